This design comes from an exercise in tuning for small area, a short achievable clock period and few clock cycles on the open sky130 flow, not from production work. Where RTL was checked, it was by simulation tests only, not by an equivalence proof against the original. The runs stand in the order in which they began. Some may have run side by side, so a run need not build on the results above it, and the first need not be the original design. Some runs may be left out. An edit can pass the tests and still lose a function that they never use. For runs 5 to 7, 11, 14 and 16, only the layout was checked, not whether the RTL still works.

==> flow/design.v <==
module EX#(parameter DATA_WIDTH = 16,
           parameter ADDR_WIDTH = 8,
           parameter IMM8_WIDTH = 8,
           parameter REG_WIDTH  = 4,
           parameter CV_WIDTH   = 11,
           parameter OP_WIDTH   = 4)
       (input clk,
        input rst,
        input[ADDR_WIDTH-1:0] PCE_i,
        input[DATA_WIDTH-1:0] r1_data_r_i,
        input[DATA_WIDTH-1:0] r2_data_r_i,
        input[IMM8_WIDTH-1:0] imm8E_i,
        input[REG_WIDTH-1:0] rsE_i,
        input[REG_WIDTH-1:0] rdE_i,
        input flush_EX_MEM_i,
        input stall_EX_MEM_i,
        input RegWriteE_i ,
        input[1:0] ALUopE_i ,
        input BranchE_i ,
        input MemReadE_i ,
        input RegDstE_i ,
        input MemWriteE_i ,
        input MemToRegE_i ,
        input MovE_i ,
        input FloatingE_i ,
        input jumpE_i,
        output[DATA_WIDTH-1:0] floating_din_1_o,
        output[DATA_WIDTH-1:0] floating_din_2_o,
        output reg[ADDR_WIDTH-1:0] PCM_o,
        output reg[DATA_WIDTH-1:0] WriteDataM_o,
        output reg[IMM8_WIDTH-1:0] imm8M_o,
        output reg[REG_WIDTH-1:0]  rsM_o,
        output reg[REG_WIDTH-1:0]  WriteRegM_o,
        output reg[DATA_WIDTH-1:0] alu_outM_o,
        output reg RegWriteM_o ,
        output reg BranchM_o ,
        output reg MemReadM_o ,
        output reg MemWriteM_o ,
        output reg MemToRegM_o ,
        output reg MovM_o,
        output reg jumpM_o,
        output reg FloatingE_o,
        input[DATA_WIDTH-1:0] WBResultM_i,
        input[DATA_WIDTH-1:0] ResultW_i,
        input[1:0] alu_src1_i,
        input[1:0] alu_src2_i);
reg[DATA_WIDTH-1:0] alu_in1;
reg[DATA_WIDTH-1:0] alu_in2;
wire[DATA_WIDTH-1:0] WriteDataE_w;
wire[DATA_WIDTH-1:0] WriteRegE_w;
reg[DATA_WIDTH-1:0] alu_w;
always @(*)
begin
    case(alu_src1_i)
        'd0:
        begin
            alu_in1 = r1_data_r_i;
        end
        'd1:
        begin
            alu_in1 = WBResultM_i;
        end
        'd2:
        begin
            alu_in1 = ResultW_i;
        end
        default:
        begin
            alu_in1 = r1_data_r_i;
        end
    endcase
end
always @(*)
begin
    case(alu_src2_i)
        'd0:
        begin
            alu_in2 = r2_data_r_i;
        end
        'd1:
        begin
            alu_in2 = WBResultM_i;
        end
        'd2:
        begin
            alu_in2 = ResultW_i;
        end
        default:
        begin
            alu_in2 = r2_data_r_i;
        end
    endcase
end
always @(*)
begin
    case(ALUopE_i)
        2'b00:
            alu_w = alu_in1 + alu_in2;
        2'b01:
            alu_w = alu_in1 - alu_in2;
        2'b10:
            alu_w = alu_in1 < alu_in2;
        default:
            alu_w = 2'd0;
    endcase
end
always @(posedge clk)
begin
    if(rst)
    begin
        PCM_o <= 'd0;
        WriteDataM_o<='d0;
        imm8M_o<='d0;
        rsM_o<='d0;
        WriteRegM_o<='d0;
        alu_outM_o<='d0;
        RegWriteM_o<='d0;
        BranchM_o<='d0;
        MemReadM_o<='d0;
        MemWriteM_o<='d0;
        MemToRegM_o<='d0;
        MovM_o<='d0;
        jumpM_o <= 'd0;
        FloatingE_o <= 'd0;
    end
    else if(flush_EX_MEM_i)
    begin
        PCM_o <= 'd0;
        WriteDataM_o<='d0;
        imm8M_o<= 'd15;
        rsM_o<= 'd15;
        WriteRegM_o<= 'd15;
        alu_outM_o<= 'd15;
        RegWriteM_o<='d0;
        BranchM_o<='d0;
        MemReadM_o<='d0;
        MemWriteM_o<='d0;
        MemToRegM_o<='d0;
        MovM_o<='d0;
        jumpM_o <= 'd0;
        FloatingE_o <= 'd0;
    end
    else if(stall_EX_MEM_i)
    begin
        PCM_o <= PCM_o;
        WriteDataM_o        <=  WriteDataM_o;
        imm8M_o             <=  imm8M_o;
        rsM_o               <=  rsM_o;
        WriteRegM_o         <=  WriteRegM_o;
        alu_outM_o          <=  alu_outM_o;
        RegWriteM_o         <=  RegWriteM_o;
        BranchM_o           <=  BranchM_o;
        MemReadM_o          <=  MemReadM_o;
        MemWriteM_o         <=  MemWriteM_o;
        MemToRegM_o         <=  MemToRegM_o;
        MovM_o              <=  MovM_o;
        jumpM_o <= jumpM_o;
        FloatingE_o <= FloatingE_o;
    end
    else
    begin
        PCM_o <= PCE_i;
        WriteDataM_o        <=  WriteDataE_w;
        imm8M_o             <=  imm8E_i;
        rsM_o               <=  rsE_i;
        WriteRegM_o         <=  WriteRegE_w;
        alu_outM_o          <=  alu_w;
        RegWriteM_o         <=  RegWriteE_i;
        BranchM_o           <=  BranchE_i;
        MemReadM_o          <=  MemReadE_i;
        MemWriteM_o         <=  MemWriteE_i;
        MemToRegM_o         <=  MemToRegE_i;
        MovM_o              <=  MovE_i;
        jumpM_o <= jumpE_i;
        FloatingE_o <= FloatingE_i;
    end
end
assign WriteDataE_w = alu_in1;
assign WriteRegE_w  = RegDstE_i ? rsE_i : rdE_i;
endmodule
module hazardUnit#(parameter REG_WIDTH = 4)
       (
           input  clk,
           input  rst,
           input[REG_WIDTH-1:0] rsE        ,
           input[REG_WIDTH-1:0] rtE        ,
           input RegWriteD  ,
           input RegWriteM  ,
           input RegWriteW  ,
           input R_type     ,
           input[REG_WIDTH-1:0] WriteRegM  ,
           input[REG_WIDTH-1:0] WriteRegW  ,
           input[REG_WIDTH-1:0] rsM        ,
           input[REG_WIDTH-1:0] rsD        ,
           input[REG_WIDTH-1:0] rtD        ,
           input MemReadE   ,
           input MemWriteM  ,
           input MemReadW   ,
           input PCSrc      ,
           input jump       ,
           output reg[1:0] alu_src1,
           output reg[1:0] alu_src2,
           output reg      mem_src,
           output reg      flushEX_MEM,
           output reg      flushIF_ID,
           output reg      pcstall,
           output reg      flushID_EX,
           output reg      IF_IDstall,
           output reg      ID_EXstall,
           output reg      EX_MEMstall,
           output reg      MEM_WBstall);
reg branch_hazard_flag_w;
reg branch_hazard_flag_r;
wire branch_flush_flag = branch_hazard_flag_w ;
reg[2:0] flush_cnt;
wire flush_done_flag  = (flush_cnt == 'd3);
always @(*)
begin
    if((rsE == WriteRegM) && (RegWriteM == 1) && (MemReadE != 1))
    begin
        alu_src1 = 2'b01;
    end
    else if ((rsE == WriteRegW) && (RegWriteW == 1) && (MemReadE != 1))
    begin
        alu_src1 = 2'b10;
    end
    else
    begin
        alu_src1 = 2'b00;
    end
end
always @(*)
begin
    if((rtE == WriteRegM) && (RegWriteM == 1) && (MemReadE != 1))
    begin
        alu_src2 = 2'b01;
    end
    else if ((rtE == WriteRegW) && (RegWriteW == 1) && (MemReadE != 1))
    begin
        alu_src2 = 2'b10;
    end
    else
    begin
        alu_src2 = 2'b00;
    end
end
always @(*)
begin
    if((rsM == WriteRegW) && (MemReadW == 1) && (MemWriteM == 1))
    begin
        mem_src = 1'b1;
    end
    else
    begin
        mem_src = 1'b0;
    end
end
always @(*)
begin
    if(((((rsD == rsE) || (rtD == rsE)) && (MemReadE == 1)) && (R_type == 1)) || (branch_flush_flag))
    begin
        IF_IDstall  = 1'b0;
        ID_EXstall  = 1'b0;
        EX_MEMstall = 1'b0;
        MEM_WBstall = 1'b0;
        pcstall     = 1'b1;
        flushID_EX   = 1'b1;
    end
    else
    begin
        IF_IDstall  = 1'b0;
        ID_EXstall  = 1'b0;
        EX_MEMstall = 1'b0;
        MEM_WBstall = 1'b0;
        pcstall     = 1'b0;
        flushID_EX   = 1'b0;
    end
end
always @(*)
begin
    if(jump==1)
    begin
        flushIF_ID  = 1'b1;
        flushEX_MEM = 1'b0;
    end
    else if(branch_flush_flag)
    begin
        flushIF_ID  = 1'b1;
        flushEX_MEM = 1'b1;
    end
    else
    begin
        flushIF_ID  = 1'b0;
        flushEX_MEM = 1'b0;
    end
end
always @(posedge clk)
begin
    if(rst)
    begin
        flush_cnt <= 3'd0;
    end
    else if(branch_hazard_flag_r || branch_hazard_flag_w)
    begin
        flush_cnt <= flush_cnt + 3'd1;
    end
    else if(flush_done_flag)
    begin
        flush_cnt <= 3'd0;
    end
    else
    begin
        flush_cnt <= flush_cnt;
    end
end
always @(posedge clk)
begin
    branch_hazard_flag_r <= rst ? 1'd0 : branch_hazard_flag_w;
end
always @(*)
begin
    if(rst)
    begin
        branch_hazard_flag_w = 1'b0;
    end
    else if(PCSrc)
    begin
        branch_hazard_flag_w = 1'd1;
    end
    else if(flush_done_flag)
    begin
        branch_hazard_flag_w = 1'b0;
    end
    else
    begin
        branch_hazard_flag_w = branch_hazard_flag_r;
    end
end
endmodule
module ID#(parameter DATA_WIDTH = 16,
           parameter ADDR_WIDTH = 8,
           parameter IMM8_WIDTH = 8,
           parameter REG_WIDTH  = 4,
           parameter CV_WIDTH   = 11,
           parameter OP_WIDTH   = 4)
       (input rst,
        input clk,
        input[ADDR_WIDTH-1:0] PCD_i,
        input[DATA_WIDTH-1:0] instruction_mem_rD_i,
        input flush_ID_EX_i,
        input stall_ID_EX_i,
        output[REG_WIDTH-1:0] reg_file_r1,
        output[REG_WIDTH-1:0] reg_file_r2,
        output[REG_WIDTH-1:0]  rsD ,
        output[REG_WIDTH-1:0]  rtD ,
        output[REG_WIDTH-1:0]  rdD ,
        output RegWrite_o,
        output R_type    ,
        output reg[REG_WIDTH-1:0]  rtE,
        output reg[REG_WIDTH-1:0]  rsE,
        output reg[REG_WIDTH-1:0]  rdE,
        output reg[ADDR_WIDTH-1:0] PCE,
        output reg[IMM8_WIDTH-1:0] imm8D,
        output Stop,
        output reg RegWriteE,
        output reg[1:0] ALUopE,
        output reg BranchE,
        output reg MemReadE,
        output reg RegDstE,
        output reg MemWriteE,
        output reg MemToRegE,
        output reg MovE,
        output reg FloatingE,
        output reg jumpE
       );
assign  rsD     = instruction_mem_rD_i[11:8];
assign  rtD     = instruction_mem_rD_i[7:4];
assign  rdD     = instruction_mem_rD_i[3:0];
wire[IMM8_WIDTH-1:0] imm8D_w = instruction_mem_rD_i[7:0];
wire[OP_WIDTH-1:0]   opcode = instruction_mem_rD_i[15:12];
wire[1:0] ALUop;
wire RegWrite;
wire Branch;
wire MemRead;
wire RegDst;
wire MemWrite;
wire MemToReg;
wire Mov;
wire Floating;
wire Jump;
assign reg_file_r1 = rsD;
assign reg_file_r2 = rtD;
CTR ctr(.opcode_i(opcode),
        .RegWrite(RegWrite),
        .ALUop(ALUop),
        .Branch(Branch),
        .MemRead(MemRead),
        .RegDst(RegDst),
        .MemWrite(MemWrite),
        .Jump(Jump),
        .MemToReg(MemToReg),
        .Mov(Mov),
        .Floating(Floating),
        .Stop(Stop),
        .R_type(R_type));
assign RegWrite_o = RegWrite;
always @(posedge clk)
begin: ID_EX
    if(rst)
    begin
        PCE   <= PCD_i;
        RegWriteE <= 'd0;
        ALUopE <= 'd0;
        BranchE <= 'd0;
        MemReadE <= 'd0;
        RegDstE <= 'd0;
        MemWriteE <= 'd0;
        MemToRegE <= 'd0;
        MovE <= 'd0;
        FloatingE <= 'd0;
        rtE <= 'd15;
        rsE <= 'd15;
        rdE <= 'd15;
        imm8D<= 'd250;
        jumpE <= 'd0;
    end
    else if(stall_ID_EX_i)
    begin
        PCE   <= PCE;
        RegWriteE <= RegWriteE;
        ALUopE <= ALUopE;
        BranchE <= BranchE;
        MemReadE <= MemReadE;
        RegDstE <= RegDstE;
        MemWriteE <= MemWriteE;
        MemToRegE <= MemToRegE;
        MovE <= MovE;
        FloatingE <= FloatingE;
        rtE <= rtE;
        rsE <= rsE;
        rdE <= rdE;
        imm8D<= imm8D;
        jumpE <= jumpE;
    end
    else if(flush_ID_EX_i)
    begin
        PCE   <= 'd0;
        RegWriteE <= 'd0;
        ALUopE <= 'd0;
        BranchE <= 'd0;
        MemReadE <= 'd0;
        RegDstE <= 'd0;
        MemWriteE <= 'd0;
        MemToRegE <= 'd0;
        MovE <= 'd0;
        FloatingE <= 'd0;
        rtE <= 'd0;
        rsE <= 'd0;
        rdE <= 'd0;
        imm8D<='d0;
        jumpE <= 'd0;
    end
    else
    begin
        PCE   <= PCD_i;
        RegWriteE <= RegWrite;
        ALUopE <= ALUop;
        BranchE <= Branch;
        MemReadE <= MemRead;
        RegDstE <= RegDst;
        MemWriteE <= MemWrite;
        MemToRegE <= MemToReg;
        MovE <= Mov;
        FloatingE <= Floating;
        rtE <= rtD;
        rsE <= rsD;
        rdE <= rdD;
        imm8D<=imm8D_w;
        jumpE <= Jump;
    end
end
endmodule
module CTR#(parameter OP_WIDTH = 4,
            parameter CV_WIDTH = 12)
       (input [OP_WIDTH-1:0] opcode_i,
        output RegWrite ,
        output[1:0] ALUop ,
        output Branch ,
        output MemRead ,
        output RegDst ,
        output MemWrite ,
        output Jump ,
        output MemToReg ,
        output Mov ,
        output Floating ,
        output Stop,
        output R_type);
localparam ADD =    4'b0010 ;
localparam SW =     4'b0001 ;
localparam LW =     4'b0000 ;
localparam SUB =    4'b0100 ;
localparam MOV =    4'b0011 ;
localparam JMPZ =   4'b0101 ;
localparam STOP =   4'b0111 ;
localparam ADDF =   4'b1000 ;
localparam MULTF =  4'b1001 ;
localparam NOP =    4'b1111 ;
localparam SLT =    4'b1010 ;
localparam JUMP =   4'b0110 ;
wire _ADD_       = opcode_i == ADD;
wire _SW_        = opcode_i == SW;
wire _LW_        = opcode_i == LW;
wire _SUB_       = opcode_i == SUB;
wire _MOV_       = opcode_i == MOV;
wire _JMPZ_      = opcode_i == JMPZ;
wire _STOP_      = opcode_i == STOP;
wire _ADDF_      = opcode_i == ADDF;
wire _MULTF_     = opcode_i == MULTF;
wire _NOP_       = opcode_i == NOP;
wire _SLT_       = opcode_i == SLT;
wire _JUMP_      = opcode_i == JUMP;
assign R_type    = _ADD_ || _SUB_ || _MULTF_ || _NOP_ || _STOP_ || _JMPZ_ || _SLT_;  
localparam ADD_CV   =       12'b100000000000;
localparam SW_CV    =       12'b000000100000;
localparam LW_CV    =       12'b100011001000;
localparam SUB_CV   =       12'b101000000000;
localparam MOV_CV   =       12'b100001000100;
localparam JMPZ_CV  =       12'b000100000000;
localparam STOP_CV  =       12'b000000000001;
localparam ADDF_CV  =       12'b100000000010;
localparam MULTF_CV =       12'b100000000010;
localparam NOP_CV   =       12'b000000000000;
localparam SLT_CV   =       12'b110000000000;
localparam JUMP_CV  =       12'b000000010000;
reg[CV_WIDTH-1:0] control_vector;
always @(*)
begin
    case(opcode_i)
        ADD:
        begin
            control_vector = ADD_CV;
        end
        SW:
        begin
            control_vector = SW_CV;
        end
        LW:
        begin
            control_vector = LW_CV;
        end
        SUB:
        begin
            control_vector = SUB_CV;
        end
        MOV:
        begin
            control_vector = MOV_CV;
        end
        JMPZ:
        begin
            control_vector = JMPZ_CV;
        end
        STOP:
        begin
            control_vector = STOP_CV;
        end
        ADDF:
        begin
            control_vector = ADDF_CV;
        end
        MULTF:
        begin
            control_vector = MULTF_CV;
        end
        NOP:
        begin
            control_vector = NOP_CV;
        end
        JUMP:
        begin
            control_vector = JUMP_CV;
        end
        SLT:
        begin
            control_vector = SLT_CV;
        end
        default:
        begin
            control_vector = NOP;
        end
    endcase
end
assign {RegWrite,ALUop[1:0],Branch,MemRead,RegDst,MemWrite,Jump,MemToReg,Mov,Floating,Stop} = control_vector;
endmodule
module IF#(parameter DATA_WIDTH = 16,
           parameter ADDR_WIDTH = 8)
       (input rst,
        input clk,
        input jump_i,
        input PC_src_i,
        input start,
        input[ADDR_WIDTH-1:0] branchAddr_i,
        input[ADDR_WIDTH-1:0] jumpAddr_i,
        input flushIF_ID_i,
        input stallIF_ID_i,
        input stallPC_i,
        output[ADDR_WIDTH-1:0]  im_addr_o,
        output                  im_rd_o,
        output reg[ADDR_WIDTH-1:0] PCD_IF_ID_rd_o,
        output reg processor_status_r_o,
        output[ADDR_WIDTH-1:0] PC);
reg[ADDR_WIDTH-1:0] pc_rd;
reg[ADDR_WIDTH-1:0] pc_wr;
wire[ADDR_WIDTH-1:0] PCF;
always @(posedge clk)
begin
    processor_status_r_o <= (rst) ? 1'b0 : (start ? 1'b1 :processor_status_r_o);
end
always @(posedge clk)
begin
    pc_rd <= rst ? 'd0 : pc_wr;
end
always @(*)
begin
    if(stallPC_i)
    begin
        pc_wr = pc_rd;
    end
    else if(PC_src_i)
    begin
        pc_wr = branchAddr_i;
    end
    else if(jump_i)
    begin
        pc_wr = jumpAddr_i;
    end
    else if(processor_status_r_o)
    begin
        pc_wr = PCF;
    end
    else
    begin
        pc_wr = pc_rd;
    end
end
assign PCF = pc_rd + 8'b1;
assign PC  = pc_rd;
assign im_addr_o = pc_rd;
assign im_rd_o   = 1'b1;
always @(posedge clk)
begin
    if(rst)
    begin
        PCD_IF_ID_rd_o <= 8'd0;
    end
    else if(stallIF_ID_i)
    begin
        PCD_IF_ID_rd_o <= PCD_IF_ID_rd_o;
    end
    else if(flushIF_ID_i)
    begin
        PCD_IF_ID_rd_o <= 8'd0;
    end
    else
    begin
        PCD_IF_ID_rd_o <= PCF;
    end
end
endmodule
module MEM #(parameter DATA_WIDTH = 16,
             parameter ADDR_WIDTH = 8,
             parameter IMM8_WIDTH = 8,
             parameter REG_WIDTH  = 4,
             parameter CV_WIDTH   = 11,
             parameter OP_WIDTH   = 4)
       (input clk,
        input rst,
        input[ADDR_WIDTH-1:0] PCM_i,
        input[DATA_WIDTH-1:0] alu_outM_i,
        input[DATA_WIDTH-1:0] WriteDataM_i,
        input[IMM8_WIDTH-1:0] imm8M_i,
        input[REG_WIDTH-1:0] rsM_i,
        input[REG_WIDTH-1:0] WriteRegM_i,
        input stall_MEM_WB_i,
        input MemSrc_i,
        input RegWriteM_i,
        input BranchM_i,
        input MemReadM_i,
        input MemWriteM_i,
        input MemToRegM_i,
        input MovM_i,
        input jumpM_i,
        input FloatingM_i,
        input[DATA_WIDTH-1:0] floating_Result_i,
        input[DATA_WIDTH-1:0] ResultW_i,
        output[ADDR_WIDTH-1:0] branchAddr_o,
        output[ADDR_WIDTH-1:0] jumpAddr_o,
        output jumpM_o,
        output[DATA_WIDTH-1:0] WBResultM_w,
        output reg[DATA_WIDTH-1:0] WBResultM_o,
        output reg[REG_WIDTH-1:0] WriteRegM_o,
        output reg RegWriteM_o ,
        output reg MemToRegM_o ,
        output reg MemReadM_o,
        output dm_rd,
        output dm_wr,
        output[ADDR_WIDTH-1:0] MemAddr_o,
        output[DATA_WIDTH-1:0] WriteDataM_o,
        output PC_src_o
       );
assign PC_src_o = ((WriteDataM_o == 'd0) && (BranchM_i) );
assign jumpM_o = jumpM_i;
assign branchAddr_o = imm8M_i;
assign jumpAddr_o   = imm8M_i;
assign  dm_wr = MemWriteM_i;
assign  dm_rd = MemReadM_i;
assign  MemAddr_o = imm8M_i;
assign WriteDataM_o = MemSrc_i ?  ResultW_i : WriteDataM_i ;
wire[DATA_WIDTH-1:0] sign_extended_val = {{8{imm8M_i[7]}},imm8M_i[7:0]};
assign WBResultM_w = MovM_i ? sign_extended_val : (FloatingM_i ? floating_Result_i:alu_outM_i);
always @(posedge clk)
begin
    if(rst)
    begin
        RegWriteM_o <= 'd0;
        MemToRegM_o <= 'd0;
        WBResultM_o <= 'd0;
        WriteRegM_o <= 'd0;
        MemReadM_o  <= 'd0;
    end
    else if(stall_MEM_WB_i)
    begin
        RegWriteM_o <= RegWriteM_o;
        MemToRegM_o <= MemToRegM_o;
        WBResultM_o <= WBResultM_o;
        WriteRegM_o <= WriteRegM_o;
        MemReadM_o  <= MemReadM_o;
    end
    else
    begin
        RegWriteM_o <= RegWriteM_i;
        MemToRegM_o <= MemToRegM_i;
        WBResultM_o <= WBResultM_w;
        WriteRegM_o <= WriteRegM_i;
        MemReadM_o  <= MemReadM_i;
    end
end
endmodule
module reg_file #(
parameter  DEPTH = 4,
parameter  ADDR = 2,
parameter  WIDTH = 8)
(
input     rst,
input     clk,
input     w_en,                    
input     [ADDR-1:0]    w_addr,    
input     r1_en,                   
input     r2_en,                   
input     [ADDR-1:0]    r1_addr,   
input     [ADDR-1:0]    r2_addr,   
input     [WIDTH-1:0]   w_data,    
output reg   [WIDTH-1:0]   r1_data,   
output reg   [WIDTH-1:0]   r2_data    
);
reg [WIDTH-1:0]    rf[0:DEPTH-1];
always @(posedge clk)
begin
  r1_data <= (r1_en) ? rf[r1_addr] : {(WIDTH){1'b0}};
  r2_data <= (r2_en) ? rf[r2_addr] : {(WIDTH){1'b0}};
end
always@(negedge clk)  
begin: rf_block
  integer i;
  if(rst)
     for(i=0; i<DEPTH; i=i+1)
           rf[i] <= {(WIDTH){1'b0}};
  else if(w_en)
           rf[w_addr] <= w_data;
end
endmodule
module WB #(parameter DATA_WIDTH = 16,
            parameter ADDR_WIDTH = 8,
            parameter IMM8_WIDTH = 8,
            parameter REG_WIDTH  = 4,
            parameter CV_WIDTH   = 11,
            parameter OP_WIDTH   = 4
           )(input clk,
             input rst,
             input[DATA_WIDTH-1:0] WBResultW_i,
             input[REG_WIDTH-1:0] WriteRegW_i,
             input  RegWriteW_i,
             input  MemToRegW_i,
             output RegWriteW_o,
             input[DATA_WIDTH-1:0] memData_r_i,
             output[DATA_WIDTH-1:0] ResultW_o,
             output[REG_WIDTH-1:0] WriteRegW_o
             );
assign ResultW_o = MemToRegW_i ? memData_r_i : WBResultW_i;
assign WriteRegW_o = WriteRegW_i;
assign RegWriteW_o = RegWriteW_i;
endmodule
module pipelinedPS#(parameter OP_WIDTH  = 4,
                    parameter CV_WIDTH  = 10,
                    parameter HZ_CV_WIDTH  = 10,
                    parameter STATES_WIDTH  = 15,
                    parameter ADDR_WIDTH  = 8,
                    parameter DATA_WIDTH  = 16,
                    parameter REG_WIDTH   = 4,
                    parameter IMM8_WIDTH  = 8,
                    parameter REG_NUM     = 16)
       (
           input  clk,
           input  rst,
           input  start,                   
           output reg stop_o,              
           input   [DATA_WIDTH-1:0]  im_r_data,       
           output  [ADDR_WIDTH-1:0]  im_addr,         
           output  [ADDR_WIDTH-1:0] dm_addr,          
           output  dm_wr,                  
           input  [DATA_WIDTH-1:0] dm_r_data,        
           output [DATA_WIDTH-1:0] dm_w_data         
       );
wire[OP_WIDTH-1:0] opcode;
wire RegWriteD; 
wire RegWriteE,BranchE,MemReadE,RegDstE,MemWriteE,MemToRegE ,MovE,FloatingE,jumpE; 
wire[1:0] ALUopE;
wire RegWriteM,BranchM,MemReadM,MemWriteM,MemToRegM ,MovM,jumpM; 
wire RegWriteW,MemToRegW; 
wire[1:0] alu_src1,alu_src2;
wire mem_src,flushEX_MEM,flushIF_ID,pcstall,flushID_EX ,IF_IDstall ,ID_EXstall ,EX_MEMstall,MEM_WBstall ;
wire[REG_WIDTH-1:0] rsI,rtI;
wire R_type;
wire[ADDR_WIDTH-1:0] PCD;
wire[ADDR_WIDTH-1:0] PC;
wire[REG_WIDTH-1:0] rsD,rtD,rdD;
wire[REG_WIDTH-1:0] rf_r1_addr,rf_r2_addr;
wire[DATA_WIDTH-1:0] rf_r1_data,rf_r2_data;
wire[ADDR_WIDTH-1:0]PCE;
wire[REG_WIDTH-1:0] rtE,rsE,rdE;
wire[IMM8_WIDTH-1:0] imm8E;
wire[ADDR_WIDTH-1:0] PCM;
wire[DATA_WIDTH-1:0] WriteDataM;
wire[IMM8_WIDTH-1:0] imm8M;
wire[REG_WIDTH-1:0] rsM;
wire[REG_WIDTH-1:0] WriteRegM;
wire[DATA_WIDTH-1:0] alu_outM;
wire[DATA_WIDTH-1:0] WBResultM;
wire[DATA_WIDTH-1:0] WBResultM_w;
wire MemReadW;
wire PC_src;
wire[ADDR_WIDTH-1:0] branchAddr;
wire[ADDR_WIDTH-1:0] jumpAddr;
wire jumpM_f;
wire[DATA_WIDTH-1:0] ResultW;
wire[REG_WIDTH-1:0]  WriteRegW;
wire[REG_WIDTH-1:0] WriteRegW_rf;
wire RegWriteW_rf;  
wire stop_wr;
always @(posedge clk )
begin
    stop_o <= rst ? 0 : stop_wr;
end
reg[DATA_WIDTH-1:0] instruction_pipe;
reg[DATA_WIDTH-1:0] dm_data_pipe;
hazardUnit#(
              .REG_WIDTH   ( REG_WIDTH )
          )u_hazardUnit(
              .clk         ( clk         ),
              .rst         ( rst         ),
              .rsE         ( rsE         ),
              .rtE         ( rtE         ),
              .RegWriteM   ( RegWriteM   ),
              .RegWriteW   ( RegWriteW   ),
              .WriteRegM   ( WriteRegM   ),
              .WriteRegW   ( WriteRegW   ),
              .rsM         ( rsM         ),
              .rsD         ( rsD         ),
              .rtD         ( rtD         ),
              .MemReadE    ( MemReadE    ),
              .RegWriteD   ( RegWriteD   ),
              .R_type      ( R_type      ),
              .PCSrc       ( PC_src       ),
              .jump        ( jumpM_f      ),
              .alu_src1    ( alu_src1    ),
              .alu_src2    ( alu_src2    ),
              .mem_src     ( mem_src     ),
              .flushEX_MEM ( flushEX_MEM ),
              .flushIF_ID  ( flushIF_ID  ),
              .pcstall     ( pcstall     ),
              .MemReadW    ( MemReadW    ),
              .MemWriteM   ( MemWriteM   ),
              .flushID_EX  ( flushID_EX  ),
              .IF_IDstall  ( IF_IDstall  ),
              .ID_EXstall  ( ID_EXstall  ),
              .EX_MEMstall ( EX_MEMstall ),
              .MEM_WBstall ( MEM_WBstall )
          );
IF#(
      .DATA_WIDTH   ( DATA_WIDTH ),
      .ADDR_WIDTH   ( ADDR_WIDTH )
  )u_IF(
      .rst          ( rst          ),
      .clk          ( clk          ),
      .start(start),
      .jump_i       ( jumpM_f    ),
      .PC_src_i     ( PC_src     ),
      .branchAddr_i ( branchAddr ),
      .jumpAddr_i   ( jumpAddr   ),
      .im_addr_o    ( im_addr    ),
      .im_rd_o      (            ),
      .PCD_IF_ID_rd_o ( PCD ),
      .flushIF_ID_i ( flushIF_ID ),
      .stallIF_ID_i ( IF_IDstall ),
      .PC(PC),
      .stallPC_i    ( pcstall    )
  );
always @(negedge clk)
begin
    instruction_pipe <= (rst || flushIF_ID) ? 16'b1111_0000_0000_0000 : im_r_data;
end
ID#(
      .DATA_WIDTH           ( DATA_WIDTH ),
      .ADDR_WIDTH           ( ADDR_WIDTH ),
      .IMM8_WIDTH           ( IMM8_WIDTH ),
      .REG_WIDTH            ( REG_WIDTH ),
      .CV_WIDTH             ( CV_WIDTH ),
      .OP_WIDTH             ( OP_WIDTH )
  )u_ID(
      .rst                  ( rst                  ),
      .clk                  ( clk                  ),
      .PCD_i                ( PCD             ),
      .instruction_mem_rD_i ( instruction_pipe     ),
      .flush_ID_EX_i        ( flushID_EX           ),
      .stall_ID_EX_i        ( ID_EXstall           ),
      .reg_file_r1          ( rf_r1_addr          ),
      .reg_file_r2          ( rf_r2_addr          ),
      .rsD                  ( rsD                  ),
      .rtD                  ( rtD                  ),
      .Stop                 ( stop_wr              ),
      .rtE                  ( rtE                  ),
      .rsE                  ( rsE                  ),
      .rdE                  ( rdE                  ),
      .PCE                  ( PCE                  ),
      .imm8D                ( imm8E                ),
      .RegWriteE            ( RegWriteE            ),
      .ALUopE               ( ALUopE               ),
      .BranchE              ( BranchE              ),
      .MemReadE             ( MemReadE             ),
      .RegDstE              ( RegDstE              ),
      .MemWriteE            ( MemWriteE            ),
      .MemToRegE            ( MemToRegE            ),
      .MovE                 ( MovE                 ),
      .FloatingE            ( FloatingE            ),
      .jumpE                ( jumpE                ),
      .RegWrite_o(RegWriteD),
      .R_type(R_type)
  );
reg_file#(
            .DEPTH   ( REG_NUM ),
            .ADDR    ( REG_WIDTH ),
            .WIDTH   ( DATA_WIDTH )
        )u_reg_file(
            .rst     ( rst     ),
            .clk     ( clk     ),
            .r1_en   ( 1'b1   ),
            .r2_en   ( 1'b1   ),
            .r1_addr ( rf_r1_addr ),
            .r2_addr ( rf_r2_addr ),
            .w_data  ( ResultW    ),
            .w_addr  ( WriteRegW_rf  ),
            .w_en    ( RegWriteW_rf  ),
            .r1_data ( rf_r1_data ),
            .r2_data ( rf_r2_data )
        );
EX#(
      .DATA_WIDTH     ( DATA_WIDTH ),
      .ADDR_WIDTH     ( ADDR_WIDTH ),
      .IMM8_WIDTH     ( IMM8_WIDTH ),
      .REG_WIDTH      ( REG_WIDTH ),
      .CV_WIDTH       ( CV_WIDTH ),
      .OP_WIDTH       ( OP_WIDTH )
  )u_EX(
      .clk            ( clk            ),
      .rst            ( rst            ),
      .PCE_i          ( PCE          ),
      .r1_data_r_i    ( rf_r1_data    ),
      .r2_data_r_i    ( rf_r2_data    ),
      .imm8E_i        ( imm8E        ),
      .rsE_i          ( rsE          ),
      .rdE_i          ( rdE          ),
      .floating_din_1_o(),
      .floating_din_2_o(),
      .flush_EX_MEM_i ( flushEX_MEM ),
      .stall_EX_MEM_i ( EX_MEMstall ),
      .RegWriteE_i    ( RegWriteE    ),
      .ALUopE_i       ( ALUopE       ),
      .BranchE_i      ( BranchE      ),
      .MemReadE_i     ( MemReadE     ),
      .RegDstE_i      ( RegDstE      ),
      .MemWriteE_i    ( MemWriteE    ),
      .MemToRegE_i    ( MemToRegE    ),
      .MovE_i         ( MovE         ),
      .FloatingE_i    ( FloatingE    ),
      .jumpE_i        ( jumpE        ),
      .PCM_o          ( PCM          ),
      .WriteDataM_o   ( WriteDataM   ),
      .imm8M_o        ( imm8M        ),
      .rsM_o          ( rsM          ),
      .WriteRegM_o    ( WriteRegM    ),
      .RegWriteM_o    ( RegWriteM    ),
      .alu_outM_o     ( alu_outM     ),
      .BranchM_o      ( BranchM      ),
      .MemReadM_o     ( MemReadM     ),
      .MemWriteM_o    ( MemWriteM    ),
      .MemToRegM_o    ( MemToRegM    ),
      .MovM_o         ( MovM         ),
      .jumpM_o        ( jumpM        ),
      .WBResultM_i    ( WBResultM_w  ),
      .ResultW_i      ( ResultW      ),
      .alu_src1_i     ( alu_src1     ),
      .alu_src2_i     ( alu_src2     )
  );
MEM#(
       .DATA_WIDTH     ( DATA_WIDTH ),
       .ADDR_WIDTH     ( ADDR_WIDTH ),
       .IMM8_WIDTH     ( IMM8_WIDTH ),
       .REG_WIDTH      ( REG_WIDTH ),
       .CV_WIDTH       ( CV_WIDTH ),
       .OP_WIDTH       ( OP_WIDTH )
   )u_MEM(
       .clk            ( clk            ),
       .rst            ( rst            ),
       .PCM_i          ( PCM          ),
       .alu_outM_i     ( alu_outM     ),
       .WriteDataM_i   ( WriteDataM   ),
       .imm8M_i        ( imm8M        ),
       .rsM_i          ( rsM          ),
       .stall_MEM_WB_i ( MEM_WBstall   ),
       .MemSrc_i       ( mem_src       ),
       .WriteRegM_i    ( WriteRegM    ),
       .RegWriteM_i    ( RegWriteM    ),
       .MemReadM_o     ( MemReadW     ),
       .ResultW_i      ( ResultW      ),
       .BranchM_i      ( BranchM      ),
       .MemToRegM_i    ( MemToRegM    ),
       .MovM_i         ( MovM         ),
       .jumpM_i        ( jumpM        ),
       .FloatingM_i    ( 1'b0         ),
       .floating_Result_i ( {DATA_WIDTH{1'b0}} ),
       .branchAddr_o   ( branchAddr   ),
       .PC_src_o       ( PC_src       ),
       .jumpAddr_o     ( jumpAddr     ),
       .WBResultM_w    ( WBResultM_w  ),
       .WBResultM_o    ( WBResultM    ),
       .WriteRegM_o    ( WriteRegW    ),
       .RegWriteM_o    ( RegWriteW    ),
       .MemToRegM_o    ( MemToRegW    ),
       .jumpM_o        ( jumpM_f      ),
       .MemWriteM_i    ( MemWriteM    ),
       .MemReadM_i     ( MemReadM     ),
       .dm_rd          (              ),
       .dm_wr          ( dm_wr        ),
       .MemAddr_o      ( dm_addr      ),
       .WriteDataM_o   ( dm_w_data    )
   );
always @(posedge clk)
begin
    dm_data_pipe <= rst ? 'd0 : dm_r_data;  
end
WB#(
      .DATA_WIDTH   ( DATA_WIDTH ),
      .ADDR_WIDTH   ( ADDR_WIDTH ),
      .IMM8_WIDTH   ( IMM8_WIDTH ),
      .REG_WIDTH    ( REG_WIDTH  ),
      .CV_WIDTH     ( CV_WIDTH   ),
      .OP_WIDTH     ( OP_WIDTH   )
  )u_WB(
      .clk          ( clk          ),
      .rst          ( rst          ),
      .WBResultW_i  ( WBResultM  ),
      .WriteRegW_i  ( WriteRegW  ),
      .RegWriteW_i  ( RegWriteW  ),
      .MemToRegW_i  ( MemToRegW  ),
      .RegWriteW_o  ( RegWriteW_rf  ),
      .memData_r_i  ( dm_data_pipe  ),
      .ResultW_o    ( ResultW       ),
      .WriteRegW_o  ( WriteRegW_rf  )
  );
endmodule
==> flow/run.sh <==
#!/bin/bash
# synth_recipe.tcl (not shown) runs the flow's synth.tcl, then flattens the netlist and writes it again
# the make line also repeats each setting of config.mk as NAME=value (left out here)
make -C /OpenROAD-flow-scripts/flow DESIGN_CONFIG=/design/flow/config.mk WORK_HOME=/design/flow/orfs CLKGATE_MAP_FILE= SYNTH_SCRIPT=/design/flow/synth_recipe.tcl finish
==> flow/config.mk <==
export PLATFORM = sky130hd
export DESIGN_NAME = pipelinedPS
export DESIGN_NICKNAME = pipelinedPS
export VERILOG_FILES = /design/flow/design.v
export SDC_FILE = /design/flow/constraint.sdc
export NUM_CORES = 4
export LEC_CHECK = 0
export CAP_MARGIN = 20
export CORE_MARGIN = 2
export CORE_UTILIZATION = 40
export SLEW_MARGIN = 20
==> flow/constraint.sdc <==
create_clock -name core_clock -period 6.0 [get_ports {clk}]
set_input_delay 1.2000 -clock core_clock [delete_from_list [all_inputs] [get_ports {clk}]]
set_output_delay 1.2000 -clock core_clock [all_outputs]
set_load 0.01 [all_outputs]
==> results.toml, run 1 <==
[status]
status = "complete, no violations"

[die]
initial_core_util_pct = 40.6
rows = 84
die_w_um = 236
die_area_um2 = 55500
die_h_um = 236
io_pins = 69
core_um2 = 52900

[drt]
wirelength_um = 59600
viasPerCell = 5.46
routedWlPerCell_um = 21.0
first_pass_iters = 5
vias = 15500
drc = 0
first_iter_violations = 1444
ant_nets = 0

[worst_setup_path]
worstSetupEndpointType = "flop"
worstPathArrival_ns = 3.12
critPathRequiredTime_ns = 3.54
crit_fanout = 20
crit_path_start_kind = "flop"
worstSetupPathType = "flop to flop"

[timing]
finClkSkew_ns = 0.0652
maxSlewHeadroom_pct = 27.8
setup_slack_ns = 0.422
drv_slew = 0
rsz0062_at_grt = "false"
finalHoldViolations = 0
worst_pin_slew_ns = 1.08
setup_violations = 0

[cts]
clk_path_buf_depth = 3
cts_tree = "yes"
cts_hold_buf = 0
cts.sinks = 447
clk_pin_slew_ns = 0.06
cts_buffers = 50
cts-htree-levels = 2
cts_resized = 0
clk_latency_ns = 0.65
clockRootBuffer = "clkbuf_16"
post-cts-setup-buffers = 0

[placed_design]
gp_congestion = 0.904
preCtsSetupSlack_ns = 0.0504
port_buffers = 68
place.detailed.hpwl_um = 41100

[synthesis]
synth_cell_types = 72
synthFlopType = "edfxtp_1"
syn-mean-instance-area_um2 = 12.1
syn-num-nets = 1848
netlist_top_cells_count = "330 x nor2_1, 256 x edfxtp_1, 191 x dfxtp_1"
yosysMostFrequentCell = "nor2_1"
yosys_warnings = 8
ys_async_sr_fraction_pct = 0
synth-seq-cells = 447
synth_top_area_share_pct = 35.8
yosysTopAreaCell = "edfxtp_1"
synthTopCellsByArea = "edfxtp_1 36%, dfxtp_1 18%, mux4_2 17%"
synth-edff-count = 256
synth_cells = 1774
synth_area_um2 = 21500
ys_seq_area_share_pct = 53.6

[layout]
antennaDiodeCount = 0
area_growth_pct = 21.6
drive_gt1_share_pct = 16.7
fin_nets = 2193

[global_routing]
grt_pass1_vias = 15900
antenna_found_initial = 1
grt_overflow = 0
grt_pass1_wl_um = 91200
grt_max_degree = 69
grt_usage_pct = 21.5

[job]
maxCapViolCount = 0

[worst_hold_path]
hp-class = "flop to flop"
[routing by layer]
| layer | global-route usage (%) | vias to the layer above | part of all wire (%) |
|---|---|---|---|
| li1 | - | 7137 | - |
| met1 | 28.2 | 7741 | 42 |
| met2 | 34.5 | 598 | 48 |
| met3 | 5.48 | 67 | 8.1 |
| met4 | 7.62 | 2 | 1.7 |
| met5 | 0 | - | 0.022 |
[path summary, 6_finish.rpt]
check,cells after the start,from,endpoint,slack [ns]
worst min register to register,1,u_ID.BranchE,u_EX.BranchM_o,0.42
worst max register to register,12,u_MEM.MemToRegM_o,u_ID.ctr.control_vector[11],0.42
worst min-delay path,1,u_ID.BranchE,u_EX.BranchM_o,0.42
worst max-delay path,12,u_MEM.MemToRegM_o,u_ID.ctr.control_vector[11],0.42
[cell usage in the layout (no fill, tap or decap), drive strengths merged, types with 4 or more instances in the layout]
cell type      Yosys  routed
inv               50     343
nor2             332     332
edfxtp           256     256
dfxtp            191     191
mux4             160     160
nand2            128     128
buf               41      77
clkdlybuf4s50      0      67
o21ai             61      61
clkbuf            92      60
mux2i             51      51
a21oi             49      49
and2              40      40
ha                37      37
nor2b             36      36
nand3             27      27
nor3              23      23
xnor2             22      22
o211ai            22      22
and3              19      19
xor2              18      18
nor4              13      13
nand2b            12      12
clkinv             2      12
o31ai              9       9
a211oi             8       8
bufinv             0       7
nor3b              5       5
mux2               4       4
a31o               4       4
[area by class of cell]
cell class,instances,area [um^2]
fill,4725,26700
clock buffer,60,1360
tap,688,861
inverter,51,191
timing repair buffer,144,1460
clock inverter,314,1420
multi-input combinational,1142,9300
sequential,447,11500
[critical path, stage by stage, from the launching register on]
cell and delay, ns:
dfxtp_1 0.35, buf_12 0.20, nor3_1 0.08, a21oi_1 0.30
a211oi_4 0.10, a221oi_4 0.33, nand3_2 0.22, nor2_1 0.23
inv_1 0.10, ha_1 0.21, a21oi_1 0.13, o21ai_0 0.10
a21oi_1 0.15
[registers in the layout, summed over array words and instances (netlist names), 3 cells and up]
| register | cells |
|---|---|
| dm_data_pipe | 16 |
| instruction_pipe | 16 |
| u_EX.WriteDataM_o | 16 |
| u_EX.WriteRegM_o | 4 |
| u_EX.alu_outM_o | 16 |
| u_EX.imm8M_o | 8 |
| u_EX.rsM_o | 4 |
| u_ID.ctr.control_vector | 11 |
| u_ID.imm8D | 8 |
| u_ID.rsE | 4 |
| u_IF.pc_rd | 8 |
| u_MEM.WBResultM_o | 16 |
| u_MEM.WriteRegM_o | 4 |
| u_hazardUnit.flush_cnt | 3 |
| u_reg_file.r1_data | 16 |
| u_reg_file.r2_data | 16 |
| u_reg_file.rf | 256 |
[kinds of logic (layout without fill, tap and decap cells)]
family / count (synthesis) / count (layout) / share of synthesized area (%)
compound gates: 194 / 194 / 5.92
xor+xnor: 40 / 40 / 1.63
fa+ha+maj: 39 / 39 / 2.34
buf+inv: 185 / 569 / 3.50
flops: 447 / 447 / 53.6
mux: 215 / 215 / 19.4
simple gates: 654 / 654 / 13.6
[through the flow]
stage,hold slack (ns),utilization [%],area [um^2],std cells,setup TNS [ns]
after detailed placement,0.415,44.1,23300,2473,0
after global placement,0.408,44.1,23300,2473,0
final,0.425,49.4,26100,2846,0
after floorplan,0.406,-,21500,1774,-1.09
after global routing,0.438,49.4,26100,2846,0
after CTS,0.429,49.4,26100,2846,0
Testbench counts, summed over its fixed seeds: cycles 83,267.
Power of run 1 is not shown: the default activity estimate is doubtful for this run.
==> run 2, diff against run 1 <==
==> flow/design.v (replaced) <==
module pipelinedPS#(parameter OP_WIDTH  = 4,
                    parameter CV_WIDTH  = 10,
                    parameter HZ_CV_WIDTH  = 10,
                    parameter STATES_WIDTH  = 15,
                    parameter ADDR_WIDTH  = 8,
                    parameter DATA_WIDTH  = 16,
                    parameter REG_WIDTH   = 4,
                    parameter IMM8_WIDTH  = 8,
                    parameter REG_NUM     = 16)
       (
           input  clk,
           input  rst,
           input  start,
           output reg stop_o,
           input   [DATA_WIDTH-1:0]  im_r_data,
           output  [ADDR_WIDTH-1:0]  im_addr,
           output  [ADDR_WIDTH-1:0] dm_addr,
           output  dm_wr,
           input  [DATA_WIDTH-1:0] dm_r_data,
           output [DATA_WIDTH-1:0] dm_w_data
       );
reg  [7:0]  pc;         
reg         run;
reg         vE;
reg         weE, lwE, swE, jmpzE, jumpE;
reg  [1:0]  aluE;       
reg  [3:0]  rdE;
reg  [7:0]  immE;
reg  [15:0] aE, bE;
reg         gapE;       
reg         dsE;        
reg         weW;
reg  [3:0]  rdW;
reg  [15:0] valW;
reg  [15:0] rf [0:15];
wire [15:0] ins = im_r_data;
wire [3:0]  op  = ins[15:12];
wire [3:0]  rs  = ins[11:8];
wire [3:0]  rt  = ins[7:4];
wire [3:0]  rd  = ins[3:0];
wire vF = run | start;
wire f_lw    = (op == 4'b0000);
wire f_sw    = (op == 4'b0001);
wire f_add   = (op == 4'b0010);
wire f_mov   = (op == 4'b0011);
wire f_sub   = (op == 4'b0100);
wire f_jmpz  = (op == 4'b0101);
wire f_jump  = (op == 4'b0110);
wire f_stop  = (op == 4'b0111);
wire f_addf  = (op == 4'b1000);
wire f_multf = (op == 4'b1001);
wire f_slt   = (op == 4'b1010);
wire f_nop   = (op == 4'b1111);
wire f_we    = f_lw | f_add | f_mov | f_sub | f_addf | f_multf | f_slt;
wire f_rtype = f_add | f_sub | f_multf | f_nop | f_stop | f_jmpz | f_slt;
wire [3:0] f_rd = (f_lw | f_mov) ? rs : rd;
wire [1:0] f_alu = f_sub ? 2'd1 : f_slt ? 2'd2 : f_mov ? 2'd3 : 2'd0;
wire [15:0] sum  = aE + bE;
wire [15:0] diff = aE - bE;
reg  [15:0] aluout;
always @(*) begin
    case (aluE)
        2'd0: aluout = sum;
        2'd1: aluout = diff;
        2'd2: aluout = {15'd0, (aE < bE)};
        default: aluout = {{8{immE[7]}}, immE};
    endcase
end
wire e_skip = vE & jmpzE & (aE == 16'd0);    
wire e_jump = vE & jumpE & ~(f_lw & (rs == 4'd0));
wire gapF = (vE & lwE & f_rtype & ((rs == rdE) | (rt == rdE))) | (vE & dsE) | e_skip;
wire e_fwd_g = lwE & ~(f_addf & ~gapF);
wire [15:0] resE = e_fwd_g ? dm_r_data : aluout;
wire useW_lw = gapE | gapF;
wire hitE_a = vE & weE & (rdE == rs);
wire hitE_b = vE & weE & (rdE == rt);
wire hitW_a = weW & (rdW == rs);
wire hitW_b = weW & (rdW == rt);
reg [15:0] a_n, b_n;
always @(*) begin
    if (f_lw) begin
        a_n = (hitW_a & useW_lw) ? valW : rf[rs];
        b_n = (hitW_b & useW_lw) ? valW : rf[rt];
    end else begin
        a_n = hitE_a ? resE : hitW_a ? valW : rf[rs];
        b_n = hitE_b ? resE : hitW_b ? valW : rf[rt];
    end
end
wire [7:0] fa = e_skip ? pc + 8'd1 : pc;
assign im_addr = fa;
always @(posedge clk) begin
    if (rst) begin
        pc <= 8'd1;
        run <= 1'b0;
        stop_o <= 1'b0;
        vE <= 1'b0;
        weW <= 1'b0;
    end else begin
        if (vF)
            pc <= e_jump ? immE : fa + 8'd1;
        run <= vF & ~f_stop;
        stop_o <= vF & f_stop;
        vE <= vF;
        weW <= vE & weE;
    end
end
always @(posedge clk) begin
    weE   <= f_we;
    lwE   <= f_lw;
    swE   <= f_sw;
    jmpzE <= f_jmpz;
    jumpE <= f_jump;
    aluE  <= f_alu;
    rdE   <= f_rd;
    immE  <= ins[7:0];
    aE    <= a_n;
    bE    <= b_n;
    gapE  <= gapF;
    dsE   <= vE & jumpE;
    rdW   <= rdE;
    valW  <= lwE ? dm_r_data : aluout;
end
always @(posedge clk) begin: rf_write
    integer i;
    for (i = 0; i < 16; i = i + 1)
        if (rst)
            rf[i] <= 16'd0;
        else if (weW && rdW == i)
            rf[i] <= valW;
end
assign dm_addr   = immE;
assign dm_wr     = vE & swE;
assign dm_w_data = aE;
endmodule
==> results.toml, run 2 <==
[status]
status = "complete, no violations"

[drt]
vias = 20900
routedWlPerCell_um = 30.8
first_pass_iters = 7
first_iter_violations = 2994
ant_nets = 0
wirelength_um = 101000
viasPerCell = 6.39
drc = 0

[timing]
maxSlewHeadroom_pct = 14.8
finalSetupTns_ns = 0
worst_pin_slew_ns = 1.28
finalHoldViolations = 0
rsz0062_at_grt = "false"
fmax_ghz = 0.210
finClkSkew_ns = 0.0185
drv_slew = 0
fin_crit_ns = 4.75
fin_crit_sh_pct = 79.2
setup_violations = 0

[global_routing]
grt_pass1_vias = 19600
antenna_found_initial = 2
grt_overflow = 0
grt_usage_pct = 38.9
grt_max_degree = 141
grt_pass1_wl_um = 142000

[layout]
largest_register_ffs = 256
mostFrequentLayoutCells = "631 x nand2_1, 351 x a21oi_1, 341 x dfxtp_1"
multi_input_area_um2 = 11700
nFillCells = 4931
drive_gt1_share_pct = 9.42
post-route-util_pct = 45.6
area_growth_pct = 13.1
fin_nets = 2645
regArea_um2 = 6830
top_register = "rf"
final_common_cell = "nand2_1"

[synthesis]
yosysMostFrequentCell = "nand2_1"
syn-num-nets = 2680
yosys_warnings = 2
synthTopCellsByArea = "dfxtp_1 35%, nand2_1 12%, a21oi_1 8.9%"
synth-seq-cells = 341
ys_seq_area_share_pct = 34.8
synth_cell_types = 102
yosysTopAreaCell = "dfxtp_1"
synth_cells = 2610
synth_area_um2 = 19600
syn-mean-instance-area_um2 = 7.52
synth-edff-count = 0
netlist_top_cells_count = "633 x nand2_1, 351 x a21oi_1, 341 x dfxtp_1"
synth_top_area_share_pct = 34.8
synthFlopType = "dfxtp_1"
ys_async_sr_fraction_pct = 0

[die]
die_area_um2 = 50900
io_pins = 69
die_w_um = 226
initial_core_util_pct = 40.3
core_um2 = 48700
rows = 81
die_h_um = 226

[worst_setup_path]
worstSetupPathType = "flop to primary output"
crit_fanout = 10
cpPeakStageDelay_ns = 0.60
worstPathArrival_ns = 3.55
worstPathCellList = "nor4_2 > nand3b_2 > or2_1 > nor4_4 > xor2_1 > clkdlybuf4s50_1"
critPathRequiredTime_ns = 4.80
reg2reg_depth = 9
cp_slowest_cell = "clkdlybuf4s50_1"
crit_path_start_kind = "flop"
worstSetupEndpointType = "primary output"

[job]
maxCapViolCount = 0

[placed_design]
port_buffers = 68
gp_congestion = 1.01
place.detailed.hpwl_um = 70000

[cts]
clk_latency_ns = 0.57
cts.sinks = 341
clk_pin_slew_ns = 0.06
clockRootBuffer = "clkbuf_16"
post-cts-setup-buffers = 0
cts_buffers = 40
cts_tree = "yes"
cts-htree-levels = 2
cts_hold_buf = 0
cts_resized = 0
clk_path_buf_depth = 3

[worst_hold_path]
hold_path_depth = 0
hp-class = "flop to flop"
-- run 2: final timing paths --
check,startpoint,end,slack (ns)
max,aE[8],im_addr[7],1.25
min,rdE[3],rdW[3],0.41
max reg2reg,aE[6],bE[15],2.44
min reg2reg,rdE[3],rdW[3],0.41
-- run 2: critical path, delay by kind of cell, from the launching register on --
| kind | cells | cell delay, ns |
|---|---|---|
| XOR/XNOR | 1 | 0.30 |
| flip-flops | 1 | 0.41 |
| buffers and inverters | 1 | 0.60 |
| AND/OR/NAND/NOR | 4 | 1.65 |
-- run 2: final cells by class --
type                       count  area share [%]
clock inverter                11           0.873
clock buffer                  57            5.30
tap                          664            3.74
timing repair buffer         147            5.63
multi-input combinational   1994            52.9
antenna                        1          0.0113
inverter                      51           0.862
sequential                   341            30.7
-- run 2: metrics by stage --
step,setup slack [ns],cells,instance area (um^2),hold WS (ns)
5_1_grt,1.20,3265,22200,0.406
6_report,1.25,3266,22200,0.409
4_1_cts,1.24,3265,22200,0.396
3_5_place_dp,1.56,3197,20800,0.395
3_3_place_gp,1.57,3197,20800,0.394
2_1_floorplan,2.86,2610,19600,0.375
-- run 2: logic make-up (layout without fill, tap and decap cells) --
| group | after synthesis | count (layout) | share of synthesized area (%) |
|---|---|---|---|
| and+or+nand+nor | 1035 | 1035 | 23.9 |
| AOI/OAI and AO/OA | 792 | 792 | 26.4 |
| DFF | 341 | 341 | 34.8 |
| buffers and inverters | 275 | 266 | 5.89 |
| muxes | 96 | 96 | 5.14 |
| xor gates and xnor gates | 36 | 36 | 1.61 |
| adders and majority gates | 35 | 35 | 2.31 |
| other | 0 | 1 | 0 |
-- run 2: per-layer routing --
layer  part of all wire (%)  routed length, um  GRT usage (%)
met1                     39              39400           49.0
met2                     44              44400           61.4
met3                    9.9               9960           8.18
met4                    6.8               6810           22.8
met5                  0.026                 26              0
Testbench counts for the RTL of run 2, summed over its fixed seeds: cycles 65,245.
Power of run 2 is not shown: the default activity estimate is doubtful for this run.
==> run 3, diff against run 2 <==
--- a/flow/config.mk
+++ b/flow/config.mk
@@ -8,4 +8,5 @@
 export CAP_MARGIN = 20
 export CORE_MARGIN = 2
 export CORE_UTILIZATION = 40
+export SETUP_SLACK_MARGIN = 3.0
 export SLEW_MARGIN = 20
==> results.toml, run 3 <==
[placed_design]
dpl.cell_count = 3194
gp_congestion = 1.03
port_buffers = 68
place.detailed.hpwl_um = 72000
placed_area_um2 = 20900

[drt]
viasPerCell = 6.46
ant_nets = 0
routedWlPerCell_um = 31.3
first_iter_violations = 3128
first_pass_iters = 9
vias = 21500
wirelength_um = 105000
drc = 0

[timing]
setup_violations = 0
maxSlewHeadroom_pct = 15.5
fin_crit_ns = 3.59
rsz0062_at_grt = "true"
finalHoldViolations = 0
worst_pin_slew_ns = 1.26
finalSetupTns_ns = 0
fmax_ghz = 0.279
fin_crit_sh_pct = 59.8
finClkSkew_ns = 0.0221
drv_slew = 0

[worst_setup_path]
cp.depth = 6
crit_fanout = 5
path_buf_inv = 2
worstSetupEndpointType = "primary output"
worstSetupPathType = "flop to primary output"
cp_top_family = "simple AND/OR/NAND/NOR gates"
crit_top_cell = "nor4_4"
critPathRequiredTime_ns = 4.80
cp_slowest_cell = "nor4_4"
reg2reg_depth = 23
reg2reg_slack_ns = 2.52
crit_path_start_kind = "flop"
reg2reg_to = "pc[4]"
cp-endpoint = "im_addr[6]"
worstPathCellList = "nor4_4 > nand3b_4 > buf_8 > nor4_4 > xnor2_1 > buf_2"
r2r-start = "aE[8]"
cpPeakStageDelay_ns = 0.44
worstPathArrival_ns = 2.39
cp-startpoint = "aE[8]"

[die]
core_um2 = 48700
rows = 81
io_pins = 69
die_h_um = 226
die_area_um2 = 50900
initial_core_util_pct = 40.3
die_w_um = 226

[cts]
clockRootBuffer = "clkbuf_16"
cts_hold_buf = 0
clk_path_buf_depth = 3
cts_buffers = 39
cts-htree-levels = 2
clk_latency_ns = 0.59
clk_pin_slew_ns = 0.06
cts_tree = "yes"
cts.sinks = 341

[synthesis]
netlist_top_cells_count = "633 x nand2_1, 351 x a21oi_1, 341 x dfxtp_1"
synth_xor_area_share_pct = 1.61
synth_fa_ha_area_share_pct = 2.31
synth-seq-cells = 341
muxShareOfSynthArea_pct = 5.14
yosys_warnings = 2
synthSimpleGateAreaFrac_pct = 23.9
syn-mean-instance-area_um2 = 7.52
yosysTopAreaCell = "dfxtp_1"
synth_area_um2 = 19600
synth_compound_area_share_pct = 26.4
yosysMostFrequentCell = "nand2_1"
synth_cells = 2610
synthTopCellsByArea = "dfxtp_1 35%, nand2_1 12%, a21oi_1 8.9%"
ys_seq_area_share_pct = 34.8
ys_async_sr_fraction_pct = 0
synthFlopType = "dfxtp_1"
synth_cell_types = 102
synth-edff-count = 0
synth_top_family_by_area = "compound AO/OA/AOI/OAI gates"
synth_top_area_share_pct = 34.8
syn-num-nets = 2680

[layout]
drive_gt1_share_pct = 16.5
final_common_cell = "nand2_1"
top_register = "rf"
area_growth_pct = 20.8
mostFrequentLayoutCells = "628 x nand2_1, 348 x a21oi_1, 328 x dfxtp_1"
largest_register_ffs = 256
fin_nets = 2711
final_cells = 3336
nFillCells = 4818
design_area_um2 = 23700

[global_routing]
grt_usage_pct = 40.2
grt_overflow = 0
antenna_found_initial = 1
grt_max_degree = 187
grt_pass1_wl_um = 147000
grt_pass1_vias = 20400

[worst_hold_path]
hold_path_depth = 0
hp-class = "flop to flop"

[job]
maxCapViolCount = 0

[status]
status = "complete, no violations"
## run 3: per-stage QoR
step | hold WS, ns | utilization [%] | setup slack (ns)
2_1_floorplan | 0.375 | - | 2.98
3_3_place_gp | 0.389 | 42.8 | 1.48
3_5_place_dp | 0.386 | 42.9 | 1.55
4_1_cts | 0.394 | 47.8 | 2.41
5_1_grt | 0.397 | 48.7 | 2.40
6_report | 0.398 | 48.7 | 2.41
## run 3: area by class of cell
type | count | area [um^2] | share of cell area (%)
Multi-Input combinational cell | 1995 | 12500 | 52.6
Sequential cell | 341 | 6850 | 28.9
Timing Repair Buffer | 213 | 2030 | 8.57
Clock buffer | 53 | 1110 | 4.68
Tap cell | 664 | 831 | 3.50
Clock inverter | 18 | 223 | 0.939
Inverter | 51 | 208 | 0.875
Antenna cell | 1 | 2.50 | 0.0105
## run 3: logic make-up after synthesis
logic type,Yosys count
buffers and inverters,275
AND/OR/NAND/NOR,1035
XOR/XNOR,36
adder cells (fa/ha/maj),35
multiplexers,96
flip-flops,341
AO/OA/AOI/OAI,792
## run 3: timing repair
action / 4_1_cts / 5_1_grt
setup endpoints to repair: 56 / 52
setup buffers: 52 / 12
endpoints found under the hold margin: 0 / 0
pin swaps: 35 / 23
cloned: 3 / 3
gates resized for setup: 193 / 66
## run 3: routing by layer
layer / share of wire (%) / track usage, % / wire [um] / up-vias
li1: - / - / - / 9365
met1: 39 / 49.8 / 40500 / 10400
met2: 44 / 63.7 / 46400 / 1426
met3: 9.8 / 8.34 / 10300 / 388
met4: 7.1 / 25.6 / 7430 / 0
met5: 0 / 0 / 0 / -
## run 3: worst min path at each step
stage	start	to	slack, ns
after floorplan	rdE[0]	rdW[0]	0.38
after global placement	rdE[1]	rdW[1]	0.39
after detailed placement	rdE[1]	rdW[1]	0.39
after CTS	rdE[3]	rdW[3]	0.39
after global routing	rdE[3]	rdW[3]	0.40
final	rdE[3]	rdW[3]	0.40
Power of run 3 is not shown: the default activity estimate is doubtful for this run.
==> run 4, diff against run 3 <==
--- a/flow/config.mk
+++ b/flow/config.mk
@@ -5,6 +5,7 @@
 export SDC_FILE = /design/flow/constraint.sdc
 export NUM_CORES = 4
 export LEC_CHECK = 0
+export ABC_CLOCK_PERIOD_IN_PS = 2500
 export CAP_MARGIN = 20
 export CORE_MARGIN = 2
 export CORE_UTILIZATION = 40
==> results.toml, run 4 <==
[status]
status = "complete, no violations"

[timing]
maxSlewHeadroom_pct = 15.5
drv_slew = 0
finalSetupTns_ns = 0
fin_crit_sh_pct = 59.8
finalHoldViolations = 0
rsz0062_at_grt = "true"
setup_violations = 0
fin_crit_ns = 3.59
finClkSkew_ns = 0.0221
worst_pin_slew_ns = 1.26
fmax_ghz = 0.279

[global_routing]
grt_overflow = 0
grt_max_degree = 187
grt_pass1_wl_um = 147000
grt_pass1_vias = 20400
grt_usage_pct = 40.2
antenna_found_initial = 1

[layout]
mostFrequentLayoutCells = "628 x nand2_1, 348 x a21oi_1, 328 x dfxtp_1"
largest_register_ffs = 256
fin_nets = 2711
multi_input_area_um2 = 12500
nFillCells = 4818
drive_gt1_share_pct = 16.5
area_growth_pct = 20.8
regArea_um2 = 6850
final_common_cell = "nand2_1"
final_cells = 3336
top_register = "rf"

[placed_design]
place.detailed.hpwl_um = 72000
port_buffers = 68
dpl.cell_count = 3194
gp_congestion = 1.03

[synthesis]
synth_top_area_share_pct = 34.8
synth_area_um2 = 19600
yosysTopAreaCell = "dfxtp_1"
synth_cells = 2610
netlist_top_cells_count = "633 x nand2_1, 351 x a21oi_1, 341 x dfxtp_1"
synthFlopType = "dfxtp_1"
synthTopCellsByArea = "dfxtp_1 35%, nand2_1 12%, a21oi_1 8.9%"
synth-seq-cells = 341
syn-mean-instance-area_um2 = 7.52
yosys_warnings = 2
yosysMostFrequentCell = "nand2_1"
synth_cell_types = 102
synth-edff-count = 0
ys_async_sr_fraction_pct = 0
ys_seq_area_share_pct = 34.8
syn-num-nets = 2680

[cts]
cts_hold_buf = 0
cts_buffers = 39
cts-htree-levels = 2
cts_tree = "yes"
cts.sinks = 341
clk_latency_ns = 0.59
clk_pin_slew_ns = 0.06
clockRootBuffer = "clkbuf_16"
clk_path_buf_depth = 3

[die]
rows = 81
io_pins = 69
initial_core_util_pct = 40.3
die_area_um2 = 50900
die_w_um = 226
die_h_um = 226
core_um2 = 48700

[worst_setup_path]
worstPathArrival_ns = 2.39
r2r-start = "aE[8]"
reg2reg_slack_ns = 2.52
reg2reg_depth = 23
critPathRequiredTime_ns = 4.80
crit_path_start_kind = "flop"
crit_fanout = 5
reg2reg_to = "pc[4]"
worstSetupPathType = "flop to primary output"
worstSetupEndpointType = "primary output"

[drt]
vias = 21500
ant_nets = 0
drc = 0
met2_length_um = 46400
met1_length_um = 40500
routedWlPerCell_um = 31.3
first_iter_violations = 3128
viasPerCell = 6.46
first_pass_iters = 9
dr_wl_met3_um = 10300
dr.max_layer_used = "met4"
wirelength_um = 105000

[worst_hold_path]
hold_path_depth = 0
hp-class = "flop to flop"
min_to = "rdW[3]"
hold_start = "rdE[3]"

[job]
maxCapViolCount = 0
[run 4: critical path, cell delays in order (launching register included)]
cell,delay [ns]
dfxtp_4,0.36
nor4_4,0.44
nand3b_4,0.16
buf_8,0.16
nor4_4,0.27
xnor2_1,0.23
buf_2,0.20
[run 4: how the worst max path moves through the flow]
stage	cells after the start	end	startpoint	slack, ns
floorplan	10	aE[3]	im_r_data[12]	2.98
global route	6	im_addr[6]	aE[8]	2.40
global placement	9	bE[15]	im_r_data[7]	1.48
CTS	6	im_addr[7]	aE[8]	2.41
finish	6	im_addr[6]	aE[8]	2.41
detailed placement	9	bE[14]	im_r_data[5]	1.55
[run 4: repair_timing]
| action | 4_1_cts | 5_1_grt |
|---|---|---|
| pin swaps | 35 | 23 |
| setup endpoints to repair | 56 | 52 |
| cloned | 3 | 3 |
| gates resized for setup | 193 | 66 |
| setup buffers | 52 | 12 |
[run 4: cells by family (layout without fill, tap and decap cells)]
family / after synthesis / after routing / share of synthesized area, %
muxes: 96 / 96 / 5.14
buffers and inverters: 275 / 335 / 5.89
and+or+nand+nor: 1035 / 1035 / 23.9
AOI/OAI and AO/OA: 792 / 793 / 26.4
DFF: 341 / 341 / 34.8
xor gates and xnor gates: 36 / 36 / 1.61
other: 0 / 1 / 0
adders and majority gates: 35 / 35 / 2.31
[run 4: layout make-up]
cell class	count	share of cell area, %
repair buffers	213	8.57
multi-input cells	1995	52.6
well taps	664	3.50
clock inverters	18	0.939
clock buffers	53	4.68
flip-flops and latches	341	28.9
diodes	1	0.0105
inverters	51	0.875
[run 4: metal layers]
layer / vias up / track usage (%)
met4: 0 / 25.6
met2: 1426 / 63.7
li1: 9365 / -
met3: 388 / 8.34
met1: 10400 / 49.8
met5: - / 0
[run 4: metrics by stage]
step | util [%] | hold slack, ns | instance area, um^2 | setup WS [ns]
final | 48.7 | 0.398 | 23700 | 2.41
after global routing | 48.7 | 0.397 | 23700 | 2.40
after CTS | 47.8 | 0.394 | 23300 | 2.41
after detailed placement | 42.9 | 0.386 | 20900 | 1.55
after global placement | 42.8 | 0.389 | 20900 | 1.48
after floorplan | - | 0.375 | 19800 | 2.98
Power of run 4 is not shown: the default activity estimate is doubtful for this run.
==> run 5, diff against run 4 <==
--- a/flow/design.v
+++ b/flow/design.v
@@ -55,20 +55,14 @@
 wire f_rtype = f_add | f_sub | f_multf | f_nop | f_stop | f_jmpz | f_slt;
 wire [3:0] f_rd = (f_lw | f_mov) ? rs : rd;
 wire [1:0] f_alu = f_sub ? 2'd1 : f_slt ? 2'd2 : f_mov ? 2'd3 : 2'd0;
-wire [15:0] sum  = aE + bE;
-wire [15:0] diff = aE - bE;
-reg  [15:0] aluout;
-always @(*) begin
-    case (aluE)
-        2'd0: aluout = sum;
-        2'd1: aluout = diff;
-        2'd2: aluout = {15'd0, (aE < bE)};
-        default: aluout = {{8{immE[7]}}, immE};
-    endcase
-end
+wire        inv  = aluE[0] | aluE[1];
+wire [16:0] sum  = {1'b0, aE} + {1'b0, bE ^ {16{inv}}} + {16'd0, inv};
+wire        ltu  = ~sum[16];
+wire [15:0] aluout = (aluE == 2'd3) ? {{8{immE[7]}}, immE} :
+                     (aluE == 2'd2) ? {15'd0, ltu} : sum[15:0];
 wire e_skip = vE & jmpzE & (aE == 16'd0);    
 wire e_jump = vE & jumpE & ~(f_lw & (rs == 4'd0));
-wire gapF = (vE & lwE & f_rtype & ((rs == rdE) | (rt == rdE))) | (vE & dsE) | e_skip;
+wire gapF = (vE & lwE & f_rtype & ((rs == rdE) | (rt == rdE))) | (vE & dsE);
 wire e_fwd_g = lwE & ~(f_addf & ~gapF);
 wire [15:0] resE = e_fwd_g ? dm_r_data : aluout;
 wire useW_lw = gapE | gapF;
@@ -76,18 +70,29 @@
 wire hitE_b = vE & weE & (rdE == rt);
 wire hitW_a = weW & (rdW == rs);
 wire hitW_b = weW & (rdW == rt);
+wire [15:0] sel_a = 16'd1 << rs;
+wire [15:0] sel_b = 16'd1 << rt;
+reg  [15:0] rf_a, rf_b;
+integer j;
+always @(*) begin
+    rf_a = 16'd0;
+    rf_b = 16'd0;
+    for (j = 0; j < 16; j = j + 1) begin
+        rf_a = rf_a | (rf[j] & {16{sel_a[j]}});
+        rf_b = rf_b | (rf[j] & {16{sel_b[j]}});
+    end
+end
 reg [15:0] a_n, b_n;
 always @(*) begin
     if (f_lw) begin
-        a_n = (hitW_a & useW_lw) ? valW : rf[rs];
-        b_n = (hitW_b & useW_lw) ? valW : rf[rt];
+        a_n = (hitW_a & useW_lw) ? valW : rf_a;
+        b_n = (hitW_b & useW_lw) ? valW : rf_b;
     end else begin
-        a_n = hitE_a ? resE : hitW_a ? valW : rf[rs];
-        b_n = hitE_b ? resE : hitW_b ? valW : rf[rt];
+        a_n = hitE_a ? resE : hitW_a ? valW : rf_a;
+        b_n = hitE_b ? resE : hitW_b ? valW : rf_b;
     end
 end
-wire [7:0] fa = e_skip ? pc + 8'd1 : pc;
-assign im_addr = fa;
+assign im_addr = pc;
 always @(posedge clk) begin
     if (rst) begin
         pc <= 8'd1;
@@ -97,10 +102,10 @@
         weW <= 1'b0;
     end else begin
         if (vF)
-            pc <= e_jump ? immE : fa + 8'd1;
-        run <= vF & ~f_stop;
-        stop_o <= vF & f_stop;
-        vE <= vF;
+            pc <= e_jump ? immE : pc + 8'd1;
+        run <= vF & ~(f_stop & ~e_skip);
+        stop_o <= vF & f_stop & ~e_skip;
+        vE <= vF & ~e_skip;
         weW <= vE & weE;
     end
 end
--- a/flow/config.mk
+++ b/flow/config.mk
@@ -5,9 +5,8 @@
 export SDC_FILE = /design/flow/constraint.sdc
 export NUM_CORES = 4
 export LEC_CHECK = 0
-export ABC_CLOCK_PERIOD_IN_PS = 2500
 export CAP_MARGIN = 20
 export CORE_MARGIN = 2
 export CORE_UTILIZATION = 40
-export SETUP_SLACK_MARGIN = 3.0
+export SETUP_SLACK_MARGIN = 3.5
 export SLEW_MARGIN = 20
==> results.toml, run 5 <==
[layout]
final_common_cell = "nand2_1"
area_growth_pct = 27.9
drive_gt1_share_pct = 19.7
mostFrequentLayoutCells = "592 x nand2_1, 317 x dfxtp_1, 303 x a21oi_1"
largest_register_ffs = 256
final_cells = 2941
top_register = "rf"
nFillCells = 4060
fin_nets = 2387
antennaDiodeCount = 0

[worst_setup_path]
critPathRequiredTime_ns = 6.46
reg2reg_depth = 12
worstSetupPathType = "flop to flop"
reg2reg_to = "aE[12]"
cp-endpoint = "aE[12]"
r2r-start = "aluE[1]"
worstSetupEndpointType = "flop"
reg2reg_slack_ns = 3.03
worstPathArrival_ns = 3.43
cp-startpoint = "aluE[1]"
crit_fanout = 5
crit_path_start_kind = "flop"

[global_routing]
met2_usage_pct = 58.0
grt_use_met3_pct = 10.2
grt_use_met1_pct = 46.4
grt_busiest_layer = "met2"
antenna_found_initial = 1
grt_pass1_vias = 17700
grt_max_degree = 138
grt_pass1_wl_um = 122000
grt_usage_pct = 37.4
grt_overflow = 0

[drt]
drc = 0
first_pass_iters = 6
wirelength_um = 85800
viasPerCell = 6.38
ant_nets = 0
routedWlPerCell_um = 29.2
first_iter_violations = 2510
vias = 18800

[synthesis]
synth-edff-count = 0
yosysMostFrequentCell = "nand2_1"
synth_cell_types = 84
syn-mean-instance-area_um2 = 7.75
synth-seq-cells = 341
netlist_top_cells_count = "599 x nand2_1, 341 x dfxtp_1, 311 x a21oi_1"
ys_async_sr_fraction_pct = 0
synthFlopType = "dfxtp_1"
synth_top_area_share_pct = 39.2
yosysTopAreaCell = "dfxtp_1"
synth_area_um2 = 17400
ys_seq_area_share_pct = 39.2
syn-num-nets = 2298
yosys_warnings = 2
synthTopCellsByArea = "dfxtp_1 39%, nand2_1 13%, a21oi_1 8.9%"
synth_cells = 2246

[timing]
maxSlewHeadroom_pct = 17.9
finClkSkew_ns = 0.0217
fmax_ghz = 0.337
rsz0062_at_grt = "true"
finalHoldViolations = 0
drv_slew = 0
finalSetupTns_ns = 0
fin_crit_sh_pct = 49.4
fin_crit_ns = 2.97
worst_pin_slew_ns = 1.23
setup_violations = 0

[cts]
clockRootBuffer = "clkbuf_16"
cts_buffers = 40
clk_path_buf_depth = 3
clk_latency_ns = 0.58
cts_hold_buf = 0
cts.sinks = 341
cts-htree-levels = 2
cts_tree = "yes"
clk_pin_slew_ns = 0.06

[die]
initial_core_util_pct = 40.5
die_area_um2 = 45200
rows = 76
die_h_um = 213
io_pins = 69
die_w_um = 213
core_um2 = 43000

[job]
maxCapViolCount = 0

[status]
status = "complete, no violations"

[placed_design]
dpl.cell_count = 2765
place.detailed.hpwl_um = 54500
gp_congestion = 1.00
port_buffers = 68

[worst_hold_path]
hp-class = "flop to flop"
-- run 5: changes by cell type in the layout (fill, tap and decap cells not counted), sizes merged, moves of 25 or more --
cell           change
mux2i             -34
nand2             -34
a21oi             -40
inv               -26
dlygate4sd2       +33
nor2b             -25
a22oi             +26
clkdlybuf4s50     -26
nor2              -56
o21ai             -38
-- run 5: layout make-up --
class	count	area [um^2]	share of cell area, %
flip-flops and latches	341	6860	30.8
multi-input cells	1686	10800	48.4
inverters	24	92.6	0.416
repair buffers	242	2580	11.6
clock inverters	10	52.6	0.236
well taps	585	732	3.29
clock buffers	53	1160	5.22
-- run 5: critical path, cell delays in order (launching register included) --
cell and delay (ns):
dfxtp_4 0.38, nor2_4 0.04, buf_6 0.12, buf_16 0.13, xnor2_2 0.13, ha_1 0.31, a21o_4 0.24, and2_4 0.16
o21a_4 0.23, o221a_4 0.26, o21a_1 0.19, o311a_1 0.39, o311ai_2 0.27
-- run 5: worst min path at each step --
stage | start | to | slack (ns) | cells past startpoint
2_1_floorplan | rdE[0] | rdW[0] | 0.38 | 0
3_3_place_gp | rdE[0] | rdW[0] | 0.40 | 0
3_5_place_dp | rdE[0] | rdW[0] | 0.40 | 0
4_1_cts | rdE[0] | rdW[0] | 0.43 | 0
5_1_grt | rdE[0] | rdW[0] | 0.44 | 0
6_report | rdE[0] | rdW[0] | 0.43 | 0
-- run 5: what timing repair did --
action | 4_1_cts | 5_1_grt
hold endpoints to repair | 0 | 0
buffers inserted | 80 | 22
gates cloned | 9 | 2
gates resized for setup | 270 | 81
pin swaps | 75 | 66
endpoints found under the setup margin | 96 | 88
-- run 5: logic make-up (layout without fill, tap and decap cells) --
group / count (synthesis) / after routing / synth area share, %
muxes: 44 / 44 / 2.68
DFF: 341 / 341 / 39.2
buffers and inverters: 220 / 329 / 5.12
and+or+nand+nor: 893 / 893 / 23.1
xor gates and xnor gates: 39 / 39 / 2.01
AOI/OAI and AO/OA: 692 / 693 / 26.6
adders and majority gates: 17 / 17 / 1.27
-- run 5: through the flow --
step	cell area (um^2)	hold WS, ns	utilization [%]	setup WS (ns)
floorplan	17800	0.375	-	2.98
global placement	18700	0.398	43.6	1.25
detailed placement	18800	0.402	43.8	1.28
CTS	21700	0.431	50.5	2.96
global route	22300	0.444	51.8	2.98
finish	22300	0.432	51.8	3.03
-- run 5: metal layers --
layer / wire, um / up-vias
li1: - / 8248
met1: 32800 / 8894
met2: 37900 / 1263
met3: 9640 / 351
met4: 5440 / 2
met5: 18 / -
Power of run 5 is not shown: the default activity estimate is doubtful for this run.
==> run 6, diff against run 5 <==
--- a/flow/config.mk
+++ b/flow/config.mk
@@ -8,5 +8,5 @@
 export CAP_MARGIN = 20
 export CORE_MARGIN = 2
 export CORE_UTILIZATION = 40
-export SETUP_SLACK_MARGIN = 3.5
+export SETUP_SLACK_MARGIN = 3.0
 export SLEW_MARGIN = 20
==> results.toml, run 6 <==
[die]
rows = 76
io_pins = 69
die_w_um = 213
die_area_um2 = 45200
die_h_um = 213
core_um2 = 43000
initial_core_util_pct = 40.5

[placed_design]
placed_area_um2 = 18700
gp_congestion = 1.03
preCtsSetupSlack_ns = 1.34
port_buffers = 68
place.detailed.hpwl_um = 54500
dpl.cell_count = 2771

[layout]
largest_register_ffs = 256
design_area_um2 = 21000
antennaDiodeCount = 0
area_growth_pct = 20.5
top_register = "rf"
final_cells = 2887
drive_gt1_share_pct = 14.3
final_common_cell = "nand2_1"
fin_nets = 2325
nFillCells = 4212
mostFrequentLayoutCells = "596 x nand2_1, 338 x dfxtp_1, 306 x a21oi_1"

[drt]
viasPerCell = 6.40
drc = 0
ant_nets = 0
first_pass_iters = 8
first_iter_violations = 2841
vias = 18500
routedWlPerCell_um = 28.8
wirelength_um = 83100

[synthesis]
netlist_top_cells_count = "599 x nand2_1, 341 x dfxtp_1, 311 x a21oi_1"
yosysMostFrequentCell = "nand2_1"
syn-num-nets = 2298
synth-edff-count = 0
synthFlopType = "dfxtp_1"
synth_compound_area_share_pct = 26.6
synthTopCellsByArea = "dfxtp_1 39%, nand2_1 13%, a21oi_1 8.9%"
synth_top_area_share_pct = 39.2
synth_cells = 2246
synth_fa_ha_area_share_pct = 1.27
syn-mean-instance-area_um2 = 7.75
synth_area_um2 = 17400
synth-seq-cells = 341
synth_top_family_by_area = "compound AO/OA/AOI/OAI gates"
synth_xor_area_share_pct = 2.01
synthSimpleGateAreaFrac_pct = 23.1
ys_seq_area_share_pct = 39.2
ys_async_sr_fraction_pct = 0
yosysTopAreaCell = "dfxtp_1"
synth_cell_types = 84
muxShareOfSynthArea_pct = 2.68
yosys_warnings = 2

[global_routing]
antenna_found_initial = 3
grt_overflow = 0
grt_usage_pct = 36.3
grt_pass1_wl_um = 119000
grt_max_degree = 152
grt_pass1_vias = 17300

[worst_setup_path]
cp-endpoint = "bE[7]"
r2r-start = "aluE[1]"
crit_path_start_kind = "input port"
cp-startpoint = "im_r_data[5]"
worstSetupEndpointType = "flop"
crit_fanout = 33
reg2reg_slack_ns = 2.97
worstPathArrival_ns = 3.53
reg2reg_depth = 14
worstSetupPathType = "input port to flop"
critPathRequiredTime_ns = 6.46
reg2reg_to = "bE[7]"

[cts]
cts_hold_buf = 0
cts_buffers = 39
cts-htree-levels = 2
cts.sinks = 341
cts_tree = "yes"
clk_latency_ns = 0.58
clockRootBuffer = "clkbuf_16"
clk_path_buf_depth = 3
clk_pin_slew_ns = 0.06

[timing]
setup_violations = 0
drv_slew = 0
maxSlewHeadroom_pct = 17.8
setup_slack_ns = 2.93
finalSetupTns_ns = 0
fin_crit_ns = 3.07
finClkSkew_ns = 0.0166
worst_pin_slew_ns = 1.23
rsz0062_at_grt = "true"
fin_crit_sh_pct = 51.1
fmax_ghz = 0.326
finalHoldViolations = 0

[worst_hold_path]
hp-class = "flop to flop"

[status]
status = "complete, no violations"

[job]
maxCapViolCount = 0
==> run 6: cell counts after synthesis <==
Identical to the previous run, type by type.
==> run 6: layer usage <==
layer	track usage [%]	vias to the layer above	part of all wire [%]
met3	10.1	350	12
met4	23.1	6	6.8
li1	-	8120	-
met2	55.7	1299	44
met5	0	-	0.057
met1	44.7	8712	38
==> run 6: what timing repair did <==
item	in CTS	in global routing
gates cloned	2	0
endpoints found under the setup margin	52	37
pin swaps	38	24
gates resized for setup	95	43
buffers inserted	36	8
==> run 6: how the worst min path moves through the flow <==
stage / endpoint / depth (start not counted) / startpoint
after global routing: rdW[0] / 0 / rdE[0]
final: rdW[0] / 0 / rdE[0]
after global placement: rdW[0] / 0 / rdE[0]
after CTS: rdW[0] / 0 / rdE[0]
after floorplan: rdW[0] / 0 / rdE[0]
after detailed placement: rdW[0] / 0 / rdE[0]
==> run 6: layout make-up <==
cell class              count  area (um^2)  area share (%)
flip-flops and latches    341         6830            32.6
clock inverters            16          219            1.04
inverters                  24         90.1           0.430
clock buffers              54         1130            5.41
well taps                 585          732            3.49
multi-input cells        1685        10300            49.2
repair buffers            182         1650            7.86
==> run 6: kinds of logic (layout without fill, tap and decap cells) <==
kind of cell,after synthesis,in the layout
AND/OR/NAND/NOR,893,893
multiplexers,44,44
flip-flops,341,341
adder cells (fa/ha/maj),17,17
AO/OA/AOI/OAI,692,692
buffers and inverters,220,276
XOR/XNOR,39,39
==> run 6: worst max-delay path, stage by stage <==
cell and delay, ns:
buf_6 0.33, and4bb_2 0.51, a22oi_1 0.27, nand2_1 0.07, a221oi_1 0.67, a21oi_1 0.16, a221o_1 0.29
==> run 6: stage by stage <==
step | utilization (%) | hold WS [ns]
2_1_floorplan | - | 0.375
6_report | 48.8 | 0.407
3_3_place_gp | 43.5 | 0.387
5_1_grt | 48.8 | 0.420
3_5_place_dp | 43.6 | 0.394
4_1_cts | 48.3 | 0.403
Power of run 6 is not shown: the default activity estimate is doubtful for this run.
==> run 7, diff against run 6 <==
--- a/flow/config.mk
+++ b/flow/config.mk
@@ -7,6 +7,6 @@
 export LEC_CHECK = 0
 export CAP_MARGIN = 20
 export CORE_MARGIN = 2
-export CORE_UTILIZATION = 40
-export SETUP_SLACK_MARGIN = 3.0
+export CORE_UTILIZATION = 70
+export SETUP_SLACK_MARGIN = 3.2
 export SLEW_MARGIN = 20
==> results.toml, run 7 <==
[die]
rows = 57
io_pins = 69
die_w_um = 162
die_h_um = 162
initial_core_util_pct = 71.3

[synthesis]
synth_cells = 2246
synthTopCellsByArea = "dfxtp_1 39%, nand2_1 13%, a21oi_1 8.9%"
synthFlopType = "dfxtp_1"
syn-num-nets = 2298
yosys_warnings = 2
synth_top_area_share_pct = 39.2
yosysTopAreaCell = "dfxtp_1"
synth-edff-count = 0
syn-mean-instance-area_um2 = 7.75
ys_seq_area_share_pct = 39.2
synth-seq-cells = 341
yosysMostFrequentCell = "nand2_1"
synth_cell_types = 84
netlist_top_cells_count = "599 x nand2_1, 341 x dfxtp_1, 311 x a21oi_1"
ys_async_sr_fraction_pct = 0
synth_area_um2 = 17400

[status]
stop_stage = "global routing (5_1_grt)"
error = "[ERROR GRT-0232] Routing congestion too high. Check the congestion heatmap in the GUI."
status = "aborted with a tool error"

[cts]
cts_hold_buf = 0
cts-htree-levels = 2
cts_buffers = 35
cts.sinks = 341
clockRootBuffer = "clkbuf_16"
clk_path_buf_depth = 3

[timing]
endpoint_type = "register data pin"
worst_endpoint = "bE[14]$_DFF_P_/D"

[global_routing]
grt_usage_pct = 83.4
grt_overflow = 115
grt_max_degree = 269
antenna_found_initial = 14

[placed_design]
gp_congestion = 1.13
place.detailed.hpwl_um = 47500
port_buffers = 68
-- run 7: stage by stage --
step / cells / instance area (um^2) / hold slack (ns) / worst slack, ns / utilization [%]
2_1_floorplan: 2246 / 17700 / 0.375 / 2.98 / -
3_3_place_gp: 2492 / 18300 / 0.385 / 1.35 / 75.2
3_5_place_dp: 2493 / 18300 / 0.391 / 1.33 / 75.2
4_1_cts: 2614 / 20500 / 0.393 / 2.96 / 84.2
-- run 7: cell families after synthesis --
group	Yosys count	synth area share, %
AND/OR/NAND/NOR	893	23.1
AO/OA/AOI/OAI	692	26.6
flip-flops	341	39.2
buffers and inverters	220	5.12
multiplexers	44	2.68
XOR/XNOR	39	2.01
adder cells (fa/ha/maj)	17	1.27
-- run 7: layer usage --
layer  overflow  GRT usage, %
met1          6          84.5
met2         42          94.7
met3          8          73.4
met4         58          81.0
met5          1          46.8
-- run 7: what timing repair did --
| action | CTS |
|---|---|
| buffers inserted | 56 |
| cloned | 5 |
| resized for setup | 145 |
| pin swaps | 46 |
| setup endpoints to repair | 55 |
-- run 7: worst min-delay path by stage --
stage / startpoint / endpoint / slack (ns) / cells past startpoint
after floorplan: rdE[0] / rdW[0] / 0.38 / 0
after global placement: rdE[0] / rdW[0] / 0.39 / 0
after detailed placement: rdE[0] / rdW[0] / 0.39 / 0
after CTS: rdE[0] / rdW[0] / 0.39 / 0
==> run 8, diff against run 7 <==
--- a/flow/design.v
+++ b/flow/design.v
@@ -23,7 +23,8 @@
 reg         run;
 reg         vE;
 reg         weE, lwE, swE, jmpzE, jumpE;
-reg  [1:0]  aluE;       
+reg         invE;       
+reg         sltE, movE;
 reg  [3:0]  rdE;
 reg  [7:0]  immE;
 reg  [15:0] aE, bE;
@@ -54,12 +55,10 @@
 wire f_we    = f_lw | f_add | f_mov | f_sub | f_addf | f_multf | f_slt;
 wire f_rtype = f_add | f_sub | f_multf | f_nop | f_stop | f_jmpz | f_slt;
 wire [3:0] f_rd = (f_lw | f_mov) ? rs : rd;
-wire [1:0] f_alu = f_sub ? 2'd1 : f_slt ? 2'd2 : f_mov ? 2'd3 : 2'd0;
-wire        inv  = aluE[0] | aluE[1];
-wire [16:0] sum  = {1'b0, aE} + {1'b0, bE ^ {16{inv}}} + {16'd0, inv};
+wire [16:0] sum  = {1'b0, aE} + {1'b0, bE ^ {16{invE}}} + {16'd0, invE};
 wire        ltu  = ~sum[16];
-wire [15:0] aluout = (aluE == 2'd3) ? {{8{immE[7]}}, immE} :
-                     (aluE == 2'd2) ? {15'd0, ltu} : sum[15:0];
+wire [15:0] aluout = movE ? {{8{immE[7]}}, immE} :
+                     sltE ? {15'd0, ltu} : sum[15:0];
 wire e_skip = vE & jmpzE & (aE == 16'd0);    
 wire e_jump = vE & jumpE & ~(f_lw & (rs == 4'd0));
 wire gapF = (vE & lwE & f_rtype & ((rs == rdE) | (rt == rdE))) | (vE & dsE);
@@ -82,16 +81,14 @@
         rf_b = rf_b | (rf[j] & {16{sel_b[j]}});
     end
 end
-reg [15:0] a_n, b_n;
-always @(*) begin
-    if (f_lw) begin
-        a_n = (hitW_a & useW_lw) ? valW : rf_a;
-        b_n = (hitW_b & useW_lw) ? valW : rf_b;
-    end else begin
-        a_n = hitE_a ? resE : hitW_a ? valW : rf_a;
-        b_n = hitE_b ? resE : hitW_b ? valW : rf_b;
-    end
-end
+wire ua_E = hitE_a & ~f_lw;
+wire ub_E = hitE_b & ~f_lw;
+wire ua_W = hitW_a & ~ua_E & (~f_lw | useW_lw);
+wire ub_W = hitW_b & ~ub_E & (~f_lw | useW_lw);
+wire ua_R = ~ua_E & ~ua_W;
+wire ub_R = ~ub_E & ~ub_W;
+wire [15:0] a_n = (resE & {16{ua_E}}) | (valW & {16{ua_W}}) | (rf_a & {16{ua_R}});
+wire [15:0] b_n = (resE & {16{ub_E}}) | (valW & {16{ub_W}}) | (rf_b & {16{ub_R}});
 assign im_addr = pc;
 always @(posedge clk) begin
     if (rst) begin
@@ -115,7 +112,9 @@
     swE   <= f_sw;
     jmpzE <= f_jmpz;
     jumpE <= f_jump;
-    aluE  <= f_alu;
+    invE  <= f_sub | f_slt;
+    sltE  <= f_slt;
+    movE  <= f_mov;
     rdE   <= f_rd;
     immE  <= ins[7:0];
     aE    <= a_n;
--- a/flow/config.mk
+++ b/flow/config.mk
@@ -7,6 +7,6 @@
 export LEC_CHECK = 0
 export CAP_MARGIN = 20
 export CORE_MARGIN = 2
-export CORE_UTILIZATION = 70
-export SETUP_SLACK_MARGIN = 3.2
+export CORE_UTILIZATION = 50
+export SETUP_SLACK_MARGIN = 3.0
 export SLEW_MARGIN = 20
==> results.toml, run 8 <==
[status]
status = "complete, no violations"

[global_routing]
grt_usage_pct = 42.8
grt_pass1_wl_um = 107000
grt_overflow = 0
antenna_found_initial = 1
grt_pass1_vias = 16000
grt_max_degree = 111

[cts]
cts.sinks = 342
cts_hold_buf = 0
cts_buffers = 39
cts_tree = "yes"
clk_path_buf_depth = 3
cts-htree-levels = 2
clk_latency_ns = 0.55
clockRootBuffer = "clkbuf_16"
clk_pin_slew_ns = 0.06

[drt]
wirelength_um = 75300
drc = 0
routedWlPerCell_um = 29.1
viasPerCell = 6.79
first_iter_violations = 2509
ant_nets = 0
first_pass_iters = 8
vias = 17600

[worst_setup_path]
reg2reg_slack_ns = 3.07
crit_path_start_kind = "input port"
reg2reg_to = "aE[13]"
worstPathArrival_ns = 3.48
cpPeakStageDelay_ns = 0.61
reg2reg_depth = 9
cp_top_family = "simple AND/OR/NAND/NOR gates"
cp-endpoint = "bE[14]"
r2r-start = "invE"
worstSetupPathType = "input port to flop"
critPathRequiredTime_ns = 6.48
path_buf_inv = 2
crit_fanout = 10
cp-startpoint = "im_r_data[5]"
worstSetupEndpointType = "flop"
worstPathCellList = "clkdlybuf4s15_2 > nand2b_1 > nor2_2 > buf_4 > a221oi_1 > a31oi_1 > a221o_1"
cp.depth = 7
cp_slowest_cell = "nor2_2"

[layout]
area_growth_pct = 16.5
multi_input_area_um2 = 9220
final_cells = 2584
mostFrequentLayoutCells = "553 x nand2_1, 341 x dfxtp_1, 298 x a21oi_1"
largest_register_ffs = 256
regArea_um2 = 6850
nFillCells = 3001
drive_gt1_share_pct = 10.9
final_common_cell = "nand2_1"
top_register = "rf"
fin_nets = 2162

[synthesis]
synthTopCellsByArea = "dfxtp_1 41%, nand2_1 13%, a21oi_1 9.1%"
syn-num-nets = 2152
ys_async_sr_fraction_pct = 0
synth-edff-count = 0
ys_seq_area_share_pct = 41.5
synth_top_area_share_pct = 41.5
synth_cell_types = 63
netlist_top_cells_count = "555 x nand2_1, 342 x dfxtp_1, 300 x a21oi_1"
synth-seq-cells = 342
yosysTopAreaCell = "dfxtp_1"
synth_area_um2 = 16500
synthFlopType = "dfxtp_1"
syn-mean-instance-area_um2 = 7.86
synth_cells = 2100
yosys_warnings = 2
yosysMostFrequentCell = "nand2_1"

[worst_hold_path]
hp-class = "flop to flop"

[die]
die_w_um = 186
io_pins = 69
rows = 66
die_h_um = 186
die_area_um2 = 34500
initial_core_util_pct = 50.7
core_um2 = 32500

[timing]
fmax_ghz = 0.333
fin_crit_ns = 3.00
fin_crit_sh_pct = 50.0
finalHoldViolations = 0
maxSlewHeadroom_pct = 12.5
rsz0062_at_grt = "true"
worst_pin_slew_ns = 1.31
finalSetupTns_ns = 0
finClkSkew_ns = 0.0198
drv_slew = 0
setup_violations = 0

[placed_design]
place.detailed.hpwl_um = 45300
gp_congestion = 0.953
port_buffers = 68
dpl.cell_count = 2499

[job]
maxCapViolCount = 0
[run 8: cell types whose count changed after synthesis, moves of 17 or more]
cell	change
a221o_1	+18
a22o_1	+34
a221oi_1	+36
and3_1	+20
nand2_1	-44
buf_2	-22
nand3_1	-18
xor2_1	+17
a222oi_1	-20
mux2i_1	-23
[run 8: timing repair]
item                                    CTS  global route
resized for setup                        55            19
pin swaps                                 3             1
setup buffers                            12             0
endpoints found under the setup margin   44            30
[run 8: routing by layer]
| metal | global-route usage [%] | vias up | part of all wire [%] | wire (um) |
|---|---|---|---|---|
| met4 | 25.9 | 0 | 7.2 | 5420 |
| li1 | - | 7592 | - | - |
| met3 | 13.5 | 388 | 14 | 10400 |
| met1 | 53.2 | 8178 | 36 | 27300 |
| met5 | 0 | - | 0 | 0 |
| met2 | 64.8 | 1393 | 43 | 32200 |
[run 8: worst min path at each step]
stage / start / endpoint / slack, ns / cells after the start
floorplan: rdE[0] / rdW[0] / 0.37 / 0
global placement: rdE[2] / rdW[2] / 0.39 / 0
detailed placement: rdE[2] / rdW[2] / 0.38 / 0
CTS: rdE[2] / rdW[2] / 0.39 / 0
global route: rdE[2] / rdW[2] / 0.40 / 0
finish: rdE[2] / rdW[2] / 0.39 / 0
[run 8: metrics by stage]
stage | area [um^2] | hold slack (ns) | utilization [%] | worst slack (ns)
6_report | 19200 | 0.387 | 59.1 | 3.00
5_1_grt | 19200 | 0.396 | 59.1 | 2.98
4_1_cts | 19200 | 0.388 | 59.0 | 3.00
3_5_place_dp | 17600 | 0.384 | 54.2 | 1.64
3_3_place_gp | 17600 | 0.388 | 54.0 | 1.68
2_1_floorplan | 16500 | 0.373 | - | 3.08
[run 8: worst register-to-register path: stages, from the launching register on]
cell	delay [ns]
dfxtp_4	0.39
xor2_1	0.17
ha_1	0.39
a21oi_1	0.27
o21ai_0	0.26
and3_1	0.29
a21o_1	0.22
a211oi_2	0.25
a21oi_1	0.21
a221o_1	0.35
[run 8: kinds of logic (layout without fill, tap and decap cells)]
| kind of cell | Yosys count | in the layout | synth area share, % |
|---|---|---|---|
| compound gates | 691 | 691 | 28.1 |
| xor+xnor | 41 | 41 | 2.18 |
| fa+ha+maj | 17 | 17 | 1.33 |
| buf+inv | 180 | 221 | 4.40 |
| flops | 342 | 342 | 41.5 |
| mux | 17 | 17 | 1.15 |
| other cells | 0 | 1 | 0 |
| simple gates | 812 | 812 | 21.3 |
[run 8: cell type report]
cell class,count,share of cell area (%)
Clock buffer,51,5.78
Multi-Input combinational cell,1578,48.0
Clock inverter,21,1.07
Sequential cell,342,35.6
Timing Repair Buffer,141,6.54
Antenna cell,1,0.0130
Inverter,8,0.156
Tap cell,442,2.88
Testbench counts for the RTL of run 8, summed over its fixed seeds: cycles 67,337.
Power of run 8 is not shown: the default activity estimate is doubtful for this run.
==> run 9, diff against run 8 <==
==> flow/design.v (replaced) <==
module pipelinedPS#(parameter OP_WIDTH  = 4,
                    parameter CV_WIDTH  = 10,
                    parameter HZ_CV_WIDTH  = 10,
                    parameter STATES_WIDTH  = 15,
                    parameter ADDR_WIDTH  = 8,
                    parameter DATA_WIDTH  = 16,
                    parameter REG_WIDTH   = 4,
                    parameter IMM8_WIDTH  = 8,
                    parameter REG_NUM     = 16)
       (
           input  clk,
           input  rst,
           input  start,
           output reg stop_o,
           input   [DATA_WIDTH-1:0]  im_r_data,
           output  [ADDR_WIDTH-1:0]  im_addr,
           output  [ADDR_WIDTH-1:0] dm_addr,
           output  dm_wr,
           input  [DATA_WIDTH-1:0] dm_r_data,
           output [DATA_WIDTH-1:0] dm_w_data
       );
reg  [7:0]  pc;         
reg         run;
reg         vR;
reg  [15:0] ir;
reg         dsR;        
reg         vE;
reg         weE, lwE, swE, jmpzE;
reg         invE;       
reg         sltE, movE;
reg  [3:0]  rdE;
reg  [7:0]  immE;
reg  [15:0] aE, bE;
reg         gapE;       
reg         dsE;
reg         weW;
reg  [3:0]  rdW;
reg  [15:0] valW;
reg  [15:0] rf [0:15];
wire vF = run | start;
wire f_stop  = (im_r_data[15:12] == 4'b0111);
wire f_lwr0  = (im_r_data[15:8] == 8'h00);      
wire [3:0]  op  = ir[15:12];
wire [3:0]  rs  = ir[11:8];
wire [3:0]  rt  = ir[7:4];
wire [3:0]  rd  = ir[3:0];
wire r_lw    = (op == 4'b0000);
wire r_sw    = (op == 4'b0001);
wire r_add   = (op == 4'b0010);
wire r_mov   = (op == 4'b0011);
wire r_sub   = (op == 4'b0100);
wire r_jmpz  = (op == 4'b0101);
wire r_jump  = (op == 4'b0110);
wire r_stop  = (op == 4'b0111);
wire r_addf  = (op == 4'b1000);
wire r_multf = (op == 4'b1001);
wire r_slt   = (op == 4'b1010);
wire r_nop   = (op == 4'b1111);
wire r_we    = r_lw | r_add | r_mov | r_sub | r_addf | r_multf | r_slt;
wire r_rtype = r_add | r_sub | r_multf | r_nop | r_stop | r_jmpz | r_slt;
wire [3:0] r_rd = (r_lw | r_mov) ? rs : rd;
wire r_jumpgo = vR & r_jump & ~f_lwr0;
wire [16:0] sum  = {1'b0, aE} + {1'b0, bE ^ {16{invE}}} + {16'd0, invE};
wire        ltu  = ~sum[16];
wire [15:0] aluout = movE ? {{8{immE[7]}}, immE} :
                     sltE ? {15'd0, ltu} : sum[15:0];
wire e_skip = vE & jmpzE & (aE == 16'd0);    
wire gapR = (vE & lwE & r_rtype & ((rs == rdE) | (rt == rdE))) | (vE & dsE);
wire e_fwd_g = lwE & ~(r_addf & ~gapR);
wire [15:0] resE = e_fwd_g ? dm_r_data : aluout;
wire useW_lw = gapE | gapR;
wire hitE_a = vE & weE & (rdE == rs);
wire hitE_b = vE & weE & (rdE == rt);
wire hitW_a = weW & (rdW == rs);
wire hitW_b = weW & (rdW == rt);
wire [15:0] sel_a = 16'd1 << rs;
wire [15:0] sel_b = 16'd1 << rt;
reg  [15:0] rf_a, rf_b;
integer j;
always @(*) begin
    rf_a = 16'd0;
    rf_b = 16'd0;
    for (j = 0; j < 16; j = j + 1) begin
        rf_a = rf_a | (rf[j] & {16{sel_a[j]}});
        rf_b = rf_b | (rf[j] & {16{sel_b[j]}});
    end
end
wire ua_E = hitE_a & ~r_lw;
wire ub_E = hitE_b & ~r_lw;
wire ua_W = hitW_a & ~ua_E & (~r_lw | useW_lw);
wire ub_W = hitW_b & ~ub_E & (~r_lw | useW_lw);
wire ua_R = ~ua_E & ~ua_W;
wire ub_R = ~ub_E & ~ub_W;
wire [15:0] a_n = (resE & {16{ua_E}}) | (valW & {16{ua_W}}) | (rf_a & {16{ua_R}});
wire [15:0] b_n = (resE & {16{ub_E}}) | (valW & {16{ub_W}}) | (rf_b & {16{ub_R}});
assign im_addr = pc;
always @(posedge clk) begin
    if (rst) begin
        pc <= 8'd1;
        run <= 1'b0;
        stop_o <= 1'b0;
        vR <= 1'b0;
        vE <= 1'b0;
        weW <= 1'b0;
    end else begin
        if (vF)
            pc <= r_jumpgo ? ir[7:0] : pc + 8'd1;
        run <= vF & ~f_stop;
        stop_o <= vF & f_stop;
        vR <= vF;
        vE <= vR & ~e_skip;
        weW <= vE & weE;
    end
end
always @(posedge clk) begin
    ir    <= im_r_data;
    dsR   <= vR & r_jump;
    weE   <= r_we;
    lwE   <= r_lw;
    swE   <= r_sw;
    jmpzE <= r_jmpz;
    invE  <= r_sub | r_slt;
    sltE  <= r_slt;
    movE  <= r_mov;
    rdE   <= r_rd;
    immE  <= ir[7:0];
    aE    <= a_n;
    bE    <= b_n;
    gapE  <= gapR;
    dsE   <= dsR;
    rdW   <= rdE;
    valW  <= lwE ? dm_r_data : aluout;
end
always @(posedge clk) begin: rf_write
    integer i;
    for (i = 0; i < 16; i = i + 1)
        if (rst)
            rf[i] <= 16'd0;
        else if (weW && rdW == i)
            rf[i] <= valW;
end
assign dm_addr   = immE;
assign dm_wr     = vE & swE;
assign dm_w_data = aE;
endmodule
--- a/flow/config.mk
+++ b/flow/config.mk
@@ -8,5 +8,5 @@
 export CAP_MARGIN = 20
 export CORE_MARGIN = 2
 export CORE_UTILIZATION = 50
-export SETUP_SLACK_MARGIN = 3.0
+export SETUP_SLACK_MARGIN = 3.7
 export SLEW_MARGIN = 20
==> results.toml, run 9 <==
[layout]
regArea_um2 = 7290
mostFrequentLayoutCells = "554 x nand2_1, 313 x dfxtp_1, 281 x a21oi_1"
drive_gt1_share_pct = 19.4
largest_register_ffs = 256
top_register = "rf"
final_common_cell = "nand2_1"
multi_input_area_um2 = 9760
final_cells = 2687
nFillCells = 2971
antennaDiodeCount = 0
fin_nets = 2261
area_growth_pct = 22.0

[global_routing]
grt_busiest_layer = "met2"
grt_usage_pct = 41.3
antenna_found_initial = 2
grt_pass1_wl_um = 109000
grt_max_degree = 137
grt_pass1_vias = 16800
grt_use_met3_pct = 11.4
grt_use_met1_pct = 52.4
met2_usage_pct = 62.8
grt_overflow = 0

[synthesis]
yosys_warnings = 2
synth_area_um2 = 17000
syn-num-nets = 2180
ys_async_sr_fraction_pct = 0
synth-edff-count = 0
yosysMostFrequentCell = "nand2_1"
synth_cell_types = 69
synthFlopType = "dfxtp_1"
synthTopCellsByArea = "dfxtp_1 42%, nand2_1 12%, a21oi_1 8.6%"
syn-mean-instance-area_um2 = 8.00
yosysTopAreaCell = "dfxtp_1"
synth_cells = 2128
synth_top_area_share_pct = 42.2
netlist_top_cells_count = "561 x nand2_1, 359 x dfxtp_1, 292 x a21oi_1"
ys_seq_area_share_pct = 42.2
synth-seq-cells = 359

[die]
core_um2 = 33500
die_h_um = 188
rows = 67
die_w_um = 188
initial_core_util_pct = 50.7
die_area_um2 = 35500
io_pins = 69

[worst_hold_path]
hold_path_depth = 0
hold_start = "dsR"
min_to = "dsE"
hp-class = "flop to flop"

[cts]
cts_buffers = 39
cts.sinks = 359
cts_tree = "yes"
cts_hold_buf = 0
clk_path_buf_depth = 3
clk_latency_ns = 0.57
clk_pin_slew_ns = 0.06
cts-htree-levels = 2
clockRootBuffer = "clkbuf_16"

[timing]
finalSetupTns_ns = 0
finClkSkew_ns = 0.0357
fmax_ghz = 0.372
fin_crit_ns = 2.69
setup_violations = 0
drv_slew = 0
finalHoldViolations = 0
worst_pin_slew_ns = 1.24
maxSlewHeadroom_pct = 16.9
rsz0062_at_grt = "true"
fin_crit_sh_pct = 44.8

[drt]
routedWlPerCell_um = 28.1
viasPerCell = 6.65
ant_nets = 0
vias = 17900
drc = 0
first_pass_iters = 6
wirelength_um = 75600
first_iter_violations = 2843

[worst_setup_path]
reg2reg_depth = 10
worstSetupPathType = "flop to flop"
worstSetupEndpointType = "flop"
worstPathArrival_ns = 3.12
r2r-start = "invE"
reg2reg_slack_ns = 3.31
cpPeakStageDelay_ns = 0.41
reg2reg_to = "aE[0]"
cp_slowest_cell = "a311o_1"
critPathRequiredTime_ns = 6.43
crit_path_start_kind = "flop"
crit_top_cell = "buf_4"
worstPathCellList = "buf_12 > buf_4 > buf_4 > xor2_1 > ha_1 > o21ai_0 > a311o_1 > a22oi_1 > a21bo_1 > a221o_1"
crit_fanout = 8

[job]
maxCapViolCount = 0

[placed_design]
place.detailed.hpwl_um = 43400
dpl.cell_count = 2538
gp_congestion = 0.923
port_buffers = 68

[status]
status = "complete, no violations"
==> run 9: cell types whose count changed after synthesis, moves of 8 or more <==
cell,delta
a21oi_1,-8
a221oi_1,-10
a22o_1,-10
a22oi_1,+26
clkbuf_1,-13
dfxtp_1,+17
o21ai_0,-8
==> run 9: worst max-delay path, delay by kind of cell, from the launching register on <==
kind,cells,cell delay [ns]
buf+inv,3,0.39
fa+ha+maj,1,0.36
compound gates,5,1.31
xor+xnor,1,0.15
flops,1,0.37
==> run 9: area by class of cell <==
type                            count  area share, %
Sequential cell                   359           35.1
Tap cell                          448           2.70
Clock buffer                       54           5.50
Multi-Input combinational cell   1587           47.0
Timing Repair Buffer              209           8.20
Clock inverter                     17           1.23
Inverter                           13          0.235
==> run 9: worst max path at each step <==
stage,startpoint,to,slack (ns),cells after the start
6_report,invE,aE[0],3.31,10
5_1_grt,invE,aE[11],3.24,11
4_1_cts,invE,aE[10],3.38,10
3_5_place_dp,im_r_data[12],pc[4],2.49,8
3_3_place_gp,im_r_data[13],pc[4],2.56,8
2_1_floorplan,invE,aE[14],3.42,12
==> run 9: cell families (layout without fill, tap and decap cells) <==
kind of cell               Yosys count  count (layout)  synth area share [%]
AOI/OAI and AO/OA                  693             694                  27.9
buffers and inverters              183             293                  4.46
DFF                                359             359                  42.2
xor gates and xnor gates            43              43                  2.21
muxes                               15              15                 0.985
and+or+nand+nor                    818             818                  20.9
adders and majority gates           17              17                  1.29
==> run 9: repair_timing <==
| action | 4_1_cts | 5_1_grt |
|---|---|---|
| resized for setup | 250 | 80 |
| cloned | 2 | 0 |
| pin swaps | 42 | 30 |
| setup endpoints to repair | 161 | 207 |
| buffers inserted | 54 | 22 |
==> run 9: per-layer routing <==
metal / vias up / wire, um
met3: 365 / 9810
met2: 1313 / 32500
met5: - / 13
li1: 7823 / -
met4: 2 / 5120
met1: 8373 / 28200
==> run 9: metrics by stage <==
step                      hold slack (ns)  cell area [um^2]  setup slack [ns]  util, %
final                               0.328             20800              3.31     61.9
after global routing                0.335             20800              3.24     61.9
after CTS                           0.327             20400              3.38     60.7
after detailed placement            0.312             18300              2.49     54.5
after global placement              0.315             18200              2.56     54.4
after floorplan                     0.310             17200              3.42        -
Testbench counts for the RTL of run 9, summed over its fixed seeds: cycles 67,337.
Power of run 9 is not shown: the default activity estimate is doubtful for this run.
==> run 10, diff against run 9 <==
--- a/flow/config.mk
+++ b/flow/config.mk
@@ -8,5 +8,5 @@
 export CAP_MARGIN = 20
 export CORE_MARGIN = 2
 export CORE_UTILIZATION = 50
-export SETUP_SLACK_MARGIN = 3.7
+export SETUP_SLACK_MARGIN = 3.4
 export SLEW_MARGIN = 20
==> results.toml, run 10 <==
[status]
status = "complete, no violations"

[synthesis]
synthSimpleGateAreaFrac_pct = 20.9
yosys_warnings = 2
ys_async_sr_fraction_pct = 0
synthFlopType = "dfxtp_1"
synthTopCellsByArea = "dfxtp_1 42%, nand2_1 12%, a21oi_1 8.6%"
synth_xor_area_share_pct = 2.21
synth_area_um2 = 17000
syn-mean-instance-area_um2 = 8.00
synth-seq-cells = 359
yosysTopAreaCell = "dfxtp_1"
muxShareOfSynthArea_pct = 0.985
netlist_top_cells_count = "561 x nand2_1, 359 x dfxtp_1, 292 x a21oi_1"
synth_cells = 2128
synth-edff-count = 0
synth_top_family_by_area = "compound AO/OA/AOI/OAI gates"
yosysMostFrequentCell = "nand2_1"
synth_fa_ha_area_share_pct = 1.29
ys_seq_area_share_pct = 42.2
synth_cell_types = 69
syn-num-nets = 2180
synth_compound_area_share_pct = 27.9
synth_top_area_share_pct = 42.2

[drt]
ant_nets = 0
first_iter_violations = 3074
first_pass_iters = 7
drc = 0
routedWlPerCell_um = 28.6
viasPerCell = 6.76
wirelength_um = 75200
vias = 17800

[layout]
nFillCells = 3056
final_common_cell = "nand2_1"
antennaDiodeCount = 0
drive_gt1_share_pct = 12.5
mostFrequentLayoutCells = "559 x nand2_1, 337 x dfxtp_1, 287 x a21oi_1"
top_register = "rf"
fin_nets = 2206
largest_register_ffs = 256
area_growth_pct = 17.7

[timing]
fin_crit_sh_pct = 44.2
finClkSkew_ns = 0.0127
setup_violations = 0
finalHoldViolations = 0
rsz0062_at_grt = "true"
finalSetupTns_ns = 0
maxSlewHeadroom_pct = 17.6
drv_slew = 0
worst_pin_slew_ns = 1.23
fmax_ghz = 0.377
fin_crit_ns = 2.65
setup_slack_ns = 3.35

[worst_setup_path]
path_buf_inv = 2
reg2reg_slack_ns = 3.35
reg2reg_to = "aE[9]"
cpPeakStageDelay_ns = 0.39
cp_slowest_cell = "dfxtp_4"
worstSetupPathType = "flop to flop"
worstPathArrival_ns = 3.11
cp_top_family = "compound AO/OA/AOI/OAI gates"
crit_fanout = 6
r2r-start = "invE"
crit_path_start_kind = "flop"
worstPathCellList = "buf_6 > xor2_2 > ha_1 > a41oi_4 > nand4_1 > o211ai_1 > buf_4 > mux2i_1 > nand3_1 > a221o_1"
critPathRequiredTime_ns = 6.45
reg2reg_depth = 10
worstSetupEndpointType = "flop"

[worst_hold_path]
hold_path_depth = 0
hold_start = "dsR"
hp-class = "flop to flop"
min_to = "dsE"

[global_routing]
grt_pass1_wl_um = 108000
antenna_found_initial = 1
grt_max_degree = 157
grt_pass1_vias = 16700
grt_overflow = 0
grt_usage_pct = 41.3

[die]
rows = 67
core_um2 = 33500
die_h_um = 188
die_w_um = 188
io_pins = 69
initial_core_util_pct = 50.7
die_area_um2 = 35500

[cts]
clk_path_buf_depth = 3
clk_latency_ns = 0.57
clk_pin_slew_ns = 0.07
cts-htree-levels = 2
cts_tree = "yes"
clockRootBuffer = "clkbuf_16"
cts_hold_buf = 0
cts_buffers = 39
cts.sinks = 359

[placed_design]
place.detailed.hpwl_um = 44100
preCtsSetupSlack_ns = 2.56
port_buffers = 68
gp_congestion = 0.960

[job]
maxCapViolCount = 0
[run 10: cell count changes in the layout (fill, tap and decap cells not counted), sizes merged]
cell           previous run  this run
dlygate4sd2               0        34
a2111oi                   3         2
clkbuf                   65        53
clkinvlp                  2         4
buf                     171        86
clkdlybuf4s50            25        33
bufinv                    5         6
bufbuf                    1         0
inv                      16        13
[run 10: kinds of logic (layout without fill, tap and decap cells)]
family,count (synthesis),in the layout
mux,15,15
flops,359,359
xor+xnor,43,43
buf+inv,183,237
simple gates,818,818
compound gates,693,693
fa+ha+maj,17,17
[run 10: cell type report]
cell class / instances / area (um^2) / area share, %
clock inverters: 17 / 245 / 1.22
inverters: 13 / 48.8 / 0.244
multi-input cells: 1586 / 9480 / 47.3
flip-flops and latches: 359 / 7220 / 36.0
well taps: 448 / 561 / 2.80
repair buffers: 155 / 1340 / 6.67
clock buffers: 52 / 1140 / 5.68
[run 10: layer usage]
| layer | wire length, um | global-route usage (%) |
|---|---|---|
| met2 | 32000 | 61.7 |
| met1 | 27600 | 51.9 |
| met3 | 10400 | 12.7 |
| met5 | 12 | 0 |
| met4 | 5260 | 25.8 |
[run 10: worst register-to-register path, stage by stage, from the launching register on]
cell,delay (ns)
dfxtp_4,0.39
buf_6,0.14
xor2_2,0.17
ha_1,0.34
a41oi_4,0.31
nand4_1,0.14
o211ai_1,0.17
buf_4,0.19
mux2i_1,0.17
nand3_1,0.15
a221o_1,0.37
[run 10: per-stage QoR]
stage | std cells | instance area [um^2] | hold slack, ns | util, %
final | 2630 | 20000 | 0.336 | 59.7
after CTS | 2623 | 19800 | 0.335 | 58.9
after floorplan | 2128 | 17000 | 0.310 | -
after global placement | 2537 | 18100 | 0.318 | 54.1
after detailed placement | 2537 | 18100 | 0.318 | 54.1
after global routing | 2630 | 20000 | 0.348 | 59.7
[run 10: worst max-delay path by stage]
stage / from / end / slack [ns] / cells past startpoint
floorplan: invE / aE[14] / 3.41 / 12
global placement: invE / aE[12] / 2.63 / 10
detailed placement: invE / aE[12] / 2.56 / 10
CTS: invE / aE[14] / 3.36 / 10
global route: invE / aE[9] / 3.23 / 10
finish: invE / aE[9] / 3.35 / 10
[run 10: what timing repair did]
item | 4_1_cts | 5_1_grt
pin swaps | 16 | 24
setup endpoints to repair | 84 | 62
gates resized for setup | 90 | 40
setup buffers | 17 | 5
cloned | 0 | 2
Power of run 10 is not shown: the default activity estimate is doubtful for this run.
==> run 11, diff against run 10 <==
--- a/flow/design.v
+++ b/flow/design.v
@@ -73,26 +73,28 @@
 wire hitE_b = vE & weE & (rdE == rt);
 wire hitW_a = weW & (rdW == rs);
 wire hitW_b = weW & (rdW == rt);
-wire [15:0] sel_a = 16'd1 << rs;
-wire [15:0] sel_b = 16'd1 << rt;
-reg  [15:0] rf_a, rf_b;
-integer j;
-always @(*) begin
-    rf_a = 16'd0;
-    rf_b = 16'd0;
-    for (j = 0; j < 16; j = j + 1) begin
-        rf_a = rf_a | (rf[j] & {16{sel_a[j]}});
-        rf_b = rf_b | (rf[j] & {16{sel_b[j]}});
-    end
-end
 wire ua_E = hitE_a & ~r_lw;
 wire ub_E = hitE_b & ~r_lw;
 wire ua_W = hitW_a & ~ua_E & (~r_lw | useW_lw);
 wire ub_W = hitW_b & ~ub_E & (~r_lw | useW_lw);
 wire ua_R = ~ua_E & ~ua_W;
 wire ub_R = ~ub_E & ~ub_W;
-wire [15:0] a_n = (resE & {16{ua_E}}) | (valW & {16{ua_W}}) | (rf_a & {16{ua_R}});
-wire [15:0] b_n = (resE & {16{ub_E}}) | (valW & {16{ub_W}}) | (rf_b & {16{ub_R}});
+wire [17:0] sel_a = {ua_E, ua_W, (16'd1 << rs) & {16{ua_R}}};
+wire [17:0] sel_b = {ub_E, ub_W, (16'd1 << rt) & {16{ub_R}}};
+wire [15:0] a_n, b_n;
+genvar g, k;
+generate
+    for (g = 0; g < 16; g = g + 1) begin: rdp
+        wire [17:0] col;
+        for (k = 0; k < 16; k = k + 1) begin: c
+            assign col[k] = rf[k][g];
+        end
+        assign col[16] = valW[g];
+        assign col[17] = resE[g];
+        rf_rdmux ua (.d(col), .sel(sel_a), .y(a_n[g]));
+        rf_rdmux ub (.d(col), .sel(sel_b), .y(b_n[g]));
+    end
+endgenerate
 assign im_addr = pc;
 always @(posedge clk) begin
     if (rst) begin
@@ -131,15 +133,38 @@
     rdW   <= rdE;
     valW  <= lwE ? dm_r_data : aluout;
 end
+wire [15:0] rf_wen = {16{rst}} | ({16{weW}} & (16'd1 << rdW));
+wire [15:0] rf_wd  = rst ? 16'd0 : valW;
 always @(posedge clk) begin: rf_write
     integer i;
     for (i = 0; i < 16; i = i + 1)
-        if (rst)
-            rf[i] <= 16'd0;
-        else if (weW && rdW == i)
-            rf[i] <= valW;
+        if (rf_wen[i])
+            rf[i] <= rf_wd;
 end
 assign dm_addr   = immE;
 assign dm_wr     = vE & swE;
 assign dm_w_data = aE;
 endmodule
+module rf_rdmux(input [17:0] d, input [17:0] sel, output y);
+wire [5:0] p;
+wire [1:0] q;
+genvar k;
+generate
+    for (k = 0; k < 6; k = k + 1) begin: g
+        rf_aoi222 u (.a(d[3*k]), .b(sel[3*k]), .c(d[3*k+1]), .d(sel[3*k+1]),
+                     .e(d[3*k+2]), .f(sel[3*k+2]), .y(p[k]));
+    end
+endgenerate
+rf_nand3 n0 (.a(p[0]), .b(p[1]), .c(p[2]), .y(q[0]));
+rf_nand3 n1 (.a(p[3]), .b(p[4]), .c(p[5]), .y(q[1]));
+rf_or2   o  (.a(q[0]), .b(q[1]), .y(y));
+endmodule
+module rf_aoi222(input a, input b, input c, input d, input e, input f, output y);
+assign y = ~((a & b) | (c & d) | (e & f));
+endmodule
+module rf_nand3(input a, input b, input c, output y);
+assign y = ~(a & b & c);
+endmodule
+module rf_or2(input a, input b, output y);
+assign y = a | b;
+endmodule
--- a/flow/config.mk
+++ b/flow/config.mk
@@ -10,3 +10,5 @@
 export CORE_UTILIZATION = 50
 export SETUP_SLACK_MARGIN = 3.4
 export SLEW_MARGIN = 20
+export SYNTH_HIERARCHICAL = 1
+export SYNTH_MINIMUM_KEEP_SIZE = 0
==> results.toml, run 11 <==
[status]
status = "complete, no violations"

[synthesis]
synth_compound_area_share_pct = 18.1
synth_cell_types = 58
synthSimpleGateAreaFrac_pct = 11.0
synth_top_family_by_area = "compound AO/OA/AOI/OAI gates"
synth_fa_ha_area_share_pct = 1.45
ys_seq_area_share_pct = 64.3
syn-mean-instance-area_um2 = 13.6
yosys_warnings = 8
synth_xor_area_share_pct = 2.43
synth_area_um2 = 15200
synthFlopType = "edfxtp_1"
ys_async_sr_fraction_pct = 0
muxShareOfSynthArea_pct = 1.54
netlist_top_cells_count = "256 x edfxtp_1, 192 x a222oi_1, 103 x dfxtp_1"
synth_cells = 1111
synthTopCellsByArea = "edfxtp_1 51%, dfxtp_1 14%, a222oi_1 13%"
yosysTopAreaCell = "edfxtp_1"
synth_top_area_share_pct = 50.7
synth-seq-cells = 359
synth-edff-count = 256
yosysMostFrequentCell = "edfxtp_1"
syn-num-nets = 1163

[timing]
worst_pin_slew_ns = 0.968
finClkSkew_ns = 0.0141
rsz0062_at_grt = "true"
drv_slew = 0
maxSlewHeadroom_pct = 35.4
fin_crit_ns = 3.14
setup_violations = 0
setup_slack_ns = 2.86
finalSetupTns_ns = 0
fin_crit_sh_pct = 52.4
finalHoldViolations = 0
fmax_ghz = 0.318

[layout]
post-route-util_pct = 67.0
regArea_um2 = 9820
nFillCells = 2067
fin_nets = 1372
multi_input_area_um2 = 6140
final_common_cell = "edfxtp_1"
area_growth_pct = 31.4
top_register = "rf"
largest_register_ffs = 256
mostFrequentLayoutCells = "256 x edfxtp_1, 192 x a222oi_1, 87 x buf_4"
drive_gt1_share_pct = 28.4

[cts]
clk_pin_slew_ns = 0.06
clockRootBuffer = "clkbuf_16"
cts_buffers = 38
cts-htree-levels = 2
clk_path_buf_depth = 3
clk_latency_ns = 0.53
cts.sinks = 359
cts_tree = "yes"

[global_routing]
grt_usage_pct = 33.1
grt_max_degree = 45
antenna_found_initial = 1
grt_pass1_wl_um = 76600
grt_pass1_vias = 11900
grt_overflow = 0

[die]
core_um2 = 29700
initial_core_util_pct = 51.0
die_h_um = 178
rows = 63
io_pins = 69
die_w_um = 178
die_area_um2 = 31700

[drt]
routedWlPerCell_um = 30.8
ant_nets = 0
first_iter_violations = 2767
vias = 12400
first_pass_iters = 17
wirelength_um = 53600
viasPerCell = 7.16
drc = 0

[worst_setup_path]
worstPathArrival_ns = 3.55
crit_path_start_kind = "flop"
worstSetupEndpointType = "flop"
critPathRequiredTime_ns = 6.41
crit_fanout = 7
worstSetupPathType = "flop to flop"

[job]
maxCapViolCount = 0

[placed_design]
port_buffers = 68
gp_congestion = 0.877
preCtsSetupSlack_ns = 2.20
place.detailed.hpwl_um = 31100

[worst_hold_path]
hp-class = "flop to flop"
==> run 11: final timing paths <==
kind / startpoint / to / slack [ns] / cells past startpoint
hold / removal: dsR / dsE / 0.33 / 0
hold reg to reg: dsR / dsE / 0.33 / 0
setup reg to reg: invE / bE[11] / 2.86 / 13
setup / recovery: invE / bE[11] / 2.86 / 13
==> run 11: per-module statistics from Yosys (local to each module, per instance), a selection <==
module / cells / flops+latches / copies in the design
pipelinedPS: 823 / 359 / 1
rf_aoi222: 1 / 0 / 192
rf_nand3: 1 / 0 / 64
rf_or2: 1 / 0 / 32
==> run 11: final cells by class <==
cell class | instances | share of cell area, %
antenna | 1 | 0.0126
clock buffer | 54 | 5.87
clock inverter | 13 | 0.327
inverter | 8 | 0.151
multi-input combinational | 709 | 30.8
sequential | 359 | 49.3
tap | 390 | 2.45
timing repair buffer | 204 | 11.1
==> run 11: cell families (layout without fill, tap and decap cells) <==
kind of cell	Yosys count	count (layout)
other cells	0	1
compound gates	313	313
fa+ha+maj	17	17
xor+xnor	42	42
simple gates	316	316
flops	359	359
mux	21	21
buf+inv	43	279
==> run 11: layer usage <==
| layer | vias to the layer above | routed length [um] | GRT usage, % |
|---|---|---|---|
| met2 | 970 | 24100 | 51.6 |
| li1 | 5196 | - | - |
| met5 | - | 0 | 0 |
| met4 | 0 | 1480 | 9.63 |
| met1 | 6143 | 21100 | 47.3 |
| met3 | 129 | 6930 | 6.71 |
==> run 11: critical path, stage by stage, from the launching register on <==
cell      delay [ns]
dfxtp_4         0.36
buf_12          0.14
buf_12          0.14
xor2_2          0.18
ha_4            0.26
a21o_1          0.20
a21o_1          0.18
a21o_1          0.18
a21o_1          0.19
xor2_2          0.15
a221o_1         0.33
a222oi_1        0.35
nand3_1         0.12
or2_1           0.25
==> run 11: per-stage QoR <==
step | std cells | hold WS, ns | cell area [um^2]
final | 1738 | 0.327 | 19900
after global routing | 1737 | 0.342 | 19900
after floorplan | 1111 | 0.310 | 15300
after detailed placement | 1543 | 0.318 | 16500
after CTS | 1709 | 0.333 | 19400
after global placement | 1543 | 0.314 | 16500
==> run 11: repair_timing <==
item,4_1_cts,5_1_grt
pin swaps,84,68
gates resized for setup,172,60
setup buffers,98,28
cloned,1,0
hold buffers,0,0
endpoints found under the setup margin,421,264
Power of run 11 is not shown: the default activity estimate is doubtful for this run.
==> run 12, diff against run 11 <==
--- a/flow/design.v
+++ b/flow/design.v
@@ -73,28 +73,28 @@
 wire hitE_b = vE & weE & (rdE == rt);
 wire hitW_a = weW & (rdW == rs);
 wire hitW_b = weW & (rdW == rt);
+wire [15:0] sel_a = 16'd1 << rs;
+wire [15:0] sel_b = 16'd1 << rt;
+wire [15:0] rf_a, rf_b;
+genvar g, k;
+generate
+    for (g = 0; g < 16; g = g + 1) begin: rdp
+        wire [15:0] col;
+        for (k = 0; k < 16; k = k + 1) begin: c
+            assign col[k] = rf[k][g];
+        end
+        rf_rdmux ua (.d(col), .sel(sel_a), .y(rf_a[g]));
+        rf_rdmux ub (.d(col), .sel(sel_b), .y(rf_b[g]));
+    end
+endgenerate
 wire ua_E = hitE_a & ~r_lw;
 wire ub_E = hitE_b & ~r_lw;
 wire ua_W = hitW_a & ~ua_E & (~r_lw | useW_lw);
 wire ub_W = hitW_b & ~ub_E & (~r_lw | useW_lw);
 wire ua_R = ~ua_E & ~ua_W;
 wire ub_R = ~ub_E & ~ub_W;
-wire [17:0] sel_a = {ua_E, ua_W, (16'd1 << rs) & {16{ua_R}}};
-wire [17:0] sel_b = {ub_E, ub_W, (16'd1 << rt) & {16{ub_R}}};
-wire [15:0] a_n, b_n;
-genvar g, k;
-generate
-    for (g = 0; g < 16; g = g + 1) begin: rdp
-        wire [17:0] col;
-        for (k = 0; k < 16; k = k + 1) begin: c
-            assign col[k] = rf[k][g];
-        end
-        assign col[16] = valW[g];
-        assign col[17] = resE[g];
-        rf_rdmux ua (.d(col), .sel(sel_a), .y(a_n[g]));
-        rf_rdmux ub (.d(col), .sel(sel_b), .y(b_n[g]));
-    end
-endgenerate
+wire [15:0] a_n = (resE & {16{ua_E}}) | (valW & {16{ua_W}}) | (rf_a & {16{ua_R}});
+wire [15:0] b_n = (resE & {16{ub_E}}) | (valW & {16{ub_W}}) | (rf_b & {16{ub_R}});
 assign im_addr = pc;
 always @(posedge clk) begin
     if (rst) begin
@@ -145,16 +145,17 @@
 assign dm_wr     = vE & swE;
 assign dm_w_data = aE;
 endmodule
-module rf_rdmux(input [17:0] d, input [17:0] sel, output y);
+module rf_rdmux(input [15:0] d, input [15:0] sel, output y);
 wire [5:0] p;
 wire [1:0] q;
 genvar k;
 generate
-    for (k = 0; k < 6; k = k + 1) begin: g
+    for (k = 0; k < 5; k = k + 1) begin: g
         rf_aoi222 u (.a(d[3*k]), .b(sel[3*k]), .c(d[3*k+1]), .d(sel[3*k+1]),
                      .e(d[3*k+2]), .f(sel[3*k+2]), .y(p[k]));
     end
 endgenerate
+rf_nand2 u5 (.a(d[15]), .b(sel[15]), .y(p[5]));
 rf_nand3 n0 (.a(p[0]), .b(p[1]), .c(p[2]), .y(q[0]));
 rf_nand3 n1 (.a(p[3]), .b(p[4]), .c(p[5]), .y(q[1]));
 rf_or2   o  (.a(q[0]), .b(q[1]), .y(y));
@@ -162,6 +163,9 @@
 module rf_aoi222(input a, input b, input c, input d, input e, input f, output y);
 assign y = ~((a & b) | (c & d) | (e & f));
 endmodule
+module rf_nand2(input a, input b, output y);
+assign y = ~(a & b);
+endmodule
 module rf_nand3(input a, input b, input c, output y);
 assign y = ~(a & b & c);
 endmodule
==> results.toml, run 12 <==
[cts]
clk_pin_slew_ns = 0.06
cts_tree = "yes"
clk_latency_ns = 0.54
cts_hold_buf = 0
clk_path_buf_depth = 3
clockRootBuffer = "clkbuf_16"
cts_buffers = 38
cts-htree-levels = 2
cts.sinks = 359

[worst_hold_path]
hp-class = "flop to flop"

[worst_setup_path]
path_buf_inv = 1
cp_top_family = "simple AND/OR/NAND/NOR gates"
crit_fanout = 16
crit_path_start_kind = "flop"
reg2reg_to = "aE[13]"
critPathRequiredTime_ns = 6.40
cpPeakStageDelay_ns = 0.46
worstSetupEndpointType = "flop"
worstPathCellList = "nand2b_4 > nor2_1 > buf_4 > a222oi_1 > nand3_1 > or2_4 > and2b_1 > a211oi_2 > a21oi_1"
reg2reg_depth = 9
worstPathArrival_ns = 2.99
cp-endpoint = "aE[13]"
r2r-start = "ir[8]"
reg2reg_slack_ns = 3.41
cp.depth = 9
cp-startpoint = "ir[8]"
worstSetupPathType = "flop to flop"
cp_slowest_cell = "a222oi_1"

[timing]
maxSlewHeadroom_pct = 30.1
drv_slew = 0
worst_pin_slew_ns = 1.05
finClkSkew_ns = 0.0255
finalSetupTns_ns = 0
rsz0062_at_grt = "true"
fin_crit_sh_pct = 43.1
fmax_ghz = 0.386
setup_violations = 0
finalHoldViolations = 0
fin_crit_ns = 2.59

[synthesis]
yosys_warnings = 8
synth_top_area_share_pct = 48.8
ys_async_sr_fraction_pct = 0
synth_cell_types = 66
syn-num-nets = 1290
synth_area_um2 = 15700
synthFlopType = "edfxtp_1"
yosysTopAreaCell = "edfxtp_1"
synth-seq-cells = 359
synth_cells = 1238
ys_seq_area_share_pct = 61.9
yosysMostFrequentCell = "edfxtp_1"
netlist_top_cells_count = "256 x edfxtp_1, 160 x a222oi_1, 103 x dfxtp_1"
synthTopCellsByArea = "edfxtp_1 49%, dfxtp_1 13%, a222oi_1 10%"
synth-edff-count = 256
syn-mean-instance-area_um2 = 12.7

[die]
initial_core_util_pct = 51.1
rows = 64
io_pins = 69
die_area_um2 = 32900
core_um2 = 30800
die_h_um = 181
die_w_um = 181

[global_routing]
grt_overflow = 0
met2_usage_pct = 47.8
grt_use_met3_pct = 4.63
grt_pass1_wl_um = 74100
grt_max_degree = 45
grt_pass1_vias = 11600
grt_use_met1_pct = 42.0
antenna_found_initial = 0
grt_busiest_layer = "met2"
grt_usage_pct = 30.3

[drt]
first_iter_violations = 1845
first_pass_iters = 10
wirelength_um = 50900
viasPerCell = 6.80
vias = 12200
ant_nets = 0
routedWlPerCell_um = 28.4
drc = 0

[layout]
top_register = "rf"
final_common_cell = "edfxtp_1"
drive_gt1_share_pct = 18.7
fin_nets = 1420
mostFrequentLayoutCells = "256 x edfxtp_1, 160 x a222oi_1, 84 x dfxtp_1"
largest_register_ffs = 256
antennaDiodeCount = 0
nFillCells = 2470
area_growth_pct = 19.5

[job]
maxCapViolCount = 0

[status]
status = "complete, no violations"

[placed_design]
place.detailed.hpwl_um = 32500
gp_congestion = 0.916
port_buffers = 68
-- run 12: changes by cell type in the layout (fill, tap and decap cells not counted), sizes merged, moves of 13 or more --
cell,before,now
buf,136,67
nand2,36,85
o21ai,17,36
nor2,61,74
a222oi,192,160
a211oi,4,17
-- run 12: per-module statistics from Yosys, one instance, submodules excluded, excerpt --
| module | flops+latches | cells inside |
|---|---|---|
| rf_or2 | 0 | 1 |
| rf_nand3 | 0 | 1 |
| rf_nand2 | 0 | 1 |
| pipelinedPS | 359 | 950 |
| rf_aoi222 | 0 | 1 |
-- run 12: worst reg2reg max path: cells and delay by family, from the launching register on --
| family | cells | cell delay (ns) |
|---|---|---|
| DFF | 1 | 0.42 |
| AOI/OAI and AO/OA | 3 | 0.79 |
| buffers and inverters | 1 | 0.21 |
| and+or+nand+nor | 5 | 1.05 |
-- run 12: worst min-delay path by stage --
stage / from / endpoint / slack [ns] / depth (start not counted)
after floorplan: dsR / dsE / 0.31 / 0
after global placement: dsR / dsE / 0.32 / 0
after detailed placement: dsR / dsE / 0.32 / 0
after CTS: dsR / dsE / 0.33 / 0
after global routing: dsR / dsE / 0.35 / 0
final: dsR / dsE / 0.33 / 0
-- run 12: cells by family after synthesis --
| kind of cell | after synthesis | synth area share, % |
|---|---|---|
| and+or+nand+nor | 391 | 12.5 |
| DFF | 359 | 61.9 |
| AOI/OAI and AO/OA | 355 | 18.8 |
| buffers and inverters | 52 | 1.43 |
| xor gates and xnor gates | 37 | 2.06 |
| muxes | 27 | 1.88 |
| adders and majority gates | 17 | 1.40 |
-- run 12: stage by stage --
| step | setup slack [ns] | util [%] | std cells | hold WS [ns] | cell area [um^2] |
|---|---|---|---|---|---|
| 5_1_grt | 3.34 | 61.0 | 1789 | 0.349 | 18800 |
| 3_3_place_gp | 2.83 | 55.4 | 1695 | 0.317 | 17100 |
| 6_report | 3.41 | 61.0 | 1789 | 0.329 | 18800 |
| 4_1_cts | 3.35 | 59.5 | 1766 | 0.329 | 18300 |
| 3_5_place_dp | 2.72 | 55.4 | 1696 | 0.316 | 17100 |
| 2_1_floorplan | 3.40 | - | 1238 | 0.310 | 15800 |
-- run 12: metal layers --
layer / routed length [um] / vias up
met2: 23400 / 730
met3: 5100 / 113
met5: 0 / -
li1: - / 5398
met4: 2110 / 0
met1: 20300 / 5919
-- run 12: area by class of cell --
cell class	instances	area, um^2	area share, %
Sequential cell	359	9800	52.1
Multi-Input combinational cell	827	6200	32.9
Clock inverter	14	95.1	0.505
Inverter	8	30.0	0.160
Timing Repair Buffer	134	1140	6.04
Clock buffer	51	1060	5.65
Tap cell	396	495	2.63
-- run 12: what timing repair did --
action / in CTS / in global routing
setup endpoints to repair: 82 / 33
pin swaps: 5 / 22
buffers inserted: 5 / 23
resized for setup: 72 / 64
Testbench counts for the RTL of run 12, summed over its fixed seeds: cycles 67,337.
Power of run 12 is not shown: the default activity estimate is doubtful for this run.
==> run 13, diff against run 12 <==
--- a/flow/config.mk
+++ b/flow/config.mk
@@ -8,7 +8,7 @@
 export CAP_MARGIN = 20
 export CORE_MARGIN = 2
 export CORE_UTILIZATION = 50
-export SETUP_SLACK_MARGIN = 3.4
+export SETUP_SLACK_MARGIN = 3.65
 export SLEW_MARGIN = 20
 export SYNTH_HIERARCHICAL = 1
 export SYNTH_MINIMUM_KEEP_SIZE = 0
==> results.toml, run 13 <==
[worst_setup_path]
cp-startpoint = "invE"
crit_fanout = 6
worstSetupEndpointType = "flop"
r2r-start = "invE"
crit_path_start_kind = "flop"
reg2reg_depth = 10
path_buf_inv = 3
critPathRequiredTime_ns = 6.39
worstPathCellList = "buf_12 > buf_4 > xor2_2 > ha_4 > buf_4 > o2111a_1 > o211ai_1 > and4_1 > o31ai_2 > a21oi_1"
cp.depth = 10
reg2reg_slack_ns = 3.54
cpPeakStageDelay_ns = 0.37
cp-endpoint = "aE[13]"
cp_slowest_cell = "dfxtp_4"
worstPathArrival_ns = 2.85
worstSetupPathType = "flop to flop"
crit_top_cell = "buf_4"
reg2reg_to = "aE[13]"
cp_top_family = "compound AO/OA/AOI/OAI gates"

[global_routing]
grt_overflow = 0
grt_pass1_vias = 12100
grt_use_met3_pct = 5.01
grt_busiest_layer = "met2"
grt_pass1_wl_um = 74200
grt_usage_pct = 30.0
grt_max_degree = 45
antenna_found_initial = 0
grt_use_met1_pct = 39.4
met2_usage_pct = 50.0

[timing]
worst_pin_slew_ns = 1.05
setup_slack_ns = 3.54
finalSetupTns_ns = 0
fin_crit_ns = 2.46
setup_violations = 0
drv_slew = 0
finClkSkew_ns = 0.0301
maxSlewHeadroom_pct = 29.8
fin_crit_sh_pct = 41.0
finalHoldViolations = 0
rsz0062_at_grt = "true"
fmax_ghz = 0.407

[layout]
mostFrequentLayoutCells = "256 x edfxtp_1, 160 x a222oi_1, 99 x buf_4"
top_register = "rf"
drive_gt1_share_pct = 31.1
antennaDiodeCount = 0
area_growth_pct = 27.4
largest_register_ffs = 256
final_common_cell = "edfxtp_1"
final_cells = 1847
fin_nets = 1479
design_area_um2 = 20100

[synthesis]
ys_async_sr_fraction_pct = 0
synth-edff-count = 256
synthTopCellsByArea = "edfxtp_1 49%, dfxtp_1 13%, a222oi_1 10%"
syn-num-nets = 1290
synth_area_um2 = 15700
syn-mean-instance-area_um2 = 12.7
synth-seq-cells = 359
yosys_warnings = 8
synth_top_area_share_pct = 48.8
synth_cells = 1238
yosysTopAreaCell = "edfxtp_1"
synth_cell_types = 66
ys_seq_area_share_pct = 61.9
synthFlopType = "edfxtp_1"
yosysMostFrequentCell = "edfxtp_1"
netlist_top_cells_count = "256 x edfxtp_1, 160 x a222oi_1, 103 x dfxtp_1"

[drt]
first_iter_violations = 2005
vias = 12500
ant_nets = 0
routedWlPerCell_um = 28.2
viasPerCell = 6.77
first_pass_iters = 9
wirelength_um = 52100
drc = 0

[cts]
cts_hold_buf = 0
cts.sinks = 359
cts_buffers = 37
clk_latency_ns = 0.54
clk_path_buf_depth = 3
cts_tree = "yes"
clk_pin_slew_ns = 0.06
clockRootBuffer = "clkbuf_16"
cts-htree-levels = 2

[die]
die_area_um2 = 32900
initial_core_util_pct = 51.1
rows = 64
die_h_um = 181
die_w_um = 181
io_pins = 69
core_um2 = 30800

[placed_design]
preCtsSetupSlack_ns = 2.82
dpl.cell_count = 1691
port_buffers = 68
gp_congestion = 0.905
placed_area_um2 = 17100
place.detailed.hpwl_um = 31800

[status]
status = "complete, no violations"

[job]
maxCapViolCount = 0

[worst_hold_path]
hp-class = "flop to flop"
hold_path_depth = 0
-- run 13: cell types whose count changed in the layout (fill, tap and decap cells not counted), moves of 11 or more --
cell | before | now
clkbuf_2 | 1 | 12
dfxtp_2 | 9 | 20
xor2_1 | 18 | 7
dlygate4sd2_1 | 33 | 7
dfxtp_1 | 84 | 60
buf_6 | 1 | 18
clkdlybuf4s15_2 | 0 | 19
dfxtp_4 | 10 | 23
xor2_2 | 0 | 11
buf_4 | 65 | 99
-- run 13: metal layers --
metal | share of wire (%) | routed length (um)
met5 | 0 | 0
met4 | 3.6 | 1900
met3 | 8.1 | 4220
met2 | 48 | 25100
met1 | 40 | 20900
-- run 13: cells by family after synthesis --
logic type / Yosys count / synth area share, %
AND/OR/NAND/NOR: 391 / 12.5
multiplexers: 27 / 1.88
buffers and inverters: 52 / 1.43
adder cells (fa/ha/maj): 17 / 1.40
XOR/XNOR: 37 / 2.06
AO/OA/AOI/OAI: 355 / 18.8
flip-flops: 359 / 61.9
-- run 13: layout make-up --
class | instances | area, um^2
clock buffers | 51 | 1040
well taps | 396 | 495
fillers | 2329 | 10800
repair buffers | 193 | 1730
inverters | 8 | 30.0
flip-flops and latches | 359 | 9860
clock inverters | 12 | 161
multi-input cells | 828 | 6740
-- run 13: timing repair --
action,in CTS,in global routing
gates cloned,0,2
gates resized for setup,239,116
pin swaps,60,78
setup buffers,36,55
endpoints found under the setup margin,136,115
-- run 13: modules after synthesis (local to each module, per instance), excerpt --
module	cells inside	flops+latches
rf_nand2	1	0
rf_aoi222	1	0
rf_nand3	1	0
pipelinedPS	950	359
rf_or2	1	0
-- run 13: worst register-to-register path, cell delays in order (launching register included) --
cell and delay, ns:
dfxtp_4 0.37, buf_12 0.15, buf_4 0.15, xor2_2 0.16, ha_4 0.31, buf_4 0.16, o2111a_1 0.18, o211ai_1 0.19
and4_1 0.30, o31ai_2 0.26, a21oi_1 0.10
-- run 13: metrics by stage --
| stage | hold WS, ns | util [%] |
|---|---|---|
| 2_1_floorplan | 0.310 | - |
| 3_3_place_gp | 0.311 | 55.6 |
| 3_5_place_dp | 0.313 | 55.6 |
| 4_1_cts | 0.327 | 62.2 |
| 5_1_grt | 0.337 | 65.1 |
| 6_report | 0.329 | 65.1 |
-- run 13: how the worst min path moves through the flow --
stage | from | to
finish | dsR | dsE
global route | dsR | dsE
CTS | dsR | dsE
detailed placement | dsR | dsE
global placement | dsR | dsE
floorplan | dsR | dsE
Power of run 13 is not shown: the default activity estimate is doubtful for this run.
==> run 14, diff against run 13 <==
--- a/flow/design.v
+++ b/flow/design.v
@@ -33,8 +33,7 @@
 reg  [15:0] aE, bE;
 reg         gapE;       
 reg         dsE;
-reg         weW;
-reg  [3:0]  rdW;
+reg  [15:0] wenW;       
 reg  [15:0] valW;
 reg  [15:0] rf [0:15];
 wire vF = run | start;
@@ -71,8 +70,8 @@
 wire useW_lw = gapE | gapR;
 wire hitE_a = vE & weE & (rdE == rs);
 wire hitE_b = vE & weE & (rdE == rt);
-wire hitW_a = weW & (rdW == rs);
-wire hitW_b = weW & (rdW == rt);
+wire hitW_a = |(wenW & (16'd1 << rs));
+wire hitW_b = |(wenW & (16'd1 << rt));
 wire [15:0] sel_a = 16'd1 << rs;
 wire [15:0] sel_b = 16'd1 << rt;
 wire [15:0] rf_a, rf_b;
@@ -103,7 +102,7 @@
         stop_o <= 1'b0;
         vR <= 1'b0;
         vE <= 1'b0;
-        weW <= 1'b0;
+        wenW <= 16'd0;
     end else begin
         if (vF)
             pc <= r_jumpgo ? ir[7:0] : pc + 8'd1;
@@ -111,7 +110,7 @@
         stop_o <= vF & f_stop;
         vR <= vF;
         vE <= vR & ~e_skip;
-        weW <= vE & weE;
+        wenW <= {16{vE & weE}} & (16'd1 << rdE);
     end
 end
 always @(posedge clk) begin
@@ -130,10 +129,9 @@
     bE    <= b_n;
     gapE  <= gapR;
     dsE   <= dsR;
-    rdW   <= rdE;
     valW  <= lwE ? dm_r_data : aluout;
 end
-wire [15:0] rf_wen = {16{rst}} | ({16{weW}} & (16'd1 << rdW));
+wire [15:0] rf_wen = {16{rst}} | wenW;
 wire [15:0] rf_wd  = rst ? 16'd0 : valW;
 always @(posedge clk) begin: rf_write
     integer i;
--- a/flow/config.mk
+++ b/flow/config.mk
@@ -8,7 +8,7 @@
 export CAP_MARGIN = 20
 export CORE_MARGIN = 2
 export CORE_UTILIZATION = 50
-export SETUP_SLACK_MARGIN = 3.65
+export SETUP_SLACK_MARGIN = 3.4
 export SLEW_MARGIN = 20
 export SYNTH_HIERARCHICAL = 1
 export SYNTH_MINIMUM_KEEP_SIZE = 0
==> results.toml, run 14 <==
[cts]
cts-htree-levels = 2
clk_path_buf_depth = 3
clockRootBuffer = "clkbuf_16"
cts_tree = "yes"
clk_pin_slew_ns = 0.06
clk_latency_ns = 0.52
cts_hold_buf = 0
cts.sinks = 370
cts_buffers = 38

[synthesis]
netlist_top_cells_count = "256 x edfxtp_1, 160 x a222oi_1, 114 x dfxtp_1"
yosysTopAreaCell = "edfxtp_1"
ys_seq_area_share_pct = 62.5
synth-seq-cells = 370
synth_cell_types = 66
synth_cells = 1254
synthFlopType = "edfxtp_1"
yosysMostFrequentCell = "edfxtp_1"
synth-edff-count = 256
syn-num-nets = 1306
synth_top_area_share_pct = 48.2
synthTopCellsByArea = "edfxtp_1 48%, dfxtp_1 14%, a222oi_1 10%"
yosys_warnings = 8
syn-mean-instance-area_um2 = 12.7
synth_area_um2 = 15900
ys_async_sr_fraction_pct = 0

[timing]
drv_slew = 0
setup_violations = 0
fin_crit_sh_pct = 44.8
finalSetupTns_ns = 0
holdWs_ns = 0.330
maxSlewHeadroom_pct = 26.2
finalHoldViolations = 0
fin_crit_ns = 2.69
rsz0062_at_grt = "true"
finClkSkew_ns = 0.0140
worst_pin_slew_ns = 1.11
fmax_ghz = 0.372

[drt]
routedWlPerCell_um = 28.4
wirelength_um = 51800
ant_nets = 0
drc = 0
viasPerCell = 6.80
vias = 12400
first_iter_violations = 2018
first_pass_iters = 10

[layout]
nFillCells = 2532
post-route-util_pct = 62.2
final_common_cell = "edfxtp_1"
fin_nets = 1450
top_register = "rf"
drive_gt1_share_pct = 21.1
antennaDiodeCount = 0
area_growth_pct = 22.6
mostFrequentLayoutCells = "256 x edfxtp_1, 160 x a222oi_1, 94 x dfxtp_1"
largest_register_ffs = 256

[worst_setup_path]
critPathRequiredTime_ns = 6.39
reg2reg_depth = 11
crit_path_start_kind = "flop"
worstPathCellList = "xor2_1 > ha_1 > a21oi_1 > o21ai_4 > a2111oi_4 > o21bai_2 > buf_4 > buf_6 > xor2_1 > a21oi_1 > a21oi_1"
reg2reg_to = "valW[12]"
cp_top_family = "compound AO/OA/AOI/OAI gates"
cpPeakStageDelay_ns = 0.43
cp_slowest_cell = "ha_1"
reg2reg_slack_ns = 3.31
worstSetupEndpointType = "flop"
crit_fanout = 8
worstPathArrival_ns = 3.08
crit_top_cell = "a21oi_1"
worstSetupPathType = "flop to flop"
path_buf_inv = 2
r2r-start = "invE"
cp-startpoint = "invE"

[global_routing]
antenna_found_initial = 2
grt_max_degree = 38
grt_overflow = 0
grt_pass1_vias = 11600
grt_pass1_wl_um = 73700
grt_usage_pct = 29.9

[worst_hold_path]
hp-class = "flop to flop"
hold_start = "dsR"
min_to = "dsE"
hold_path_depth = 0

[die]
die_h_um = 183
io_pins = 69
core_um2 = 31500
initial_core_util_pct = 50.7
die_w_um = 183
die_area_um2 = 33300
rows = 65

[job]
maxCapViolCount = 0

[status]
status = "complete, no violations"

[placed_design]
gp_congestion = 0.869
port_buffers = 68
place.detailed.hpwl_um = 32600
## run 14: changes by cell type after synthesis, sizes merged, moves of 7 or more
cell    before  now
or2         39   50
a21o        19    7
a31o         8    0
o21ai       36   56
dfxtp      103  114
inv          8   20
mux2i        9   20
xnor2       19   12
and2b        8    0
a211oi      17    8
nand2       85   76
nor2        74   64
## run 14: final cells by class
| class | instances | area (um^2) | share of cell area, % |
|---|---|---|---|
| inverters | 20 | 75.1 | 0.384 |
| repair buffers | 147 | 1340 | 6.86 |
| clock buffers | 46 | 1020 | 5.23 |
| multi-input cells | 821 | 6420 | 32.8 |
| well taps | 402 | 503 | 2.57 |
| clock inverters | 20 | 180 | 0.921 |
| flip-flops and latches | 370 | 10000 | 51.2 |
## run 14: how the worst max path moves through the flow
stage	endpoint	slack, ns	depth (start not counted)
2_1_floorplan	aE[12]	3.40	11
3_3_place_gp	aE[9]	2.63	9
3_5_place_dp	aE[9]	2.55	9
4_1_cts	rf[14][4]	3.29	3
5_1_grt	valW[12]	3.18	11
6_report	valW[12]	3.31	11
## run 14: logic make-up (layout without fill, tap and decap cells)
| family | Yosys count | count (layout) | share of synthesized area [%] |
|---|---|---|---|
| fa+ha+maj | 17 | 17 | 1.38 |
| mux | 41 | 41 | 2.81 |
| xor+xnor | 33 | 33 | 1.81 |
| compound gates | 333 | 333 | 17.1 |
| buf+inv | 63 | 233 | 1.58 |
| flops | 370 | 370 | 62.5 |
| simple gates | 397 | 397 | 12.8 |
## run 14: stage by stage
step | instance area (um^2) | setup WS, ns | instances
floorplan | 16000 | 3.40 | 1254
global placement | 17300 | 2.63 | 1711
detailed placement | 17300 | 2.55 | 1711
CTS | 18800 | 3.29 | 1789
global route | 19600 | 3.18 | 1826
finish | 19600 | 3.31 | 1826
## run 14: what timing repair did
action	in CTS	in global routing
resized for setup	110	102
pin swaps	12	39
cloned	0	1
setup buffers	12	36
hold endpoints to repair	0	0
endpoints found under the setup margin	224	61
## run 14: Yosys stat by module (local to each module, per instance), excerpt
module / cells / cell area, um^2 / flops+latches / copies in the design
rf_aoi222: 1 / 10.0 / 0 / 160
pipelinedPS: 966 / 13700 / 370 / 1
rf_or2: 1 / 6.26 / 0 / 32
rf_nand3: 1 / 5.00 / 0 / 64
rf_nand2: 1 / 3.75 / 0 / 32
## run 14: layer usage
metal	vias up	track usage (%)	share of wire, %
li1	5453	-	-
met1	6180	41.0	40
met2	673	46.5	46
met3	102	6.84	10
met4	0	11.5	3.7
met5	-	0	0
Power of run 14 is not shown: the default activity estimate is doubtful for this run.
==> run 15, diff against run 14 <==
--- a/flow/design.v
+++ b/flow/design.v
@@ -33,7 +33,8 @@
 reg  [15:0] aE, bE;
 reg         gapE;       
 reg         dsE;
-reg  [15:0] wenW;       
+reg         weW;
+reg  [3:0]  rdW;
 reg  [15:0] valW;
 reg  [15:0] rf [0:15];
 wire vF = run | start;
@@ -70,8 +71,8 @@
 wire useW_lw = gapE | gapR;
 wire hitE_a = vE & weE & (rdE == rs);
 wire hitE_b = vE & weE & (rdE == rt);
-wire hitW_a = |(wenW & (16'd1 << rs));
-wire hitW_b = |(wenW & (16'd1 << rt));
+wire hitW_a = weW & (rdW == rs);
+wire hitW_b = weW & (rdW == rt);
 wire [15:0] sel_a = 16'd1 << rs;
 wire [15:0] sel_b = 16'd1 << rt;
 wire [15:0] rf_a, rf_b;
@@ -102,7 +103,7 @@
         stop_o <= 1'b0;
         vR <= 1'b0;
         vE <= 1'b0;
-        wenW <= 16'd0;
+        weW <= 1'b0;
     end else begin
         if (vF)
             pc <= r_jumpgo ? ir[7:0] : pc + 8'd1;
@@ -110,7 +111,7 @@
         stop_o <= vF & f_stop;
         vR <= vF;
         vE <= vR & ~e_skip;
-        wenW <= {16{vE & weE}} & (16'd1 << rdE);
+        weW <= vE & weE;
     end
 end
 always @(posedge clk) begin
@@ -129,9 +130,10 @@
     bE    <= b_n;
     gapE  <= gapR;
     dsE   <= dsR;
+    rdW   <= rdE;
     valW  <= lwE ? dm_r_data : aluout;
 end
-wire [15:0] rf_wen = {16{rst}} | wenW;
+wire [15:0] rf_wen = {16{rst}} | ({16{weW}} & (16'd1 << rdW));
 wire [15:0] rf_wd  = rst ? 16'd0 : valW;
 always @(posedge clk) begin: rf_write
     integer i;
--- a/flow/config.mk
+++ b/flow/config.mk
@@ -8,7 +8,7 @@
 export CAP_MARGIN = 20
 export CORE_MARGIN = 2
 export CORE_UTILIZATION = 50
-export SETUP_SLACK_MARGIN = 3.4
+export SETUP_SLACK_MARGIN = 3.2
 export SLEW_MARGIN = 20
 export SYNTH_HIERARCHICAL = 1
 export SYNTH_MINIMUM_KEEP_SIZE = 0
==> results.toml, run 15 <==
[status]
status = "complete, no violations"

[synthesis]
synthFlopType = "edfxtp_1"
synth-edff-count = 256
ys_async_sr_fraction_pct = 0
ys_seq_area_share_pct = 61.9
syn-num-nets = 1290
synth_top_family_by_area = "compound AO/OA/AOI/OAI gates"
synth_area_um2 = 15700
muxShareOfSynthArea_pct = 1.88
synth_cells = 1238
synthTopCellsByArea = "edfxtp_1 49%, dfxtp_1 13%, a222oi_1 10%"
synth_top_area_share_pct = 48.8
netlist_top_cells_count = "256 x edfxtp_1, 160 x a222oi_1, 103 x dfxtp_1"
synth_cell_types = 66
synth_fa_ha_area_share_pct = 1.40
yosys_warnings = 8
synth_xor_area_share_pct = 2.06
yosysMostFrequentCell = "edfxtp_1"
synth-seq-cells = 359
synthSimpleGateAreaFrac_pct = 12.5
yosysTopAreaCell = "edfxtp_1"
synth_compound_area_share_pct = 18.8
syn-mean-instance-area_um2 = 12.7

[worst_setup_path]
critPathRequiredTime_ns = 6.39
crit_path_start_kind = "flop"
reg2reg_slack_ns = 3.24
worstSetupPathType = "flop to flop"
reg2reg_depth = 9
crit_fanout = 16
worstPathArrival_ns = 3.15
worstSetupEndpointType = "flop"

[cts]
cts-htree-levels = 2
clk_pin_slew_ns = 0.06
cts_buffers = 39
cts.sinks = 359
clk_latency_ns = 0.54
clk_path_buf_depth = 3
clockRootBuffer = "clkbuf_16"
cts_tree = "yes"
cts_hold_buf = 0

[global_routing]
antenna_found_initial = 0
grt_overflow = 0
grt_pass1_vias = 11500
grt_max_degree = 45
grt_pass1_wl_um = 73500
grt_usage_pct = 30.0

[worst_hold_path]
hp-class = "flop to flop"
hold_path_depth = 0

[drt]
routedWlPerCell_um = 28.5
viasPerCell = 6.92
first_pass_iters = 13
first_iter_violations = 1897
vias = 12200
wirelength_um = 50300
ant_nets = 0
drc = 0

[placed_design]
gp_congestion = 0.918
port_buffers = 68
place.detailed.hpwl_um = 32500

[timing]
fin_crit_ns = 2.76
finalSetupTns_ns = 0
maxSlewHeadroom_pct = 28.1
drv_slew = 0
setup_violations = 0
worst_pin_slew_ns = 1.08
fin_crit_sh_pct = 45.9
finalHoldViolations = 0
fmax_ghz = 0.363
rsz0062_at_grt = "true"
finClkSkew_ns = 0.0233

[layout]
multi_input_area_um2 = 5960
nFillCells = 2420
fin_nets = 1392
mostFrequentLayoutCells = "256 x edfxtp_1, 160 x a222oi_1, 92 x dfxtp_1"
top_register = "rf"
regArea_um2 = 9770
largest_register_ffs = 256
final_common_cell = "edfxtp_1"
drive_gt1_share_pct = 13.5
area_growth_pct = 16.9

[die]
die_h_um = 181
core_um2 = 30800
die_area_um2 = 32900
initial_core_util_pct = 51.1
die_w_um = 181
io_pins = 69
rows = 64

[job]
maxCapViolCount = 0
==> run 15: what timing repair did <==
action / CTS / global route
endpoints found under the setup margin: 40 / 19
gates resized for setup: 15 / 19
buffers inserted: 0 / 1
hold endpoints to repair: 0 / 0
pin swaps: 0 / 5
==> run 15: cell type report <==
type	instances	share of cell area, %
antenna	2	0.0272
clock buffer	52	5.73
clock inverter	15	0.666
inverter	8	0.163
multi-input combinational	827	32.4
sequential	359	53.1
tap	396	2.69
timing repair buffer	105	5.22
==> run 15: path summary, 6_finish.rpt <==
kind	startpoint	endpoint
worst max-delay path	ir[11]	aE[10]
worst min-delay path	dsR	dsE
worst max register to register	ir[11]	aE[10]
worst min register to register	dsR	dsE
==> run 15: metal layers <==
metal	GRT usage [%]	routed length, um
met1	41.7	20600
met2	47.4	22800
met3	5.11	5030
met4	11.6	1840
met5	0	0
==> run 15: cell families (layout without fill, tap and decap cells) <==
logic type | Yosys count | in the layout
XOR/XNOR | 37 | 37
AND/OR/NAND/NOR | 391 | 391
multiplexers | 27 | 27
AO/OA/AOI/OAI | 355 | 355
buffers and inverters | 52 | 180
adder cells (fa/ha/maj) | 17 | 17
flip-flops | 359 | 359
other | 0 | 2
==> run 15: stage by stage <==
step	instance area [um^2]	hold slack, ns	worst slack (ns)	instances	utilization, %
after global routing	18400	0.357	3.15	1762	59.7
after floorplan	15700	0.310	3.34	1238	-
final	18400	0.338	3.24	1764	59.7
after global placement	17100	0.318	2.82	1693	55.3
after CTS	18300	0.341	3.18	1761	59.3
after detailed placement	17100	0.321	2.77	1694	55.4
==> run 15: modules after synthesis, one instance, submodules excluded, a selection <==
module / flip-flops and latches / area [um^2] / cells
rf_aoi222: 0 / 10.0 / 1
rf_or2: 0 / 6.26 / 1
rf_nand3: 0 / 5.00 / 1
pipelinedPS: 359 / 13500 / 950
rf_nand2: 0 / 3.75 / 1
==> run 15: worst max-delay path, stage by stage (launching register included) <==
cell and delay (ns):
dfxtp_2 0.51, nand2b_1 0.25, nor2_1 0.06, buf_4 0.22, a222oi_1 0.42, nand3_1 0.26
or2_1 0.34, and2b_1 0.19, a211oi_1 0.31, a221oi_2 0.07
Testbench counts for the RTL of run 15, summed over its fixed seeds: cycles 67,337.
Power of run 15 is not shown: the default activity estimate is doubtful for this run.
==> run 16, diff against run 15 <==
--- a/flow/design.v
+++ b/flow/design.v
@@ -24,6 +24,7 @@
 reg         vR;
 reg  [15:0] ir;
 reg         dsR;        
+reg  [15:0] selRa, selRb;   
 reg         vE;
 reg         weE, lwE, swE, jmpzE;
 reg         invE;       
@@ -73,9 +74,7 @@
 wire hitE_b = vE & weE & (rdE == rt);
 wire hitW_a = weW & (rdW == rs);
 wire hitW_b = weW & (rdW == rt);
-wire [15:0] sel_a = 16'd1 << rs;
-wire [15:0] sel_b = 16'd1 << rt;
-wire [15:0] rf_a, rf_b;
+wire [15:0] rf_a0, rf_a1, rf_b0, rf_b1;
 genvar g, k;
 generate
     for (g = 0; g < 16; g = g + 1) begin: rdp
@@ -83,8 +82,8 @@
         for (k = 0; k < 16; k = k + 1) begin: c
             assign col[k] = rf[k][g];
         end
-        rf_rdmux ua (.d(col), .sel(sel_a), .y(rf_a[g]));
-        rf_rdmux ub (.d(col), .sel(sel_b), .y(rf_b[g]));
+        rf_rdmux ua (.d(col), .sel(selRa), .y0(rf_a0[g]), .y1(rf_a1[g]));
+        rf_rdmux ub (.d(col), .sel(selRb), .y0(rf_b0[g]), .y1(rf_b1[g]));
     end
 endgenerate
 wire ua_E = hitE_a & ~r_lw;
@@ -93,8 +92,10 @@
 wire ub_W = hitW_b & ~ub_E & (~r_lw | useW_lw);
 wire ua_R = ~ua_E & ~ua_W;
 wire ub_R = ~ub_E & ~ub_W;
-wire [15:0] a_n = (resE & {16{ua_E}}) | (valW & {16{ua_W}}) | (rf_a & {16{ua_R}});
-wire [15:0] b_n = (resE & {16{ub_E}}) | (valW & {16{ub_W}}) | (rf_b & {16{ub_R}});
+wire [15:0] fw_a = (resE & {16{ua_E}}) | (valW & {16{ua_W}});
+wire [15:0] fw_b = (resE & {16{ub_E}}) | (valW & {16{ub_W}});
+wire [15:0] a_n = (rf_a0 & {16{ua_R}}) | (rf_a1 & {16{ua_R}}) | fw_a;
+wire [15:0] b_n = (rf_b0 & {16{ub_R}}) | (rf_b1 & {16{ub_R}}) | fw_b;
 assign im_addr = pc;
 always @(posedge clk) begin
     if (rst) begin
@@ -116,6 +117,8 @@
 end
 always @(posedge clk) begin
     ir    <= im_r_data;
+    selRa <= 16'd1 << im_r_data[11:8];
+    selRb <= 16'd1 << im_r_data[7:4];
     dsR   <= vR & r_jump;
     weE   <= r_we;
     lwE   <= r_lw;
@@ -145,9 +148,8 @@
 assign dm_wr     = vE & swE;
 assign dm_w_data = aE;
 endmodule
-module rf_rdmux(input [15:0] d, input [15:0] sel, output y);
+module rf_rdmux(input [15:0] d, input [15:0] sel, output y0, output y1);
 wire [5:0] p;
-wire [1:0] q;
 genvar k;
 generate
     for (k = 0; k < 5; k = k + 1) begin: g
@@ -156,9 +158,8 @@
     end
 endgenerate
 rf_nand2 u5 (.a(d[15]), .b(sel[15]), .y(p[5]));
-rf_nand3 n0 (.a(p[0]), .b(p[1]), .c(p[2]), .y(q[0]));
-rf_nand3 n1 (.a(p[3]), .b(p[4]), .c(p[5]), .y(q[1]));
-rf_or2   o  (.a(q[0]), .b(q[1]), .y(y));
+rf_nand3 n0 (.a(p[0]), .b(p[1]), .c(p[2]), .y(y0));
+rf_nand3 n1 (.a(p[3]), .b(p[4]), .c(p[5]), .y(y1));
 endmodule
 module rf_aoi222(input a, input b, input c, input d, input e, input f, output y);
 assign y = ~((a & b) | (c & d) | (e & f));
@@ -169,6 +170,3 @@
 module rf_nand3(input a, input b, input c, output y);
 assign y = ~(a & b & c);
 endmodule
-module rf_or2(input a, input b, output y);
-assign y = a | b;
-endmodule
--- a/flow/config.mk
+++ b/flow/config.mk
@@ -8,7 +8,7 @@
 export CAP_MARGIN = 20
 export CORE_MARGIN = 2
 export CORE_UTILIZATION = 50
-export SETUP_SLACK_MARGIN = 3.2
+export SETUP_SLACK_MARGIN = 3.6
 export SLEW_MARGIN = 20
 export SYNTH_HIERARCHICAL = 1
 export SYNTH_MINIMUM_KEEP_SIZE = 0
==> results.toml, run 16 <==
[global_routing]
grt_max_degree = 33
grt_use_met1_pct = 43.1
grt_pass1_vias = 12000
antenna_found_initial = 1
grt_busiest_layer = "met2"
grt_overflow = 0
grt_use_met3_pct = 5.86
grt_pass1_wl_um = 78200
grt_usage_pct = 32.0
met2_usage_pct = 51.8

[cts]
clk_path_buf_depth = 3
cts_buffers = 42
clockRootBuffer = "clkbuf_16"
clk_latency_ns = 0.55
cts_hold_buf = 0
cts-htree-levels = 2
clk_pin_slew_ns = 0.06
cts_tree = "yes"
cts.sinks = 391

[layout]
drive_gt1_share_pct = 18.4
final_common_cell = "edfxtp_1"
largest_register_ffs = 256
area_growth_pct = 22.0
mostFrequentLayoutCells = "256 x edfxtp_1, 160 x a222oi_1, 106 x dfxtp_1"
fin_nets = 1420
top_register = "rf"
antennaDiodeCount = 0

[synthesis]
synth-edff-count = 256
yosys_warnings = 8
yosysTopAreaCell = "edfxtp_1"
ys_async_sr_fraction_pct = 0
synth_cell_types = 72
synth_cells = 1236
ys_seq_area_share_pct = 64.4
syn-num-nets = 1288
synthFlopType = "edfxtp_1"
synth-seq-cells = 391
synth_top_area_share_pct = 47.6
synthTopCellsByArea = "edfxtp_1 48%, dfxtp_1 17%, a222oi_1 9.9%"
syn-mean-instance-area_um2 = 13.1
yosysMostFrequentCell = "edfxtp_1"
synth_area_um2 = 16100
netlist_top_cells_count = "256 x edfxtp_1, 160 x a222oi_1, 135 x dfxtp_1"

[timing]
rsz0062_at_grt = "true"
drv_slew = 0
finalHoldViolations = 0
maxSlewHeadroom_pct = 31.5
fin_crit_ns = 2.72
setup_violations = 0
worst_pin_slew_ns = 1.02
fin_crit_sh_pct = 45.3
finClkSkew_ns = 0.0199
finalSetupTns_ns = 0
fmax_ghz = 0.368

[job]
maxCapViolCount = 0

[worst_setup_path]
crit_fanout = 6
crit_path_start_kind = "flop"
worstSetupPathType = "flop to flop"
reg2reg_depth = 11
cpPeakStageDelay_ns = 0.39
r2r-start = "invE"
reg2reg_to = "aE[8]"
worstPathArrival_ns = 3.15
cp_slowest_cell = "dfxtp_4"
critPathRequiredTime_ns = 6.43
worstSetupEndpointType = "flop"
worstPathCellList = "buf_4 > buf_4 > xor2_1 > ha_1 > and3_4 > a221oi_4 > buf_6 > o21bai_1 > xor2_1 > a21oi_1 > o31ai_1"
reg2reg_slack_ns = 3.28

[placed_design]
port_buffers = 68
gp_congestion = 0.945
place.detailed.hpwl_um = 36300

[worst_hold_path]
min_to = "dsE"
hold_path_depth = 0
hold_start = "dsR"
hp-class = "flop to flop"

[die]
io_pins = 69
core_um2 = 31600
die_h_um = 184
initial_core_util_pct = 51.0
rows = 65
die_w_um = 184
die_area_um2 = 33700

[status]
status = "complete, no violations"

[drt]
first_iter_violations = 2305
ant_nets = 0
vias = 12700
wirelength_um = 55000
routedWlPerCell_um = 30.5
drc = 0
first_pass_iters = 12
viasPerCell = 7.04
-- run 16: cell type report --
class | instances | area (um^2)
Fill cell | 2429 | 12000
Sequential cell | 391 | 10400
Multi-Input combinational cell | 796 | 6140
Timing Repair Buffer | 122 | 1220
Clock buffer | 59 | 1190
Tap cell | 402 | 503
Clock inverter | 17 | 130
Inverter | 15 | 60.1
-- run 16: worst max-delay path by stage --
stage | start | end | slack [ns] | cells after the start
2_1_floorplan | invE | bE[12] | 3.54 | 10
3_3_place_gp | rst | rf[15][15] | 2.27 | 4
3_5_place_dp | rst | rf[11][11] | 2.22 | 4
4_1_cts | invE | aE[8] | 3.34 | 9
5_1_grt | invE | bE[12] | 3.21 | 10
6_report | invE | aE[8] | 3.28 | 11
-- run 16: layer usage --
metal  vias up  part of all wire [%]
li1       5446                     -
met1      6299                    39
met2       806                    47
met3       136                    11
met4         2                   4.2
met5         -                 0.024
-- run 16: repair_timing --
item / in CTS / in global routing
resized for setup: 139 / 61
endpoints found under the setup margin: 448 / 369
cloned: 5 / 2
setup buffers: 23 / 16
pin swaps: 13 / 22
hold endpoints to repair: 0 / 0
-- run 16: cells by family after synthesis --
kind of cell / synth area share, %
adder cells (fa/ha/maj): 1.36
flip-flops: 64.4
AND/OR/NAND/NOR: 11.5
XOR/XNOR: 2.23
buffers and inverters: 1.47
multiplexers: 1.07
AO/OA/AOI/OAI: 18.0
-- run 16: stage by stage --
stage | setup WS [ns] | cell area [um^2] | utilization (%) | instances | hold slack, ns
3_5_place_dp | 2.22 | 17400 | 55.1 | 1680 | 0.315
6_report | 3.28 | 19700 | 62.2 | 1802 | 0.330
3_3_place_gp | 2.27 | 17400 | 55.1 | 1680 | 0.318
4_1_cts | 3.34 | 19300 | 61.1 | 1784 | 0.331
5_1_grt | 3.21 | 19700 | 62.2 | 1802 | 0.332
2_1_floorplan | 3.54 | 16300 | - | 1236 | 0.310
-- run 16: modules after synthesis (local to each module, per instance), a selection --
module       flip-flops and latches  copies in the design  cells
pipelinedPS                     391                     1    980
rf_aoi222                         0                   160      1
rf_nand2                          0                    32      1
rf_nand3                          0                    64      1
-- run 16: critical path, delay by kind of cell, from the launching register on --
family	cells	cell delay (ns)
xor gates and xnor gates	2	0.39
adders and majority gates	1	0.33
buffers and inverters	3	0.45
and+or+nand+nor	1	0.19
DFF	1	0.39
AOI/OAI and AO/OA	4	0.86
Power of run 16 is not shown: the default activity estimate is doubtful for this run.
==> run 17, diff against run 16 <==
==> flow/design.v: back to that of run 12 <==
--- a/flow/config.mk
+++ b/flow/config.mk
@@ -7,8 +7,8 @@
 export LEC_CHECK = 0
 export CAP_MARGIN = 20
 export CORE_MARGIN = 2
-export CORE_UTILIZATION = 50
-export SETUP_SLACK_MARGIN = 3.6
+export CORE_UTILIZATION = 45
+export SETUP_SLACK_MARGIN = 3.4
 export SLEW_MARGIN = 20
 export SYNTH_HIERARCHICAL = 1
 export SYNTH_MINIMUM_KEEP_SIZE = 0
==> results.toml, run 17 <==
[global_routing]
grt_overflow = 0
grt_usage_pct = 26.5
grt_max_degree = 45
antenna_found_initial = 6
grt_pass1_vias = 11700
grt_pass1_wl_um = 72600

[worst_hold_path]
hold_path_depth = 0
min_to = "dsE"
hp-class = "flop to flop"
hold_start = "dsR"

[synthesis]
synthFlopType = "edfxtp_1"
synthTopCellsByArea = "edfxtp_1 49%, dfxtp_1 13%, a222oi_1 10%"
ys_async_sr_fraction_pct = 0
synth_top_area_share_pct = 48.8
synth-edff-count = 256
yosysMostFrequentCell = "edfxtp_1"
syn-mean-instance-area_um2 = 12.7
yosys_warnings = 8
syn-num-nets = 1290
synth_area_um2 = 15700
synth_cells = 1238
netlist_top_cells_count = "256 x edfxtp_1, 160 x a222oi_1, 103 x dfxtp_1"
ys_seq_area_share_pct = 61.9
synth-seq-cells = 359
synth_cell_types = 66
yosysTopAreaCell = "edfxtp_1"

[placed_design]
placed_area_um2 = 17100
place.detailed.hpwl_um = 31500
gp_congestion = 0.932
port_buffers = 68

[worst_setup_path]
crit_path_start_kind = "input port"
reg2reg_depth = 9
critPathRequiredTime_ns = 6.18
crit_fanout = 44
reg2reg_to = "bE[7]"
r2r-start = "invE"
worstSetupEndpointType = "flop"
worstPathArrival_ns = 2.84
reg2reg_slack_ns = 3.45
worstSetupPathType = "input port to flop"

[drt]
viasPerCell = 6.71
vias = 12300
routedWlPerCell_um = 26.7
drc = 0
wirelength_um = 49100
first_pass_iters = 10
ant_nets = 0
first_iter_violations = 2078

[layout]
largest_register_ffs = 256
top_register = "rf"
drive_gt1_share_pct = 17.3
final_common_cell = "edfxtp_1"
area_growth_pct = 19.6
nFillCells = 2832
mostFrequentLayoutCells = "256 x edfxtp_1, 160 x a222oi_1, 83 x nand2_1, 83 x dfxtp_1, 76 x nand3_1"
fin_nets = 1400
design_area_um2 = 18800

[die]
core_um2 = 34500
io_pins = 69
rows = 68
die_w_um = 191
initial_core_util_pct = 45.7
die_h_um = 191
die_area_um2 = 36500

[timing]
fin_crit_ns = 2.66
drv_slew = 0
setup_violations = 0
finClkSkew_ns = 0.0262
finalHoldViolations = 0
maxSlewHeadroom_pct = 27.1
finalSetupTns_ns = 0
fmax_ghz = 0.376
worst_pin_slew_ns = 1.09
rsz0062_at_grt = "true"
fin_crit_sh_pct = 44.3

[job]
maxCapViolCount = 0

[cts]
clk_pin_slew_ns = 0.06
cts.sinks = 359
clockRootBuffer = "clkbuf_16"
cts_buffers = 38
clk_latency_ns = 0.56
cts-htree-levels = 2
clk_path_buf_depth = 3
cts_tree = "yes"

[status]
status = "complete, no violations"
## run 17: cell types whose count changed in the layout (fill, tap and decap cells not counted), moves of 22 or more
cell,delta
or2_1,+31
or3_1,-27
dlygate4sd2_1,+25
dfxtp_1,-23
nor2_1,+23
clkdlybuf4s15_1,-22
## run 17: area by class of cell
type / instances / area [um^2] / share of cell area [%]
flip-flops and latches: 359 / 9800 / 52.0
multi-input cells: 827 / 6090 / 32.3
clock buffers: 51 / 1120 / 5.93
repair buffers: 114 / 1000 / 5.33
well taps: 455 / 569 / 3.02
clock inverters: 19 / 216 / 1.15
inverters: 8 / 30.0 / 0.159
diodes: 3 / 7.51 / 0.0399
## run 17: repair_timing
action	CTS	global route
gates cloned	0	0
buffers inserted	5	5
setup endpoints to repair	323	246
pin swaps	3	12
hold buffers	0	0
gates resized for setup	80	45
## run 17: kinds of logic after synthesis
logic type                 after synthesis  share of synthesized area (%)
muxes                                   27                           1.88
xor gates and xnor gates                37                           2.06
DFF                                    359                           61.9
buffers and inverters                   52                           1.43
and+or+nand+nor                        391                           12.5
adders and majority gates               17                           1.40
AOI/OAI and AO/OA                      355                           18.8
## run 17: per-stage QoR
step | hold slack, ns | std cells | worst slack, ns | utilization (%)
final | 0.333 | 1836 | 3.34 | 54.6
after global routing | 0.339 | 1835 | 3.27 | 54.6
after CTS | 0.334 | 1828 | 3.33 | 54.0
after detailed placement | 0.322 | 1753 | 2.69 | 49.8
after global placement | 0.314 | 1753 | 2.66 | 49.7
after floorplan | 0.310 | 1238 | 3.40 | -
## run 17: critical path, stage by stage
cell	delay [ns]
clkdlybuf4s50_1	0.39
buf_4	0.30
nor2b_1	0.91
## run 17: worst max-delay path by stage
stage / startpoint / endpoint / slack [ns] / cells past startpoint
after floorplan: invE / aE[13] / 3.40 / 10
after global placement: im_r_data[12] / pc[5] / 2.66 / 7
after detailed placement: im_r_data[9] / pc[4] / 2.69 / 7
after CTS: rst / rf[6][9] / 3.33 / 3
after global routing: rst / rf[7][5] / 3.27 / 3
final: rst / rf[7][5] / 3.34 / 3
## run 17: metal layers
metal  GRT usage, %  routed length [um]
met1           37.9               20000
met2           40.9               22100
met3           4.39                5520
met4           9.03                1390
met5              0                  25
## run 17: per-module statistics from Yosys (local to each module, per instance), excerpt
module	times used	cells	area (um^2)	flip-flops and latches
pipelinedPS	1	950	13500	359
rf_aoi222	160	1	10.0	0
rf_or2	32	1	6.26	0
rf_nand3	64	1	5.00	0
rf_nand2	32	1	3.75	0
Testbench counts for the RTL of run 17, summed over its fixed seeds: cycles 67,337.
Power of run 17 is not shown: the default activity estimate is doubtful for this run.
==> run 18, diff against run 17 <==
--- a/flow/config.mk
+++ b/flow/config.mk
@@ -7,7 +7,7 @@
 export LEC_CHECK = 0
 export CAP_MARGIN = 20
 export CORE_MARGIN = 2
-export CORE_UTILIZATION = 45
+export CORE_UTILIZATION = 55
 export SETUP_SLACK_MARGIN = 3.4
 export SLEW_MARGIN = 20
 export SYNTH_HIERARCHICAL = 1
==> results.toml, run 18 <==
[placed_design]
place.detailed.hpwl_um = 32000
preCtsSetupSlack_ns = 2.70
placed_area_um2 = 17100
gp_congestion = 0.950
port_buffers = 68

[timing]
setup_violations = 0
worst_pin_slew_ns = 1.08
finalHoldViolations = 0
finClkSkew_ns = 0.0218
finalSetupTns_ns = 0
setup_slack_ns = 3.33
fin_crit_sh_pct = 44.6
drv_slew = 0
fin_crit_ns = 2.67
maxSlewHeadroom_pct = 27.7
fmax_ghz = 0.374
rsz0062_at_grt = "true"

[die]
io_pins = 69
die_h_um = 173
core_um2 = 28000
die_w_um = 173
die_area_um2 = 30000
rows = 61
initial_core_util_pct = 56.2

[worst_setup_path]
cpPeakStageDelay_ns = 0.56
cp_top_family = "compound AO/OA/AOI/OAI gates"
worstSetupEndpointType = "flop"
critPathRequiredTime_ns = 6.39
worstSetupPathType = "flop to flop"
worstPathCellList = "buf_8 > buf_4 > xor2_1 > ha_4 > a2111oi_1 > o211ai_1 > a31oi_1 > nand3b_1 > o2bb2ai_1 > o21ai_0"
path_buf_inv = 2
crit_path_start_kind = "flop"
crit_fanout = 7
worstPathArrival_ns = 3.07
cp_slowest_cell = "a2111oi_1"

[cts]
clk_path_buf_depth = 3
cts.sinks = 359
clk_pin_slew_ns = 0.07
cts_tree = "yes"
cts-htree-levels = 2
clockRootBuffer = "clkbuf_16"
clk_latency_ns = 0.54
cts_buffers = 37
cts_hold_buf = 0

[synthesis]
yosysMostFrequentCell = "edfxtp_1"
netlist_top_cells_count = "256 x edfxtp_1, 160 x a222oi_1, 103 x dfxtp_1"
synth_cells = 1238
synthFlopType = "edfxtp_1"
synthTopCellsByArea = "edfxtp_1 49%, dfxtp_1 13%, a222oi_1 10%"
synth_top_area_share_pct = 48.8
yosys_warnings = 8
syn-mean-instance-area_um2 = 12.7
ys_seq_area_share_pct = 61.9
yosysTopAreaCell = "edfxtp_1"
syn-num-nets = 1290
ys_async_sr_fraction_pct = 0
synth_area_um2 = 15700
synth_cell_types = 66
synth-edff-count = 256
synth-seq-cells = 359

[drt]
ant_nets = 0
vias = 12300
routedWlPerCell_um = 28.0
wirelength_um = 49800
first_pass_iters = 10
first_iter_violations = 2024
viasPerCell = 6.94
drc = 0

[global_routing]
grt_usage_pct = 31.9
grt_pass1_wl_um = 71600
antenna_found_initial = 1
grt_max_degree = 45
grt_overflow = 0
grt_pass1_vias = 11700

[worst_hold_path]
hp-class = "flop to flop"

[layout]
fin_nets = 1425
largest_register_ffs = 256
top_register = "rf"
antennaDiodeCount = 0
mostFrequentLayoutCells = "256 x edfxtp_1, 160 x a222oi_1, 82 x nand2_1"
area_growth_pct = 20.8
drive_gt1_share_pct = 19.9
design_area_um2 = 19000
final_common_cell = "edfxtp_1"

[status]
status = "complete, no violations"

[job]
maxCapViolCount = 0
## run 18: cell counts after synthesis
No cell type changed its count.
## run 18: final cells by class
cell class	instances	area [um^2]
Sequential cell	359	9800
Clock buffer	55	1040
Clock inverter	12	163
Fill cell	2050	9000
Tap cell	378	473
Inverter	8	30.0
Timing Repair Buffer	140	1210
Multi-Input combinational cell	827	6290
## run 18: per-stage QoR
stage / cells / util, % / hold slack [ns]
2_1_floorplan: 1238 / - / 0.310
3_3_place_gp: 1676 / 60.8 / 0.316
3_5_place_dp: 1676 / 60.9 / 0.329
4_1_cts: 1745 / 65.5 / 0.343
5_1_grt: 1779 / 67.9 / 0.345
6_report: 1779 / 67.9 / 0.337
## run 18: worst register-to-register path, stage by stage, from the launching register on
cell	delay, ns
dfxtp_4	0.40
buf_8	0.15
buf_4	0.13
xor2_1	0.18
ha_4	0.19
a2111oi_1	0.56
o211ai_1	0.24
a31oi_1	0.23
nand3b_1	0.19
o2bb2ai_1	0.17
o21ai_0	0.10
## run 18: kinds of logic (layout without fill, tap and decap cells)
| family | count (synthesis) | after routing | share of synthesized area [%] |
|---|---|---|---|
| AND/OR/NAND/NOR | 391 | 391 | 12.5 |
| flip-flops | 359 | 359 | 61.9 |
| AO/OA/AOI/OAI | 355 | 355 | 18.8 |
| buffers and inverters | 52 | 215 | 1.43 |
| XOR/XNOR | 37 | 37 | 2.06 |
| multiplexers | 27 | 27 | 1.88 |
| adder cells (fa/ha/maj) | 17 | 17 | 1.40 |
## run 18: path summary, 6_finish.rpt
check	depth (start not counted)	startpoint	slack, ns	endpoint
max	10	invE	3.33	bE[7]
min	0	dsR	0.34	dsE
max reg2reg	10	invE	3.33	bE[7]
min reg2reg	0	dsR	0.34	dsE
## run 18: metal layers
metal,GRT usage (%),part of all wire [%],up-vias,wire length (um)
met3,6.22,9.8,129,4880
met5,0,0.016,-,8
met4,15.2,4.5,2,2250
met1,42.3,39,6051,19300
met2,50.7,47,767,23400
li1,-,-,5398,-
## run 18: Yosys stat by module (local to each module, per instance), excerpt
module       flops+latches  cell area (um^2)  copies in the design  cells
rf_aoi222                0              10.0                   160      1
rf_nand3                 0              5.00                    64      1
pipelinedPS            359             13500                     1    950
rf_or2                   0              6.26                    32      1
rf_nand2                 0              3.75                    32      1
## run 18: what timing repair did
| item | 4_1_cts | 5_1_grt |
|---|---|---|
| gates resized for setup | 75 | 86 |
| buffers inserted | 2 | 33 |
| endpoints found under the hold margin | 0 | 0 |
| pin swaps | 5 | 50 |
| setup endpoints to repair | 98 | 178 |
Power of run 18 is not shown: the default activity estimate is doubtful for this run.
==> run 19, diff against run 18 <==
--- a/flow/design.v
+++ b/flow/design.v
@@ -30,7 +30,7 @@
 reg         sltE, movE;
 reg  [3:0]  rdE;
 reg  [7:0]  immE;
-reg  [15:0] aE, bE;
+reg  [15:0] aE, bE;     
 reg         gapE;       
 reg         dsE;
 reg         weW;
@@ -60,7 +60,7 @@
 wire r_rtype = r_add | r_sub | r_multf | r_nop | r_stop | r_jmpz | r_slt;
 wire [3:0] r_rd = (r_lw | r_mov) ? rs : rd;
 wire r_jumpgo = vR & r_jump & ~f_lwr0;
-wire [16:0] sum  = {1'b0, aE} + {1'b0, bE ^ {16{invE}}} + {16'd0, invE};
+wire [16:0] sum  = {1'b0, aE} + {1'b0, bE} + {16'd0, invE};
 wire        ltu  = ~sum[16];
 wire [15:0] aluout = movE ? {{8{immE[7]}}, immE} :
                      sltE ? {15'd0, ltu} : sum[15:0];
@@ -94,7 +94,8 @@
 wire ua_R = ~ua_E & ~ua_W;
 wire ub_R = ~ub_E & ~ub_W;
 wire [15:0] a_n = (resE & {16{ua_E}}) | (valW & {16{ua_W}}) | (rf_a & {16{ua_R}});
-wire [15:0] b_n = (resE & {16{ub_E}}) | (valW & {16{ub_W}}) | (rf_b & {16{ub_R}});
+wire [15:0] b_n = ((resE & {16{ub_E}}) | (valW & {16{ub_W}}) | (rf_b & {16{ub_R}})) ^
+                  {16{r_sub | r_slt}};
 assign im_addr = pc;
 always @(posedge clk) begin
     if (rst) begin
--- a/flow/config.mk
+++ b/flow/config.mk
@@ -7,7 +7,7 @@
 export LEC_CHECK = 0
 export CAP_MARGIN = 20
 export CORE_MARGIN = 2
-export CORE_UTILIZATION = 55
+export CORE_UTILIZATION = 50
 export SETUP_SLACK_MARGIN = 3.4
 export SLEW_MARGIN = 20
 export SYNTH_HIERARCHICAL = 1
==> results.toml, run 19 <==
[cts]
clockRootBuffer = "clkbuf_16"
cts_hold_buf = 0
cts_buffers = 38
cts-htree-levels = 2
clk_pin_slew_ns = 0.06
clk_path_buf_depth = 3
clk_latency_ns = 0.54
cts_tree = "yes"
cts.sinks = 359

[synthesis]
yosysTopAreaCell = "edfxtp_1"
synthTopCellsByArea = "edfxtp_1 49%, dfxtp_1 13%, a222oi_1 10%"
syn-mean-instance-area_um2 = 13.0
synth_cells = 1204
ys_async_sr_fraction_pct = 0
ys_seq_area_share_pct = 62.2
syn-num-nets = 1257
synth_cell_types = 78
synth_top_area_share_pct = 49.1
synth-edff-count = 256
yosysMostFrequentCell = "edfxtp_1"
synth_area_um2 = 15700
yosys_warnings = 8
synth-seq-cells = 359
synthFlopType = "edfxtp_1"
netlist_top_cells_count = "256 x edfxtp_1, 160 x a222oi_1, 103 x dfxtp_1"

[worst_setup_path]
worstPathArrival_ns = 2.98
cp-startpoint = "aE[0]"
reg2reg_depth = 9
crit_path_start_kind = "flop"
reg2reg_to = "aE[4]"
worstSetupEndpointType = "flop"
r2r-start = "aE[0]"
cp-endpoint = "aE[4]"
critPathRequiredTime_ns = 6.41
worstSetupPathType = "flop to flop"
reg2reg_slack_ns = 3.42
crit_fanout = 4

[layout]
antennaDiodeCount = 0
nFillCells = 2423
fin_nets = 1382
top_register = "rf"
final_cells = 1754
largest_register_ffs = 256
final_common_cell = "edfxtp_1"
mostFrequentLayoutCells = "256 x edfxtp_1, 160 x a222oi_1, 89 x dfxtp_1"
drive_gt1_share_pct = 19.4
area_growth_pct = 20.0

[global_routing]
grt_overflow = 0
antenna_found_initial = 1
grt_pass1_wl_um = 73400
grt_pass1_vias = 11500
grt_usage_pct = 30.1
grt_max_degree = 37

[drt]
ant_nets = 0
wirelength_um = 50800
routedWlPerCell_um = 29.0
vias = 12200
first_pass_iters = 10
first_iter_violations = 2197
viasPerCell = 6.93
drc = 0

[die]
die_h_um = 181
io_pins = 69
die_w_um = 181
core_um2 = 30700
die_area_um2 = 32800
initial_core_util_pct = 51.0
rows = 64

[timing]
setup_violations = 0
finalHoldViolations = 0
worst_pin_slew_ns = 1.09
fin_crit_ns = 2.58
fmax_ghz = 0.388
finalSetupTns_ns = 0
fin_crit_sh_pct = 43.0
maxSlewHeadroom_pct = 27.2
drv_slew = 0
finClkSkew_ns = 0.0307
rsz0062_at_grt = "true"

[status]
status = "complete, no violations"

[placed_design]
dpl.cell_count = 1659
gp_congestion = 0.902
place.detailed.hpwl_um = 31900
port_buffers = 68

[worst_hold_path]
hp-class = "flop to flop"

[job]
maxCapViolCount = 0
-- run 19: cell types whose count changed in the layout (fill, tap and decap cells not counted), moves of 6 or more --
cell | previous run | this run
a21o_1 | 18 | 6
nor2_4 | 1 | 7
clkinv_2 | 2 | 9
nor2_1 | 69 | 57
a221o_1 | 4 | 10
dfxtp_1 | 81 | 89
clkbuf_1 | 14 | 4
or2_2 | 7 | 1
a21oi_1 | 33 | 25
and2b_1 | 8 | 0
buf_4 | 67 | 54
nand2_1 | 82 | 71
-- run 19: how the worst min path moves through the flow --
stage,from,end,slack (ns),depth (start not counted)
global placement,dsR,dsE,0.32,0
finish,dsR,dsE,0.33,0
global route,dsR,dsE,0.33,0
CTS,dsR,dsE,0.33,0
detailed placement,dsR,dsE,0.31,0
floorplan,dsR,dsE,0.31,0
-- run 19: final cells by class --
cell class	count	area, um^2	area share, %
inverter	13	48.8	0.260
clock inverter	25	250	1.33
clock buffer	44	993	5.28
tap	396	495	2.64
multi-input combinational	791	6120	32.6
sequential	359	9780	52.1
timing repair buffer	126	1100	5.86
-- run 19: kinds of logic (layout without fill, tap and decap cells) --
family,after synthesis,after routing,share of synthesized area [%]
mux,20,20,1.39
flops,359,359,62.2
fa+ha+maj,18,18,1.53
simple gates,379,379,12.5
compound gates,341,342,18.7
xor+xnor,32,32,1.79
buf+inv,55,208,1.85
-- run 19: worst max-delay path, stage by stage (launching register included) --
cell,delay (ns)
dfxtp_1,0.34
inv_1,0.07
fa_2,0.37
fa_2,0.38
nor2b_4,0.20
o21a_1,0.14
o21ai_0,0.07
a32o_2,0.30
mux2_4,0.27
a221o_1,0.32
-- run 19: per-module statistics from Yosys, one instance, submodules excluded, excerpt --
module | flops+latches | cells inside | cell area [um^2]
rf_nand3 | 0 | 1 | 5.00
pipelinedPS | 359 | 916 | 13400
rf_nand2 | 0 | 1 | 3.75
rf_or2 | 0 | 1 | 6.26
rf_aoi222 | 0 | 1 | 10.0
-- run 19: metrics by stage --
step | setup WS, ns | hold WS (ns) | area, um^2 | util (%)
after floorplan | 3.44 | 0.310 | 15700 | -
after global placement | 2.61 | 0.316 | 17000 | 55.1
after detailed placement | 2.55 | 0.314 | 17000 | 55.1
after CTS | 3.39 | 0.327 | 18400 | 59.9
after global routing | 3.35 | 0.333 | 18800 | 61.1
final | 3.42 | 0.327 | 18800 | 61.1
-- run 19: repair_timing --
item / CTS / global route
cloned: 1 / 0
gates resized for setup: 89 / 54
pin swaps: 13 / 19
endpoints found under the setup margin: 282 / 137
setup buffers: 12 / 12
-- run 19: layer usage --
metal	vias to the layer above	GRT usage [%]	share of wire (%)
met1	5984	40.7	39
met3	118	4.86	10
met2	764	48.6	47
li1	5294	-	-
met4	0	12.6	4.0
met5	-	0	0
Testbench counts for the RTL of run 19, summed over its fixed seeds: cycles 67,337.
Power of run 19 is not shown: the default activity estimate is doubtful for this run.
==> run 20, diff against run 19 <==
--- a/flow/design.v
+++ b/flow/design.v
@@ -30,7 +30,7 @@
 reg         sltE, movE;
 reg  [3:0]  rdE;
 reg  [7:0]  immE;
-reg  [15:0] aE, bE;     
+reg  [15:0] aE, bE;
 reg         gapE;       
 reg         dsE;
 reg         weW;
@@ -60,7 +60,7 @@
 wire r_rtype = r_add | r_sub | r_multf | r_nop | r_stop | r_jmpz | r_slt;
 wire [3:0] r_rd = (r_lw | r_mov) ? rs : rd;
 wire r_jumpgo = vR & r_jump & ~f_lwr0;
-wire [16:0] sum  = {1'b0, aE} + {1'b0, bE} + {16'd0, invE};
+wire [16:0] sum  = {1'b0, aE} + {1'b0, bE ^ {16{invE}}} + {16'd0, invE};
 wire        ltu  = ~sum[16];
 wire [15:0] aluout = movE ? {{8{immE[7]}}, immE} :
                      sltE ? {15'd0, ltu} : sum[15:0];
@@ -94,8 +94,7 @@
 wire ua_R = ~ua_E & ~ua_W;
 wire ub_R = ~ub_E & ~ub_W;
 wire [15:0] a_n = (resE & {16{ua_E}}) | (valW & {16{ua_W}}) | (rf_a & {16{ua_R}});
-wire [15:0] b_n = ((resE & {16{ub_E}}) | (valW & {16{ub_W}}) | (rf_b & {16{ub_R}})) ^
-                  {16{r_sub | r_slt}};
+wire [15:0] b_n = (resE & {16{ub_E}}) | (valW & {16{ub_W}}) | (rf_b & {16{ub_R}});
 assign im_addr = pc;
 always @(posedge clk) begin
     if (rst) begin
--- a/flow/config.mk
+++ b/flow/config.mk
@@ -8,6 +8,8 @@
 export CAP_MARGIN = 20
 export CORE_MARGIN = 2
 export CORE_UTILIZATION = 50
+export CTS_BUF_LIST = sky130_fd_sc_hd__clkbuf_8
+export CTS_CLUSTER_SIZE = 16
 export SETUP_SLACK_MARGIN = 3.4
 export SLEW_MARGIN = 20
 export SYNTH_HIERARCHICAL = 1
==> results.toml, run 20 <==
[synthesis]
yosys_warnings = 8
synth-edff-count = 256
yosysTopAreaCell = "edfxtp_1"
synth_area_um2 = 15700
synth_cell_types = 66
syn-mean-instance-area_um2 = 12.7
synth_cells = 1238
synth_top_area_share_pct = 48.8
ys_seq_area_share_pct = 61.9
netlist_top_cells_count = "256 x edfxtp_1, 160 x a222oi_1, 103 x dfxtp_1"
syn-num-nets = 1290
synthTopCellsByArea = "edfxtp_1 49%, dfxtp_1 13%, a222oi_1 10%"
yosysMostFrequentCell = "edfxtp_1"
synthFlopType = "edfxtp_1"
ys_async_sr_fraction_pct = 0
synth-seq-cells = 359

[drt]
wirelength_um = 51200
drc = 0
viasPerCell = 6.69
routedWlPerCell_um = 27.9
vias = 12300
ant_nets = 0
first_pass_iters = 10
first_iter_violations = 1746

[global_routing]
grt_usage_pct = 30.5
antenna_found_initial = 0
grt_pass1_vias = 11800
grt_max_degree = 45
grt_pass1_wl_um = 74500
grt_overflow = 0

[worst_setup_path]
critPathRequiredTime_ns = 6.45
worstSetupPathType = "flop to flop"
worstSetupEndpointType = "flop"
reg2reg_slack_ns = 3.40
worstPathArrival_ns = 3.05
crit_fanout = 16
crit_path_start_kind = "flop"

[status]
status = "complete, no violations"

[die]
initial_core_util_pct = 51.1
core_um2 = 30800
die_h_um = 181
die_w_um = 181
rows = 64
io_pins = 69
die_area_um2 = 32900

[timing]
finalHoldViolations = 0
fin_crit_sh_pct = 43.3
fin_crit_ns = 2.60
setup_violations = 0
worst_pin_slew_ns = 1.09
fmax_ghz = 0.385
finClkSkew_ns = 0.0634
rsz0062_at_grt = "true"
finalSetupTns_ns = 0
drv_slew = 0
maxSlewHeadroom_pct = 27.1
setup_slack_ns = 3.40

[layout]
antennaDiodeCount = 0
largest_register_ffs = 256
fin_nets = 1446
top_register = "rf"
final_common_cell = "edfxtp_1"
area_growth_pct = 19.3
mostFrequentLayoutCells = "256 x edfxtp_1, 160 x a222oi_1, 83 x nand2_1"
drive_gt1_share_pct = 19.9

[worst_hold_path]
hp-class = "flop to flop"

[cts]
cts.sinks = 359
cts-htree-levels = 2
clk_path_buf_depth = 3
cts_buffers = 56
clockRootBuffer = "clkbuf_8"
clk_pin_slew_ns = 0.06
cts_tree = "yes"
clk_latency_ns = 0.64

[placed_design]
gp_congestion = 0.916
preCtsSetupSlack_ns = 2.72
place.detailed.hpwl_um = 32500
port_buffers = 68

[job]
maxCapViolCount = 0
==> run 20: cell count changes after synthesis, sizes merged, moves of 6 or more <==
cell / before / now
nand2: 74 / 85
a221o: 10 / 4
buf: 28 / 10
a21o: 7 / 19
nor2: 67 / 74
clkbuf: 14 / 34
and2b: 0 / 8
a211oi: 10 / 17
==> run 20: timing repair <==
item | CTS | global route
gates resized for setup | 86 | 46
hold buffers | 0 | 0
buffers inserted | 7 | 29
endpoints found under the hold margin | 0 | 0
pin swaps | 8 | 20
setup endpoints to repair | 80 | 38
==> run 20: metrics by stage <==
stage          instances  utilization [%]  area [um^2]  hold slack (ns)
6_report            1838             60.9        18800            0.337
5_1_grt             1838             60.9        18800            0.357
4_1_cts             1809             59.4        18300            0.336
3_5_place_dp        1696             55.4        17100            0.316
3_3_place_gp        1695             55.4        17100            0.317
2_1_floorplan       1238                -        15800            0.310
==> run 20: per-layer routing <==
metal / vias to the layer above / share of wire (%) / track usage (%)
met1: 6033 / 41 / 42.3
met4: 0 / 4.0 / 13.6
met3: 114 / 9.5 / 4.49
met2: 689 / 46 / 47.9
met5: - / 0 / 0
li1: 5457 / - / -
==> run 20: final timing paths <==
check             endpoint  depth (start not counted)   from
hold reg to reg        dsE                          0    dsR
hold / removal         dsE                          0    dsR
setup / recovery    aE[13]                          9  ir[8]
setup reg to reg    aE[13]                          9  ir[8]
==> run 20: cells by family after synthesis <==
| kind of cell | after synthesis | synth area share (%) |
|---|---|---|
| buf+inv | 52 | 1.43 |
| flops | 359 | 61.9 |
| compound gates | 355 | 18.8 |
| fa+ha+maj | 17 | 1.40 |
| simple gates | 391 | 12.5 |
| mux | 27 | 1.88 |
| xor+xnor | 37 | 2.06 |
==> run 20: per-module statistics from Yosys (local to each module, per instance), a selection <==
module       copies in the design  flip-flops and latches  cell area [um^2]
rf_or2                         32                       0              6.26
rf_aoi222                     160                       0              10.0
pipelinedPS                     1                     359             13500
rf_nand3                       64                       0              5.00
rf_nand2                       32                       0              3.75
==> run 20: worst max-delay path, stage by stage, from the launching register on <==
cell and delay, ns:
dfxtp_4 0.44, nand2b_4 0.20, nor2_1 0.05, buf_4 0.22, a222oi_1 0.41, nand3_1 0.25
or2_1 0.34, and2b_1 0.19, a211oi_2 0.25, a21oi_1 0.07
==> run 20: layout make-up <==
class,count,area (um^2)
repair buffers,142,1210
multi-input cells,827,6200
flip-flops and latches,359,9800
inverters,8,30.0
clock inverters,45,206
clock buffers,61,840
well taps,396,495
fillers,2528,12000
Testbench counts for the RTL of run 20, summed over its fixed seeds: cycles 67,337.
Power of run 20 is not shown: the default activity estimate is doubtful for this run.
==> run 21, diff against run 20 <==
--- a/flow/config.mk
+++ b/flow/config.mk
@@ -8,8 +8,8 @@
 export CAP_MARGIN = 20
 export CORE_MARGIN = 2
 export CORE_UTILIZATION = 50
-export CTS_BUF_LIST = sky130_fd_sc_hd__clkbuf_8
-export CTS_CLUSTER_SIZE = 16
+export CTS_BUF_LIST = sky130_fd_sc_hd__clkbuf_4 sky130_fd_sc_hd__clkbuf_8
+export CTS_CLUSTER_SIZE = 10
 export SETUP_SLACK_MARGIN = 3.4
 export SLEW_MARGIN = 20
 export SYNTH_HIERARCHICAL = 1
==> results.toml, run 21 <==
[synthesis]
synth_cells = 1238
synth_top_area_share_pct = 48.8
synth-seq-cells = 359
yosys_warnings = 8
syn-num-nets = 1290
ys_async_sr_fraction_pct = 0
synthTopCellsByArea = "edfxtp_1 49%, dfxtp_1 13%, a222oi_1 10%"
synth_area_um2 = 15700
synthFlopType = "edfxtp_1"
ys_seq_area_share_pct = 61.9
netlist_top_cells_count = "256 x edfxtp_1, 160 x a222oi_1, 103 x dfxtp_1"
yosysTopAreaCell = "edfxtp_1"
yosysMostFrequentCell = "edfxtp_1"
synth_cell_types = 66
synth-edff-count = 256
syn-mean-instance-area_um2 = 12.7

[layout]
multi_input_area_um2 = 6180
mostFrequentLayoutCells = "256 x edfxtp_1, 160 x a222oi_1, 83 x nand2_1"
largest_register_ffs = 256
top_register = "rf"
antennaDiodeCount = 0
fin_nets = 1450
nFillCells = 2512
post-route-util_pct = 61.2
drive_gt1_share_pct = 21.6
area_growth_pct = 19.9
regArea_um2 = 9800
final_common_cell = "edfxtp_1"

[placed_design]
place.detailed.hpwl_um = 32500
gp_congestion = 0.916
port_buffers = 68

[worst_hold_path]
hp-class = "flop to flop"
hold_path_depth = 0

[worst_setup_path]
worstSetupPathType = "flop to flop"
reg2reg_slack_ns = 3.43
crit_fanout = 16
reg2reg_depth = 9
worstPathArrival_ns = 3.03
crit_path_start_kind = "flop"
worstSetupEndpointType = "flop"
critPathRequiredTime_ns = 6.46

[drt]
first_pass_iters = 9
first_iter_violations = 1846
routedWlPerCell_um = 27.7
viasPerCell = 6.66
vias = 12300
ant_nets = 0
wirelength_um = 51000
drc = 0

[cts]
cts_tree = "yes"
clk_latency_ns = 0.64
cts_buffers = 56
cts.sinks = 359
clk_pin_slew_ns = 0.06
clockRootBuffer = "clkbuf_8"
cts_hold_buf = 0
cts-htree-levels = 2
clk_path_buf_depth = 3

[status]
status = "complete, no violations"

[global_routing]
antenna_found_initial = 0
grt_pass1_vias = 11800
grt_usage_pct = 30.5
grt_pass1_wl_um = 74500
grt_overflow = 0
grt_max_degree = 45

[die]
io_pins = 69
die_area_um2 = 32900
initial_core_util_pct = 51.1
rows = 64
die_w_um = 181
core_um2 = 30800
die_h_um = 181

[timing]
holdWs_ns = 0.339
fin_crit_ns = 2.57
setup_violations = 0
rsz0062_at_grt = "true"
worst_pin_slew_ns = 1.06
maxSlewHeadroom_pct = 29.1
finalSetupTns_ns = 0
finalHoldViolations = 0
fmax_ghz = 0.388
finClkSkew_ns = 0.0651
fin_crit_sh_pct = 42.9
drv_slew = 0

[job]
maxCapViolCount = 0
==> run 21: per-layer routing <==
metal  wire length (um)  global-route usage, %
met5                  0                      0
met4               2000                   13.8
met3               4680                   4.45
met2              23500                   48.0
met1              20900                   42.2
==> run 21: path summary, 6_finish.rpt <==
path               from  endpoint
setup / recovery  ir[8]    aE[13]
hold / removal      dsR       dsE
hold reg to reg     dsR       dsE
setup reg to reg  ir[8]    aE[13]
==> run 21: cells by family after synthesis <==
logic type	synth area share, %
XOR/XNOR	2.06
adder cells (fa/ha/maj)	1.40
AO/OA/AOI/OAI	18.8
multiplexers	1.88
buffers and inverters	1.43
flip-flops	61.9
AND/OR/NAND/NOR	12.5
==> run 21: critical path, cell delays in order (launching register included) <==
cell      delay (ns)
dfxtp_4         0.43
nand2b_4        0.19
nor2_1          0.05
buf_4           0.21
a222oi_1        0.40
nand3_1         0.25
or2_1           0.34
and2b_1         0.19
a211oi_2        0.25
a21oi_1         0.07
==> run 21: what timing repair did <==
item / in CTS / in global routing
resized for setup: 85 / 44
buffers inserted: 7 / 33
pin swaps: 8 / 20
setup endpoints to repair: 80 / 38
==> run 21: Yosys stat by module (local to each module, per instance), excerpt <==
module | flops+latches | cells inside
pipelinedPS | 359 | 950
rf_or2 | 0 | 1
rf_nand3 | 0 | 1
rf_aoi222 | 0 | 1
rf_nand2 | 0 | 1
==> run 21: area by class of cell <==
type	count	share of cell area (%)
timing repair buffer	146	6.59
clock inverter	23	0.656
clock buffer	83	5.32
tap	396	2.62
multi-input combinational	827	32.7
sequential	359	51.9
inverter	8	0.159
==> run 21: metrics by stage <==
| stage | setup WS, ns | instances | area (um^2) |
|---|---|---|---|
| floorplan | 3.40 | 1238 | 15800 |
| global placement | 2.83 | 1695 | 17100 |
| detailed placement | 2.72 | 1696 | 17100 |
| CTS | 3.38 | 1809 | 18400 |
| global route | 3.34 | 1842 | 18900 |
| finish | 3.43 | 1842 | 18900 |
Power of run 21 is not shown: the default activity estimate is doubtful for this run.
==> run 22, diff against run 21 <==
--- a/flow/config.mk
+++ b/flow/config.mk
@@ -8,9 +8,8 @@
 export CAP_MARGIN = 20
 export CORE_MARGIN = 2
 export CORE_UTILIZATION = 50
-export CTS_BUF_LIST = sky130_fd_sc_hd__clkbuf_4 sky130_fd_sc_hd__clkbuf_8
-export CTS_CLUSTER_SIZE = 10
 export SETUP_SLACK_MARGIN = 3.4
 export SLEW_MARGIN = 20
 export SYNTH_HIERARCHICAL = 1
 export SYNTH_MINIMUM_KEEP_SIZE = 0
+export TNS_END_PERCENT = 5
==> results.toml, run 22 <==
[worst_setup_path]
worstPathCellList = "clkdlybuf4s50_1"
crit_fanout = 3
path_buf_inv = 1
worstSetupPathType = "flop to primary output"
reg2reg_depth = 9
r2r-start = "ir[6]"
cp_top_family = "buffers and inverters"
reg2reg_slack_ns = 3.40
reg2reg_to = "bE[13]"
critPathRequiredTime_ns = 4.80
crit_path_start_kind = "flop"
cp_slowest_cell = "clkdlybuf4s50_1"
worstSetupEndpointType = "primary output"
cpPeakStageDelay_ns = 0.57
worstPathArrival_ns = 1.51

[timing]
worst_pin_slew_ns = 1.09
finClkSkew_ns = 0.0214
fin_crit_ns = 2.71
finalHoldViolations = 0
drv_slew = 0
fin_crit_sh_pct = 45.2
maxSlewHeadroom_pct = 27.2
holdWs_ns = 0.336
fmax_ghz = 0.368
setup_violations = 0
rsz0062_at_grt = "true"
finalSetupTns_ns = 0

[cts]
cts_buffers = 39
clk_path_buf_depth = 3
cts.sinks = 359
clk_pin_slew_ns = 0.06
cts-htree-levels = 2
clk_latency_ns = 0.54
cts_tree = "yes"
cts_hold_buf = 0
clockRootBuffer = "clkbuf_16"

[placed_design]
placed_area_um2 = 17100
port_buffers = 68
gp_congestion = 0.940
place.detailed.hpwl_um = 32500

[global_routing]
grt_max_degree = 45
grt_usage_pct = 30.3
grt_pass1_vias = 11800
grt_pass1_wl_um = 74300
antenna_found_initial = 0
grt_overflow = 0

[worst_hold_path]
min_to = "dsE"
hold_start = "dsR"
hp-class = "flop to flop"
hold_path_depth = 0

[synthesis]
synthTopCellsByArea = "edfxtp_1 49%, dfxtp_1 13%, a222oi_1 10%"
synth_top_area_share_pct = 48.8
synth_area_um2 = 15700
yosys_warnings = 8
syn-num-nets = 1290
yosysTopAreaCell = "edfxtp_1"
yosysMostFrequentCell = "edfxtp_1"
synth_cell_types = 66
ys_seq_area_share_pct = 61.9
syn-mean-instance-area_um2 = 12.7
netlist_top_cells_count = "256 x edfxtp_1, 160 x a222oi_1, 103 x dfxtp_1"
synth-edff-count = 256
synth-seq-cells = 359
synth_cells = 1238
ys_async_sr_fraction_pct = 0
synthFlopType = "edfxtp_1"

[layout]
drive_gt1_share_pct = 18.9
mostFrequentLayoutCells = "256 x edfxtp_1, 160 x a222oi_1, 85 x dfxtp_1"
fin_nets = 1424
largest_register_ffs = 256
area_growth_pct = 20.3
top_register = "rf"
design_area_um2 = 18900
final_common_cell = "edfxtp_1"
nFillCells = 2422
antennaDiodeCount = 0

[drt]
first_pass_iters = 10
first_iter_violations = 2033
routedWlPerCell_um = 28.4
wirelength_um = 50900
ant_nets = 0
drc = 0
vias = 12200
viasPerCell = 6.80

[die]
initial_core_util_pct = 51.1
die_w_um = 181
die_area_um2 = 32900
io_pins = 69
die_h_um = 181
rows = 64
core_um2 = 30800

[job]
maxCapViolCount = 0

[status]
status = "complete, no violations"
## run 22: cell count changes in the layout (fill, tap and decap cells not counted), moves of 4 or more
cell             change
buf_4                -8
clkbuf_1             +6
clkbuf_16           +39
clkbuf_4            -22
clkbuf_8            -58
clkdlybuf4s50_1     +32
clkinv_1             -7
dlygate4sd2_1       -32
nor2b_1              -4
nor2b_2              +4
## run 22: worst max path at each step
stage / start / endpoint / slack, ns / cells after the start
finish: aE[7] / dm_w_data[7] / 3.29 / 1
detailed placement: invE / bE[14] / 2.78 / 9
floorplan: ir[6] / bE[10] / 3.37 / 8
global route: aE[7] / dm_w_data[7] / 3.26 / 1
global placement: invE / bE[14] / 2.81 / 8
CTS: immE[7] / dm_addr[7] / 3.23 / 1
## run 22: per-stage QoR
stage	setup WS (ns)	utilization, %	instances
5_1_grt	3.26	61.4	1796
3_5_place_dp	2.78	55.4	1689
6_report	3.29	61.4	1796
3_3_place_gp	2.81	55.3	1689
4_1_cts	3.23	60.1	1771
2_1_floorplan	3.37	-	1238
## run 22: timing repair
action | in CTS | in global routing
pin swaps | 10 | 14
resized for setup | 34 | 61
hold endpoints to repair | 0 | 0
endpoints found under the setup margin | 82 | 200
gates cloned | 0 | 0
setup buffers | 13 | 24
## run 22: cells by family (layout without fill, tap and decap cells)
family	after synthesis	after routing	synth area share (%)
simple gates	391	391	12.5
flops	359	359	61.9
compound gates	355	355	18.8
buf+inv	52	214	1.43
xor+xnor	37	37	2.06
mux	27	27	1.88
fa+ha+maj	17	17	1.40
## run 22: worst reg2reg max path: stages (launching register included)
cell	delay (ns)
dfxtp_4	0.47
nand2b_1	0.29
nor3_2	0.06
buf_4	0.22
a222oi_1	0.33
nand3_1	0.28
or2_1	0.35
mux2_2	0.29
nand2_1	0.09
o21ai_1	0.07
## run 22: modules after synthesis (local to each module, per instance), a selection
module,cells,times used,cell area (um^2)
rf_nand3,1,64,5.00
pipelinedPS,950,1,13500
rf_aoi222,1,160,10.0
rf_or2,1,32,6.26
rf_nand2,1,32,3.75
## run 22: area by class of cell
| type | instances | area [um^2] | share of cell area, % |
|---|---|---|---|
| Sequential cell | 359 | 9800 | 51.7 |
| Multi-Input combinational cell | 827 | 6150 | 32.5 |
| Timing Repair Buffer | 137 | 1200 | 6.33 |
| Clock buffer | 48 | 1040 | 5.49 |
| Tap cell | 396 | 495 | 2.62 |
| Clock inverter | 21 | 225 | 1.19 |
| Inverter | 8 | 30.0 | 0.159 |
## run 22: metal layers
layer	vias to the layer above	track usage, %	share of wire [%]
met5	-	0	0
met4	0	14.9	5.1
met3	133	5.58	9.6
met2	728	47.4	45
met1	5952	41.0	40
li1	5394	-	-
Power of run 22 is not shown: the default activity estimate is doubtful for this run.
==> run 23, diff against run 22 <==
--- a/flow/config.mk
+++ b/flow/config.mk
@@ -8,8 +8,9 @@
 export CAP_MARGIN = 20
 export CORE_MARGIN = 2
 export CORE_UTILIZATION = 50
+export CTS_CLUSTER_DIAMETER = 100
+export CTS_CLUSTER_SIZE = 24
 export SETUP_SLACK_MARGIN = 3.4
 export SLEW_MARGIN = 20
 export SYNTH_HIERARCHICAL = 1
 export SYNTH_MINIMUM_KEEP_SIZE = 0
-export TNS_END_PERCENT = 5
==> results.toml, run 23 <==
[die]
initial_core_util_pct = 51.1
die_h_um = 181
rows = 64
core_um2 = 30800
io_pins = 69
die_area_um2 = 32900
die_w_um = 181

[timing]
fin_crit_ns = 2.66
fin_crit_sh_pct = 44.3
finalSetupTns_ns = 0
worst_pin_slew_ns = 1.02
rsz0062_at_grt = "true"
setup_slack_ns = 3.34
finalHoldViolations = 0
finClkSkew_ns = 0.0268
setup_violations = 0
drv_slew = 0
fmax_ghz = 0.376
maxSlewHeadroom_pct = 31.7

[layout]
regArea_um2 = 9820
area_growth_pct = 15.7
fin_nets = 1400
drive_gt1_share_pct = 17.4
antennaDiodeCount = 0
final_common_cell = "edfxtp_1"
nFillCells = 2530
top_register = "rf"
multi_input_area_um2 = 6170
largest_register_ffs = 256
mostFrequentLayoutCells = "256 x edfxtp_1, 160 x a222oi_1, 82 x nand2_1"

[worst_setup_path]
path_buf_inv = 1
worstPathArrival_ns = 3.05
reg2reg_slack_ns = 3.34
worstSetupEndpointType = "flop"
crit_path_start_kind = "flop"
reg2reg_depth = 9
cp.depth = 9
cp_top_family = "simple AND/OR/NAND/NOR gates"
crit_fanout = 16
worstSetupPathType = "flop to flop"
cp_slowest_cell = "dfxtp_4"
r2r-start = "ir[8]"
critPathRequiredTime_ns = 6.39
reg2reg_to = "aE[13]"
cpPeakStageDelay_ns = 0.43
worstPathCellList = "nand2b_2 > nor2_1 > buf_4 > a222oi_1 > nand3_1 > or2_1 > and2b_1 > a211oi_2 > a21oi_1"

[synthesis]
ys_async_sr_fraction_pct = 0
syn-num-nets = 1290
synth-seq-cells = 359
yosys_warnings = 8
synthFlopType = "edfxtp_1"
synth-edff-count = 256
syn-mean-instance-area_um2 = 12.7
synth_cells = 1238
ys_seq_area_share_pct = 61.9
yosysTopAreaCell = "edfxtp_1"
synth_area_um2 = 15700
synth_cell_types = 66
synthTopCellsByArea = "edfxtp_1 49%, dfxtp_1 13%, a222oi_1 10%"
synth_top_area_share_pct = 48.8
netlist_top_cells_count = "256 x edfxtp_1, 160 x a222oi_1, 103 x dfxtp_1"
yosysMostFrequentCell = "edfxtp_1"

[cts]
clk_pin_slew_ns = 0.09
cts-htree-levels = 1
cts_buffers = 19
cts.sinks = 359
clockRootBuffer = "clkbuf_16"
clk_latency_ns = 0.53
cts_hold_buf = 0
clk_path_buf_depth = 3
cts_tree = "yes"

[global_routing]
grt_usage_pct = 30.0
grt_use_met1_pct = 42.1
grt_pass1_wl_um = 73500
grt_busiest_layer = "met2"
grt_pass1_vias = 11400
met2_usage_pct = 47.8
grt_max_degree = 45
grt_overflow = 0
grt_use_met3_pct = 4.21
antenna_found_initial = 0

[placed_design]
place.detailed.hpwl_um = 32500
preCtsSetupSlack_ns = 2.72
gp_congestion = 0.916
port_buffers = 68

[job]
maxCapViolCount = 0

[worst_hold_path]
hp-class = "flop to flop"
hold_path_depth = 0
min_to = "dsE"
hold_start = "dsR"

[drt]
routedWlPerCell_um = 28.8
first_pass_iters = 10
ant_nets = 0
vias = 12100
wirelength_um = 50500
viasPerCell = 6.89
first_iter_violations = 1866
drc = 0

[status]
status = "complete, no violations"
run 23: cell counts after synthesis:
Identical to the previous run, type by type.
run 23: layout make-up:
class	instances	area share [%]
timing repair buffer	133	6.20
multi-input combinational	827	33.9
clock inverter	1	0.165
clock buffer	31	2.98
tap	396	2.72
sequential	359	53.9
inverter	8	0.165
run 23: how the worst max path moves through the flow:
stage                from  endpoint  slack [ns]
finish              ir[8]    aE[13]        3.34
global placement     invE    bE[14]        2.83
global route         invE     bE[4]        3.33
CTS                  invE    bE[14]        3.33
floorplan            invE    aE[13]        3.40
detailed placement   invE    bE[14]        2.72
run 23: layer usage:
layer  share of wire (%)  up-vias
met4                 3.8        0
met3                 9.0       90
met2                  46      655
li1                    -     5335
met1                  41     6017
met5                   0        -
run 23: modules after synthesis (local to each module, per instance), excerpt:
module | cells inside | times used | flops+latches
pipelinedPS | 950 | 1 | 359
rf_aoi222 | 1 | 160 | 0
rf_nand2 | 1 | 32 | 0
rf_nand3 | 1 | 64 | 0
rf_or2 | 1 | 32 | 0
run 23: worst register-to-register path, stage by stage, from the launching register on:
cell      delay (ns)
dfxtp_4         0.43
nand2b_2        0.22
nor2_1          0.06
buf_4           0.22
a222oi_1        0.44
nand3_1         0.27
or2_1           0.34
and2b_1         0.19
a211oi_2        0.27
a21oi_1         0.07
run 23: cells by family after synthesis:
| family | Yosys count | share of synthesized area [%] |
|---|---|---|
| adder cells (fa/ha/maj) | 17 | 1.40 |
| AND/OR/NAND/NOR | 391 | 12.5 |
| buffers and inverters | 52 | 1.43 |
| multiplexers | 27 | 1.88 |
| flip-flops | 359 | 61.9 |
| XOR/XNOR | 37 | 2.06 |
| AO/OA/AOI/OAI | 355 | 18.8 |
run 23: per-stage QoR:
step,cells,hold WS (ns),utilization (%),instance area (um^2)
after detailed placement,1696,0.316,55.4,17100
after global placement,1695,0.317,55.4,17100
final,1755,0.345,59.1,18200
after global routing,1755,0.358,59.1,18200
after floorplan,1238,0.310,-,15800
after CTS,1733,0.342,57.6,17800
run 23: repair_timing:
action | 4_1_cts | 5_1_grt
pin swaps | 5 | 28
setup endpoints to repair | 81 | 37
hold endpoints to repair | 0 | 0
gates cloned | 0 | 0
buffers inserted | 5 | 22
gates resized for setup | 85 | 62
Power of run 23 is not shown: the default activity estimate is doubtful for this run.
==> run 24, diff against run 23 <==
--- a/flow/config.mk
+++ b/flow/config.mk
@@ -10,7 +10,7 @@
 export CORE_UTILIZATION = 50
 export CTS_CLUSTER_DIAMETER = 100
 export CTS_CLUSTER_SIZE = 24
-export SETUP_SLACK_MARGIN = 3.4
+export SETUP_SLACK_MARGIN = 3.6
 export SLEW_MARGIN = 20
 export SYNTH_HIERARCHICAL = 1
 export SYNTH_MINIMUM_KEEP_SIZE = 0
==> results.toml, run 24 <==
[status]
status = "complete, no violations"

[layout]
area_growth_pct = 20.3
final_common_cell = "edfxtp_1"
largest_register_ffs = 256
top_register = "rf"
nFillCells = 2422
fin_nets = 1429
mostFrequentLayoutCells = "256 x edfxtp_1, 160 x a222oi_1, 84 x buf_4"
antennaDiodeCount = 0
final_cells = 1783
drive_gt1_share_pct = 25.4

[worst_setup_path]
crit_path_start_kind = "flop"
reg2reg_to = "bE[14]"
worstSetupEndpointType = "flop"
r2r-start = "invE"
reg2reg_depth = 10
reg2reg_slack_ns = 3.46
worstPathArrival_ns = 2.99
worstSetupPathType = "flop to flop"
critPathRequiredTime_ns = 6.45
crit_fanout = 7

[global_routing]
grt_pass1_vias = 11800
antenna_found_initial = 1
grt_pass1_wl_um = 75900
grt_max_degree = 45
grt_usage_pct = 30.8
grt_overflow = 0

[worst_hold_path]
hold_path_depth = 0
min_to = "dsE"
hp-class = "flop to flop"
hold_start = "dsR"

[placed_design]
gp_congestion = 0.942
dpl.cell_count = 1694
place.detailed.hpwl_um = 32600
port_buffers = 68

[synthesis]
synthTopCellsByArea = "edfxtp_1 49%, dfxtp_1 13%, a222oi_1 10%"
synth_cell_types = 66
synthFlopType = "edfxtp_1"
synth-edff-count = 256
netlist_top_cells_count = "256 x edfxtp_1, 160 x a222oi_1, 103 x dfxtp_1"
yosys_warnings = 8
syn-mean-instance-area_um2 = 12.7
yosysTopAreaCell = "edfxtp_1"
synth_area_um2 = 15700
synth-seq-cells = 359
ys_seq_area_share_pct = 61.9
yosysMostFrequentCell = "edfxtp_1"
syn-num-nets = 1290
synth_cells = 1238
ys_async_sr_fraction_pct = 0
synth_top_area_share_pct = 48.8

[timing]
setup_violations = 0
finClkSkew_ns = 0.0380
finalSetupTns_ns = 0
rsz0062_at_grt = "true"
worst_pin_slew_ns = 1.03
drv_slew = 0
fin_crit_ns = 2.54
finalHoldViolations = 0
fin_crit_sh_pct = 42.3
fmax_ghz = 0.394
maxSlewHeadroom_pct = 31.3

[cts]
clockRootBuffer = "clkbuf_16"
clk_latency_ns = 0.55
clk_pin_slew_ns = 0.10
cts_hold_buf = 0
cts_buffers = 18
cts.sinks = 359
cts_tree = "yes"
cts-htree-levels = 1
clk_path_buf_depth = 3

[drt]
routedWlPerCell_um = 29.2
viasPerCell = 6.94
first_iter_violations = 2063
ant_nets = 0
first_pass_iters = 10
drc = 0
wirelength_um = 52100
vias = 12400

[die]
rows = 64
die_w_um = 181
io_pins = 69
die_area_um2 = 32900
core_um2 = 30800
die_h_um = 181
initial_core_util_pct = 51.1

[job]
maxCapViolCount = 0
-- run 24: cell counts after synthesis --
Identical to the previous run, type by type.
-- run 24: layout make-up --
cell class	count	area [um^2]	share of cell area, %
Clock buffer	29	492	2.60
Multi-Input combinational cell	827	6670	35.2
Sequential cell	359	9840	52.0
Inverter	8	30.0	0.159
Tap cell	396	495	2.62
Clock inverter	1	30.0	0.159
Timing Repair Buffer	163	1380	7.29
-- run 24: kinds of logic after synthesis --
group	share of synthesized area, %
simple gates	12.5
fa+ha+maj	1.40
compound gates	18.8
mux	1.88
flops	61.9
buf+inv	1.43
xor+xnor	2.06
-- run 24: per-module statistics from Yosys (local to each module, per instance), excerpt --
| module | cells | flip-flops and latches | copies in the design |
|---|---|---|---|
| pipelinedPS | 950 | 359 | 1 |
| rf_aoi222 | 1 | 0 | 160 |
| rf_nand2 | 1 | 0 | 32 |
| rf_nand3 | 1 | 0 | 64 |
| rf_or2 | 1 | 0 | 32 |
-- run 24: worst max-delay path by stage --
stage | cells past startpoint | startpoint | slack (ns) | endpoint
2_1_floorplan | 6 | im_r_data[13] | 3.60 | pc[3]
3_3_place_gp | 7 | im_r_data[9] | 2.92 | pc[4]
3_5_place_dp | 8 | invE | 2.81 | aE[13]
4_1_cts | 8 | invE | 3.45 | aE[13]
5_1_grt | 9 | invE | 3.40 | bE[14]
6_report | 10 | invE | 3.46 | bE[14]
-- run 24: what timing repair did --
action	in CTS	in global routing
gates resized for setup	182	122
cloned	0	1
pin swaps	42	46
buffers inserted	45	13
endpoints found under the hold margin	0	0
setup endpoints to repair	230	331
-- run 24: per-stage QoR --
step           util [%]  cell area [um^2]  worst slack (ns)  hold WS (ns)
2_1_floorplan         -             15900              3.60         0.310
3_3_place_gp       55.5             17100              2.92         0.319
3_5_place_dp       55.6             17100              2.81         0.319
4_1_cts            59.7             18400              3.45         0.340
5_1_grt            61.4             18900              3.40         0.347
6_report           61.4             18900              3.46         0.337
-- run 24: worst max-delay path, cell delays in order (launching register included) --
cell       delay [ns]
dfxtp_4          0.41
buf_8            0.16
mux2i_4          0.16
inv_2            0.08
fa_2             0.39
a21oi_4          0.23
o21ai_4          0.11
a2111oi_4        0.36
o31a_1           0.19
o21ai_2          0.10
a221oi_2         0.27
-- run 24: routing by layer --
| metal | GRT usage (%) | wire length (um) | up-vias | share of wire, % |
|---|---|---|---|---|
| met5 | 0 | 0 | - | 0 |
| met4 | 11.2 | 2220 | 0 | 4.3 |
| met3 | 3.79 | 4810 | 122 | 9.2 |
| met2 | 49.5 | 24000 | 762 | 46 |
| met1 | 43.4 | 21100 | 6113 | 41 |
| li1 | - | - | 5382 | - |
Power of run 24 is not shown: the default activity estimate is doubtful for this run.
==> run 25, diff against run 24 <==
--- a/flow/design.v
+++ b/flow/design.v
@@ -30,7 +30,7 @@
 reg         sltE, movE;
 reg  [3:0]  rdE;
 reg  [7:0]  immE;
-reg  [15:0] aE, bE;
+reg  [15:0] aE, bE;     
 reg         gapE;       
 reg         dsE;
 reg         weW;
@@ -60,7 +60,7 @@
 wire r_rtype = r_add | r_sub | r_multf | r_nop | r_stop | r_jmpz | r_slt;
 wire [3:0] r_rd = (r_lw | r_mov) ? rs : rd;
 wire r_jumpgo = vR & r_jump & ~f_lwr0;
-wire [16:0] sum  = {1'b0, aE} + {1'b0, bE ^ {16{invE}}} + {16'd0, invE};
+wire [16:0] sum  = {1'b0, aE} + {1'b0, bE} + {16'd0, invE};
 wire        ltu  = ~sum[16];
 wire [15:0] aluout = movE ? {{8{immE[7]}}, immE} :
                      sltE ? {15'd0, ltu} : sum[15:0];
@@ -94,7 +94,8 @@
 wire ua_R = ~ua_E & ~ua_W;
 wire ub_R = ~ub_E & ~ub_W;
 wire [15:0] a_n = (resE & {16{ua_E}}) | (valW & {16{ua_W}}) | (rf_a & {16{ua_R}});
-wire [15:0] b_n = (resE & {16{ub_E}}) | (valW & {16{ub_W}}) | (rf_b & {16{ub_R}});
+wire [15:0] b_n = ((resE & {16{ub_E}}) | (valW & {16{ub_W}}) | (rf_b & {16{ub_R}})) ^
+                  {16{r_sub | r_slt}};
 assign im_addr = pc;
 always @(posedge clk) begin
     if (rst) begin
--- a/flow/config.mk
+++ b/flow/config.mk
@@ -10,7 +10,7 @@
 export CORE_UTILIZATION = 50
 export CTS_CLUSTER_DIAMETER = 100
 export CTS_CLUSTER_SIZE = 24
-export SETUP_SLACK_MARGIN = 3.6
+export SETUP_SLACK_MARGIN = 3.4
 export SLEW_MARGIN = 20
 export SYNTH_HIERARCHICAL = 1
 export SYNTH_MINIMUM_KEEP_SIZE = 0
==> results.toml, run 25 <==
[synthesis]
netlist_top_cells_count = "256 x edfxtp_1, 160 x a222oi_1, 103 x dfxtp_1"
synth-seq-cells = 359
ys_seq_area_share_pct = 62.2
synthTopCellsByArea = "edfxtp_1 49%, dfxtp_1 13%, a222oi_1 10%"
yosysTopAreaCell = "edfxtp_1"
yosysMostFrequentCell = "edfxtp_1"
ys_async_sr_fraction_pct = 0
synthFlopType = "edfxtp_1"
synth_top_area_share_pct = 49.1
synth_cell_types = 78
synth-edff-count = 256
synth_cells = 1204
syn-mean-instance-area_um2 = 13.0
synth_area_um2 = 15700
yosys_warnings = 8
syn-num-nets = 1257

[timing]
rsz0062_at_grt = "true"
finalHoldViolations = 0
maxSlewHeadroom_pct = 24.1
drv_slew = 0
fmax_ghz = 0.390
fin_crit_sh_pct = 42.7
setup_violations = 0
fin_crit_ns = 2.56
worst_pin_slew_ns = 1.14
finClkSkew_ns = 0.0123
finalSetupTns_ns = 0

[worst_hold_path]
hp-class = "flop to flop"

[cts]
clk_latency_ns = 0.52
clk_pin_slew_ns = 0.10
cts-htree-levels = 1
cts_tree = "yes"
cts_hold_buf = 0
clk_path_buf_depth = 3
cts.sinks = 359
clockRootBuffer = "clkbuf_16"
cts_buffers = 18

[die]
die_h_um = 181
rows = 64
initial_core_util_pct = 51.0
core_um2 = 30700
io_pins = 69
die_w_um = 181
die_area_um2 = 32800

[layout]
mostFrequentLayoutCells = "256 x edfxtp_1, 160 x a222oi_1, 75 x nand3_1"
final_common_cell = "edfxtp_1"
largest_register_ffs = 256
fin_nets = 1359
antennaDiodeCount = 0
nFillCells = 2511
top_register = "rf"
drive_gt1_share_pct = 17.8
area_growth_pct = 15.2

[drt]
routedWlPerCell_um = 29.2
viasPerCell = 6.90
wirelength_um = 50100
vias = 11800
first_pass_iters = 12
first_iter_violations = 2081
drc = 0
ant_nets = 0

[placed_design]
place.detailed.hpwl_um = 31900
port_buffers = 68
gp_congestion = 0.902

[global_routing]
antenna_found_initial = 1
grt_max_degree = 37
grt_overflow = 0
grt_pass1_wl_um = 72200
grt_usage_pct = 29.6
grt_pass1_vias = 11200

[worst_setup_path]
reg2reg_slack_ns = 3.44
worstPathArrival_ns = 2.98
worstSetupEndpointType = "flop"
crit_path_start_kind = "flop"
crit_fanout = 4
critPathRequiredTime_ns = 6.42
worstSetupPathType = "flop to flop"

[status]
status = "complete, no violations"

[job]
maxCapViolCount = 0
==> run 25: cell count changes in the layout (fill, tap and decap cells not counted), moves of 7 or more <==
cell / previous run / this run
and2b_1: 8 / 0
buf_4: 84 / 51
clkbuf_2: 9 / 0
clkdlybuf4s15_1: 15 / 0
clkdlybuf4s50_1: 26 / 35
dfxtp_1: 66 / 73
dfxtp_4: 19 / 7
dlygate4sd2_1: 15 / 33
ha_1: 7 / 16
ha_4: 7 / 0
nor2_1: 66 / 57
o21ai_0: 20 / 27
==> run 25: logic make-up (layout without fill, tap and decap cells) <==
logic type / count (synthesis) / after routing / synth area share [%]
xor gates and xnor gates: 32 / 32 / 1.79
adders and majority gates: 18 / 18 / 1.53
muxes: 20 / 20 / 1.39
DFF: 359 / 359 / 62.2
AOI/OAI and AO/OA: 341 / 342 / 18.7
and+or+nand+nor: 379 / 380 / 12.5
buffers and inverters: 55 / 166 / 1.85
==> run 25: per-layer routing <==
metal,up-vias,GRT usage (%),share of wire [%]
li1,5214,-,-
met1,5792,40.2,39
met2,730,48.2,47
met3,88,4.60,10
met4,0,11.4,3.9
met5,-,0,0
==> run 25: final timing paths <==
check | from | depth (start not counted) | endpoint
max | bE[0] | 9 | aE[4]
min | dsR | 0 | dsE
max reg2reg | bE[0] | 9 | aE[4]
min reg2reg | dsR | 0 | dsE
==> run 25: timing repair <==
action	in CTS	in global routing
cloned	2	0
gates resized for setup	100	55
buffers inserted	7	14
pin swaps	13	20
setup endpoints to repair	305	170
==> run 25: worst max-delay path: stages (launching register included) <==
cell and delay, ns:
dfxtp_2 0.34, inv_1 0.06, fa_2 0.38, fa_2 0.38, nor2b_4 0.19, o21a_1 0.14, o21ai_0 0.08, a32o_2 0.29
mux2_4 0.27, a221o_1 0.32
==> run 25: cell type report <==
type / count / area, um^2 / area share, %
well taps: 396 / 495 / 2.74
flip-flops and latches: 359 / 9800 / 54.3
repair buffers: 122 / 1070 / 5.92
clock buffers: 30 / 517 / 2.86
multi-input cells: 792 / 6110 / 33.8
inverters: 13 / 48.8 / 0.270
clock inverters: 1 / 17.5 / 0.0970
==> run 25: Yosys stat by module, one instance, submodules excluded, a selection <==
| module | cells inside | area [um^2] | flops+latches | times used |
|---|---|---|---|---|
| rf_or2 | 1 | 6.26 | 0 | 32 |
| rf_aoi222 | 1 | 10.0 | 0 | 160 |
| rf_nand2 | 1 | 3.75 | 0 | 32 |
| rf_nand3 | 1 | 5.00 | 0 | 64 |
| pipelinedPS | 916 | 13400 | 359 | 1 |
==> run 25: through the flow <==
stage	cell area, um^2	setup WS, ns	util, %	std cells	hold WS (ns)
after floorplan	15700	3.44	-	1204	0.310
after global placement	17000	2.61	55.1	1659	0.316
after detailed placement	17000	2.55	55.1	1659	0.314
after CTS	17700	3.39	57.5	1699	0.337
after global routing	18100	3.37	58.7	1713	0.343
final	18100	3.44	58.7	1713	0.335
Testbench counts for the RTL of run 25, summed over its fixed seeds: cycles 67,337.
Power of run 25 is not shown: the default activity estimate is doubtful for this run.
==> run 26, diff against run 25 <==
--- a/flow/config.mk
+++ b/flow/config.mk
@@ -10,7 +10,7 @@
 export CORE_UTILIZATION = 50
 export CTS_CLUSTER_DIAMETER = 100
 export CTS_CLUSTER_SIZE = 24
-export SETUP_SLACK_MARGIN = 3.4
+export SETUP_SLACK_MARGIN = 3.55
 export SLEW_MARGIN = 20
 export SYNTH_HIERARCHICAL = 1
 export SYNTH_MINIMUM_KEEP_SIZE = 0
==> results.toml, run 26 <==
[worst_setup_path]
worstPathCellList = "inv_2 > fa_2 > fa_2 > nor2b_4 > buf_4 > o21a_1 > o21ai_1 > a32o_2 > mux2_4 > a221o_1"
cp_top_family = "compound AO/OA/AOI/OAI gates"
worstSetupPathType = "flop to flop"
r2r-start = "bE[0]"
critPathRequiredTime_ns = 6.43
path_buf_inv = 2
cpPeakStageDelay_ns = 0.41
worstPathArrival_ns = 3.11
cp-startpoint = "bE[0]"
crit_path_start_kind = "flop"
crit_top_cell = "fa_2"
cp_slowest_cell = "fa_2"
worstSetupEndpointType = "flop"
crit_fanout = 3

[cts]
cts.sinks = 359
cts_buffers = 18
cts_hold_buf = 0
clk_latency_ns = 0.55
clk_pin_slew_ns = 0.10
clk_path_buf_depth = 3
cts_tree = "yes"
clockRootBuffer = "clkbuf_16"
cts-htree-levels = 1

[synthesis]
yosys_warnings = 8
synth_area_um2 = 15700
ys_async_sr_fraction_pct = 0
ys_seq_area_share_pct = 62.2
yosysTopAreaCell = "edfxtp_1"
synth_top_area_share_pct = 49.1
syn-mean-instance-area_um2 = 13.0
synthTopCellsByArea = "edfxtp_1 49%, dfxtp_1 13%, a222oi_1 10%"
synthFlopType = "edfxtp_1"
syn-num-nets = 1257
netlist_top_cells_count = "256 x edfxtp_1, 160 x a222oi_1, 103 x dfxtp_1"
synth_cell_types = 78
synth-edff-count = 256
yosysMostFrequentCell = "edfxtp_1"
synth-seq-cells = 359
synth_cells = 1204

[layout]
fin_nets = 1375
largest_register_ffs = 256
final_common_cell = "edfxtp_1"
drive_gt1_share_pct = 22.4
area_growth_pct = 18.6
post-route-util_pct = 60.4
antennaDiodeCount = 0
nFillCells = 2470
top_register = "rf"
mostFrequentLayoutCells = "256 x edfxtp_1, 160 x a222oi_1, 75 x nand3_1"

[timing]
drv_slew = 0
fin_crit_sh_pct = 44.6
maxSlewHeadroom_pct = 23.7
fin_crit_ns = 2.68
fmax_ghz = 0.373
finalSetupTns_ns = 0
holdWs_ns = 0.340
finalHoldViolations = 0
rsz0062_at_grt = "true"
setup_violations = 0
worst_pin_slew_ns = 1.14
finClkSkew_ns = 0.0208

[drt]
wirelength_um = 51500
routedWlPerCell_um = 29.8
first_pass_iters = 9
ant_nets = 0
drc = 0
first_iter_violations = 1854
viasPerCell = 6.97
vias = 12100

[job]
maxCapViolCount = 0

[global_routing]
grt_pass1_vias = 11500
grt_overflow = 0
grt_pass1_wl_um = 73800
antenna_found_initial = 1
grt_max_degree = 37
grt_usage_pct = 30.2

[worst_hold_path]
hold_start = "dsR"
hp-class = "flop to flop"

[die]
initial_core_util_pct = 51.0
die_h_um = 181
die_area_um2 = 32800
io_pins = 69
die_w_um = 181
core_um2 = 30700
rows = 64

[placed_design]
gp_congestion = 0.938
place.detailed.hpwl_um = 31800
port_buffers = 68

[status]
status = "complete, no violations"
## run 26: final cells by class
type	instances	area [um^2]	share of cell area, %
flip-flops and latches	359	9810	52.8
multi-input cells	791	6440	34.7
repair buffers	139	1260	6.79
well taps	396	495	2.67
clock buffers	29	492	2.65
inverters	13	48.8	0.263
clock inverters	1	30.0	0.162
## run 26: path summary, 6_finish.rpt
kind / end / slack [ns] / depth (start not counted)
worst max-delay path: aE[4] / 3.32 / 10
worst min-delay path: dsE / 0.34 / 0
worst max register to register: aE[4] / 3.32 / 10
worst min register to register: dsE / 0.34 / 0
## run 26: metrics by stage
stage          cell area [um^2]  cells  worst slack [ns]
2_1_floorplan             15700   1204              3.52
3_3_place_gp              16900   1645              2.66
3_5_place_dp              16900   1645              2.60
4_1_cts                   18100   1706              3.40
5_1_grt                   18600   1728              3.29
6_report                  18600   1728              3.32
## run 26: logic make-up (layout without fill, tap and decap cells)
kind of cell               Yosys count  count (layout)  share of synthesized area [%]
and+or+nand+nor                    379             379                           12.5
DFF                                359             359                           62.2
AOI/OAI and AO/OA                  341             342                           18.7
buffers and inverters               55             182                           1.85
xor gates and xnor gates            32              32                           1.79
muxes                               20              20                           1.39
adders and majority gates           18              18                           1.53
## run 26: worst reg2reg max path, cell delays in order (launching register included)
cell and delay, ns:
dfxtp_2 0.34, inv_2 0.04, fa_2 0.41, fa_2 0.39, nor2b_4 0.18, buf_4 0.14
o21a_1 0.13, o21ai_1 0.07, a32o_2 0.29, mux2_4 0.27, a221o_1 0.32
## run 26: Yosys stat by module (local to each module, per instance), a selection
| module | cells inside | flip-flops and latches | copies in the design | area [um^2] |
|---|---|---|---|---|
| pipelinedPS | 916 | 359 | 1 | 13400 |
| rf_or2 | 1 | 0 | 32 | 6.26 |
| rf_nand2 | 1 | 0 | 32 | 3.75 |
| rf_nand3 | 1 | 0 | 64 | 5.00 |
| rf_aoi222 | 1 | 0 | 160 | 10.0 |
## run 26: layer usage
metal	GRT usage [%]	wire [um]
met1	41.3	20200
met2	49.3	23800
met5	0	13
met4	10.2	1830
met3	5.28	5590
## run 26: what timing repair did
action,4_1_cts,5_1_grt
gates cloned,1,2
resized for setup,168,65
buffers inserted,30,19
setup endpoints to repair,354,49
pin swaps,33,38
endpoints found under the hold margin,0,0
Power of run 26 is not shown: the default activity estimate is doubtful for this run.
==> run 27, diff against run 26 <==
--- a/flow/config.mk
+++ b/flow/config.mk
@@ -10,7 +10,7 @@
 export CORE_UTILIZATION = 50
 export CTS_CLUSTER_DIAMETER = 100
 export CTS_CLUSTER_SIZE = 24
-export SETUP_SLACK_MARGIN = 3.55
+export SETUP_SLACK_MARGIN = 3.3
 export SLEW_MARGIN = 20
 export SYNTH_HIERARCHICAL = 1
 export SYNTH_MINIMUM_KEEP_SIZE = 0
==> results.toml, run 27 <==
[layout]
top_register = "rf"
mostFrequentLayoutCells = "256 x edfxtp_1, 160 x a222oi_1, 75 x nand3_1"
largest_register_ffs = 256
area_growth_pct = 14.1
fin_nets = 1346
nFillCells = 2505
regArea_um2 = 9800
drive_gt1_share_pct = 16.0
final_common_cell = "edfxtp_1"
multi_input_area_um2 = 6010

[placed_design]
gp_congestion = 0.932
place.detailed.hpwl_um = 31600
port_buffers = 68
preCtsSetupSlack_ns = 2.59

[synthesis]
synth-edff-count = 256
synth-seq-cells = 359
yosysTopAreaCell = "edfxtp_1"
syn-num-nets = 1257
synthFlopType = "edfxtp_1"
synth_top_area_share_pct = 49.1
synth_cell_types = 78
netlist_top_cells_count = "256 x edfxtp_1, 160 x a222oi_1, 103 x dfxtp_1"
ys_seq_area_share_pct = 62.2
yosys_warnings = 8
syn-mean-instance-area_um2 = 13.0
synth_cells = 1204
ys_async_sr_fraction_pct = 0
yosysMostFrequentCell = "edfxtp_1"
synth_area_um2 = 15700
synthTopCellsByArea = "edfxtp_1 49%, dfxtp_1 13%, a222oi_1 10%"

[worst_setup_path]
worstSetupPathType = "input port to flop"
reg2reg_to = "aE[14]"
worstPathArrival_ns = 2.85
r2r-start = "aE[0]"
worstSetupEndpointType = "flop"
crit_path_start_kind = "input port"
reg2reg_slack_ns = 3.36
reg2reg_depth = 10
critPathRequiredTime_ns = 6.16
crit_fanout = 36

[cts]
cts.sinks = 359
cts_tree = "yes"
cts_buffers = 18
clk_path_buf_depth = 3
clk_pin_slew_ns = 0.10
clk_latency_ns = 0.55
cts-htree-levels = 1
cts_hold_buf = 0
clockRootBuffer = "clkbuf_16"

[drt]
dr.max_layer_used = "met4"
routedWlPerCell_um = 29.6
dr_wl_met3_um = 5090
met2_length_um = 23300
ant_nets = 0
first_pass_iters = 12
first_iter_violations = 1957
wirelength_um = 50100
vias = 11800
drc = 0
met1_length_um = 19900
viasPerCell = 6.94

[timing]
rsz0062_at_grt = "true"
setup_violations = 0
finalHoldViolations = 0
drv_slew = 0
finalSetupTns_ns = 0
fin_crit_sh_pct = 44.8
setup_slack_ns = 3.31
finClkSkew_ns = 0.0265
maxSlewHeadroom_pct = 29.8
worst_pin_slew_ns = 1.05
holdWs_ns = 0.352
fmax_ghz = 0.372
fin_crit_ns = 2.69

[die]
initial_core_util_pct = 51.0
io_pins = 69
die_h_um = 181
die_area_um2 = 32800
die_w_um = 181
rows = 64
core_um2 = 30700

[global_routing]
antenna_found_initial = 0
grt_pass1_vias = 11400
grt_usage_pct = 30.0
grt_pass1_wl_um = 72900
grt_max_degree = 37
grt_overflow = 0

[worst_hold_path]
hold_path_depth = 0
hold_start = "dsR"
min_to = "dsE"
hp-class = "flop to flop"

[status]
status = "complete, no violations"

[job]
maxCapViolCount = 0
-- run 27: cell counts after synthesis --
No cell type changed its count.
-- run 27: cells by family after synthesis --
logic type                 synth area share, %
muxes                                     1.39
and+or+nand+nor                           12.5
adders and majority gates                 1.53
DFF                                       62.2
AOI/OAI and AO/OA                         18.7
xor gates and xnor gates                  1.79
buffers and inverters                     1.85
-- run 27: per-module statistics from Yosys, one instance, submodules excluded, a selection --
module,flops+latches,cells,times used
rf_nand2,0,1,32
rf_aoi222,0,1,160
rf_or2,0,1,32
rf_nand3,0,1,64
pipelinedPS,359,916,1
-- run 27: layout make-up --
type,count,area share (%)
Sequential cell,359,54.8
Multi-Input combinational cell,791,33.6
Timing Repair Buffer,110,5.82
Tap cell,396,2.77
Clock buffer,22,2.60
Inverter,13,0.273
Clock inverter,1,0.0910
Antenna cell,2,0.0280
-- run 27: through the flow --
step	cells	util, %	instance area (um^2)
detailed placement	1653	55.1	16900
finish	1694	58.2	17900
global route	1692	58.1	17900
CTS	1684	57.4	17700
global placement	1653	55.0	16900
floorplan	1204	-	15700
-- run 27: timing repair --
| action | CTS | global route |
|---|---|---|
| setup buffers | 7 | 7 |
| resized for setup | 57 | 35 |
| setup endpoints to repair | 59 | 125 |
| gates cloned | 1 | 0 |
| endpoints found under the hold margin | 0 | 0 |
| pin swaps | 9 | 7 |
-- run 27: worst max path at each step --
| stage | startpoint | to | cells past startpoint | slack [ns] |
|---|---|---|---|---|
| floorplan | aE[0] | bE[14] | 10 | 3.35 |
| global placement | im_r_data[8] | pc[4] | 7 | 2.65 |
| detailed placement | im_r_data[11] | pc[7] | 7 | 2.59 |
| CTS | aE[15] | dm_w_data[15] | 1 | 3.30 |
| global route | ir[5] | bE[9] | 10 | 3.26 |
| finish | rst | rf[4][14] | 3 | 3.31 |
-- run 27: critical path: stages --
cell and delay, ns:
clkdlybuf4s50_1 0.48, buf_6 0.32, a21o_1 0.81
-- run 27: routing by layer --
layer | vias to the layer above | global-route usage [%]
met5 | - | 0
met4 | 0 | 13.2
met3 | 93 | 4.43
met2 | 717 | 47.8
met1 | 5744 | 41.2
li1 | 5196 | -
Power of run 27 is not shown: the default activity estimate is doubtful for this run.

[separate check: timing with driven ports]
The results above use ideal ports. As a check the final layouts listed here were re-extracted and re-timed, cells and wires unchanged. Step 1: set_driving_cell puts a clkbuf_16 on clk and a buf_2 on each other input, an assumption about the parent block. Step 2 moves the port delays by t, midway between the first and last clock arrival at a register: inputs arrive t later, outputs are due t later. That takes back most of the time a late clock gives input paths. Slacks: no drivers / after step 1 / after step 2; pairs: no drivers / after step 1.
| run | t, ns | setup WS [ns] | worst setup path at the end | worst register clock-pin slew, ns |
|---|---|---|---|---|
| run 2 | 0.629 | 1.248 / 1.187 / 1.258 | input to register | 0.07 / 0.07 |
| run 3 | 0.641 | 2.414 / 2.351 / 2.203 | input to register | 0.07 / 0.07 |
| run 4 | 0.641 | 2.414 / 2.351 / 2.203 | input to register | 0.07 / 0.07 |
| run 5 | 0.621 | 3.033 / 3.033 / 2.514 | input to register | 0.07 / 0.07 |
| run 6 | 0.629 | 2.934 / 2.952 / 2.323 | input to register | 0.07 / 0.07 |
| run 8 | 0.595 | 3.001 / 3.017 / 2.422 | input to register | 0.07 / 0.07 |
| run 9 | 0.612 | 3.311 / 3.311 / 3.150 | input to register | 0.07 / 0.07 |
| run 10 | 0.620 | 3.348 / 3.348 / 2.852 | input to register | 0.07 / 0.07 |
| run 11 | 0.572 | 2.857 / 2.857 / 2.857 | register to register | 0.07 / 0.07 |
| run 12 | 0.583 | 3.411 / 3.400 / 2.942 | input to register | 0.06 / 0.06 |
| run 13 | 0.575 | 3.540 / 3.540 / 3.165 | input to register | 0.06 / 0.06 |
| run 14 | 0.569 | 3.313 / 3.313 / 3.020 | input to register | 0.07 / 0.07 |
| run 15 | 0.579 | 3.244 / 3.194 / 2.848 | input to register | 0.06 / 0.06 |
| run 16 | 0.596 | 3.284 / 3.284 / 3.108 | input to register | 0.06 / 0.06 |
| run 17 | 0.593 | 3.342 / 3.369 / 2.775 | input to register | 0.06 / 0.06 |
| run 18 | 0.583 | 3.326 / 3.326 / 2.934 | input to register | 0.07 / 0.07 |
| run 19 | 0.577 | 3.422 / 3.401 / 2.887 | input to register | 0.06 / 0.06 |
| run 20 | 0.651 | 3.400 / 3.400 / 2.902 | input to register | 0.07 / 0.07 |
| run 21 | 0.651 | 3.425 / 3.425 / 2.927 | input to register | 0.07 / 0.07 |
| run 22 | 0.583 | 3.286 / 3.233 / 2.820 | input to register | 0.07 / 0.07 |
| run 23 | 0.574 | 3.341 / 3.341 / 2.957 | input to register | 0.10 / 0.10 |
| run 24 | 0.585 | 3.461 / 3.461 / 3.081 | input to register | 0.10 / 0.10 |
| run 25 | 0.568 | 3.435 / 3.392 / 2.910 | input to register | 0.10 / 0.10 |
| run 26 | 0.591 | 3.322 / 3.322 / 3.135 | input to register | 0.11 / 0.11 |
| run 27 | 0.583 | 3.311 / 3.278 / 2.753 | input to register | 0.10 / 0.10 |
After both steps setup and hold are still met in every run listed. For run 6, which loses most, drivers alone change the setup slack by +0.018 ns; drivers and shift together by -0.611 ns.
